Background: an optimization exercise with open tools, aiming at small area and a short achievable clock period. Do not read the settings as production practice.
In this exercise RTL edits were held to simulation tests only and were not proved equivalent to the original.
Runs are listed by start time; runs that overlapped did not see each other's results, and the first one shown may already differ from the original design.
The series may have gaps, and a smaller design here may also do less where the tests do not look.

**flow/design.v**
```verilog
module PE (
    input              clk,
    input              CIM_en,
    input              STDW,  
    input              STDR,  
    input        [5:0] STD_A,  
    input        [3:0] weight_in,  
    input      [255:0] act_in,  
    output reg   [3:0] weight_out,  
    output reg  [13:0] PSUM  
);
reg  [255:0] weight;  
integer i;
always @(posedge clk) begin
    for (i = 0; i < 64; i = i+1) begin
        if (STDW && STD_A == i) begin  
            weight[4*i+3 -: 4] <= weight_in;
        end
    end
end
always@(*) begin
    weight_out = 4'b0;
    PSUM = 14'b0;
    if (STDW) begin  
    end
    else if (STDR) begin  
        weight_out = weight[4*STD_A+3 -: 4];
    end
    else begin  
        if (CIM_en) begin
            for (i = 0; i < 64; i = i+1) begin
                PSUM = PSUM + weight[4*i+3 -: 4] * act_in[4*i+3 -: 4];  
            end
        end
    end
end
endmodule
```
**flow/run.sh**
```bash
#!/bin/bash
# synth_recipe.tcl (not shown) runs the flow's synth.tcl, then flattens the netlist and writes it again
# the make line also repeats each setting of config.mk as NAME=value (left out here)
make -C /OpenROAD-flow-scripts/flow DESIGN_CONFIG=/design/flow/config.mk WORK_HOME=/design/flow/orfs CLKGATE_MAP_FILE= SYNTH_SCRIPT=/design/flow/synth_recipe.tcl finish
```
**flow/config.mk**
```make
export PLATFORM = sky130hd
export DESIGN_NAME = PE
export DESIGN_NICKNAME = PE
export VERILOG_FILES = /design/flow/design.v
export SDC_FILE = /design/flow/constraint.sdc
export NUM_CORES = 4
export LEC_CHECK = 0
export CAP_MARGIN = 20
export CORE_MARGIN = 2
export CORE_UTILIZATION = 40
export SLEW_MARGIN = 20
```
**flow/constraint.sdc**
```tcl
create_clock -name core_clock -period 20.0 [get_ports {clk}]
set_input_delay 4.0000 -clock core_clock [delete_from_list [all_inputs] [get_ports {clk}]]
set_output_delay 4.0000 -clock core_clock [all_outputs]
set_load 0.01 [all_outputs]
```
==> results.txt, run 1 <==
share of cells above drive strength 1=0.0250; relative slew slack=0.231; Cells after Synth=4,352; Initial DRT Pass Iterations=6; CP Data Required Time=between 15,000 and 20,000 ps; CP startpoint kind=input pin; post-synthesis cell area=roughly 47,000 µm²; Hold Path Class=in -> reg; Final setup viols=0; die span in x=~350 µm; full die area=121,000 µm²; Arr. time, crit path=roughly 14,000 ps; RSZ-0062 raised after global routing=no; CTS H-Tree Depth=2; via count=30,480; core area=~120,000 µm²; postcts setup bufs=0; Post-CTS Resized=0; CTS tree=yes; busiest grt layer=met2; WL per Instance=23.4 µm; Slowest-stage cell, CP=clkdlybuf4s50_1; drc violations=0; crit path launch=act_in[36]; CTS Hold Buffers Added=0; Syn Area/Cell=10.9 µm²; largest net degree at the start of global routing=52; final WL=~150,000 µm; setup TNS=0 ps; ANT nets after route=0; chip height=~350 µm; crit end category=output port; most used cell, CP=fa_1; vias per cell=about 4.9; clock root buffer=clkbuf_16; fmax=~54 MHz; Final Hold Vio Count=0; met1 global-route usage=0.329; GR Overflow Total=0; initial antenna violation count=34; fin. max-slew vios=0; input/output buffers=~290; met3 Use GR=0.0663; post-DP HPWL=roughly 130,000 µm; critical path class=in -> out; Reg clk slew, reported paths=approximately 50 ps; Synth Register Bits=around 260; Num Clock Sinks=256; first-pass GRT wire length=about 220,000 µm; hold path cells=1; Unique masters post-synth=38; status=finished clean; grt met2 use=0.403; largest registers=weight x256; Hold Startpoint=weight_in[3]; Starting Density=0.402; gr usage total=0.250; number of flip-flops under the largest register name=approximately 260; DRT iter0 DRCs=roughly 1,800; CP max stage delay=650 ps; commonest non-fill, non-tap cell in the layout=inv_1; register area share after synthesis=0.162; minimum clock period after layout=about 18,000 ps; Post-Syn Nets=just over 6,000; fin crit share=0.923; Largest Register=weight; YS warnings=1; Worst Path Max Fanout=4; io pins=approximately 290; CTS max path bufs=3; vias in the first global route=34,153; GP Congestion=0.947; Final #Nets=~6,400; Least-Margin Pin Slew=1150 ps; Max-cap violations=0; most frequent cells in the layout=1,196 x inv_1, 1,002 x fa_1, 742 x and2_1; TritonCTS buffer count=34; std cell rows=126; area grow syn2layout=12.2%; WHS Endpoint=weight[179]
area by class of cell:
cell class              instances  area, µm²
diodes                          5       12.5
clock buffers                  39        933
clock inverters                20        199
fillers                     11134      64700
inverters                    1196       4490
multi-input cells            2867      34900
flip-flops and latches        256       7690
well taps                    1536       1920
repair buffers                296       2920
synth_stat cells:
cell,number,share of area
a21o_1,7,0.0011
a21oi_1,19,0.0020
a22oi_1,32,0.0051
a311o_1,1,0.00021
a311oi_1,3,0.00056
and2_1,742,0.098
and3_1,2,0.00026
and3b_1,1,0.00019
and4_1,4,0.00074
buf_1,3,0.00024
buf_2,5,0.00053
buf_4,4,0.00063
buf_6,8,0.0019
clkbuf_1,13,0.0010
edfxtp_1,256,0.16
fa_1,1002,0.42
ha_1,518,0.14
inv_1,1196,0.095
mux2i_1,34,0.0072
mux4_2,48,0.023
nand2_1,317,0.025
nand2b_1,4,0.00053
nand3_1,15,0.0016
nand3b_1,3,0.00048
nor2_1,79,0.0063
nor2b_1,7,0.00093
nor3_1,2,0.00021
nor3b_1,3,0.00048
nor4_1,1,0.00013
o211ai_1,2,0.00032
o21ai_0,3,0.00032
o21ai_1,4,0.00042
o221ai_1,1,0.00019
or2_2,1,0.00013
or3_1,4,0.00053
or3b_1,2,0.00037
xnor2_1,5,0.00093
xor2_1,1,0.00019
through the flow:
step / hold slack (ps) / cells / worst slack (ps) / instance area, µm² / utilization
final: 4060 / 6215 / 1530 / 53100 / 0.451
after global routing: 4090 / 6212 / 1230 / 53100 / 0.451
after floorplan: 4100 / 4352 / 3360 / 47300 / -
after CTS: 4060 / 6210 / 1550 / 53100 / 0.451
after global placement: 4660 / 6151 / 1590 / 52000 / 0.441
after detailed placement: 4660 / 6151 / 1590 / 52000 / 0.441
logic make-up (layout without fill, tap and decap cells):
kind of cell | Yosys count | in the layout | share of synthesized area
mux | 82 | 82 | 0.0300
other cells | 0 | 5 | 0
compound gates | 72 | 72 | 0.0102
fa+ha+maj | 1520 | 1520 | 0.561
flops | 256 | 256 | 0.162
simple gates | 1187 | 1187 | 0.136
buf+inv | 1229 | 1551 | 0.0992
xor+xnor | 6 | 6 | 0.00111
metal layers:
layer / part of all wire / up-vias
met4: 0.034 / 52
met1: 0.41 / 15696
met2: 0.47 / 928
met3: 0.081 / 212
met5: 0.0022 / -
li1: - / 13592
how the worst max path moves through the flow:
stage | depth (start not counted) | end | slack, ps
final | 31 | PSUM[11] | 1530
after global routing | 31 | PSUM[11] | 1230
after CTS | 31 | PSUM[11] | 1550
after detailed placement | 30 | PSUM[11] | 1590
after global placement | 32 | PSUM[11] | 1590
after floorplan | 31 | PSUM[11] | 3360
critical path, delay by kind of cell:
family / cells / cell delay [ps]
AO/OA/AOI/OAI: 3 / 740
AND/OR/NAND/NOR: 3 / 780
buffers and inverters: 10 / 1650
adder cells (fa/ha/maj): 15 / 7290
Power of run 1 is not shown: default switching activity piles up to over one toggle a cycle in this logic, so the estimate is an artifact.
## Run 2: large edit since run 1, in outline
flow/design.v: 37 -> 2069 lines; modules unchanged: 0
  PE: edited, 37 -> 2059 lines, shown in part
  PE_fa: new, 10 lines
==> module PE, changes in run 2, first 49 of 2058 lines <==
@@ -13,25 +13,2047 @@
 integer i;
 always @(posedge clk) begin
     for (i = 0; i < 64; i = i+1) begin
-        if (STDW && STD_A == i) begin  
+        if (STDW && STD_A == i) begin
             weight[4*i+3 -: 4] <= weight_in;
         end
     end
 end
-always@(*) begin
+wire [1023:0] pp;
+genvar gi, gj, gk;
+generate for (gi = 0; gi < 64; gi = gi + 1) begin : g_pp
+  for (gj = 0; gj < 4; gj = gj + 1) begin : g_w
+    for (gk = 0; gk < 4; gk = gk + 1) begin : g_a
+      assign pp[gi*16+gj*4+gk] = ~(weight[4*gi+gj] & act_in[4*gi+gk]);
+    end
+  end
+end endgenerate
+wire s0, c0;
+PE_fa u_fa0 (.a(pp[0]), .b(pp[1008]), .c(pp[112]), .s(s0), .co(c0));
+wire s1, c1;
+PE_fa u_fa1 (.a(pp[128]), .b(pp[144]), .c(pp[160]), .s(s1), .co(c1));
+wire s2, c2;
+PE_fa u_fa2 (.a(pp[16]), .b(pp[176]), .c(pp[192]), .s(s2), .co(c2));
+wire s3, c3;
+PE_fa u_fa3 (.a(pp[208]), .b(pp[224]), .c(pp[240]), .s(s3), .co(c3));
+wire s4, c4;
+PE_fa u_fa4 (.a(pp[256]), .b(pp[272]), .c(pp[288]), .s(s4), .co(c4));
+wire s5, c5;
+PE_fa u_fa5 (.a(pp[304]), .b(pp[320]), .c(pp[32]), .s(s5), .co(c5));
+wire s6, c6;
+PE_fa u_fa6 (.a(pp[336]), .b(pp[352]), .c(pp[368]), .s(s6), .co(c6));
+wire s7, c7;
+PE_fa u_fa7 (.a(pp[384]), .b(pp[400]), .c(pp[416]), .s(s7), .co(c7));
+wire s8, c8;
+PE_fa u_fa8 (.a(pp[432]), .b(pp[448]), .c(pp[464]), .s(s8), .co(c8));
+wire s9, c9;
+PE_fa u_fa9 (.a(pp[480]), .b(pp[48]), .c(pp[496]), .s(s9), .co(c9));
+wire s10, c10;
+PE_fa u_fa10 (.a(pp[512]), .b(pp[528]), .c(pp[544]), .s(s10), .co(c10));
+wire s11, c11;
+PE_fa u_fa11 (.a(pp[560]), .b(pp[576]), .c(pp[592]), .s(s11), .co(c11));
+wire s12, c12;
+PE_fa u_fa12 (.a(pp[608]), .b(pp[624]), .c(pp[640]), .s(s12), .co(c12));
+wire s13, c13;
+PE_fa u_fa13 (.a(pp[64]), .b(pp[656]), .c(pp[672]), .s(s13), .co(c13));
+wire s14, c14;
==> module PE_fa as of run 2 <==
module PE_fa (
    input  a,
    input  b,
    input  c,
    output s,
    output co
);
assign s = a ^ b ^ c;
assign co = (a & b) | (a & c) | (b & c);
endmodule
--- a/flow/config.mk
+++ b/flow/config.mk
@@ -9,3 +9,4 @@
 export CORE_MARGIN = 2
 export CORE_UTILIZATION = 40
 export SLEW_MARGIN = 20
+export SYNTH_HIERARCHICAL = 1
==> run 2 against run 1 <==
Net effect:
- still clean on timing, DRC and antenna
- flip-flop and latch count did not move
- critical path depth fell by 8
- first-iteration DRC count rose by 97%
- wire length rose by 9.6%
- cell count fell by 34%
- via count fell by 19%
- global-route usage rose by 12 points
- non-clock buffer count rose by 3
- worst hold slack improved by 180 ps
- synthesized cell count fell by 39%
- core utilization rose by 1.7 points
- die area fell by 27%
- critical path type unchanged
- largest cell class unchanged
==> results.txt, run 2 <==
Post-Syn Nets=just under 4,000; GP Congestion=about 1.1; postcts setup bufs=0; TritonCTS buffer count=34; CTS tree=yes; Final setup viols=0; Max-cap violations=0; io pins=around 290; Hold Path Class=in -> reg; Arr. time, crit path=~14,000 ps; fmax=56.6 MHz; status=finished clean; largest net degree at the start of global routing=65; DRT iter0 DRCs=3,626; most frequent cells in the layout=1,052 x nand2_1, 1,007 x fa_1, 281 x clkdlybuf4s50_1; Reg clk slew, reported paths=60 ps; Syn Area/Cell=13.1 µm²; commonest cells in the netlist=1,052 x nand2_1, 1,007 x fa_1, 256 x edfxtp_1, 84 x nor2_1, 48 x mux4_2; commonest non-fill, non-tap cell in the layout=nand2_1; chip height=just under 300 µm; ys flop type=edfxtp_1; input/output buffers=around 290; vias per cell=~6; fin. max-slew vios=0; relative slew slack=0.199; full die area=between 80,000 and 90,000 µm²; first-pass GRT wire length=roughly 220,000 µm; Largest Register=weight; crit end category=output port; WL per Instance=38.7 µm; Unique masters post-synth=36; YS warnings=7; number of fillers in the final layout=just under 8,000; Final Hold Vio Count=0; ANT nets after route=0; setup TNS=0 ps; largest registers=weight x256; Hold Startpoint=weight_in[2]; die span in x=roughly 300 µm; Post-synth EDFFs=between 200 and 300; CTS Hold Buffers Added=0; via count=24,808; GR Overflow Total=0; gr usage total=0.367; minimum clock period after layout=roughly 18,000 ps; number of flip-flops under the largest register name=roughly 260; initial antenna violation count=8; post-DP HPWL=138,000 µm; Async S/R FF share, synth=0; CP startpoint kind=input pin; hold path cells=2; post-synth top area share=0.583; drc violations=0; WHS Endpoint=weight[118]; Final #Nets=~4,200; Synth Register Bits=256; critical path class=in -> out; Yosys top cell by area=fa_1; area grow syn2layout=15.5%; CTS max path bufs=3; RSZ-0062 raised after global routing=no; share of cells above drive strength 1=0.0425; post-synthesis cell area=about 35,000 µm²; Cells after Synth=between 2,000 and 3,000; fin crit share=0.884; Post-CTS Resized=0; main area contributors after synthesis=fa_1 58%, edfxtp_1 22%, nand2_1 11%; final WL=roughly 160,000 µm; Initial DRT Pass Iterations=6; register area share after synthesis=0.222; clock root buffer=clkbuf_16; core area=about 85,000 µm²; std cell rows=approximately 110; Least-Margin Pin Slew=roughly 1200 ps; Num Clock Sinks=approximately 260; CTS H-Tree Depth=2; vias in the first global route=around 27,000; CP Data Required Time=~16,000 ps; most instantiated library cell after synthesis=nand2_1; Starting Density=0.405; Worst Path Max Fanout=4
-- run 2: cell type report --
class	instances	area (µm²)	share of cell area
antenna	5	12.5	0.000313
clock buffer	37	883	0.0221
clock inverter	22	284	0.00711
inverter	12	45.0	0.00113
multi-input combinational	2340	26600	0.667
sequential	256	7690	0.192
tap	1144	1430	0.0358
timing repair buffer	299	2950	0.0738
-- run 2: kinds of logic after synthesis --
group | after synthesis | synth area share
compound gates | 53 | 0.0106
xor+xnor | 11 | 0.00279
fa+ha+maj | 1012 | 0.585
buf+inv | 48 | 0.00709
flops | 256 | 0.222
mux | 80 | 0.0405
simple gates | 1184 | 0.132
-- run 2: worst max-delay path, cell delays in order --
cell and delay [ps]:
clkdlybuf4s50_1 650, nand2_1 290, fa_1 620, fa_1 550
fa_1 540, fa_1 680, fa_1 460, fa_1 410
fa_1 430, fa_1 480, fa_1 550, fa_1 440
fa_1 400, fa_1 420, fa_1 410, fa_1 410
fa_1 490, nor3_1 210, nand2_1 110, o31ai_1 240
xnor2_1 180, nor2_1 130, clkdlybuf4s50_1 550
-- run 2: how the worst max path moves through the flow --
stage                          start       end  slack (ps)  depth (start not counted)
after floorplan           act_in[98]  PSUM[12]        4490                         21
after global placement     act_in[0]  PSUM[12]        2430                         23
after detailed placement   act_in[0]  PSUM[12]        2470                         23
after CTS                  act_in[0]  PSUM[12]        2470                         23
after global routing       act_in[0]  PSUM[12]        2190                         23
final                      act_in[1]  PSUM[12]        2330                         23
-- run 2: through the flow --
step / cells / hold slack (ps) / utilization / instance area [µm²] / setup WS, ps
floorplan: 2644 / 4100 / - / 34600 / 4490
global placement: 4048 / 4850 / 0.453 / 38700 / 2430
detailed placement: 4050 / 4870 / 0.454 / 38700 / 2470
CTS: 4109 / 4270 / 0.467 / 39900 / 2470
global route: 4111 / 4280 / 0.467 / 39900 / 2190
finish: 4115 / 4240 / 0.468 / 39900 / 2330
-- run 2: Yosys stat by module (local to each module, per instance) --
module / cells inside / cell area (µm²)
PE_fa: 1 / 20.0
PE: 1637 / 14400
-- run 2: per-layer routing --
metal  GRT usage  share of wire  up-vias
met1       0.497           0.38    13391
met5           0        0.00035        -
met3      0.0876           0.11      403
met4       0.183          0.066        8
met2       0.558           0.45     1898
li1            -              -     9108
Power of run 2 is left out for the same reason.
==> inputs of run 3 (changes only) <==
--- a/flow/design.v
+++ b/flow/design.v
@@ -21,11 +21,11 @@
 wire [1023:0] pp;
 genvar gi, gj, gk;
 generate for (gi = 0; gi < 64; gi = gi + 1) begin : g_pp
-  for (gj = 0; gj < 4; gj = gj + 1) begin : g_w
-    for (gk = 0; gk < 4; gk = gk + 1) begin : g_a
-      assign pp[gi*16+gj*4+gk] = ~(weight[4*gi+gj] & act_in[4*gi+gk]);
+    for (gj = 0; gj < 4; gj = gj + 1) begin : g_w
+        for (gk = 0; gk < 4; gk = gk + 1) begin : g_a
+            assign pp[gi*16+gj*4+gk] = ~(weight[4*gi+gj] & act_in[4*gi+gk]);
+        end
     end
-  end
 end endgenerate
 wire s0, c0;
 PE_fa u_fa0 (.a(pp[0]), .b(pp[1008]), .c(pp[112]), .s(s0), .co(c0));
@@ -1944,7 +1944,7 @@
 wire s957, c957;
 PE_fa u_fa957 (.a(c901), .b(s955), .c(c902), .s(s957), .co(c957));
 wire s958, c958;
-PE_fa u_fa958 (.a(s956), .b(c903), .c(s957), .s(s958), .co(c958));
+PE_ha u_ha958 (.a(s956), .b(c903), .s(s958), .co(c958));
 wire s959, c959;
 PE_fa u_fa959 (.a(c904), .b(c905), .c(c906), .s(s959), .co(c959));
 wire s960, c960;
@@ -1998,7 +1998,7 @@
 wire s984, c984;
 PE_fa u_fa984 (.a(c956), .b(s982), .c(s983), .s(s984), .co(c984));
 wire s985, c985;
-PE_fa u_fa985 (.a(c957), .b(s984), .c(c958), .s(s985), .co(c985));
+PE_ha u_ha985 (.a(c957), .b(s984), .s(s985), .co(c985));
 wire s986, c986;
 PE_fa u_fa986 (.a(c959), .b(c960), .c(c961), .s(s986), .co(c986));
 wire s987, c987;
@@ -2024,7 +2024,7 @@
 wire s997, c997;
 PE_fa u_fa997 (.a(s995), .b(c983), .c(s996), .s(s997), .co(c997));
 wire s998, c998;
-PE_fa u_fa998 (.a(c984), .b(s997), .c(c985), .s(s998), .co(c998));
+PE_ha u_ha998 (.a(c984), .b(c985), .s(s998), .co(c998));
 wire s999, c999;
 PE_fa u_fa999 (.a(c986), .b(c987), .c(c988), .s(s999), .co(c999));
 wire s1000, c1000;
@@ -2036,13 +2036,13 @@
 wire s1003, c1003;
 PE_fa u_fa1003 (.a(c995), .b(s1002), .c(c996), .s(s1003), .co(c1003));
 wire s1004, c1004;
-PE_fa u_fa1004 (.a(c997), .b(s1003), .c(c998), .s(s1004), .co(c1004));
+PE_ha u_ha1004 (.a(c997), .b(s1003), .s(s1004), .co(c1004));
 wire s1005, c1005;
 PE_fa u_fa1005 (.a(c999), .b(c1000), .c(c1001), .s(s1005), .co(c1005));
 wire s1006, c1006;
 PE_fa u_fa1006 (.a(c1002), .b(s1005), .c(c1003), .s(s1006), .co(c1006));
-wire [13:0] rx = {1'b0, ~c1005, ~s1006, ~s1004, ~s998, ~s985, ~s958, ~c792, ~s792, ~s632, ~s439, ~s244, ~s109, ~s29};
-wire [13:0] ry = {1'b0, ~c1006, ~c1004, 1'b0, 1'b0, 1'b0, 1'b0, ~s903, 1'b0, 1'b0, 1'b0, 1'b0, 1'b0, ~s30};
+wire [13:0] rx = {1'b0, ~c1005, ~c1004, ~c998, ~s997, ~c958, ~s957, ~c792, ~s792, ~s632, ~s439, ~s244, ~s109, ~s29};
+wire [13:0] ry = {1'b0, ~c1006, ~s1006, ~s1004, ~s998, ~s985, ~s958, ~s903, 1'b0, 1'b0, 1'b0, 1'b0, 1'b0, ~s30};
 wire [13:0] dot = rx + ry;
 always @(*) begin
     weight_out = 4'b0;
@@ -2067,3 +2067,12 @@
 assign s = a ^ b ^ c;
 assign co = (a & b) | (a & c) | (b & c);
 endmodule
+module PE_ha (
+    input  a,
+    input  b,
+    output s,
+    output co
+);
+assign s = ~(a ^ b);
+assign co = a | b;
+endmodule
==> flow/flow/run.sh (new file) <==
#!/bin/bash
# The standard layout, with plain buf_1 cells as the port buffers.
set -euo pipefail
bash standard.sh synth > synth.log 2>&1
bash standard.sh BUFFER_PORTS_ARGS="-buffer_cell sky130_fd_sc_hd__buf_1" finish > finish.log 2>&1
==> flow/standard.sh (new file) <==
#!/bin/bash
# synth_recipe.tcl (not shown) runs the flow's synth.tcl, then flattens the netlist and writes it again
# the make line also repeats each setting of config.mk as NAME=value (left out here)
make -C /OpenROAD-flow-scripts/flow DESIGN_CONFIG=/design/flow/config.mk WORK_HOME=/design/flow/orfs CLKGATE_MAP_FILE= SYNTH_SCRIPT=/design/flow/synth_recipe.tcl "${@:-finish}"
removed: flow/run.sh
==> run 3 against run 2 <==
Net effect:
- largest cell class unchanged
- count of clock-buffer cells in the layout did not move
- critical path depth rose by 1
- final area fell by 3.9%
- synthesized cell count rose by 1.6%
- flip-flop and latch count did not move
- non-clock buffer count fell by 3
- global-route usage fell by 1.5 points
- sequential share of layout area rose by 0.79 points
==> results.txt, run 3 <==
status=finished clean; DRT iter0 DRCs=about 3,400; fin crit share=0.802; post-DP HPWL=about 130,000 µm; Placed Area=37,200 µm²; Post-Layout Inst Area=about 38,000 µm²; fmax=62.3 MHz; clock root buffer=clkbuf_16; die span in x=about 300 µm; crit end category=output port; Initial DRT Pass Iterations=5; ANT nets after route=0; CTS Hold Buffers Added=0; CP max stage delay=approximately 600 ps; number of fillers in the final layout=between 8,000 and 9,000; RSZ-0062 raised after global routing=no; Least-Margin Pin Slew=between 1000 and 1500 ps; post-synthesis simple-gate area fraction=0.132; chip height=about 300 µm; Worst Setup EP=PSUM[13]; Post-Syn Nets=approximately 4,000; Unique masters post-synth=a little under 50; fin. max-slew vios=0; relative slew slack=0.221; Hold Startpoint=weight_in[1]; critical path class=in -> out; area grow syn2layout=10.2%; YS warnings=7; largest registers=weight x256; CTS H-Tree Depth=2; synthesized-area fraction occupied by adder cells=0.582; GR Overflow Total=0; Reg clk slew, reported paths=50 ps; mux share of post-synthesis cell area=0.0405; Num Clock Sinks=~260; Cells after Synth=between 2,000 and 3,000; CTS max path bufs=3; Post-CTS Resized=0; initial antenna violation count=11; via count=24,683; WL per Instance=between 30 and 40 µm; Hold Path Class=in -> reg; commonest non-fill, non-tap cell in the layout=nand2_1; Largest Register=weight; Async S/R FF share, synth=0; most used cell, CP=fa_1; Final #Nets=about 4,300; vias in the first global route=between 20,000 and 30,000; Arr. time, crit path=between 10,000 and 15,000 ps; ys flop type=edfxtp_1; setup TNS=0 ps; Max-cap violations=0; number of flip-flops under the largest register name=approximately 260; Slowest-stage cell, CP=fa_1; worst-path cell chain=buf_1 > nand2_1 > fa_1 > fa_1 > fa_1 > fa_1 > fa_1 > fa_1 > fa_1 > fa_1 > fa_1 > fa_1 > fa_1 > inv_1 > ha_1 > inv_1 > inv_1 > ha_1 > or2_2 > a311oi_1 > o21ai_1 > a211oi_1 > nor2_1 > buf_1; first-pass GRT wire length=roughly 210,000 µm; share of cells above drive strength 1=0.0415; Worst Path Max Fanout=5; drc violations=0; main area contributors after synthesis=fa_1 58%, edfxtp_1 22%, nand2_1 11%; post-synthesis cell area=approximately 35,000 µm²; Worst path top cell family by delay=adder cells; core area=around 86,000 µm²; CP bufs+invs=5; register area share after synthesis=0.221; Syn Area/Cell=13.0 µm²; Post-synth EDFFs=between 200 and 300; XOR/XNOR Fraction of Synth Area=0.00176; crit path launch=act_in[14]; final WL=approximately 150,000 µm; CTS tree=yes; std cell rows=108; postcts setup bufs=0; WP depth=24; TritonCTS buffer count=34; commonest cells in the netlist=1,047 x nand2_1, 1,003 x fa_1, 256 x edfxtp_1, 85 x nor2_1, 48 x mux4_2; Final Hold Vio Count=0; vias per cell=between 5 and 6; io pins=288; Synth Register Bits=around 260; minimum clock period after layout=16,040 ps; post-synthesis compound-gate area fraction=0.0139; post-synth top area share=0.577; fin util=0.444; largest net degree at the start of global routing=between 60 and 70; GP Congestion=between 1 and 1.5; most frequent cells in the layout=1,047 x nand2_1, 1,003 x fa_1, 281 x buf_1; Final setup viols=0; most instantiated library cell after synthesis=nand2_1; input/output buffers=287; full die area=89,400 µm²; Yosys top cell by area=fa_1; Starting Density=0.402; CP Data Required Time=16,000 ps; CP startpoint kind=input pin; combinational family with the most area after synthesis=adder cells; gr usage total=0.352
run 3: per-module statistics from Yosys, one instance, submodules excluded:
module / flops+latches / times used
PE: 256 / 1
PE_ha: 0 / 4
PE_fa: 0 / 1003
run 3: layer usage:
layer | vias up | GRT usage | part of all wire
met3 | 385 | 0.100 | 0.11
met4 | 12 | 0.189 | 0.064
met2 | 1730 | 0.529 | 0.45
li1 | 9242 | - | -
met1 | 13314 | 0.466 | 0.38
met5 | - | 0 | 0.00055
run 3: final cells by class:
class	count	area, µm²	area share
inverters	34	128	0.00333
well taps	1155	1450	0.0377
multi-input cells	2362	26800	0.699
clock buffers	37	862	0.0225
repair buffers	296	1160	0.0302
flip-flops and latches	256	7690	0.200
clock inverters	24	269	0.00701
diodes	8	20.0	0.000522
run 3: stage by stage:
step	worst slack, ps	instances	hold slack, ps
2_1_floorplan	5170	2685	4100
3_3_place_gp	4000	4103	4830
3_5_place_dp	3970	4103	4860
4_1_cts	3990	4164	4200
5_1_grt	3760	4167	4230
6_report	3960	4172	4190
run 3: worst min path at each step:
stage,to,depth (start not counted)
after global placement,weight[61],2
after detailed placement,weight[143],2
final,weight[65],2
after floorplan,weight[0],0
after global routing,weight[65],2
after CTS,weight[65],2
run 3: logic make-up after synthesis:
family | count (synthesis)
mux | 81
simple gates | 1185
fa+ha+maj | 1016
compound gates | 73
flops | 256
xor+xnor | 7
buf+inv | 67
Power of run 3 is left out for the same reason.
==> inputs of run 4 (changes only) <==
--- a/flow/config.mk
+++ b/flow/config.mk
@@ -7,6 +7,6 @@
 export LEC_CHECK = 0
 export CAP_MARGIN = 20
 export CORE_MARGIN = 2
-export CORE_UTILIZATION = 40
+export CORE_UTILIZATION = 60
 export SLEW_MARGIN = 20
 export SYNTH_HIERARCHICAL = 1
==> run 4 against run 3 <==
Net effect:
- worst hold slack worse by 81 ps
- largest cell class unchanged
- global-route usage increased by 16 points
- core utilization grew 21 points
- area after synthesis is the same
- non-clock buffer count is 1 higher
- count of clock-buffer cells in the layout fell by 5
- still clean on timing, DRC and antenna
- critical path depth up 1
- final area decreased by 1.5%
- via count up 4.7%
- flip-flop and latch count did not move
- first-iteration DRC count increased by 20%
==> results.txt, run 4 <==
Unique masters post-synth=49; commonest non-fill, non-tap cell in the layout=nand2_1; gr usage total=0.510; largest registers=weight x256; GR Overflow Total=0; YS warnings=7; Final setup viols=0; crit end category=output port; Synth Register Bits=between 200 and 300; Initial DRT Pass Iterations=8; via count=around 26,000; fin. max-slew vios=0; Least-Margin Pin Slew=1190 ps; Post-synth EDFFs=256; io pins=about 290; XOR/XNOR Fraction of Synth Area=0.00176; Cells after Synth=between 2,000 and 3,000; first-pass GRT wire length=just over 200,000 µm; ys flop type=edfxtp_1; number of flip-flops under the largest register name=about 260; WL per Instance=a little under 40 µm; Max-cap violations=0; Post-Syn Nets=3,971; TritonCTS buffer count=31; Reg clk slew, reported paths=approximately 60 ps; relative slew slack=0.203; crit path launch=act_in[2]; full die area=approximately 60,000 µm²; std cell rows=88; CTS Hold Buffers Added=0; critical path class=in -> out; vias in the first global route=roughly 28,000; post-synthesis simple-gate area fraction=0.132; Worst Path Max Fanout=5; input/output buffers=287; drc violations=0; initial antenna violation count=7; most instantiated library cell after synthesis=nand2_1; clock root buffer=clkbuf_16; CTS max path bufs=3; post-DP HPWL=126,000 µm; Final #Nets=around 4,300; DRT iter0 DRCs=4,068; DR top layer=met5; GP Congestion=between 1 and 1.5; CTS H-Tree Depth=1; area grow syn2layout=8.54%; fin crit share=0.817; commonest cells in the netlist=1,047 x nand2_1, 1,003 x fa_1, 256 x edfxtp_1, 85 x nor2_1, 48 x mux4_2; final WL=147,000 µm; share of cells above drive strength 1=0.0419; CP Data Required Time=16,000 ps; core area=approximately 57,000 µm²; Starting Density=0.606; CP bufs+invs=7; die span in x=245 µm; mux share of post-synthesis cell area=0.0405; Slowest-stage cell, CP=fa_1; Async S/R FF share, synth=0; minimum clock period after layout=16,340 ps; ANT nets after route=0; Hold Path Class=in -> reg; CTS tree=yes; register area share after synthesis=0.221; postcts setup bufs=0; post-synthesis compound-gate area fraction=0.0139; Num Clock Sinks=about 260; status=finished clean; met3 routed WL=approximately 23,000 µm; Largest Register=weight; Syn Area/Cell=roughly 13 µm²; M1 WL=about 46,000 µm; Arr. time, crit path=12,340 ps; CP startpoint kind=input pin; Worst path top cell family by delay=adder cells; most frequent cells in the layout=1,047 x nand2_1, 1,003 x fa_1, 281 x buf_1; largest net degree at the start of global routing=65; chip height=between 200 and 250 µm; RSZ-0062 raised after global routing=no; most used cell, CP=fa_1; main area contributors after synthesis=fa_1 58%, edfxtp_1 22%, nand2_1 11%; fin util=0.657; setup TNS=0 ps; Yosys top cell by area=fa_1; post-synthesis cell area=~35,000 µm²; Placed Area=36,700 µm²; Final Hold Vio Count=0; Hold Startpoint=weight_in[0]; CP max stage delay=600 ps; Post-CTS Resized=0; fmax=61.2 MHz; Post-Layout Inst Area=about 38,000 µm²; met2 routed WL=~64,000 µm; post-synth top area share=0.577; synthesized-area fraction occupied by adder cells=0.582; combinational family with the most area after synthesis=adder cells; vias per cell=around 7
-- run 4: changes by cell type in the layout (fill, tap and decap cells not counted), sizes merged --
cell / previous run / this run
clkinv: 13 / 12
clkbuf: 43 / 38
clkinvlp: 4 / 3
diode: 8 / 3
inv: 38 / 41
buf: 290 / 291
-- run 4: cell families (layout without fill, tap and decap cells) --
kind of cell,Yosys count,after routing
simple gates,1185,1185
mux,81,81
xor+xnor,7,7
other cells,0,3
flops,256,256
compound gates,73,73
buf+inv,67,388
fa+ha+maj,1016,1016
-- run 4: worst paths after layout --
path,end,cells past startpoint
setup / recovery,PSUM[12],25
hold / removal,weight[72],2
-- run 4: per-layer routing --
layer	global-route usage	vias to the layer above
met4	0.334	8
met3	0.197	620
met1	0.641	13284
li1	-	9238
met2	0.746	2685
met5	0	-
-- run 4: per-module statistics from Yosys, one instance, submodules excluded --
module	cells	flip-flops and latches	times used	cell area, µm²
PE_ha	5	0	4	27.5
PE	1662	256	1	14600
PE_fa	1	0	1003	20.0
-- run 4: cell type report --
type | instances | area, µm²
well taps | 765 | 957
fillers | 4501 | 19700
clock inverters | 25 | 253
inverters | 34 | 128
multi-input cells | 2362 | 26800
clock buffers | 32 | 779
flip-flops and latches | 256 | 7690
repair buffers | 297 | 1160
diodes | 3 | 7.51
-- run 4: stage by stage --
step                hold slack, ps  setup WS, ps  std cells
floorplan                     4100          5170       2685
global placement              4800          3860       3714
detailed placement            4810          3830       3714
CTS                           4150          3860       3771
global route                  4170          3530       3772
finish                        4110          3660       3774
Power of run 4 is left out for the same reason.
==> inputs of run 5 (changes only) <==
--- a/flow/config.mk
+++ b/flow/config.mk
@@ -7,6 +7,7 @@
 export LEC_CHECK = 0
 export CAP_MARGIN = 20
 export CORE_MARGIN = 2
-export CORE_UTILIZATION = 60
+export CORE_UTILIZATION = 40
+export CTS_BUF_LIST = sky130_fd_sc_hd__clkbuf_4
 export SLEW_MARGIN = 20
 export SYNTH_HIERARCHICAL = 1
==> run 5 against run 4 <==
Net effect:
- critical endpoint is now PSUM[13]
- sequential share of layout area down 0.16 points
- critical path depth down 1
- non-clock buffer count down 1
- via count down 3.1%
- largest cell class unchanged
- maximum frequency up 0.96%
- die area up 49%
- worst hold slack worse by 230 ps
- area after synthesis unchanged
- core utilization down 22 points
- flip-flop and latch count unchanged
- count of clock-buffer cells in the layout up 62
- global-route usage down 16 points
==> results.txt, run 5 <==
Unique masters post-synth=just under 50; Arr. time, crit path=between 10,000 and 15,000 ps; post-route worst setup slack=3820 ps; clock root buffer=clkbuf_4; status=finished clean; Post-CTS Resized=0; number of fillers in the final layout=approximately 8,000; CTS Hold Buffers Added=0; largest net degree at the start of global routing=65; most frequent cells in the layout=1,047 x nand2_1, 1,003 x fa_1, 281 x buf_1; final WL=154,000 µm; most instantiated library cell after synthesis=nand2_1; setup TNS=0 ps; share of cells above drive strength 1=0.0578; multi-input logic area=26,800 µm²; post-synth top area share=0.577; Least-Margin Pin Slew=1180 ps; fin util=0.440; Post-synth EDFFs=~260; Yosys top cell by area=fa_1; io pins=approximately 290; Place WS=between 3000 and 4000 ps; full die area=89,400 µm²; core area=roughly 86,000 µm²; initial antenna violation count=14; die span in x=~300 µm; post-synthesis cell area=34,800 µm²; vias per cell=~6; ys flop type=edfxtp_1; Hold Startpoint=weight_in[1]; CP max stage delay=roughly 620 ps; Synth Register Bits=between 200 and 300; GR Overflow Total=0; CTS H-Tree Depth=3; WL per Instance=~36 µm; Fin Hold WS=a little under 4000 ps; Final #Nets=4,306; TritonCTS buffer count=70; chip height=between 200 and 300 µm; Max-cap violations=0; relative slew slack=0.209; number of flip-flops under the largest register name=about 260; minimum clock period after layout=roughly 16,000 ps; Largest Register=weight; std cell rows=approximately 110; CTS tree=yes; Starting Density=0.402; largest registers=weight x256; first-pass GRT wire length=approximately 210,000 µm; worst-path cell chain=buf_1 > nand2_1 > fa_1 > fa_1 > fa_1 > fa_1 > fa_1 > fa_1 > fa_1 > fa_1 > fa_1 > fa_1 > fa_1 > inv_1 > ha_1 > inv_1 > inv_1 > ha_1 > or2_2 > a311oi_1 > o21ai_1 > a211oi_1 > nor2_1 > buf_1; commonest cells in the netlist=1,047 x nand2_1, 1,003 x fa_1, 256 x edfxtp_1, 85 x nor2_1, 48 x mux4_2; CP Data Required Time=between 15,000 and 20,000 ps; hold path cells=2; commonest non-fill, non-tap cell in the layout=nand2_1; critical path class=in -> out; Final Hold Vio Count=0; crit end category=output port; DRT iter0 DRCs=3,477; CTS max path bufs=3; Reg clk slew, reported paths=roughly 60 ps; fmax=between 60 and 70 MHz; input/output buffers=287; area grow syn2layout=9.37%; YS warnings=7; main area contributors after synthesis=fa_1 58%, edfxtp_1 22%, nand2_1 11%; Slowest-stage cell, CP=fa_1; sequential cell area=~7700 µm²; drc violations=0; Num Clock Sinks=around 260; GP Congestion=around 1.1; vias in the first global route=27,040; Final setup viols=0; Hold Path Class=in -> reg; CP startpoint kind=input pin; Worst Path Max Fanout=5; Async S/R FF share, synth=0; crit path launch=act_in[1]; Initial DRT Pass Iterations=6; Cells after Synth=2,685; RSZ-0062 raised after global routing=no; via count=about 25,000; postcts setup bufs=0; Syn Area/Cell=roughly 13 µm²; register area share after synthesis=0.221; post-DP HPWL=~130,000 µm; gr usage total=0.355; ANT nets after route=0; Post-Syn Nets=about 4,000; most used cell, CP=fa_1; fin crit share=0.809; fin. max-slew vios=0
-- run 5: area by class of cell --
cell class                      count  share of cell area
Antenna cell                       16             0.00105
Clock buffer                       94              0.0185
Clock inverter                     22             0.00266
Inverter                           34             0.00335
Multi-Input combinational cell   2362               0.704
Sequential cell                   256               0.202
Tap cell                         1155              0.0380
Timing Repair Buffer              296              0.0304
-- run 5: logic make-up (layout without fill, tap and decap cells) --
| kind of cell | Yosys count | in the layout | synth area share |
|---|---|---|---|
| simple gates | 1185 | 1185 | 0.132 |
| mux | 81 | 81 | 0.0405 |
| xor+xnor | 7 | 7 | 0.00176 |
| other cells | 0 | 16 | 0 |
| flops | 256 | 256 | 0.221 |
| buf+inv | 67 | 446 | 0.00909 |
| fa+ha+maj | 1016 | 1016 | 0.582 |
| compound gates | 73 | 73 | 0.0139 |
-- run 5: metal layers --
| layer | share of wire | vias to the layer above | GRT usage |
|---|---|---|---|
| met2 | 0.45 | 1911 | 0.538 |
| met5 | 0.00034 | - | 0 |
| met4 | 0.058 | 8 | 0.173 |
| li1 | - | 9362 | - |
| met3 | 0.12 | 328 | 0.104 |
| met1 | 0.37 | 13430 | 0.470 |
-- run 5: path summary, 6_finish.rpt --
check | endpoint | slack [ps]
hold / removal | weight[61] | 3880
setup / recovery | PSUM[13] | 3820
-- run 5: per-stage QoR --
stage / std cells / area (µm²)
after floorplan: 2685 / 34800
after global placement: 4103 / 37200
after detailed placement: 4103 / 37200
after CTS: 4219 / 38000
after global routing: 4230 / 38100
final: 4235 / 38100
-- run 5: modules after synthesis, one instance, submodules excluded --
module  area, µm²  cells  copies in the design  flip-flops and latches
PE_ha        27.5      5                     4                       0
PE          14600   1662                     1                     256
PE_fa        20.0      1                  1003                       0
-- run 5: worst max-delay path, delay by kind of cell --
| family | cells | cell delay (ps) |
|---|---|---|
| fa+ha+maj | 13 | 6150 |
| simple gates | 3 | 730 |
| compound gates | 3 | 670 |
| buf+inv | 5 | 610 |
Power of run 5 is left out for the same reason.
==> inputs of run 6 (changes only) <==
--- a/flow/config.mk
+++ b/flow/config.mk
@@ -8,6 +8,6 @@
 export CAP_MARGIN = 20
 export CORE_MARGIN = 2
 export CORE_UTILIZATION = 40
-export CTS_BUF_LIST = sky130_fd_sc_hd__clkbuf_4
+export CTS_BUF_LIST = sky130_fd_sc_hd__clkbuf_2 sky130_fd_sc_hd__clkbuf_4
 export SLEW_MARGIN = 20
 export SYNTH_HIERARCHICAL = 1
==> run 6 against run 5 <==
Net effect:
- worst setup slack stayed put
- critical endpoint unchanged
- cell count stayed put
- maximum frequency stayed put
==> results.txt, run 6 <==
status=finished clean; RSZ-0062 raised after global routing=no; std cell rows=about 110; commonest cells in the netlist=1,047 x nand2_1, 1,003 x fa_1, 256 x edfxtp_1, 85 x nor2_1, 48 x mux4_2; core area=between 80,000 and 90,000 µm²; CP startpoint kind=input pin; Worst Path Max Fanout=5; WL per Instance=36.3 µm; Hold Path Class=in -> reg; DR top layer=met5; dpl cells=between 4,000 and 5,000; CTS H-Tree Depth=3; postcts setup bufs=0; minimum clock period after layout=16,180 ps; fin crit share=0.809; initial antenna violation count=14; drc violations=0; first-pass GRT wire length=between 200,000 and 250,000 µm; ANT nets after route=0; main area contributors after synthesis=fa_1 58%, edfxtp_1 22%, nand2_1 11%; CP max stage delay=620 ps; Post-synth EDFFs=between 200 and 300; final WL=about 150,000 µm; Async S/R FF share, synth=0; CP Data Required Time=16,000 ps; Least-Margin Pin Slew=about 1200 ps; Max-cap violations=0; Num Clock Sinks=256; met2 routed WL=around 70,000 µm; GR Overflow Total=0; Finished Layout Cells=4,235; Yosys top cell by area=fa_1; Largest Register=weight; full die area=about 89,000 µm²; setup TNS=0 ps; TritonCTS buffer count=70; via count=approximately 25,000; ys flop type=edfxtp_1; CTS tree=yes; M1 WL=between 50,000 and 60,000 µm; worst-path cell chain=buf_1 > nand2_1 > fa_1 > fa_1 > fa_1 > fa_1 > fa_1 > fa_1 > fa_1 > fa_1 > fa_1 > fa_1 > fa_1 > inv_1 > ha_1 > inv_1 > inv_1 > ha_1 > or2_2 > a311oi_1 > o21ai_1 > a211oi_1 > nor2_1 > buf_1; io pins=between 200 and 300; Unique masters post-synth=49; Initial DRT Pass Iterations=6; Arr. time, crit path=~12,000 ps; Cells after Synth=between 2,000 and 3,000; register area share after synthesis=0.221; largest net degree at the start of global routing=65; chip height=roughly 300 µm; fmax=between 60 and 70 MHz; Final setup viols=0; Starting Density=0.402; die span in x=roughly 300 µm; relative slew slack=0.209; DRT iter0 DRCs=approximately 3,500; crit end category=output port; Synth Register Bits=roughly 260; post-synth top area share=0.577; CTS max path bufs=3; vias per cell=5.91; YS warnings=7; share of cells above drive strength 1=0.0578; post-synthesis cell area=about 35,000 µm²; vias in the first global route=27,040; Final #Nets=around 4,300; CP bufs+invs=5; critical path class=in -> out; Post-Syn Nets=roughly 4,000; commonest non-fill, non-tap cell in the layout=nand2_1; gr usage total=0.355; Worst path top cell family by delay=adder cells; clock root buffer=clkbuf_4; most frequent cells in the layout=1,047 x nand2_1, 1,003 x fa_1, 281 x buf_1; Slowest-stage cell, CP=fa_1; area grow syn2layout=9.37%; GP Congestion=1.11; Post-CTS Resized=0; met3 routed WL=roughly 18,000 µm; Syn Area/Cell=13.0 µm²; Final Hold Vio Count=0; most used cell, CP=fa_1; largest registers=weight x256; post-DP HPWL=~130,000 µm; number of flip-flops under the largest register name=about 260; fin. max-slew vios=0; Reg clk slew, reported paths=roughly 60 ps; CTS Hold Buffers Added=0; input/output buffers=about 290; most instantiated library cell after synthesis=nand2_1
==> run 6: cell counts after synthesis <==
Identical to the previous run, type by type.
==> run 6: modules after synthesis, one instance, submodules excluded <==
| module | area, µm² | flip-flops and latches | copies in the design | cells inside |
|---|---|---|---|---|
| PE_fa | 20.0 | 0 | 1003 | 1 |
| PE | 14600 | 256 | 1 | 1662 |
| PE_ha | 27.5 | 0 | 4 | 5 |
==> run 6: final cells by class <==
type                            count  area, µm²
Antenna cell                       16       40.0
Clock buffer                       94        706
Clock inverter                     22        101
Fill cell                        8241      48400
Inverter                           34        128
Multi-Input combinational cell   2362      26800
Sequential cell                   256       7690
Tap cell                         1155       1450
Timing Repair Buffer              296       1160
==> run 6: metrics by stage <==
step	hold slack (ps)	worst slack (ps)	cell area, µm²	utilization
floorplan	4100	5170	34800	-
global placement	4830	4000	37200	0.430
detailed placement	4860	3970	37200	0.430
CTS	3880	3990	38000	0.440
global route	3910	3740	38100	0.440
finish	3880	3820	38100	0.440
==> run 6: worst paths after layout <==
path	start	endpoint	slack, ps	cells after the start
worst max-delay path	act_in[1]	PSUM[13]	3820	24
worst min-delay path	weight_in[1]	weight[61]	3880	2
==> run 6: cell families after synthesis <==
group | share of synthesized area
AND/OR/NAND/NOR | 0.132
multiplexers | 0.0405
XOR/XNOR | 0.00176
AO/OA/AOI/OAI | 0.0139
adder cells (fa/ha/maj) | 0.582
buffers and inverters | 0.00909
flip-flops | 0.221
==> run 6: metal layers <==
layer | up-vias | track usage
met3 | 328 | 0.104
met2 | 1911 | 0.538
met5 | - | 0
met4 | 8 | 0.173
li1 | 9362 | -
met1 | 13430 | 0.470
Power of run 6 is left out for the same reason.
==> inputs of run 7 (changes only) <==
==> flow/design.v (replaced) <==
module PE (
    input              clk,
    input              CIM_en,
    input              STDW,  
    input              STDR,  
    input        [5:0] STD_A,  
    input        [3:0] weight_in,  
    input      [255:0] act_in,  
    output reg   [3:0] weight_out,  
    output reg  [13:0] PSUM  
);
reg  [255:0] weight;  
integer i;
always @(posedge clk) begin
    for (i = 0; i < 64; i = i+1) begin
        if (STDW && STD_A == i) begin
            weight[4*i+3 -: 4] <= weight_in;
        end
    end
end
wire [159:0] ws;    
wire [639:0] pp;
genvar gp, gk, gj;
generate for (gp = 0; gp < 32; gp = gp + 1) begin : g_pair
    wire c0, c1, c2;
    PE_ha u_s0 (.a(weight[8*gp]),   .b(weight[8*gp+4]), .s(ws[5*gp]),   .co(c0));
    PE_fa u_s1 (.a(weight[8*gp+1]), .b(weight[8*gp+5]), .c(c0), .s(ws[5*gp+1]), .co(c1));
    PE_fa u_s2 (.a(weight[8*gp+2]), .b(weight[8*gp+6]), .c(c1), .s(ws[5*gp+2]), .co(c2));
    PE_fa u_s3 (.a(weight[8*gp+3]), .b(weight[8*gp+7]), .c(c2), .s(ws[5*gp+3]), .co(ws[5*gp+4]));
    for (gk = 0; gk < 4; gk = gk + 1) begin : g_k
        wire d1, d2, d3;
        PE_dec u_dec (.a(act_in[8*gp+gk]), .b(act_in[8*gp+4+gk]), .d1(d1), .d2(d2), .d3(d3));
        for (gj = 0; gj < 4; gj = gj + 1) begin : g_j
            PE_sel u_sel (.d1(d1), .d2(d2), .d3(d3), .x(weight[8*gp+gj]), .y(weight[8*gp+4+gj]),
                          .z(ws[5*gp+gj]), .yn(pp[5*(4*gp+gk)+gj]));
        end
        assign pp[5*(4*gp+gk)+4] = ~(d3 & ws[5*gp+4]);
    end
end endgenerate
wire en_n = ~(CIM_en & ~STDW & ~STDR);
wire s0, c0;
PE_fa u_fa0 (.a(pp[0]), .b(pp[100]), .c(pp[120]), .s(s0), .co(c0));
wire s1, c1;
PE_fa u_fa1 (.a(pp[140]), .b(pp[160]), .c(pp[180]), .s(s1), .co(c1));
wire s2, c2;
PE_fa u_fa2 (.a(pp[200]), .b(pp[20]), .c(pp[220]), .s(s2), .co(c2));
wire s3, c3;
PE_fa u_fa3 (.a(pp[240]), .b(pp[260]), .c(pp[280]), .s(s3), .co(c3));
wire s4, c4;
PE_fa u_fa4 (.a(pp[300]), .b(pp[320]), .c(pp[340]), .s(s4), .co(c4));
wire s5, c5;
PE_fa u_fa5 (.a(pp[360]), .b(pp[380]), .c(pp[400]), .s(s5), .co(c5));
wire s6, c6;
PE_fa u_fa6 (.a(pp[40]), .b(pp[420]), .c(pp[440]), .s(s6), .co(c6));
wire s7, c7;
PE_fa u_fa7 (.a(pp[460]), .b(pp[480]), .c(pp[500]), .s(s7), .co(c7));
wire s8, c8;
PE_fa u_fa8 (.a(pp[520]), .b(pp[540]), .c(pp[560]), .s(s8), .co(c8));
wire s9, c9;
PE_fa u_fa9 (.a(pp[580]), .b(pp[600]), .c(pp[60]), .s(s9), .co(c9));
wire s10, c10;
PE_fa u_fa10 (.a(pp[620]), .b(pp[80]), .c(s0), .s(s10), .co(c10));
wire s11, c11;
PE_fa u_fa11 (.a(s1), .b(s2), .c(s3), .s(s11), .co(c11));
wire s12, c12;
PE_fa u_fa12 (.a(s4), .b(s5), .c(s6), .s(s12), .co(c12));
wire s13, c13;
PE_fa u_fa13 (.a(s7), .b(s8), .c(s9), .s(s13), .co(c13));
wire s14, c14;
PE_fa u_fa14 (.a(s10), .b(s11), .c(s12), .s(s14), .co(c14));
wire s15, c15;
PE_fa u_fa15 (.a(pp[101]), .b(pp[105]), .c(pp[121]), .s(s15), .co(c15));
wire s16, c16;
PE_fa u_fa16 (.a(pp[125]), .b(pp[141]), .c(pp[145]), .s(s16), .co(c16));
wire s17, c17;
PE_fa u_fa17 (.a(pp[161]), .b(pp[165]), .c(pp[181]), .s(s17), .co(c17));
wire s18, c18;
PE_fa u_fa18 (.a(pp[185]), .b(pp[1]), .c(pp[201]), .s(s18), .co(c18));
wire s19, c19;
PE_fa u_fa19 (.a(pp[205]), .b(pp[21]), .c(pp[221]), .s(s19), .co(c19));
wire s20, c20;
PE_fa u_fa20 (.a(pp[225]), .b(pp[241]), .c(pp[245]), .s(s20), .co(c20));
wire s21, c21;
PE_fa u_fa21 (.a(pp[25]), .b(pp[261]), .c(pp[265]), .s(s21), .co(c21));
wire s22, c22;
PE_fa u_fa22 (.a(pp[281]), .b(pp[285]), .c(pp[301]), .s(s22), .co(c22));
wire s23, c23;
PE_fa u_fa23 (.a(pp[305]), .b(pp[321]), .c(pp[325]), .s(s23), .co(c23));
wire s24, c24;
PE_fa u_fa24 (.a(pp[341]), .b(pp[345]), .c(pp[361]), .s(s24), .co(c24));
wire s25, c25;
PE_fa u_fa25 (.a(pp[365]), .b(pp[381]), .c(pp[385]), .s(s25), .co(c25));
wire s26, c26;
PE_fa u_fa26 (.a(pp[401]), .b(pp[405]), .c(pp[41]), .s(s26), .co(c26));
wire s27, c27;
PE_fa u_fa27 (.a(pp[421]), .b(pp[425]), .c(pp[441]), .s(s27), .co(c27));
wire s28, c28;
PE_fa u_fa28 (.a(pp[445]), .b(pp[45]), .c(pp[461]), .s(s28), .co(c28));
wire s29, c29;
PE_fa u_fa29 (.a(pp[465]), .b(pp[481]), .c(pp[485]), .s(s29), .co(c29));
wire s30, c30;
PE_fa u_fa30 (.a(pp[501]), .b(pp[505]), .c(pp[521]), .s(s30), .co(c30));
wire s31, c31;
PE_fa u_fa31 (.a(pp[525]), .b(pp[541]), .c(pp[545]), .s(s31), .co(c31));
wire s32, c32;
PE_fa u_fa32 (.a(pp[561]), .b(pp[565]), .c(pp[581]), .s(s32), .co(c32));
wire s33, c33;
PE_fa u_fa33 (.a(pp[585]), .b(pp[5]), .c(pp[601]), .s(s33), .co(c33));
wire s34, c34;
PE_fa u_fa34 (.a(pp[605]), .b(pp[61]), .c(pp[621]), .s(s34), .co(c34));
wire s35, c35;
PE_fa u_fa35 (.a(pp[625]), .b(pp[65]), .c(pp[81]), .s(s35), .co(c35));
wire s36, c36;
PE_fa u_fa36 (.a(pp[85]), .b(c0), .c(c1), .s(s36), .co(c36));
wire s37, c37;
PE_fa u_fa37 (.a(c2), .b(c3), .c(c4), .s(s37), .co(c37));
wire s38, c38;
PE_fa u_fa38 (.a(c5), .b(c6), .c(c7), .s(s38), .co(c38));
wire s39, c39;
PE_fa u_fa39 (.a(c8), .b(c9), .c(s15), .s(s39), .co(c39));
wire s40, c40;
PE_fa u_fa40 (.a(s16), .b(s17), .c(s18), .s(s40), .co(c40));
wire s41, c41;
PE_fa u_fa41 (.a(s19), .b(s20), .c(s21), .s(s41), .co(c41));
wire s42, c42;
PE_fa u_fa42 (.a(s22), .b(s23), .c(s24), .s(s42), .co(c42));
wire s43, c43;
PE_fa u_fa43 (.a(s25), .b(s26), .c(s27), .s(s43), .co(c43));
wire s44, c44;
PE_fa u_fa44 (.a(s28), .b(s29), .c(s30), .s(s44), .co(c44));
wire s45, c45;
PE_fa u_fa45 (.a(s31), .b(s32), .c(s33), .s(s45), .co(c45));
wire s46, c46;
PE_fa u_fa46 (.a(s34), .b(s35), .c(c10), .s(s46), .co(c46));
wire s47, c47;
PE_fa u_fa47 (.a(s36), .b(c11), .c(c12), .s(s47), .co(c47));
wire s48, c48;
PE_fa u_fa48 (.a(c13), .b(s37), .c(s38), .s(s48), .co(c48));
wire s49, c49;
PE_fa u_fa49 (.a(s39), .b(s40), .c(s41), .s(s49), .co(c49));
wire s50, c50;
PE_fa u_fa50 (.a(s42), .b(s43), .c(s44), .s(s50), .co(c50));
wire s51, c51;
PE_fa u_fa51 (.a(s45), .b(s46), .c(c14), .s(s51), .co(c51));
wire s52, c52;
PE_fa u_fa52 (.a(s47), .b(s48), .c(s49), .s(s52), .co(c52));
wire s53, c53;
PE_fa u_fa53 (.a(s50), .b(s51), .c(s52), .s(s53), .co(c53));
wire s54, c54;
PE_fa u_fa54 (.a(pp[102]), .b(pp[106]), .c(pp[10]), .s(s54), .co(c54));
wire s55, c55;
PE_fa u_fa55 (.a(pp[110]), .b(pp[122]), .c(pp[126]), .s(s55), .co(c55));
wire s56, c56;
PE_fa u_fa56 (.a(pp[130]), .b(pp[142]), .c(pp[146]), .s(s56), .co(c56));
wire s57, c57;
PE_fa u_fa57 (.a(pp[150]), .b(pp[162]), .c(pp[166]), .s(s57), .co(c57));
wire s58, c58;
PE_fa u_fa58 (.a(pp[170]), .b(pp[182]), .c(pp[186]), .s(s58), .co(c58));
wire s59, c59;
PE_fa u_fa59 (.a(pp[190]), .b(pp[202]), .c(pp[206]), .s(s59), .co(c59));
wire s60, c60;
PE_fa u_fa60 (.a(pp[210]), .b(pp[222]), .c(pp[226]), .s(s60), .co(c60));
wire s61, c61;
PE_fa u_fa61 (.a(pp[22]), .b(pp[230]), .c(pp[242]), .s(s61), .co(c61));
wire s62, c62;
PE_fa u_fa62 (.a(pp[246]), .b(pp[250]), .c(pp[262]), .s(s62), .co(c62));
wire s63, c63;
PE_fa u_fa63 (.a(pp[266]), .b(pp[26]), .c(pp[270]), .s(s63), .co(c63));
wire s64, c64;
PE_fa u_fa64 (.a(pp[282]), .b(pp[286]), .c(pp[290]), .s(s64), .co(c64));
wire s65, c65;
PE_fa u_fa65 (.a(pp[2]), .b(pp[302]), .c(pp[306]), .s(s65), .co(c65));
wire s66, c66;
PE_fa u_fa66 (.a(pp[30]), .b(pp[310]), .c(pp[322]), .s(s66), .co(c66));
wire s67, c67;
PE_fa u_fa67 (.a(pp[326]), .b(pp[330]), .c(pp[342]), .s(s67), .co(c67));
wire s68, c68;
PE_fa u_fa68 (.a(pp[346]), .b(pp[350]), .c(pp[362]), .s(s68), .co(c68));
wire s69, c69;
PE_fa u_fa69 (.a(pp[366]), .b(pp[370]), .c(pp[382]), .s(s69), .co(c69));
wire s70, c70;
PE_fa u_fa70 (.a(pp[386]), .b(pp[390]), .c(pp[402]), .s(s70), .co(c70));
wire s71, c71;
PE_fa u_fa71 (.a(pp[406]), .b(pp[410]), .c(pp[422]), .s(s71), .co(c71));
wire s72, c72;
PE_fa u_fa72 (.a(pp[426]), .b(pp[42]), .c(pp[430]), .s(s72), .co(c72));
wire s73, c73;
PE_fa u_fa73 (.a(pp[442]), .b(pp[446]), .c(pp[450]), .s(s73), .co(c73));
wire s74, c74;
PE_fa u_fa74 (.a(pp[462]), .b(pp[466]), .c(pp[46]), .s(s74), .co(c74));
wire s75, c75;
PE_fa u_fa75 (.a(pp[470]), .b(pp[482]), .c(pp[486]), .s(s75), .co(c75));
wire s76, c76;
PE_fa u_fa76 (.a(pp[490]), .b(pp[502]), .c(pp[506]), .s(s76), .co(c76));
wire s77, c77;
PE_fa u_fa77 (.a(pp[50]), .b(pp[510]), .c(pp[522]), .s(s77), .co(c77));
wire s78, c78;
PE_fa u_fa78 (.a(pp[526]), .b(pp[530]), .c(pp[542]), .s(s78), .co(c78));
wire s79, c79;
PE_fa u_fa79 (.a(pp[546]), .b(pp[550]), .c(pp[562]), .s(s79), .co(c79));
wire s80, c80;
PE_fa u_fa80 (.a(pp[566]), .b(pp[570]), .c(pp[582]), .s(s80), .co(c80));
wire s81, c81;
PE_fa u_fa81 (.a(pp[586]), .b(pp[590]), .c(pp[602]), .s(s81), .co(c81));
wire s82, c82;
PE_fa u_fa82 (.a(pp[606]), .b(pp[610]), .c(pp[622]), .s(s82), .co(c82));
wire s83, c83;
PE_fa u_fa83 (.a(pp[626]), .b(pp[62]), .c(pp[630]), .s(s83), .co(c83));
wire s84, c84;
PE_fa u_fa84 (.a(pp[66]), .b(pp[6]), .c(pp[70]), .s(s84), .co(c84));
wire s85, c85;
PE_fa u_fa85 (.a(pp[82]), .b(pp[86]), .c(pp[90]), .s(s85), .co(c85));
wire s86, c86;
PE_fa u_fa86 (.a(c15), .b(c16), .c(c17), .s(s86), .co(c86));
wire s87, c87;
PE_fa u_fa87 (.a(c18), .b(c19), .c(c20), .s(s87), .co(c87));
wire s88, c88;
PE_fa u_fa88 (.a(c21), .b(c22), .c(c23), .s(s88), .co(c88));
wire s89, c89;
PE_fa u_fa89 (.a(c24), .b(c25), .c(c26), .s(s89), .co(c89));
wire s90, c90;
PE_fa u_fa90 (.a(c27), .b(c28), .c(c29), .s(s90), .co(c90));
wire s91, c91;
PE_fa u_fa91 (.a(c30), .b(c31), .c(c32), .s(s91), .co(c91));
wire s92, c92;
PE_fa u_fa92 (.a(c33), .b(c34), .c(c35), .s(s92), .co(c92));
wire s93, c93;
PE_fa u_fa93 (.a(s54), .b(s55), .c(s56), .s(s93), .co(c93));
wire s94, c94;
PE_fa u_fa94 (.a(s57), .b(s58), .c(s59), .s(s94), .co(c94));
wire s95, c95;
PE_fa u_fa95 (.a(s60), .b(s61), .c(s62), .s(s95), .co(c95));
wire s96, c96;
PE_fa u_fa96 (.a(s63), .b(s64), .c(s65), .s(s96), .co(c96));
wire s97, c97;
PE_fa u_fa97 (.a(s66), .b(s67), .c(s68), .s(s97), .co(c97));
wire s98, c98;
PE_fa u_fa98 (.a(s69), .b(s70), .c(s71), .s(s98), .co(c98));
wire s99, c99;
PE_fa u_fa99 (.a(s72), .b(s73), .c(s74), .s(s99), .co(c99));
wire s100, c100;
PE_fa u_fa100 (.a(s75), .b(s76), .c(s77), .s(s100), .co(c100));
wire s101, c101;
PE_fa u_fa101 (.a(s78), .b(s79), .c(s80), .s(s101), .co(c101));
wire s102, c102;
PE_fa u_fa102 (.a(s81), .b(s82), .c(s83), .s(s102), .co(c102));
wire s103, c103;
PE_fa u_fa103 (.a(s84), .b(s85), .c(c36), .s(s103), .co(c103));
wire s104, c104;
PE_fa u_fa104 (.a(c37), .b(c38), .c(c39), .s(s104), .co(c104));
wire s105, c105;
PE_fa u_fa105 (.a(c40), .b(c41), .c(c42), .s(s105), .co(c105));
wire s106, c106;
PE_fa u_fa106 (.a(c43), .b(c44), .c(c45), .s(s106), .co(c106));
wire s107, c107;
PE_fa u_fa107 (.a(s86), .b(s87), .c(s88), .s(s107), .co(c107));
wire s108, c108;
PE_fa u_fa108 (.a(s89), .b(s90), .c(s91), .s(s108), .co(c108));
wire s109, c109;
PE_fa u_fa109 (.a(s92), .b(s100), .c(s101), .s(s109), .co(c109));
wire s110, c110;
PE_fa u_fa110 (.a(s102), .b(s93), .c(s94), .s(s110), .co(c110));
wire s111, c111;
PE_fa u_fa111 (.a(s95), .b(s96), .c(s97), .s(s111), .co(c111));
wire s112, c112;
PE_fa u_fa112 (.a(s98), .b(s99), .c(c46), .s(s112), .co(c112));
wire s113, c113;
PE_fa u_fa113 (.a(s103), .b(c47), .c(c48), .s(s113), .co(c113));
wire s114, c114;
PE_fa u_fa114 (.a(s104), .b(c49), .c(c50), .s(s114), .co(c114));
wire s115, c115;
PE_fa u_fa115 (.a(s105), .b(s106), .c(s107), .s(s115), .co(c115));
wire s116, c116;
PE_fa u_fa116 (.a(s108), .b(s109), .c(s110), .s(s116), .co(c116));
wire s117, c117;
PE_fa u_fa117 (.a(s111), .b(s112), .c(c51), .s(s117), .co(c117));
wire s118, c118;
PE_fa u_fa118 (.a(s113), .b(c52), .c(s114), .s(s118), .co(c118));
wire s119, c119;
PE_fa u_fa119 (.a(s115), .b(s116), .c(s117), .s(s119), .co(c119));
wire s120, c120;
PE_fa u_fa120 (.a(c53), .b(s118), .c(s119), .s(s120), .co(c120));
wire s121, c121;
PE_fa u_fa121 (.a(pp[103]), .b(pp[107]), .c(pp[111]), .s(s121), .co(c121));
wire s122, c122;
PE_fa u_fa122 (.a(pp[115]), .b(pp[11]), .c(pp[123]), .s(s122), .co(c122));
wire s123, c123;
PE_fa u_fa123 (.a(pp[127]), .b(pp[131]), .c(pp[135]), .s(s123), .co(c123));
wire s124, c124;
PE_fa u_fa124 (.a(pp[143]), .b(pp[147]), .c(pp[151]), .s(s124), .co(c124));
wire s125, c125;
PE_fa u_fa125 (.a(pp[155]), .b(pp[15]), .c(pp[163]), .s(s125), .co(c125));
wire s126, c126;
PE_fa u_fa126 (.a(pp[167]), .b(pp[171]), .c(pp[175]), .s(s126), .co(c126));
wire s127, c127;
PE_fa u_fa127 (.a(pp[183]), .b(pp[187]), .c(pp[191]), .s(s127), .co(c127));
wire s128, c128;
PE_fa u_fa128 (.a(pp[195]), .b(pp[203]), .c(pp[207]), .s(s128), .co(c128));
wire s129, c129;
PE_fa u_fa129 (.a(pp[211]), .b(pp[215]), .c(pp[223]), .s(s129), .co(c129));
wire s130, c130;
PE_fa u_fa130 (.a(pp[227]), .b(pp[231]), .c(pp[235]), .s(s130), .co(c130));
wire s131, c131;
PE_fa u_fa131 (.a(pp[23]), .b(pp[243]), .c(pp[247]), .s(s131), .co(c131));
wire s132, c132;
PE_fa u_fa132 (.a(pp[251]), .b(pp[255]), .c(pp[263]), .s(s132), .co(c132));
wire s133, c133;
PE_fa u_fa133 (.a(pp[267]), .b(pp[271]), .c(pp[275]), .s(s133), .co(c133));
wire s134, c134;
PE_fa u_fa134 (.a(pp[27]), .b(pp[283]), .c(pp[287]), .s(s134), .co(c134));
wire s135, c135;
PE_fa u_fa135 (.a(pp[291]), .b(pp[295]), .c(pp[303]), .s(s135), .co(c135));
wire s136, c136;
PE_fa u_fa136 (.a(pp[307]), .b(pp[311]), .c(pp[315]), .s(s136), .co(c136));
wire s137, c137;
PE_fa u_fa137 (.a(pp[31]), .b(pp[323]), .c(pp[327]), .s(s137), .co(c137));
wire s138, c138;
PE_fa u_fa138 (.a(pp[331]), .b(pp[335]), .c(pp[343]), .s(s138), .co(c138));
wire s139, c139;
PE_fa u_fa139 (.a(pp[347]), .b(pp[351]), .c(pp[355]), .s(s139), .co(c139));
wire s140, c140;
PE_fa u_fa140 (.a(pp[35]), .b(pp[363]), .c(pp[367]), .s(s140), .co(c140));
wire s141, c141;
PE_fa u_fa141 (.a(pp[371]), .b(pp[375]), .c(pp[383]), .s(s141), .co(c141));
wire s142, c142;
PE_fa u_fa142 (.a(pp[387]), .b(pp[391]), .c(pp[395]), .s(s142), .co(c142));
wire s143, c143;
PE_fa u_fa143 (.a(pp[3]), .b(pp[403]), .c(pp[407]), .s(s143), .co(c143));
wire s144, c144;
PE_fa u_fa144 (.a(pp[411]), .b(pp[415]), .c(pp[423]), .s(s144), .co(c144));
wire s145, c145;
PE_fa u_fa145 (.a(pp[427]), .b(pp[431]), .c(pp[435]), .s(s145), .co(c145));
wire s146, c146;
PE_fa u_fa146 (.a(pp[43]), .b(pp[443]), .c(pp[447]), .s(s146), .co(c146));
wire s147, c147;
PE_fa u_fa147 (.a(pp[451]), .b(pp[455]), .c(pp[463]), .s(s147), .co(c147));
wire s148, c148;
PE_fa u_fa148 (.a(pp[467]), .b(pp[471]), .c(pp[475]), .s(s148), .co(c148));
wire s149, c149;
PE_fa u_fa149 (.a(pp[47]), .b(pp[483]), .c(pp[487]), .s(s149), .co(c149));
wire s150, c150;
PE_fa u_fa150 (.a(pp[491]), .b(pp[495]), .c(pp[503]), .s(s150), .co(c150));
wire s151, c151;
PE_fa u_fa151 (.a(pp[507]), .b(pp[511]), .c(pp[515]), .s(s151), .co(c151));
wire s152, c152;
PE_fa u_fa152 (.a(pp[51]), .b(pp[523]), .c(pp[527]), .s(s152), .co(c152));
wire s153, c153;
PE_fa u_fa153 (.a(pp[531]), .b(pp[535]), .c(pp[543]), .s(s153), .co(c153));
wire s154, c154;
PE_fa u_fa154 (.a(pp[547]), .b(pp[551]), .c(pp[555]), .s(s154), .co(c154));
wire s155, c155;
PE_fa u_fa155 (.a(pp[55]), .b(pp[563]), .c(pp[567]), .s(s155), .co(c155));
wire s156, c156;
PE_fa u_fa156 (.a(pp[571]), .b(pp[575]), .c(pp[583]), .s(s156), .co(c156));
wire s157, c157;
PE_fa u_fa157 (.a(pp[587]), .b(pp[591]), .c(pp[595]), .s(s157), .co(c157));
wire s158, c158;
PE_fa u_fa158 (.a(pp[603]), .b(pp[607]), .c(pp[611]), .s(s158), .co(c158));
wire s159, c159;
PE_fa u_fa159 (.a(pp[615]), .b(pp[623]), .c(pp[627]), .s(s159), .co(c159));
wire s160, c160;
PE_fa u_fa160 (.a(pp[631]), .b(pp[635]), .c(pp[63]), .s(s160), .co(c160));
wire s161, c161;
PE_fa u_fa161 (.a(pp[67]), .b(pp[71]), .c(pp[75]), .s(s161), .co(c161));
wire s162, c162;
PE_fa u_fa162 (.a(pp[7]), .b(pp[83]), .c(pp[87]), .s(s162), .co(c162));
wire s163, c163;
PE_fa u_fa163 (.a(pp[91]), .b(pp[95]), .c(c54), .s(s163), .co(c163));
wire s164, c164;
PE_fa u_fa164 (.a(c55), .b(c56), .c(c57), .s(s164), .co(c164));
wire s165, c165;
PE_fa u_fa165 (.a(c58), .b(c59), .c(c60), .s(s165), .co(c165));
wire s166, c166;
PE_fa u_fa166 (.a(c61), .b(c62), .c(c63), .s(s166), .co(c166));
wire s167, c167;
PE_fa u_fa167 (.a(c64), .b(c65), .c(c66), .s(s167), .co(c167));
wire s168, c168;
PE_fa u_fa168 (.a(c67), .b(c68), .c(c69), .s(s168), .co(c168));
wire s169, c169;
PE_fa u_fa169 (.a(c70), .b(c71), .c(c72), .s(s169), .co(c169));
wire s170, c170;
PE_fa u_fa170 (.a(c73), .b(c74), .c(c75), .s(s170), .co(c170));
wire s171, c171;
PE_fa u_fa171 (.a(c76), .b(c77), .c(c78), .s(s171), .co(c171));
wire s172, c172;
PE_fa u_fa172 (.a(c79), .b(c80), .c(c81), .s(s172), .co(c172));
wire s173, c173;
PE_fa u_fa173 (.a(c82), .b(c83), .c(c84), .s(s173), .co(c173));
wire s174, c174;
PE_fa u_fa174 (.a(c85), .b(s121), .c(s122), .s(s174), .co(c174));
wire s175, c175;
PE_fa u_fa175 (.a(s123), .b(s124), .c(s125), .s(s175), .co(c175));
wire s176, c176;
PE_fa u_fa176 (.a(s126), .b(s127), .c(s128), .s(s176), .co(c176));
wire s177, c177;
PE_fa u_fa177 (.a(s129), .b(s130), .c(s131), .s(s177), .co(c177));
wire s178, c178;
PE_fa u_fa178 (.a(s132), .b(s133), .c(s134), .s(s178), .co(c178));
wire s179, c179;
PE_fa u_fa179 (.a(s135), .b(s136), .c(s137), .s(s179), .co(c179));
wire s180, c180;
PE_fa u_fa180 (.a(s138), .b(s139), .c(s140), .s(s180), .co(c180));
wire s181, c181;
PE_fa u_fa181 (.a(s141), .b(s142), .c(s143), .s(s181), .co(c181));
wire s182, c182;
PE_fa u_fa182 (.a(s144), .b(s145), .c(s146), .s(s182), .co(c182));
wire s183, c183;
PE_fa u_fa183 (.a(s147), .b(s148), .c(s149), .s(s183), .co(c183));
wire s184, c184;
PE_fa u_fa184 (.a(s150), .b(s151), .c(s152), .s(s184), .co(c184));
wire s185, c185;
PE_fa u_fa185 (.a(s153), .b(s154), .c(s155), .s(s185), .co(c185));
wire s186, c186;
PE_fa u_fa186 (.a(s156), .b(s157), .c(s158), .s(s186), .co(c186));
wire s187, c187;
PE_fa u_fa187 (.a(s159), .b(s160), .c(s161), .s(s187), .co(c187));
wire s188, c188;
PE_fa u_fa188 (.a(s162), .b(s163), .c(c86), .s(s188), .co(c188));
wire s189, c189;
PE_fa u_fa189 (.a(c87), .b(c88), .c(c89), .s(s189), .co(c189));
wire s190, c190;
PE_fa u_fa190 (.a(c90), .b(c91), .c(c92), .s(s190), .co(c190));
wire s191, c191;
PE_fa u_fa191 (.a(c100), .b(c101), .c(c102), .s(s191), .co(c191));
wire s192, c192;
PE_fa u_fa192 (.a(c93), .b(c94), .c(c95), .s(s192), .co(c192));
wire s193, c193;
PE_fa u_fa193 (.a(c96), .b(c97), .c(c98), .s(s193), .co(c193));
wire s194, c194;
PE_fa u_fa194 (.a(c99), .b(s164), .c(s165), .s(s194), .co(c194));
wire s195, c195;
PE_fa u_fa195 (.a(s166), .b(s167), .c(s168), .s(s195), .co(c195));
wire s196, c196;
PE_fa u_fa196 (.a(s169), .b(s170), .c(s171), .s(s196), .co(c196));
wire s197, c197;
PE_fa u_fa197 (.a(s172), .b(s173), .c(s174), .s(s197), .co(c197));
wire s198, c198;
PE_fa u_fa198 (.a(s175), .b(s176), .c(s177), .s(s198), .co(c198));
wire s199, c199;
PE_fa u_fa199 (.a(s178), .b(s179), .c(s180), .s(s199), .co(c199));
wire s200, c200;
PE_fa u_fa200 (.a(s181), .b(s182), .c(s183), .s(s200), .co(c200));
wire s201, c201;
PE_fa u_fa201 (.a(s184), .b(s185), .c(s186), .s(s201), .co(c201));
wire s202, c202;
PE_fa u_fa202 (.a(s187), .b(c103), .c(c104), .s(s202), .co(c202));
wire s203, c203;
PE_fa u_fa203 (.a(s188), .b(c105), .c(c106), .s(s203), .co(c203));
wire s204, c204;
PE_fa u_fa204 (.a(c107), .b(c108), .c(s189), .s(s204), .co(c204));
wire s205, c205;
PE_fa u_fa205 (.a(s190), .b(c109), .c(c110), .s(s205), .co(c205));
wire s206, c206;
PE_fa u_fa206 (.a(c111), .b(s191), .c(s192), .s(s206), .co(c206));
wire s207, c207;
PE_fa u_fa207 (.a(s193), .b(s194), .c(s195), .s(s207), .co(c207));
wire s208, c208;
PE_fa u_fa208 (.a(s196), .b(s197), .c(s198), .s(s208), .co(c208));
wire s209, c209;
PE_fa u_fa209 (.a(s199), .b(s200), .c(s201), .s(s209), .co(c209));
wire s210, c210;
PE_fa u_fa210 (.a(c112), .b(s202), .c(c113), .s(s210), .co(c210));
wire s211, c211;
PE_fa u_fa211 (.a(c114), .b(s203), .c(c115), .s(s211), .co(c211));
wire s212, c212;
PE_fa u_fa212 (.a(s204), .b(c116), .c(s205), .s(s212), .co(c212));
wire s213, c213;
PE_fa u_fa213 (.a(s206), .b(s207), .c(s208), .s(s213), .co(c213));
wire s214, c214;
PE_fa u_fa214 (.a(s209), .b(c117), .c(s210), .s(s214), .co(c214));
wire s215, c215;
PE_fa u_fa215 (.a(c118), .b(s211), .c(s212), .s(s215), .co(c215));
wire s216, c216;
PE_fa u_fa216 (.a(s213), .b(c119), .c(s214), .s(s216), .co(c216));
wire s217, c217;
PE_fa u_fa217 (.a(s215), .b(c120), .c(s216), .s(s217), .co(c217));
wire s218, c218;
PE_fa u_fa218 (.a(pp[104]), .b(pp[124]), .c(pp[144]), .s(s218), .co(c218));
wire s219, c219;
PE_fa u_fa219 (.a(pp[164]), .b(pp[184]), .c(pp[204]), .s(s219), .co(c219));
wire s220, c220;
PE_fa u_fa220 (.a(pp[224]), .b(pp[244]), .c(pp[24]), .s(s220), .co(c220));
wire s221, c221;
PE_fa u_fa221 (.a(pp[264]), .b(pp[284]), .c(pp[304]), .s(s221), .co(c221));
wire s222, c222;
PE_fa u_fa222 (.a(pp[324]), .b(pp[344]), .c(pp[364]), .s(s222), .co(c222));
wire s223, c223;
PE_fa u_fa223 (.a(pp[384]), .b(pp[404]), .c(pp[424]), .s(s223), .co(c223));
wire s224, c224;
PE_fa u_fa224 (.a(pp[444]), .b(pp[44]), .c(pp[464]), .s(s224), .co(c224));
wire s225, c225;
PE_fa u_fa225 (.a(pp[484]), .b(pp[4]), .c(pp[504]), .s(s225), .co(c225));
wire s226, c226;
PE_fa u_fa226 (.a(pp[524]), .b(pp[544]), .c(pp[564]), .s(s226), .co(c226));
wire s227, c227;
PE_fa u_fa227 (.a(pp[584]), .b(pp[604]), .c(pp[624]), .s(s227), .co(c227));
wire s228, c228;
PE_fa u_fa228 (.a(pp[64]), .b(pp[84]), .c(pp[108]), .s(s228), .co(c228));
wire s229, c229;
PE_fa u_fa229 (.a(pp[112]), .b(pp[116]), .c(pp[128]), .s(s229), .co(c229));
wire s230, c230;
PE_fa u_fa230 (.a(pp[12]), .b(pp[132]), .c(pp[136]), .s(s230), .co(c230));
wire s231, c231;
PE_fa u_fa231 (.a(pp[148]), .b(pp[152]), .c(pp[156]), .s(s231), .co(c231));
wire s232, c232;
PE_fa u_fa232 (.a(pp[168]), .b(pp[16]), .c(pp[172]), .s(s232), .co(c232));
wire s233, c233;
PE_fa u_fa233 (.a(pp[176]), .b(pp[188]), .c(pp[192]), .s(s233), .co(c233));
wire s234, c234;
PE_fa u_fa234 (.a(pp[196]), .b(pp[208]), .c(pp[212]), .s(s234), .co(c234));
wire s235, c235;
PE_fa u_fa235 (.a(pp[216]), .b(pp[228]), .c(pp[232]), .s(s235), .co(c235));
wire s236, c236;
PE_fa u_fa236 (.a(pp[236]), .b(pp[248]), .c(pp[252]), .s(s236), .co(c236));
wire s237, c237;
PE_fa u_fa237 (.a(pp[256]), .b(pp[268]), .c(pp[272]), .s(s237), .co(c237));
wire s238, c238;
PE_fa u_fa238 (.a(pp[276]), .b(pp[288]), .c(pp[28]), .s(s238), .co(c238));
wire s239, c239;
PE_fa u_fa239 (.a(pp[292]), .b(pp[296]), .c(pp[308]), .s(s239), .co(c239));
wire s240, c240;
PE_fa u_fa240 (.a(pp[312]), .b(pp[316]), .c(pp[328]), .s(s240), .co(c240));
wire s241, c241;
PE_fa u_fa241 (.a(pp[32]), .b(pp[332]), .c(pp[336]), .s(s241), .co(c241));
wire s242, c242;
PE_fa u_fa242 (.a(pp[348]), .b(pp[352]), .c(pp[356]), .s(s242), .co(c242));
wire s243, c243;
PE_fa u_fa243 (.a(pp[368]), .b(pp[36]), .c(pp[372]), .s(s243), .co(c243));
wire s244, c244;
PE_fa u_fa244 (.a(pp[376]), .b(pp[388]), .c(pp[392]), .s(s244), .co(c244));
wire s245, c245;
PE_fa u_fa245 (.a(pp[396]), .b(pp[408]), .c(pp[412]), .s(s245), .co(c245));
wire s246, c246;
PE_fa u_fa246 (.a(pp[416]), .b(pp[428]), .c(pp[432]), .s(s246), .co(c246));
wire s247, c247;
PE_fa u_fa247 (.a(pp[436]), .b(pp[448]), .c(pp[452]), .s(s247), .co(c247));
wire s248, c248;
PE_fa u_fa248 (.a(pp[456]), .b(pp[468]), .c(pp[472]), .s(s248), .co(c248));
wire s249, c249;
PE_fa u_fa249 (.a(pp[476]), .b(pp[488]), .c(pp[48]), .s(s249), .co(c249));
wire s250, c250;
PE_fa u_fa250 (.a(pp[492]), .b(pp[496]), .c(pp[508]), .s(s250), .co(c250));
wire s251, c251;
PE_fa u_fa251 (.a(pp[512]), .b(pp[516]), .c(pp[528]), .s(s251), .co(c251));
wire s252, c252;
PE_fa u_fa252 (.a(pp[52]), .b(pp[532]), .c(pp[536]), .s(s252), .co(c252));
wire s253, c253;
PE_fa u_fa253 (.a(pp[548]), .b(pp[552]), .c(pp[556]), .s(s253), .co(c253));
wire s254, c254;
PE_fa u_fa254 (.a(pp[568]), .b(pp[56]), .c(pp[572]), .s(s254), .co(c254));
wire s255, c255;
PE_fa u_fa255 (.a(pp[576]), .b(pp[588]), .c(pp[592]), .s(s255), .co(c255));
wire s256, c256;
PE_fa u_fa256 (.a(pp[596]), .b(pp[608]), .c(pp[612]), .s(s256), .co(c256));
wire s257, c257;
PE_fa u_fa257 (.a(pp[616]), .b(pp[628]), .c(pp[632]), .s(s257), .co(c257));
wire s258, c258;
PE_fa u_fa258 (.a(pp[636]), .b(pp[68]), .c(pp[72]), .s(s258), .co(c258));
wire s259, c259;
PE_fa u_fa259 (.a(pp[76]), .b(pp[88]), .c(pp[8]), .s(s259), .co(c259));
wire s260, c260;
PE_fa u_fa260 (.a(pp[92]), .b(pp[96]), .c(s218), .s(s260), .co(c260));
wire s261, c261;
PE_fa u_fa261 (.a(s219), .b(s220), .c(s221), .s(s261), .co(c261));
wire s262, c262;
PE_fa u_fa262 (.a(s222), .b(s223), .c(s224), .s(s262), .co(c262));
wire s263, c263;
PE_fa u_fa263 (.a(s225), .b(s226), .c(s227), .s(s263), .co(c263));
wire s264, c264;
PE_fa u_fa264 (.a(s228), .b(c121), .c(c122), .s(s264), .co(c264));
wire s265, c265;
PE_fa u_fa265 (.a(c123), .b(c124), .c(c125), .s(s265), .co(c265));
wire s266, c266;
PE_fa u_fa266 (.a(c126), .b(c127), .c(c128), .s(s266), .co(c266));
wire s267, c267;
PE_fa u_fa267 (.a(c129), .b(c130), .c(c131), .s(s267), .co(c267));
wire s268, c268;
PE_fa u_fa268 (.a(c132), .b(c133), .c(c134), .s(s268), .co(c268));
wire s269, c269;
PE_fa u_fa269 (.a(c135), .b(c136), .c(c137), .s(s269), .co(c269));
wire s270, c270;
PE_fa u_fa270 (.a(c138), .b(c139), .c(c140), .s(s270), .co(c270));
wire s271, c271;
PE_fa u_fa271 (.a(c141), .b(c142), .c(c143), .s(s271), .co(c271));
wire s272, c272;
PE_fa u_fa272 (.a(c144), .b(c145), .c(c146), .s(s272), .co(c272));
wire s273, c273;
PE_fa u_fa273 (.a(c147), .b(c148), .c(c149), .s(s273), .co(c273));
wire s274, c274;
PE_fa u_fa274 (.a(c150), .b(c151), .c(c152), .s(s274), .co(c274));
wire s275, c275;
PE_fa u_fa275 (.a(c153), .b(c154), .c(c155), .s(s275), .co(c275));
wire s276, c276;
PE_fa u_fa276 (.a(c156), .b(c157), .c(c158), .s(s276), .co(c276));
wire s277, c277;
PE_fa u_fa277 (.a(c159), .b(c160), .c(c161), .s(s277), .co(c277));
wire s278, c278;
PE_fa u_fa278 (.a(c162), .b(s229), .c(s230), .s(s278), .co(c278));
wire s279, c279;
PE_fa u_fa279 (.a(s231), .b(s232), .c(s233), .s(s279), .co(c279));
wire s280, c280;
PE_fa u_fa280 (.a(s234), .b(s235), .c(s236), .s(s280), .co(c280));
wire s281, c281;
PE_fa u_fa281 (.a(s237), .b(s238), .c(s239), .s(s281), .co(c281));
wire s282, c282;
PE_fa u_fa282 (.a(s240), .b(s241), .c(s242), .s(s282), .co(c282));
wire s283, c283;
PE_fa u_fa283 (.a(s243), .b(s244), .c(s245), .s(s283), .co(c283));
wire s284, c284;
PE_fa u_fa284 (.a(s246), .b(s247), .c(s248), .s(s284), .co(c284));
wire s285, c285;
PE_fa u_fa285 (.a(s249), .b(s250), .c(s251), .s(s285), .co(c285));
wire s286, c286;
PE_fa u_fa286 (.a(s252), .b(s253), .c(s254), .s(s286), .co(c286));
wire s287, c287;
PE_fa u_fa287 (.a(s255), .b(s256), .c(s257), .s(s287), .co(c287));
wire s288, c288;
PE_fa u_fa288 (.a(s258), .b(s259), .c(s260), .s(s288), .co(c288));
wire s289, c289;
PE_fa u_fa289 (.a(c163), .b(s261), .c(s262), .s(s289), .co(c289));
wire s290, c290;
PE_fa u_fa290 (.a(s263), .b(c164), .c(c165), .s(s290), .co(c290));
wire s291, c291;
PE_fa u_fa291 (.a(c166), .b(c167), .c(c168), .s(s291), .co(c291));
wire s292, c292;
PE_fa u_fa292 (.a(c169), .b(c170), .c(c171), .s(s292), .co(c292));
wire s293, c293;
PE_fa u_fa293 (.a(c172), .b(c173), .c(c174), .s(s293), .co(c293));
wire s294, c294;
PE_fa u_fa294 (.a(s264), .b(c175), .c(c176), .s(s294), .co(c294));
wire s295, c295;
PE_fa u_fa295 (.a(c177), .b(c178), .c(c179), .s(s295), .co(c295));
wire s296, c296;
PE_fa u_fa296 (.a(c180), .b(c181), .c(c182), .s(s296), .co(c296));
wire s297, c297;
PE_fa u_fa297 (.a(c183), .b(c184), .c(c185), .s(s297), .co(c297));
wire s298, c298;
PE_fa u_fa298 (.a(c186), .b(c187), .c(s265), .s(s298), .co(c298));
wire s299, c299;
PE_fa u_fa299 (.a(s266), .b(s267), .c(s268), .s(s299), .co(c299));
wire s300, c300;
PE_fa u_fa300 (.a(s269), .b(s270), .c(s271), .s(s300), .co(c300));
wire s301, c301;
PE_fa u_fa301 (.a(s272), .b(s273), .c(s274), .s(s301), .co(c301));
wire s302, c302;
PE_fa u_fa302 (.a(s275), .b(s276), .c(s277), .s(s302), .co(c302));
wire s303, c303;
PE_fa u_fa303 (.a(s278), .b(s279), .c(s280), .s(s303), .co(c303));
wire s304, c304;
PE_fa u_fa304 (.a(s281), .b(s282), .c(s283), .s(s304), .co(c304));
wire s305, c305;
PE_fa u_fa305 (.a(s284), .b(s285), .c(s286), .s(s305), .co(c305));
wire s306, c306;
PE_fa u_fa306 (.a(s287), .b(s288), .c(c188), .s(s306), .co(c306));
wire s307, c307;
PE_fa u_fa307 (.a(s289), .b(c189), .c(c190), .s(s307), .co(c307));
wire s308, c308;
PE_fa u_fa308 (.a(s290), .b(c191), .c(c192), .s(s308), .co(c308));
wire s309, c309;
PE_fa u_fa309 (.a(c193), .b(c194), .c(c195), .s(s309), .co(c309));
wire s310, c310;
PE_fa u_fa310 (.a(c196), .b(c197), .c(s291), .s(s310), .co(c310));
wire s311, c311;
PE_fa u_fa311 (.a(s292), .b(s293), .c(s294), .s(s311), .co(c311));
wire s312, c312;
PE_fa u_fa312 (.a(c198), .b(c199), .c(c200), .s(s312), .co(c312));
wire s313, c313;
PE_fa u_fa313 (.a(c201), .b(s295), .c(s296), .s(s313), .co(c313));
wire s314, c314;
PE_fa u_fa314 (.a(s297), .b(s298), .c(s299), .s(s314), .co(c314));
wire s315, c315;
PE_fa u_fa315 (.a(s300), .b(s301), .c(s302), .s(s315), .co(c315));
wire s316, c316;
PE_fa u_fa316 (.a(s303), .b(s304), .c(s305), .s(s316), .co(c316));
wire s317, c317;
PE_fa u_fa317 (.a(c202), .b(s306), .c(c203), .s(s317), .co(c317));
wire s318, c318;
PE_fa u_fa318 (.a(s307), .b(c204), .c(c205), .s(s318), .co(c318));
wire s319, c319;
PE_fa u_fa319 (.a(s308), .b(c206), .c(c207), .s(s319), .co(c319));
wire s320, c320;
PE_fa u_fa320 (.a(c208), .b(s309), .c(s310), .s(s320), .co(c320));
wire s321, c321;
PE_fa u_fa321 (.a(s311), .b(s312), .c(s313), .s(s321), .co(c321));
wire s322, c322;
PE_fa u_fa322 (.a(s314), .b(c209), .c(s315), .s(s322), .co(c322));
wire s323, c323;
PE_fa u_fa323 (.a(s316), .b(c210), .c(s317), .s(s323), .co(c323));
wire s324, c324;
PE_fa u_fa324 (.a(c211), .b(s318), .c(c212), .s(s324), .co(c324));
wire s325, c325;
PE_fa u_fa325 (.a(s319), .b(c213), .c(s320), .s(s325), .co(c325));
wire s326, c326;
PE_fa u_fa326 (.a(s321), .b(s322), .c(c214), .s(s326), .co(c326));
wire s327, c327;
PE_fa u_fa327 (.a(s323), .b(c215), .c(s324), .s(s327), .co(c327));
wire s328, c328;
PE_fa u_fa328 (.a(s325), .b(s326), .c(c216), .s(s328), .co(c328));
wire s329, c329;
PE_fa u_fa329 (.a(s327), .b(c217), .c(s328), .s(s329), .co(c329));
wire s330, c330;
PE_fa u_fa330 (.a(pp[109]), .b(pp[129]), .c(pp[149]), .s(s330), .co(c330));
wire s331, c331;
PE_fa u_fa331 (.a(pp[169]), .b(pp[189]), .c(pp[209]), .s(s331), .co(c331));
wire s332, c332;
PE_fa u_fa332 (.a(pp[229]), .b(pp[249]), .c(pp[269]), .s(s332), .co(c332));
wire s333, c333;
PE_fa u_fa333 (.a(pp[289]), .b(pp[29]), .c(pp[309]), .s(s333), .co(c333));
wire s334, c334;
PE_fa u_fa334 (.a(pp[329]), .b(pp[349]), .c(pp[369]), .s(s334), .co(c334));
wire s335, c335;
PE_fa u_fa335 (.a(pp[389]), .b(pp[409]), .c(pp[429]), .s(s335), .co(c335));
wire s336, c336;
PE_fa u_fa336 (.a(pp[449]), .b(pp[469]), .c(pp[489]), .s(s336), .co(c336));
wire s337, c337;
PE_fa u_fa337 (.a(pp[49]), .b(pp[509]), .c(pp[529]), .s(s337), .co(c337));
wire s338, c338;
PE_fa u_fa338 (.a(pp[549]), .b(pp[569]), .c(pp[589]), .s(s338), .co(c338));
wire s339, c339;
PE_fa u_fa339 (.a(pp[609]), .b(pp[629]), .c(pp[69]), .s(s339), .co(c339));
wire s340, c340;
PE_fa u_fa340 (.a(pp[89]), .b(pp[9]), .c(pp[113]), .s(s340), .co(c340));
wire s341, c341;
PE_fa u_fa341 (.a(pp[117]), .b(pp[133]), .c(pp[137]), .s(s341), .co(c341));
wire s342, c342;
PE_fa u_fa342 (.a(pp[13]), .b(pp[153]), .c(pp[157]), .s(s342), .co(c342));
wire s343, c343;
PE_fa u_fa343 (.a(pp[173]), .b(pp[177]), .c(pp[17]), .s(s343), .co(c343));
wire s344, c344;
PE_fa u_fa344 (.a(pp[193]), .b(pp[197]), .c(pp[213]), .s(s344), .co(c344));
wire s345, c345;
PE_fa u_fa345 (.a(pp[217]), .b(pp[233]), .c(pp[237]), .s(s345), .co(c345));
wire s346, c346;
PE_fa u_fa346 (.a(pp[253]), .b(pp[257]), .c(pp[273]), .s(s346), .co(c346));
wire s347, c347;
PE_fa u_fa347 (.a(pp[277]), .b(pp[293]), .c(pp[297]), .s(s347), .co(c347));
wire s348, c348;
PE_fa u_fa348 (.a(pp[313]), .b(pp[317]), .c(pp[333]), .s(s348), .co(c348));
wire s349, c349;
PE_fa u_fa349 (.a(pp[337]), .b(pp[33]), .c(pp[353]), .s(s349), .co(c349));
wire s350, c350;
PE_fa u_fa350 (.a(pp[357]), .b(pp[373]), .c(pp[377]), .s(s350), .co(c350));
wire s351, c351;
PE_fa u_fa351 (.a(pp[37]), .b(pp[393]), .c(pp[397]), .s(s351), .co(c351));
wire s352, c352;
PE_fa u_fa352 (.a(pp[413]), .b(pp[417]), .c(pp[433]), .s(s352), .co(c352));
wire s353, c353;
PE_fa u_fa353 (.a(pp[437]), .b(pp[453]), .c(pp[457]), .s(s353), .co(c353));
wire s354, c354;
PE_fa u_fa354 (.a(pp[473]), .b(pp[477]), .c(pp[493]), .s(s354), .co(c354));
wire s355, c355;
PE_fa u_fa355 (.a(pp[497]), .b(pp[513]), .c(pp[517]), .s(s355), .co(c355));
wire s356, c356;
PE_fa u_fa356 (.a(pp[533]), .b(pp[537]), .c(pp[53]), .s(s356), .co(c356));
wire s357, c357;
PE_fa u_fa357 (.a(pp[553]), .b(pp[557]), .c(pp[573]), .s(s357), .co(c357));
wire s358, c358;
PE_fa u_fa358 (.a(pp[577]), .b(pp[57]), .c(pp[593]), .s(s358), .co(c358));
wire s359, c359;
PE_fa u_fa359 (.a(pp[597]), .b(pp[613]), .c(pp[617]), .s(s359), .co(c359));
wire s360, c360;
PE_fa u_fa360 (.a(pp[633]), .b(pp[637]), .c(pp[73]), .s(s360), .co(c360));
wire s361, c361;
PE_fa u_fa361 (.a(pp[77]), .b(pp[93]), .c(pp[97]), .s(s361), .co(c361));
wire s362, c362;
PE_fa u_fa362 (.a(c218), .b(c219), .c(c220), .s(s362), .co(c362));
wire s363, c363;
PE_fa u_fa363 (.a(c221), .b(c222), .c(c223), .s(s363), .co(c363));
wire s364, c364;
PE_fa u_fa364 (.a(c224), .b(c225), .c(c226), .s(s364), .co(c364));
wire s365, c365;
PE_fa u_fa365 (.a(c227), .b(s330), .c(s331), .s(s365), .co(c365));
wire s366, c366;
PE_fa u_fa366 (.a(s332), .b(s333), .c(s334), .s(s366), .co(c366));
wire s367, c367;
PE_fa u_fa367 (.a(s335), .b(s336), .c(s337), .s(s367), .co(c367));
wire s368, c368;
PE_fa u_fa368 (.a(s338), .b(s339), .c(c228), .s(s368), .co(c368));
wire s369, c369;
PE_fa u_fa369 (.a(s340), .b(c229), .c(c230), .s(s369), .co(c369));
wire s370, c370;
PE_fa u_fa370 (.a(c231), .b(c232), .c(c233), .s(s370), .co(c370));
wire s371, c371;
PE_fa u_fa371 (.a(c234), .b(c235), .c(c236), .s(s371), .co(c371));
wire s372, c372;
PE_fa u_fa372 (.a(c237), .b(c238), .c(c239), .s(s372), .co(c372));
wire s373, c373;
PE_fa u_fa373 (.a(c240), .b(c241), .c(c242), .s(s373), .co(c373));
wire s374, c374;
PE_fa u_fa374 (.a(c243), .b(c244), .c(c245), .s(s374), .co(c374));
wire s375, c375;
PE_fa u_fa375 (.a(c246), .b(c247), .c(c248), .s(s375), .co(c375));
wire s376, c376;
PE_fa u_fa376 (.a(c249), .b(c250), .c(c251), .s(s376), .co(c376));
wire s377, c377;
PE_fa u_fa377 (.a(c252), .b(c253), .c(c254), .s(s377), .co(c377));
wire s378, c378;
PE_fa u_fa378 (.a(c255), .b(c256), .c(c257), .s(s378), .co(c378));
wire s379, c379;
PE_fa u_fa379 (.a(c258), .b(c259), .c(s341), .s(s379), .co(c379));
wire s380, c380;
PE_fa u_fa380 (.a(s342), .b(s343), .c(s344), .s(s380), .co(c380));
wire s381, c381;
PE_fa u_fa381 (.a(s345), .b(s346), .c(s347), .s(s381), .co(c381));
wire s382, c382;
PE_fa u_fa382 (.a(s348), .b(s349), .c(s350), .s(s382), .co(c382));
wire s383, c383;
PE_fa u_fa383 (.a(s351), .b(s352), .c(s353), .s(s383), .co(c383));
wire s384, c384;
PE_fa u_fa384 (.a(s354), .b(s355), .c(s356), .s(s384), .co(c384));
wire s385, c385;
PE_fa u_fa385 (.a(s357), .b(s358), .c(s359), .s(s385), .co(c385));
wire s386, c386;
PE_fa u_fa386 (.a(s360), .b(s361), .c(c260), .s(s386), .co(c386));
wire s387, c387;
PE_fa u_fa387 (.a(c261), .b(c262), .c(c263), .s(s387), .co(c387));
wire s388, c388;
PE_fa u_fa388 (.a(s362), .b(s363), .c(s364), .s(s388), .co(c388));
wire s389, c389;
PE_fa u_fa389 (.a(s365), .b(s366), .c(s367), .s(s389), .co(c389));
wire s390, c390;
PE_fa u_fa390 (.a(s368), .b(c264), .c(c265), .s(s390), .co(c390));
wire s391, c391;
PE_fa u_fa391 (.a(c266), .b(c267), .c(c268), .s(s391), .co(c391));
wire s392, c392;
PE_fa u_fa392 (.a(c269), .b(c270), .c(c271), .s(s392), .co(c392));
wire s393, c393;
PE_fa u_fa393 (.a(c272), .b(c273), .c(c274), .s(s393), .co(c393));
wire s394, c394;
PE_fa u_fa394 (.a(c275), .b(c276), .c(c277), .s(s394), .co(c394));
wire s395, c395;
PE_fa u_fa395 (.a(c278), .b(s369), .c(c279), .s(s395), .co(c395));
wire s396, c396;
PE_fa u_fa396 (.a(c280), .b(c281), .c(c282), .s(s396), .co(c396));
wire s397, c397;
PE_fa u_fa397 (.a(c283), .b(c284), .c(c285), .s(s397), .co(c397));
wire s398, c398;
PE_fa u_fa398 (.a(c286), .b(c287), .c(s370), .s(s398), .co(c398));
wire s399, c399;
PE_fa u_fa399 (.a(s371), .b(s372), .c(s373), .s(s399), .co(c399));
wire s400, c400;
PE_fa u_fa400 (.a(s374), .b(s375), .c(s376), .s(s400), .co(c400));
wire s401, c401;
PE_fa u_fa401 (.a(s377), .b(s378), .c(s379), .s(s401), .co(c401));
wire s402, c402;
PE_fa u_fa402 (.a(s380), .b(s381), .c(s382), .s(s402), .co(c402));
wire s403, c403;
PE_fa u_fa403 (.a(s383), .b(s384), .c(s385), .s(s403), .co(c403));
wire s404, c404;
PE_fa u_fa404 (.a(c288), .b(s386), .c(c289), .s(s404), .co(c404));
wire s405, c405;
PE_fa u_fa405 (.a(s387), .b(s388), .c(s389), .s(s405), .co(c405));
wire s406, c406;
PE_fa u_fa406 (.a(c290), .b(c291), .c(c292), .s(s406), .co(c406));
wire s407, c407;
PE_fa u_fa407 (.a(c293), .b(s390), .c(c294), .s(s407), .co(c407));
wire s408, c408;
PE_fa u_fa408 (.a(c295), .b(c296), .c(c297), .s(s408), .co(c408));
wire s409, c409;
PE_fa u_fa409 (.a(c298), .b(c299), .c(c300), .s(s409), .co(c409));
wire s410, c410;
PE_fa u_fa410 (.a(c301), .b(c302), .c(s391), .s(s410), .co(c410));
wire s411, c411;
PE_fa u_fa411 (.a(s392), .b(s393), .c(s394), .s(s411), .co(c411));
wire s412, c412;
PE_fa u_fa412 (.a(c303), .b(s395), .c(c304), .s(s412), .co(c412));
wire s413, c413;
PE_fa u_fa413 (.a(c305), .b(s396), .c(s397), .s(s413), .co(c413));
wire s414, c414;
PE_fa u_fa414 (.a(s398), .b(s399), .c(s400), .s(s414), .co(c414));
wire s415, c415;
PE_fa u_fa415 (.a(s401), .b(s402), .c(s403), .s(s415), .co(c415));
wire s416, c416;
PE_fa u_fa416 (.a(c306), .b(s404), .c(s405), .s(s416), .co(c416));
wire s417, c417;
PE_fa u_fa417 (.a(c307), .b(s406), .c(c308), .s(s417), .co(c417));
wire s418, c418;
PE_fa u_fa418 (.a(c309), .b(c310), .c(c311), .s(s418), .co(c418));
wire s419, c419;
PE_fa u_fa419 (.a(s407), .b(c312), .c(c313), .s(s419), .co(c419));
wire s420, c420;
PE_fa u_fa420 (.a(c314), .b(c315), .c(s408), .s(s420), .co(c420));
wire s421, c421;
PE_fa u_fa421 (.a(s409), .b(s410), .c(s411), .s(s421), .co(c421));
wire s422, c422;
PE_fa u_fa422 (.a(c316), .b(s412), .c(s413), .s(s422), .co(c422));
wire s423, c423;
PE_fa u_fa423 (.a(s414), .b(s415), .c(s416), .s(s423), .co(c423));
wire s424, c424;
PE_fa u_fa424 (.a(c317), .b(c318), .c(s417), .s(s424), .co(c424));
wire s425, c425;
PE_fa u_fa425 (.a(c319), .b(c320), .c(s418), .s(s425), .co(c425));
wire s426, c426;
PE_fa u_fa426 (.a(c321), .b(s419), .c(c322), .s(s426), .co(c426));
wire s427, c427;
PE_fa u_fa427 (.a(s420), .b(s421), .c(s422), .s(s427), .co(c427));
wire s428, c428;
PE_fa u_fa428 (.a(s423), .b(c323), .c(s424), .s(s428), .co(c428));
wire s429, c429;
PE_fa u_fa429 (.a(c324), .b(c325), .c(s425), .s(s429), .co(c429));
wire s430, c430;
PE_fa u_fa430 (.a(s426), .b(s427), .c(c326), .s(s430), .co(c430));
wire s431, c431;
PE_fa u_fa431 (.a(s428), .b(c327), .c(s429), .s(s431), .co(c431));
wire s432, c432;
PE_fa u_fa432 (.a(s430), .b(c328), .c(s431), .s(s432), .co(c432));
wire s433, c433;
PE_fa u_fa433 (.a(pp[114]), .b(pp[134]), .c(pp[14]), .s(s433), .co(c433));
wire s434, c434;
PE_fa u_fa434 (.a(pp[154]), .b(pp[174]), .c(pp[194]), .s(s434), .co(c434));
wire s435, c435;
PE_fa u_fa435 (.a(pp[214]), .b(pp[234]), .c(pp[254]), .s(s435), .co(c435));
wire s436, c436;
PE_fa u_fa436 (.a(pp[274]), .b(pp[294]), .c(pp[314]), .s(s436), .co(c436));
wire s437, c437;
PE_fa u_fa437 (.a(pp[334]), .b(pp[34]), .c(pp[354]), .s(s437), .co(c437));
wire s438, c438;
PE_fa u_fa438 (.a(pp[374]), .b(pp[394]), .c(pp[414]), .s(s438), .co(c438));
wire s439, c439;
PE_fa u_fa439 (.a(pp[434]), .b(pp[454]), .c(pp[474]), .s(s439), .co(c439));
wire s440, c440;
PE_fa u_fa440 (.a(pp[494]), .b(pp[514]), .c(pp[534]), .s(s440), .co(c440));
wire s441, c441;
PE_fa u_fa441 (.a(pp[54]), .b(pp[554]), .c(pp[574]), .s(s441), .co(c441));
wire s442, c442;
PE_fa u_fa442 (.a(pp[594]), .b(pp[614]), .c(pp[634]), .s(s442), .co(c442));
wire s443, c443;
PE_fa u_fa443 (.a(pp[74]), .b(pp[94]), .c(pp[118]), .s(s443), .co(c443));
wire s444, c444;
PE_fa u_fa444 (.a(pp[138]), .b(pp[158]), .c(pp[178]), .s(s444), .co(c444));
wire s445, c445;
PE_fa u_fa445 (.a(pp[18]), .b(pp[198]), .c(pp[218]), .s(s445), .co(c445));
wire s446, c446;
PE_fa u_fa446 (.a(pp[238]), .b(pp[258]), .c(pp[278]), .s(s446), .co(c446));
wire s447, c447;
PE_fa u_fa447 (.a(pp[298]), .b(pp[318]), .c(pp[338]), .s(s447), .co(c447));
wire s448, c448;
PE_fa u_fa448 (.a(pp[358]), .b(pp[378]), .c(pp[38]), .s(s448), .co(c448));
wire s449, c449;
PE_fa u_fa449 (.a(pp[398]), .b(pp[418]), .c(pp[438]), .s(s449), .co(c449));
wire s450, c450;
PE_fa u_fa450 (.a(pp[458]), .b(pp[478]), .c(pp[498]), .s(s450), .co(c450));
wire s451, c451;
PE_fa u_fa451 (.a(pp[518]), .b(pp[538]), .c(pp[558]), .s(s451), .co(c451));
wire s452, c452;
PE_fa u_fa452 (.a(pp[578]), .b(pp[58]), .c(pp[598]), .s(s452), .co(c452));
wire s453, c453;
PE_fa u_fa453 (.a(pp[618]), .b(pp[638]), .c(pp[78]), .s(s453), .co(c453));
wire s454, c454;
PE_fa u_fa454 (.a(pp[98]), .b(c330), .c(c331), .s(s454), .co(c454));
wire s455, c455;
PE_fa u_fa455 (.a(c332), .b(c333), .c(c334), .s(s455), .co(c455));
wire s456, c456;
PE_fa u_fa456 (.a(c335), .b(c336), .c(c337), .s(s456), .co(c456));
wire s457, c457;
PE_fa u_fa457 (.a(c338), .b(c339), .c(s433), .s(s457), .co(c457));
wire s458, c458;
PE_fa u_fa458 (.a(s434), .b(s435), .c(s436), .s(s458), .co(c458));
wire s459, c459;
PE_fa u_fa459 (.a(s437), .b(s438), .c(s439), .s(s459), .co(c459));
wire s460, c460;
PE_fa u_fa460 (.a(s440), .b(s441), .c(s442), .s(s460), .co(c460));
wire s461, c461;
PE_fa u_fa461 (.a(c340), .b(s443), .c(c341), .s(s461), .co(c461));
wire s462, c462;
PE_fa u_fa462 (.a(c342), .b(c343), .c(c344), .s(s462), .co(c462));
wire s463, c463;
PE_fa u_fa463 (.a(c345), .b(c346), .c(c347), .s(s463), .co(c463));
wire s464, c464;
PE_fa u_fa464 (.a(c348), .b(c349), .c(c350), .s(s464), .co(c464));
wire s465, c465;
PE_fa u_fa465 (.a(c351), .b(c352), .c(c353), .s(s465), .co(c465));
wire s466, c466;
PE_fa u_fa466 (.a(c354), .b(c355), .c(c356), .s(s466), .co(c466));
wire s467, c467;
PE_fa u_fa467 (.a(c357), .b(c358), .c(c359), .s(s467), .co(c467));
wire s468, c468;
PE_fa u_fa468 (.a(c360), .b(c361), .c(s444), .s(s468), .co(c468));
wire s469, c469;
PE_fa u_fa469 (.a(s445), .b(s446), .c(s447), .s(s469), .co(c469));
wire s470, c470;
PE_fa u_fa470 (.a(s448), .b(s449), .c(s450), .s(s470), .co(c470));
wire s471, c471;
PE_fa u_fa471 (.a(s451), .b(s452), .c(s453), .s(s471), .co(c471));
wire s472, c472;
PE_fa u_fa472 (.a(c362), .b(c363), .c(c364), .s(s472), .co(c472));
wire s473, c473;
PE_fa u_fa473 (.a(c365), .b(s454), .c(c366), .s(s473), .co(c473));
wire s474, c474;
PE_fa u_fa474 (.a(c367), .b(c368), .c(s455), .s(s474), .co(c474));
wire s475, c475;
PE_fa u_fa475 (.a(s456), .b(s457), .c(s458), .s(s475), .co(c475));
wire s476, c476;
PE_fa u_fa476 (.a(s459), .b(s460), .c(c369), .s(s476), .co(c476));
wire s477, c477;
PE_fa u_fa477 (.a(c370), .b(c371), .c(c372), .s(s477), .co(c477));
wire s478, c478;
PE_fa u_fa478 (.a(c373), .b(c374), .c(c375), .s(s478), .co(c478));
wire s479, c479;
PE_fa u_fa479 (.a(c376), .b(c377), .c(c378), .s(s479), .co(c479));
wire s480, c480;
PE_fa u_fa480 (.a(c379), .b(s461), .c(c380), .s(s480), .co(c480));
wire s481, c481;
PE_fa u_fa481 (.a(c381), .b(c382), .c(c383), .s(s481), .co(c481));
wire s482, c482;
PE_fa u_fa482 (.a(c384), .b(c385), .c(s462), .s(s482), .co(c482));
wire s483, c483;
PE_fa u_fa483 (.a(s463), .b(s464), .c(s465), .s(s483), .co(c483));
wire s484, c484;
PE_fa u_fa484 (.a(s466), .b(s467), .c(s468), .s(s484), .co(c484));
wire s485, c485;
PE_fa u_fa485 (.a(s469), .b(s470), .c(s471), .s(s485), .co(c485));
wire s486, c486;
PE_fa u_fa486 (.a(c386), .b(c387), .c(c388), .s(s486), .co(c486));
wire s487, c487;
PE_fa u_fa487 (.a(s472), .b(c389), .c(s473), .s(s487), .co(c487));
wire s488, c488;
PE_fa u_fa488 (.a(s474), .b(s475), .c(c390), .s(s488), .co(c488));
wire s489, c489;
PE_fa u_fa489 (.a(s476), .b(c391), .c(c392), .s(s489), .co(c489));
wire s490, c490;
PE_fa u_fa490 (.a(c393), .b(c394), .c(c395), .s(s490), .co(c490));
wire s491, c491;
PE_fa u_fa491 (.a(c396), .b(c397), .c(c398), .s(s491), .co(c491));
wire s492, c492;
PE_fa u_fa492 (.a(c399), .b(c400), .c(c401), .s(s492), .co(c492));
wire s493, c493;
PE_fa u_fa493 (.a(s477), .b(s478), .c(s479), .s(s493), .co(c493));
wire s494, c494;
PE_fa u_fa494 (.a(s480), .b(c402), .c(c403), .s(s494), .co(c494));
wire s495, c495;
PE_fa u_fa495 (.a(s481), .b(s482), .c(s483), .s(s495), .co(c495));
wire s496, c496;
PE_fa u_fa496 (.a(s484), .b(s485), .c(c404), .s(s496), .co(c496));
wire s497, c497;
PE_fa u_fa497 (.a(s486), .b(c405), .c(s487), .s(s497), .co(c497));
wire s498, c498;
PE_fa u_fa498 (.a(s488), .b(c406), .c(c407), .s(s498), .co(c498));
wire s499, c499;
PE_fa u_fa499 (.a(s489), .b(c408), .c(c409), .s(s499), .co(c499));
wire s500, c500;
PE_fa u_fa500 (.a(c410), .b(c411), .c(s490), .s(s500), .co(c500));
wire s501, c501;
PE_fa u_fa501 (.a(c412), .b(c413), .c(c414), .s(s501), .co(c501));
wire s502, c502;
PE_fa u_fa502 (.a(s491), .b(s492), .c(s493), .s(s502), .co(c502));
wire s503, c503;
PE_fa u_fa503 (.a(c415), .b(s494), .c(s495), .s(s503), .co(c503));
wire s504, c504;
PE_fa u_fa504 (.a(s496), .b(c416), .c(s497), .s(s504), .co(c504));
wire s505, c505;
PE_fa u_fa505 (.a(c417), .b(s498), .c(c418), .s(s505), .co(c505));
wire s506, c506;
PE_fa u_fa506 (.a(c419), .b(s499), .c(c420), .s(s506), .co(c506));
wire s507, c507;
PE_fa u_fa507 (.a(c421), .b(s500), .c(c422), .s(s507), .co(c507));
wire s508, c508;
PE_fa u_fa508 (.a(s501), .b(s502), .c(s503), .s(s508), .co(c508));
wire s509, c509;
PE_fa u_fa509 (.a(c423), .b(s504), .c(c424), .s(s509), .co(c509));
wire s510, c510;
PE_fa u_fa510 (.a(s505), .b(c425), .c(c426), .s(s510), .co(c510));
wire s511, c511;
PE_fa u_fa511 (.a(s506), .b(c427), .c(s507), .s(s511), .co(c511));
wire s512, c512;
PE_fa u_fa512 (.a(s508), .b(s509), .c(c428), .s(s512), .co(c512));
wire s513, c513;
PE_fa u_fa513 (.a(c429), .b(s510), .c(s511), .s(s513), .co(c513));
wire s514, c514;
PE_fa u_fa514 (.a(c430), .b(s512), .c(c431), .s(s514), .co(c514));
wire s515;
PE_xor u_hx515 (.a(s513), .b(c432), .y(s515));
wire c515;
PE_nor u_hn515 (.a(s513), .b(c432), .y(c515));
wire s516, c516;
PE_fa u_fa516 (.a(pp[119]), .b(pp[139]), .c(pp[159]), .s(s516), .co(c516));
wire s517, c517;
PE_fa u_fa517 (.a(pp[179]), .b(pp[199]), .c(pp[19]), .s(s517), .co(c517));
wire s518, c518;
PE_fa u_fa518 (.a(pp[219]), .b(pp[239]), .c(pp[259]), .s(s518), .co(c518));
wire s519, c519;
PE_fa u_fa519 (.a(pp[279]), .b(pp[299]), .c(pp[319]), .s(s519), .co(c519));
wire s520, c520;
PE_fa u_fa520 (.a(pp[339]), .b(pp[359]), .c(pp[379]), .s(s520), .co(c520));
wire s521, c521;
PE_fa u_fa521 (.a(pp[399]), .b(pp[39]), .c(pp[419]), .s(s521), .co(c521));
wire s522, c522;
PE_fa u_fa522 (.a(pp[439]), .b(pp[459]), .c(pp[479]), .s(s522), .co(c522));
wire s523, c523;
PE_fa u_fa523 (.a(pp[499]), .b(pp[519]), .c(pp[539]), .s(s523), .co(c523));
wire s524, c524;
PE_fa u_fa524 (.a(pp[559]), .b(pp[579]), .c(pp[599]), .s(s524), .co(c524));
wire s525, c525;
PE_fa u_fa525 (.a(pp[59]), .b(pp[619]), .c(pp[639]), .s(s525), .co(c525));
wire s526, c526;
PE_fa u_fa526 (.a(pp[79]), .b(pp[99]), .c(c433), .s(s526), .co(c526));
wire s527, c527;
PE_fa u_fa527 (.a(c434), .b(c435), .c(c436), .s(s527), .co(c527));
wire s528, c528;
PE_fa u_fa528 (.a(c437), .b(c438), .c(c439), .s(s528), .co(c528));
wire s529, c529;
PE_fa u_fa529 (.a(c440), .b(c441), .c(c442), .s(s529), .co(c529));
wire s530, c530;
PE_fa u_fa530 (.a(s516), .b(s517), .c(s518), .s(s530), .co(c530));
wire s531, c531;
PE_fa u_fa531 (.a(s519), .b(s520), .c(s521), .s(s531), .co(c531));
wire s532, c532;
PE_fa u_fa532 (.a(s522), .b(s523), .c(s524), .s(s532), .co(c532));
wire s533, c533;
PE_fa u_fa533 (.a(s525), .b(c443), .c(c444), .s(s533), .co(c533));
wire s534, c534;
PE_fa u_fa534 (.a(c445), .b(c446), .c(c447), .s(s534), .co(c534));
wire s535, c535;
PE_fa u_fa535 (.a(c448), .b(c449), .c(c450), .s(s535), .co(c535));
wire s536, c536;
PE_fa u_fa536 (.a(c451), .b(c452), .c(c453), .s(s536), .co(c536));
wire s537, c537;
PE_fa u_fa537 (.a(s526), .b(c454), .c(c455), .s(s537), .co(c537));
wire s538, c538;
PE_fa u_fa538 (.a(c456), .b(c457), .c(c458), .s(s538), .co(c538));
wire s539, c539;
PE_fa u_fa539 (.a(c459), .b(c460), .c(s527), .s(s539), .co(c539));
wire s540, c540;
PE_fa u_fa540 (.a(s528), .b(s529), .c(s530), .s(s540), .co(c540));
wire s541, c541;
PE_fa u_fa541 (.a(s531), .b(s532), .c(c461), .s(s541), .co(c541));
wire s542, c542;
PE_fa u_fa542 (.a(s533), .b(c462), .c(c463), .s(s542), .co(c542));
wire s543, c543;
PE_fa u_fa543 (.a(c464), .b(c465), .c(c466), .s(s543), .co(c543));
wire s544, c544;
PE_fa u_fa544 (.a(c467), .b(c468), .c(c469), .s(s544), .co(c544));
wire s545, c545;
PE_fa u_fa545 (.a(c470), .b(c471), .c(s534), .s(s545), .co(c545));
wire s546, c546;
PE_fa u_fa546 (.a(s535), .b(s536), .c(c472), .s(s546), .co(c546));
wire s547, c547;
PE_fa u_fa547 (.a(s537), .b(c473), .c(c474), .s(s547), .co(c547));
wire s548, c548;
PE_fa u_fa548 (.a(c475), .b(s538), .c(c476), .s(s548), .co(c548));
wire s549, c549;
PE_fa u_fa549 (.a(s539), .b(s540), .c(s541), .s(s549), .co(c549));
wire s550, c550;
PE_fa u_fa550 (.a(c477), .b(c478), .c(c479), .s(s550), .co(c550));
wire s551, c551;
PE_fa u_fa551 (.a(c480), .b(s542), .c(c481), .s(s551), .co(c551));
wire s552, c552;
PE_fa u_fa552 (.a(c482), .b(c483), .c(c484), .s(s552), .co(c552));
wire s553, c553;
PE_fa u_fa553 (.a(s543), .b(s544), .c(c485), .s(s553), .co(c553));
wire s554, c554;
PE_fa u_fa554 (.a(s545), .b(s546), .c(c486), .s(s554), .co(c554));
wire s555, c555;
PE_fa u_fa555 (.a(c487), .b(s547), .c(c488), .s(s555), .co(c555));
wire s556, c556;
PE_fa u_fa556 (.a(s548), .b(s549), .c(c489), .s(s556), .co(c556));
wire s557, c557;
PE_fa u_fa557 (.a(c490), .b(c491), .c(c492), .s(s557), .co(c557));
wire s558, c558;
PE_fa u_fa558 (.a(c493), .b(s550), .c(s551), .s(s558), .co(c558));
wire s559, c559;
PE_fa u_fa559 (.a(c494), .b(c495), .c(s552), .s(s559), .co(c559));
wire s560, c560;
PE_fa u_fa560 (.a(s553), .b(c496), .c(s554), .s(s560), .co(c560));
wire s561, c561;
PE_fa u_fa561 (.a(c497), .b(s555), .c(c498), .s(s561), .co(c561));
wire s562, c562;
PE_fa u_fa562 (.a(s556), .b(c499), .c(c500), .s(s562), .co(c562));
wire s563, c563;
PE_fa u_fa563 (.a(c501), .b(s557), .c(c502), .s(s563), .co(c563));
wire s564, c564;
PE_fa u_fa564 (.a(s558), .b(c503), .c(s559), .s(s564), .co(c564));
wire s565, c565;
PE_fa u_fa565 (.a(s560), .b(c504), .c(s561), .s(s565), .co(c565));
wire s566, c566;
PE_fa u_fa566 (.a(c505), .b(s562), .c(c506), .s(s566), .co(c566));
wire s567, c567;
PE_fa u_fa567 (.a(c507), .b(c508), .c(s563), .s(s567), .co(c567));
wire s568, c568;
PE_fa u_fa568 (.a(s564), .b(c509), .c(s565), .s(s568), .co(c568));
wire s569, c569;
PE_fa u_fa569 (.a(c510), .b(s566), .c(c511), .s(s569), .co(c569));
wire s570, c570;
PE_fa u_fa570 (.a(s567), .b(c512), .c(s568), .s(s570), .co(c570));
wire s571, c571;
PE_fa u_fa571 (.a(c513), .b(s569), .c(s570), .s(s571), .co(c571));
wire i572 = ~c515;
wire s573, c573;
PE_fa u_fa573 (.a(c514), .b(i572), .c(s571), .s(s573), .co(c573));
wire s574, c574;
PE_fa u_fa574 (.a(c516), .b(c517), .c(c518), .s(s574), .co(c574));
wire s575, c575;
PE_fa u_fa575 (.a(c519), .b(c520), .c(c521), .s(s575), .co(c575));
wire s576, c576;
PE_fa u_fa576 (.a(c522), .b(c523), .c(c524), .s(s576), .co(c576));
wire s577, c577;
PE_fa u_fa577 (.a(c525), .b(c526), .c(c527), .s(s577), .co(c577));
wire s578, c578;
PE_fa u_fa578 (.a(c528), .b(c529), .c(c530), .s(s578), .co(c578));
wire s579, c579;
PE_fa u_fa579 (.a(c531), .b(c532), .c(s574), .s(s579), .co(c579));
wire s580, c580;
PE_fa u_fa580 (.a(s575), .b(s576), .c(c533), .s(s580), .co(c580));
wire s581, c581;
PE_fa u_fa581 (.a(c534), .b(c535), .c(c536), .s(s581), .co(c581));
wire s582, c582;
PE_fa u_fa582 (.a(s577), .b(c537), .c(c538), .s(s582), .co(c582));
wire s583, c583;
PE_fa u_fa583 (.a(c539), .b(c540), .c(s578), .s(s583), .co(c583));
wire s584, c584;
PE_fa u_fa584 (.a(c541), .b(s579), .c(s580), .s(s584), .co(c584));
wire s585, c585;
PE_fa u_fa585 (.a(c542), .b(c543), .c(c544), .s(s585), .co(c585));
wire s586, c586;
PE_fa u_fa586 (.a(c545), .b(s581), .c(c546), .s(s586), .co(c586));
wire s587, c587;
PE_fa u_fa587 (.a(s582), .b(c547), .c(c548), .s(s587), .co(c587));
wire s588, c588;
PE_fa u_fa588 (.a(c549), .b(s583), .c(s584), .s(s588), .co(c588));
wire s589, c589;
PE_fa u_fa589 (.a(c550), .b(c551), .c(s585), .s(s589), .co(c589));
wire s590, c590;
PE_fa u_fa590 (.a(c552), .b(c553), .c(s586), .s(s590), .co(c590));
wire s591, c591;
PE_fa u_fa591 (.a(c554), .b(s587), .c(c555), .s(s591), .co(c591));
wire s592, c592;
PE_fa u_fa592 (.a(c556), .b(s588), .c(c557), .s(s592), .co(c592));
wire s593, c593;
PE_fa u_fa593 (.a(c558), .b(s589), .c(c559), .s(s593), .co(c593));
wire s594, c594;
PE_fa u_fa594 (.a(s590), .b(c560), .c(s591), .s(s594), .co(c594));
wire s595, c595;
PE_fa u_fa595 (.a(c561), .b(s592), .c(c562), .s(s595), .co(c595));
wire s596, c596;
PE_fa u_fa596 (.a(c563), .b(s593), .c(c564), .s(s596), .co(c596));
wire s597, c597;
PE_fa u_fa597 (.a(s594), .b(c565), .c(s595), .s(s597), .co(c597));
wire s598, c598;
PE_fa u_fa598 (.a(c566), .b(c567), .c(s596), .s(s598), .co(c598));
wire s599, c599;
PE_fa u_fa599 (.a(c568), .b(s597), .c(c569), .s(s599), .co(c599));
wire s600, c600;
PE_fa u_fa600 (.a(s598), .b(c570), .c(s599), .s(s600), .co(c600));
wire s601;
PE_xor u_hx601 (.a(c571), .b(s600), .y(s601));
wire c601;
PE_nor u_hn601 (.a(c571), .b(s600), .y(c601));
wire s602, c602;
PE_fa u_fa602 (.a(c574), .b(c575), .c(c576), .s(s602), .co(c602));
wire s603, c603;
PE_fa u_fa603 (.a(c577), .b(c578), .c(c579), .s(s603), .co(c603));
wire s604, c604;
PE_fa u_fa604 (.a(c580), .b(s602), .c(c581), .s(s604), .co(c604));
wire s605, c605;
PE_fa u_fa605 (.a(c582), .b(s603), .c(c583), .s(s605), .co(c605));
wire s606, c606;
PE_fa u_fa606 (.a(c584), .b(s604), .c(c585), .s(s606), .co(c606));
wire s607, c607;
PE_fa u_fa607 (.a(c586), .b(c587), .c(s605), .s(s607), .co(c607));
wire s608, c608;
PE_fa u_fa608 (.a(c588), .b(s606), .c(c589), .s(s608), .co(c608));
wire s609, c609;
PE_fa u_fa609 (.a(c590), .b(c591), .c(s607), .s(s609), .co(c609));
wire s610, c610;
PE_fa u_fa610 (.a(c592), .b(s608), .c(c593), .s(s610), .co(c610));
wire s611, c611;
PE_fa u_fa611 (.a(c594), .b(s609), .c(c595), .s(s611), .co(c611));
wire s612, c612;
PE_fa u_fa612 (.a(s610), .b(c596), .c(s611), .s(s612), .co(c612));
wire s613, c613;
PE_fa u_fa613 (.a(c597), .b(c598), .c(s612), .s(s613), .co(c613));
wire s614, c614;
PE_fa u_fa614 (.a(c599), .b(s613), .c(c600), .s(s614), .co(c614));
wire s615, c615;
PE_fa u_fa615 (.a(c602), .b(c603), .c(c604), .s(s615), .co(c615));
wire s616, c616;
PE_fa u_fa616 (.a(c605), .b(s615), .c(c606), .s(s616), .co(c616));
wire s617, c617;
PE_fa u_fa617 (.a(c607), .b(s616), .c(c608), .s(s617), .co(c617));
wire s618, c618;
PE_fa u_fa618 (.a(c609), .b(s617), .c(c610), .s(s618), .co(c618));
wire s619, c619;
PE_fa u_fa619 (.a(c611), .b(s618), .c(c612), .s(s619), .co(c619));
wire s620;
PE_xor u_hx620 (.a(c613), .b(s619), .y(s620));
wire c620;
PE_nor u_hn620 (.a(c613), .b(s619), .y(c620));
wire s621, c621;
PE_fa u_fa621 (.a(c615), .b(c616), .c(c617), .s(s621), .co(c621));
wire s622, c622;
PE_fa u_fa622 (.a(s621), .b(c618), .c(c619), .s(s622), .co(c622));
wire k0;
PE_nor2 u_k0 (.a(s13), .b(s14), .y(k0));
wire k1;
PE_nand2 u_k1 (.a(s13), .b(s14), .y(k1));
wire k2;
PE_xor2 u_k2 (.a(s13), .b(s14), .y(k2));
wire k3;
PE_nor2 u_k3 (.a(c329), .b(s432), .y(k3));
wire k4;
PE_nand2 u_k4 (.a(c329), .b(s432), .y(k4));
wire k5;
PE_xor2 u_k5 (.a(c329), .b(s432), .y(k5));
wire k6;
PE_inv u_k6 (.a(s514), .y(k6));
wire k7;
PE_nand2 u_k7 (.a(k6), .b(s515), .y(k7));
wire k8;
PE_nor2 u_k8 (.a(k6), .b(s515), .y(k8));
wire k9;
PE_xor2 u_k9 (.a(k6), .b(s515), .y(k9));
wire k10;
PE_inv u_k10 (.a(s601), .y(k10));
wire k11;
PE_nor2 u_k11 (.a(k10), .b(c573), .y(k11));
wire k12;
PE_nand2 u_k12 (.a(k10), .b(c573), .y(k12));
wire k13;
PE_xor2 u_k13 (.a(k10), .b(c573), .y(k13));
wire k14;
PE_inv u_k14 (.a(c601), .y(k14));
wire k15;
PE_nor2 u_k15 (.a(k14), .b(s614), .y(k15));
wire k16;
PE_nand2 u_k16 (.a(k14), .b(s614), .y(k16));
wire k17;
PE_xor2 u_k17 (.a(k14), .b(s614), .y(k17));
wire k18;
PE_inv u_k18 (.a(s620), .y(k18));
wire k19;
PE_nor2 u_k19 (.a(k18), .b(c614), .y(k19));
wire k20;
PE_nand2 u_k20 (.a(k18), .b(c614), .y(k20));
wire k21;
PE_xor2 u_k21 (.a(k18), .b(c614), .y(k21));
wire k22;
PE_inv u_k22 (.a(c620), .y(k22));
wire k23;
PE_nor2 u_k23 (.a(k22), .b(s622), .y(k23));
wire k24;
PE_nand2 u_k24 (.a(k22), .b(s622), .y(k24));
wire k25;
PE_xor2 u_k25 (.a(k22), .b(s622), .y(k25));
wire k26;
PE_nor2 u_k26 (.a(c621), .b(c622), .y(k26));
wire k27;
PE_nand2 u_k27 (.a(c621), .b(c622), .y(k27));
wire k28;
PE_xor2 u_k28 (.a(c621), .b(c622), .y(k28));
wire k29;
PE_inv u_k29 (.a(k2), .y(k29));
wire k30;
PE_nor2 u_k30 (.a(k29), .b(en_n), .y(k30));
wire k31;
PE_xor2 u_k31 (.a(s53), .b(k0), .y(k31));
wire k32;
PE_nor2 u_k32 (.a(k31), .b(en_n), .y(k32));
wire k33;
PE_inv u_k33 (.a(s53), .y(k33));
wire k34;
PE_nand2 u_k34 (.a(k33), .b(k0), .y(k34));
wire k35;
PE_xnor2 u_k35 (.a(s120), .b(k34), .y(k35));
wire k36;
PE_nor2 u_k36 (.a(k35), .b(en_n), .y(k36));
wire k37;
PE_nor2 u_k37 (.a(s120), .b(s53), .y(k37));
wire k38;
PE_nor2 u_k38 (.a(s120), .b(k34), .y(k38));
wire k39;
PE_xor2 u_k39 (.a(s217), .b(k38), .y(k39));
wire k40;
PE_nor2 u_k40 (.a(k39), .b(en_n), .y(k40));
wire k41;
PE_nor2 u_k41 (.a(s217), .b(s120), .y(k41));
wire k42;
PE_inv u_k42 (.a(k41), .y(k42));
wire k43;
PE_nor2 u_k43 (.a(k42), .b(s53), .y(k43));
wire k44;
PE_inv u_k44 (.a(s217), .y(k44));
wire k45;
PE_nand2 u_k45 (.a(k44), .b(k38), .y(k45));
wire k46;
PE_xnor2 u_k46 (.a(s329), .b(k45), .y(k46));
wire k47;
PE_nor2 u_k47 (.a(k46), .b(en_n), .y(k47));
wire k48;
PE_nor2 u_k48 (.a(s329), .b(s217), .y(k48));
wire k49;
PE_inv u_k49 (.a(k48), .y(k49));
wire k50;
PE_nor2 u_k50 (.a(k49), .b(s120), .y(k50));
wire k51;
PE_inv u_k51 (.a(k50), .y(k51));
wire k52;
PE_nor2 u_k52 (.a(k51), .b(s53), .y(k52));
wire k53;
PE_nor2 u_k53 (.a(s329), .b(k45), .y(k53));
wire k54;
PE_xnor2 u_k54 (.a(k5), .b(k53), .y(k54));
wire k55;
PE_nor2 u_k55 (.a(k54), .b(en_n), .y(k55));
wire k56;
PE_inv u_k56 (.a(k4), .y(k56));
wire k57;
PE_nor2 u_k57 (.a(k56), .b(s329), .y(k57));
wire k58;
PE_nand2 u_k58 (.a(k4), .b(k48), .y(k58));
wire k59;
PE_nand2 u_k59 (.a(k4), .b(k50), .y(k59));
wire k60;
PE_nand2 u_k60 (.a(k4), .b(k52), .y(k60));
wire k61;
PE_aoi21 u_k61 (.a1(k4), .a2(k53), .b1(k3), .y(k61));
wire k62;
PE_xor2 u_k62 (.a(k9), .b(k61), .y(k62));
wire k63;
PE_nor2 u_k63 (.a(k62), .b(en_n), .y(k63));
wire k64;
PE_inv u_k64 (.a(k8), .y(k64));
wire k65;
PE_inv u_k65 (.a(k7), .y(k65));
wire k66;
PE_aoi21 u_k66 (.a1(k64), .a2(k3), .b1(k65), .y(k66));
wire k67;
PE_inv u_k67 (.a(k8), .y(k67));
wire k68;
PE_nand2 u_k68 (.a(k67), .b(k4), .y(k68));
wire k69;
PE_inv u_k69 (.a(k8), .y(k69));
wire k70;
PE_inv u_k70 (.a(k7), .y(k70));
wire k71;
PE_aoi21 u_k71 (.a1(k69), .a2(k3), .b1(k70), .y(k71));
wire k72;
PE_inv u_k72 (.a(k8), .y(k72));
wire k73;
PE_nand2 u_k73 (.a(k72), .b(k57), .y(k73));
wire k74;
PE_inv u_k74 (.a(k8), .y(k74));
wire k75;
PE_inv u_k75 (.a(k7), .y(k75));
wire k76;
PE_aoi21 u_k76 (.a1(k74), .a2(k3), .b1(k75), .y(k76));
wire k77;
PE_nor2 u_k77 (.a(k8), .b(k58), .y(k77));
wire k78;
PE_inv u_k78 (.a(k8), .y(k78));
wire k79;
PE_inv u_k79 (.a(k7), .y(k79));
wire k80;
PE_aoi21 u_k80 (.a1(k78), .a2(k3), .b1(k79), .y(k80));
wire k81;
PE_nor2 u_k81 (.a(k8), .b(k59), .y(k81));
wire k82;
PE_inv u_k82 (.a(k8), .y(k82));
wire k83;
PE_inv u_k83 (.a(k7), .y(k83));
wire k84;
PE_aoi21 u_k84 (.a1(k82), .a2(k3), .b1(k83), .y(k84));
wire k85;
PE_nor2 u_k85 (.a(k8), .b(k60), .y(k85));
wire k86;
PE_oai21 u_k86 (.a1(k8), .a2(k61), .b1(k7), .y(k86));
wire k87;
PE_xor2 u_k87 (.a(s573), .b(k86), .y(k87));
wire k88;
PE_nor2 u_k88 (.a(k87), .b(en_n), .y(k88));
wire k89;
PE_nor2 u_k89 (.a(s573), .b(k7), .y(k89));
wire k90;
PE_nor2 u_k90 (.a(s573), .b(k8), .y(k90));
wire k91;
PE_nor2 u_k91 (.a(s573), .b(k66), .y(k91));
wire k92;
PE_nor2 u_k92 (.a(s573), .b(k68), .y(k92));
wire k93;
PE_nor2 u_k93 (.a(s573), .b(k71), .y(k93));
wire k94;
PE_nor2 u_k94 (.a(s573), .b(k73), .y(k94));
wire k95;
PE_nor2 u_k95 (.a(s573), .b(k76), .y(k95));
wire k96;
PE_inv u_k96 (.a(s573), .y(k96));
wire k97;
PE_nand2 u_k97 (.a(k96), .b(k77), .y(k97));
wire k98;
PE_nor2 u_k98 (.a(s573), .b(k80), .y(k98));
wire k99;
PE_inv u_k99 (.a(s573), .y(k99));
wire k100;
PE_nand2 u_k100 (.a(k99), .b(k81), .y(k100));
wire k101;
PE_nor2 u_k101 (.a(s573), .b(k84), .y(k101));
wire k102;
PE_inv u_k102 (.a(s573), .y(k102));
wire k103;
PE_nand2 u_k103 (.a(k102), .b(k85), .y(k103));
wire k104;
PE_inv u_k104 (.a(s573), .y(k104));
wire k105;
PE_nand2 u_k105 (.a(k104), .b(k86), .y(k105));
wire k106;
PE_xor2 u_k106 (.a(k13), .b(k105), .y(k106));
wire k107;
PE_nor2 u_k107 (.a(k106), .b(en_n), .y(k107));
wire k108;
PE_inv u_k108 (.a(k12), .y(k108));
wire k109;
PE_nor2 u_k109 (.a(k108), .b(s573), .y(k109));
wire k110;
PE_aoi21 u_k110 (.a1(k12), .a2(k89), .b1(k11), .y(k110));
wire k111;
PE_nand2 u_k111 (.a(k12), .b(k90), .y(k111));
wire k112;
PE_aoi21 u_k112 (.a1(k12), .a2(k91), .b1(k11), .y(k112));
wire k113;
PE_nand2 u_k113 (.a(k12), .b(k92), .y(k113));
wire k114;
PE_aoi21 u_k114 (.a1(k12), .a2(k93), .b1(k11), .y(k114));
wire k115;
PE_nand2 u_k115 (.a(k12), .b(k94), .y(k115));
wire k116;
PE_aoi21 u_k116 (.a1(k12), .a2(k95), .b1(k11), .y(k116));
wire k117;
PE_inv u_k117 (.a(k12), .y(k117));
wire k118;
PE_nor2 u_k118 (.a(k117), .b(k97), .y(k118));
wire k119;
PE_aoi21 u_k119 (.a1(k12), .a2(k98), .b1(k11), .y(k119));
wire k120;
PE_inv u_k120 (.a(k12), .y(k120));
wire k121;
PE_nor2 u_k121 (.a(k120), .b(k100), .y(k121));
wire k122;
PE_aoi21 u_k122 (.a1(k12), .a2(k101), .b1(k11), .y(k122));
wire k123;
PE_inv u_k123 (.a(k12), .y(k123));
wire k124;
PE_nor2 u_k124 (.a(k123), .b(k103), .y(k124));
wire k125;
PE_inv u_k125 (.a(k12), .y(k125));
wire k126;
PE_inv u_k126 (.a(k11), .y(k126));
wire k127;
PE_oai21 u_k127 (.a1(k125), .a2(k105), .b1(k126), .y(k127));
wire k128;
PE_xnor2 u_k128 (.a(k17), .b(k127), .y(k128));
wire k129;
PE_nor2 u_k129 (.a(k128), .b(en_n), .y(k129));
wire k130;
PE_aoi21 u_k130 (.a1(k16), .a2(k11), .b1(k15), .y(k130));
wire k131;
PE_nand2 u_k131 (.a(k16), .b(k12), .y(k131));
wire k132;
PE_aoi21 u_k132 (.a1(k16), .a2(k11), .b1(k15), .y(k132));
wire k133;
PE_nand2 u_k133 (.a(k16), .b(k109), .y(k133));
wire k134;
PE_inv u_k134 (.a(k16), .y(k134));
wire k135;
PE_inv u_k135 (.a(k15), .y(k135));
wire k136;
PE_oai21 u_k136 (.a1(k134), .a2(k110), .b1(k135), .y(k136));
wire k137;
PE_inv u_k137 (.a(k16), .y(k137));
wire k138;
PE_nor2 u_k138 (.a(k137), .b(k111), .y(k138));
wire k139;
PE_inv u_k139 (.a(k16), .y(k139));
wire k140;
PE_inv u_k140 (.a(k15), .y(k140));
wire k141;
PE_oai21 u_k141 (.a1(k139), .a2(k112), .b1(k140), .y(k141));
wire k142;
PE_inv u_k142 (.a(k16), .y(k142));
wire k143;
PE_nor2 u_k143 (.a(k142), .b(k113), .y(k143));
wire k144;
PE_inv u_k144 (.a(k16), .y(k144));
wire k145;
PE_inv u_k145 (.a(k15), .y(k145));
wire k146;
PE_oai21 u_k146 (.a1(k144), .a2(k114), .b1(k145), .y(k146));
wire k147;
PE_inv u_k147 (.a(k16), .y(k147));
wire k148;
PE_nor2 u_k148 (.a(k147), .b(k115), .y(k148));
wire k149;
PE_inv u_k149 (.a(k16), .y(k149));
wire k150;
PE_inv u_k150 (.a(k15), .y(k150));
wire k151;
PE_oai21 u_k151 (.a1(k149), .a2(k116), .b1(k150), .y(k151));
wire k152;
PE_nand2 u_k152 (.a(k16), .b(k118), .y(k152));
wire k153;
PE_inv u_k153 (.a(k16), .y(k153));
wire k154;
PE_inv u_k154 (.a(k15), .y(k154));
wire k155;
PE_oai21 u_k155 (.a1(k153), .a2(k119), .b1(k154), .y(k155));
wire k156;
PE_nand2 u_k156 (.a(k16), .b(k121), .y(k156));
wire k157;
PE_inv u_k157 (.a(k16), .y(k157));
wire k158;
PE_inv u_k158 (.a(k15), .y(k158));
wire k159;
PE_oai21 u_k159 (.a1(k157), .a2(k122), .b1(k158), .y(k159));
wire k160;
PE_nand2 u_k160 (.a(k16), .b(k124), .y(k160));
wire k161;
PE_inv u_k161 (.a(k133), .y(k161));
wire k162;
PE_inv u_k162 (.a(k132), .y(k162));
wire k163;
PE_aoi21 u_k163 (.a1(k161), .a2(k86), .b1(k162), .y(k163));
wire k164;
PE_xor2 u_k164 (.a(k21), .b(k163), .y(k164));
wire k165;
PE_nor2 u_k165 (.a(k164), .b(en_n), .y(k165));
wire k166;
PE_aoi21 u_k166 (.a1(k20), .a2(k15), .b1(k19), .y(k166));
wire k167;
PE_nand2 u_k167 (.a(k20), .b(k16), .y(k167));
wire k168;
PE_inv u_k168 (.a(k167), .y(k168));
wire k169;
PE_inv u_k169 (.a(k166), .y(k169));
wire k170;
PE_aoi21 u_k170 (.a1(k168), .a2(k11), .b1(k169), .y(k170));
wire k171;
PE_inv u_k171 (.a(k167), .y(k171));
wire k172;
PE_nand2 u_k172 (.a(k171), .b(k12), .y(k172));
wire k173;
PE_inv u_k173 (.a(k167), .y(k173));
wire k174;
PE_inv u_k174 (.a(k166), .y(k174));
wire k175;
PE_aoi21 u_k175 (.a1(k173), .a2(k11), .b1(k174), .y(k175));
wire k176;
PE_inv u_k176 (.a(k167), .y(k176));
wire k177;
PE_nand2 u_k177 (.a(k176), .b(k109), .y(k177));
wire k178;
PE_oai21 u_k178 (.a1(k167), .a2(k110), .b1(k166), .y(k178));
wire k179;
PE_nor2 u_k179 (.a(k167), .b(k111), .y(k179));
wire k180;
PE_oai21 u_k180 (.a1(k167), .a2(k112), .b1(k166), .y(k180));
wire k181;
PE_nor2 u_k181 (.a(k167), .b(k113), .y(k181));
wire k182;
PE_oai21 u_k182 (.a1(k167), .a2(k114), .b1(k166), .y(k182));
wire k183;
PE_nor2 u_k183 (.a(k167), .b(k115), .y(k183));
wire k184;
PE_oai21 u_k184 (.a1(k167), .a2(k116), .b1(k166), .y(k184));
wire k185;
PE_inv u_k185 (.a(k167), .y(k185));
wire k186;
PE_nand2 u_k186 (.a(k185), .b(k118), .y(k186));
wire k187;
PE_oai21 u_k187 (.a1(k167), .a2(k119), .b1(k166), .y(k187));
wire k188;
PE_inv u_k188 (.a(k167), .y(k188));
wire k189;
PE_nand2 u_k189 (.a(k188), .b(k121), .y(k189));
wire k190;
PE_oai21 u_k190 (.a1(k167), .a2(k122), .b1(k166), .y(k190));
wire k191;
PE_inv u_k191 (.a(k167), .y(k191));
wire k192;
PE_nand2 u_k192 (.a(k191), .b(k124), .y(k192));
wire k193;
PE_inv u_k193 (.a(k167), .y(k193));
wire k194;
PE_inv u_k194 (.a(k166), .y(k194));
wire k195;
PE_aoi21 u_k195 (.a1(k193), .a2(k127), .b1(k194), .y(k195));
wire k196;
PE_xor2 u_k196 (.a(k25), .b(k195), .y(k196));
wire k197;
PE_nor2 u_k197 (.a(k196), .b(en_n), .y(k197));
wire k198;
PE_aoi21 u_k198 (.a1(k24), .a2(k19), .b1(k23), .y(k198));
wire k199;
PE_nand2 u_k199 (.a(k24), .b(k20), .y(k199));
wire k200;
PE_inv u_k200 (.a(k199), .y(k200));
wire k201;
PE_inv u_k201 (.a(k198), .y(k201));
wire k202;
PE_aoi21 u_k202 (.a1(k200), .a2(k15), .b1(k201), .y(k202));
wire k203;
PE_inv u_k203 (.a(k199), .y(k203));
wire k204;
PE_nand2 u_k204 (.a(k203), .b(k16), .y(k204));
wire k205;
PE_oai21 u_k205 (.a1(k199), .a2(k130), .b1(k198), .y(k205));
wire k206;
PE_nor2 u_k206 (.a(k199), .b(k131), .y(k206));
wire k207;
PE_oai21 u_k207 (.a1(k199), .a2(k132), .b1(k198), .y(k207));
wire k208;
PE_nor2 u_k208 (.a(k199), .b(k133), .y(k208));
wire k209;
PE_inv u_k209 (.a(k199), .y(k209));
wire k210;
PE_inv u_k210 (.a(k198), .y(k210));
wire k211;
PE_aoi21 u_k211 (.a1(k209), .a2(k136), .b1(k210), .y(k211));
wire k212;
PE_inv u_k212 (.a(k199), .y(k212));
wire k213;
PE_nand2 u_k213 (.a(k212), .b(k138), .y(k213));
wire k214;
PE_inv u_k214 (.a(k199), .y(k214));
wire k215;
PE_inv u_k215 (.a(k198), .y(k215));
wire k216;
PE_aoi21 u_k216 (.a1(k214), .a2(k141), .b1(k215), .y(k216));
wire k217;
PE_inv u_k217 (.a(k199), .y(k217));
wire k218;
PE_nand2 u_k218 (.a(k217), .b(k143), .y(k218));
wire k219;
PE_inv u_k219 (.a(k199), .y(k219));
wire k220;
PE_inv u_k220 (.a(k198), .y(k220));
wire k221;
PE_aoi21 u_k221 (.a1(k219), .a2(k146), .b1(k220), .y(k221));
wire k222;
PE_inv u_k222 (.a(k199), .y(k222));
wire k223;
PE_nand2 u_k223 (.a(k222), .b(k148), .y(k223));
wire k224;
PE_inv u_k224 (.a(k199), .y(k224));
wire k225;
PE_inv u_k225 (.a(k198), .y(k225));
wire k226;
PE_aoi21 u_k226 (.a1(k224), .a2(k151), .b1(k225), .y(k226));
wire k227;
PE_nor2 u_k227 (.a(k199), .b(k152), .y(k227));
wire k228;
PE_inv u_k228 (.a(k199), .y(k228));
wire k229;
PE_inv u_k229 (.a(k198), .y(k229));
wire k230;
PE_aoi21 u_k230 (.a1(k228), .a2(k155), .b1(k229), .y(k230));
wire k231;
PE_nor2 u_k231 (.a(k199), .b(k156), .y(k231));
wire k232;
PE_inv u_k232 (.a(k199), .y(k232));
wire k233;
PE_inv u_k233 (.a(k198), .y(k233));
wire k234;
PE_aoi21 u_k234 (.a1(k232), .a2(k159), .b1(k233), .y(k234));
wire k235;
PE_nor2 u_k235 (.a(k199), .b(k160), .y(k235));
wire k236;
PE_aoi21 u_k236 (.a1(k208), .a2(k86), .b1(k207), .y(k236));
wire k237;
PE_xor2 u_k237 (.a(k28), .b(k236), .y(k237));
wire k238;
PE_nor2 u_k238 (.a(k237), .b(en_n), .y(k238));
wire k239;
PE_aoi21 u_k239 (.a1(k27), .a2(k23), .b1(k26), .y(k239));
wire k240;
PE_nand2 u_k240 (.a(k27), .b(k24), .y(k240));
wire k241;
PE_inv u_k241 (.a(k240), .y(k241));
wire k242;
PE_inv u_k242 (.a(k239), .y(k242));
wire k243;
PE_aoi21 u_k243 (.a1(k241), .a2(k19), .b1(k242), .y(k243));
wire k244;
PE_inv u_k244 (.a(k240), .y(k244));
wire k245;
PE_nand2 u_k245 (.a(k244), .b(k20), .y(k245));
wire k246;
PE_oai21 u_k246 (.a1(k240), .a2(k166), .b1(k239), .y(k246));
wire k247;
PE_nor2 u_k247 (.a(k240), .b(k167), .y(k247));
wire k248;
PE_oai21 u_k248 (.a1(k245), .a2(k130), .b1(k243), .y(k248));
wire k249;
PE_nor2 u_k249 (.a(k245), .b(k131), .y(k249));
wire k250;
PE_oai21 u_k250 (.a1(k245), .a2(k132), .b1(k243), .y(k250));
wire k251;
PE_nor2 u_k251 (.a(k245), .b(k133), .y(k251));
wire k252;
PE_inv u_k252 (.a(k245), .y(k252));
wire k253;
PE_inv u_k253 (.a(k243), .y(k253));
wire k254;
PE_aoi21 u_k254 (.a1(k252), .a2(k136), .b1(k253), .y(k254));
wire k255;
PE_inv u_k255 (.a(k245), .y(k255));
wire k256;
PE_nand2 u_k256 (.a(k255), .b(k138), .y(k256));
wire k257;
PE_inv u_k257 (.a(k245), .y(k257));
wire k258;
PE_inv u_k258 (.a(k243), .y(k258));
wire k259;
PE_aoi21 u_k259 (.a1(k257), .a2(k141), .b1(k258), .y(k259));
wire k260;
PE_inv u_k260 (.a(k245), .y(k260));
wire k261;
PE_nand2 u_k261 (.a(k260), .b(k143), .y(k261));
wire k262;
PE_inv u_k262 (.a(k245), .y(k262));
wire k263;
PE_inv u_k263 (.a(k243), .y(k263));
wire k264;
PE_aoi21 u_k264 (.a1(k262), .a2(k146), .b1(k263), .y(k264));
wire k265;
PE_inv u_k265 (.a(k245), .y(k265));
wire k266;
PE_nand2 u_k266 (.a(k265), .b(k148), .y(k266));
wire k267;
PE_inv u_k267 (.a(k245), .y(k267));
wire k268;
PE_inv u_k268 (.a(k243), .y(k268));
wire k269;
PE_aoi21 u_k269 (.a1(k267), .a2(k151), .b1(k268), .y(k269));
wire k270;
PE_nor2 u_k270 (.a(k245), .b(k152), .y(k270));
wire k271;
PE_inv u_k271 (.a(k245), .y(k271));
wire k272;
PE_inv u_k272 (.a(k243), .y(k272));
wire k273;
PE_aoi21 u_k273 (.a1(k271), .a2(k155), .b1(k272), .y(k273));
wire k274;
PE_nor2 u_k274 (.a(k245), .b(k156), .y(k274));
wire k275;
PE_inv u_k275 (.a(k245), .y(k275));
wire k276;
PE_inv u_k276 (.a(k243), .y(k276));
wire k277;
PE_aoi21 u_k277 (.a1(k275), .a2(k159), .b1(k276), .y(k277));
wire k278;
PE_nor2 u_k278 (.a(k245), .b(k160), .y(k278));
wire k279;
PE_aoi21 u_k279 (.a1(k247), .a2(k127), .b1(k246), .y(k279));
wire k280;
PE_nor2 u_k280 (.a(k279), .b(en_n), .y(k280));
wire [13:0] psum_g = {k280, k238, k197, k165, k129, k107, k88, k63, k55, k47, k40, k36, k32, k30};
always @(*) begin
    weight_out = 4'b0;
    if (STDW) begin
    end
    else if (STDR) begin
        weight_out = weight[4*STD_A+3 -: 4];
    end
end
always @(*) begin
    PSUM = psum_g;
end
endmodule
module PE_fa (
    input  a,
    input  b,
    input  c,
    output s,
    output co
);
assign s = a ^ b ^ c;
assign co = (a & b) | (a & c) | (b & c);
endmodule
module PE_aoi21 (
    input  a1,
    input  a2,
    input  b1,
    output y
);
assign y = ~((a1 & a2) | b1);
endmodule
module PE_inv (
    input  a,
    output y
);
assign y = ~a;
endmodule
module PE_nand2 (
    input  a,
    input  b,
    output y
);
assign y = ~(a & b);
endmodule
module PE_nor2 (
    input  a,
    input  b,
    output y
);
assign y = ~(a | b);
endmodule
module PE_oai21 (
    input  a1,
    input  a2,
    input  b1,
    output y
);
assign y = ~((a1 | a2) & b1);
endmodule
module PE_xnor2 (
    input  a,
    input  b,
    output y
);
assign y = ~(a ^ b);
endmodule
module PE_xor2 (
    input  a,
    input  b,
    output y
);
assign y = a ^ b;
endmodule
module PE_ha (
    input  a,
    input  b,
    output s,
    output co
);
assign s = a ^ b;
assign co = a & b;
endmodule
module PE_dec (
    input  a,
    input  b,
    output d1,
    output d2,
    output d3
);
assign d1 = a & ~b;
assign d2 = ~a & b;
assign d3 = a & b;
endmodule
module PE_sel (
    input  d1,
    input  d2,
    input  d3,
    input  x,
    input  y,
    input  z,
    output yn
);
assign yn = ~((d1 & x) | (d2 & y) | (d3 & z));
endmodule
module PE_xor (
    input  a,
    input  b,
    output y
);
assign y = a ^ b;
endmodule
module PE_nor (
    input  a,
    input  b,
    output y
);
assign y = ~(a | b);
endmodule
--- a/flow/config.mk
+++ b/flow/config.mk
@@ -8,6 +8,6 @@
 export CAP_MARGIN = 20
 export CORE_MARGIN = 2
 export CORE_UTILIZATION = 40
-export CTS_BUF_LIST = sky130_fd_sc_hd__clkbuf_2 sky130_fd_sc_hd__clkbuf_4
+export CTS_BUF_LIST = sky130_fd_sc_hd__clkbuf_4
 export SLEW_MARGIN = 20
 export SYNTH_HIERARCHICAL = 1
==> run 7 against run 6 <==
Net effect:
- worst setup slack better by 480 ps
- flip-flop and latch count unchanged
- via count increased by 13%
- first-iteration DRC count grew 81%
- core utilization increased by 0.42 points
- critical path depth down 3
==> results.txt, run 7 <==
GP Congestion=~1.1; input/output buffers=287; DRT iter0 DRCs=roughly 6,300; fin crit share=0.785; largest registers=weight x256; io pins=288; full die area=87,500 µm²; post-synthesis compound-gate area fraction=0.163; Cells after Synth=around 2,400; number of fillers in the final layout=7,679; TritonCTS buffer count=between 70 and 80; Largest Register=weight; Post-synth EDFFs=between 200 and 300; CTS Hold Buffers Added=0; Worst path top cell family by delay=adder cells; largest net degree at the start of global routing=65; CTS tree=yes; Hold Startpoint=weight_in[1]; post-synth top area share=0.420; synthesized-area fraction occupied by adder cells=0.432; post-synthesis simple-gate area fraction=0.121; Slowest-stage cell, CP=a222oi_1; fmax=63.7 MHz; die span in x=296 µm; commonest cells in the netlist=715 x fa_1, 512 x a222oi_1, 256 x edfxtp_1, 168 x nand2_1, 134 x nor2b_1; gr usage total=0.347; RSZ-0062 raised after global routing=no; postcts setup bufs=0; fin. max-slew vios=0; WP depth=21; crit end category=output port; Arr. time, crit path=between 10,000 and 15,000 ps; ys flop type=edfxtp_1; WHS Endpoint=weight[165]; Reg clk slew, reported paths=around 60 ps; Yosys top cell by area=fa_1; XOR/XNOR Fraction of Synth Area=0.00592; dpl cells=around 3,800; most used cell, CP=fa_1; register area share after synthesis=0.226; Final setup viols=0; worst-path cell chain=buf_1 > and2b_2 > a222oi_1 > fa_1 > fa_1 > fa_1 > fa_1 > fa_1 > fa_1 > fa_1 > fa_1 > fa_1 > fa_1 > fa_1 > nor2_1 > a21oi_2 > o21ai_1 > a21oi_2 > xor2_1 > nor2_1 > buf_1; most frequent cells in the layout=715 x fa_1, 512 x a222oi_1, 281 x buf_1; commonest non-fill, non-tap cell in the layout=fa_1; Max-cap violations=0; core area=~84,000 µm²; CP startpoint kind=input pin; YS warnings=7; clock root buffer=clkbuf_4; Unique masters post-synth=37; final WL=151,000 µm; hold path cells=2; Post-Syn Nets=3,449; GR Overflow Total=0; main area contributors after synthesis=fa_1 42%, edfxtp_1 23%, a222oi_1 15%; CP Data Required Time=16,000 ps; CTS H-Tree Depth=3; WL per Instance=between 30 and 40 µm; Finished Layout Cells=slightly below 4,000; relative slew slack=0.208; ANT nets after route=0; Syn Area/Cell=14.0 µm²; post-DP HPWL=127,000 µm; Hold Path Class=in -> reg; Synth Register Bits=~260; most instantiated library cell after synthesis=fa_1; Initial DRT Pass Iterations=17; minimum clock period after layout=roughly 16,000 ps; std cell rows=106; Final #Nets=around 3,800; combinational family with the most area after synthesis=adder cells; area grow syn2layout=9.61%; Least-Margin Pin Slew=between 1000 and 1500 ps; share of cells above drive strength 1=0.160; CTS max path bufs=3; vias in the first global route=around 28,000; Final Hold Vio Count=0; Worst Path Max Fanout=4; status=finished clean; setup TNS=0 ps; via count=28,281; mux share of post-synthesis cell area=0.0412; Starting Density=0.405; CP max stage delay=690 ps; initial antenna violation count=12; Num Clock Sinks=between 200 and 300; CP bufs+invs=2; post-synthesis cell area=~34,000 µm²; Post-CTS Resized=0; chip height=slightly below 300 µm; drc violations=0; Fin Hold WS=just under 4000 ps; Async S/R FF share, synth=0; first-pass GRT wire length=210,000 µm; number of flip-flops under the largest register name=~260; vias per cell=between 7 and 8; critical path class=in -> out
[run 7: changes by cell type in the layout (fill, tap and decap cells not counted), moves of 11 or more]
cell      change
a21oi_1      -11
a222oi_1    +512
and2_2      +128
and2b_2     +128
diode_2      -14
fa_1        -288
ha_1         +19
inv_1        -17
nand2_1     -879
nor2_1       +13
nor2b_1     +128
xor2_1       +16
[run 7: per-stage QoR]
stage,util,instance area (µm²),worst slack (ps)
2_1_floorplan,-,34000,5540
3_3_place_gp,0.433,36300,4500
3_5_place_dp,0.433,36300,4390
4_1_cts,0.444,37300,4360
5_1_grt,0.444,37300,4210
6_report,0.444,37300,4300
[run 7: cell families after synthesis]
kind of cell	after synthesis
XOR/XNOR	23
AND/OR/NAND/NOR	689
flip-flops	256
AO/OA/AOI/OAI	573
adder cells (fa/ha/maj)	747
buffers and inverters	64
multiplexers	80
[run 7: final cells by class]
class,instances,area (µm²),share of cell area
multi-input combinational,2112,26000,0.697
sequential,256,7690,0.206
tap,1134,1420,0.0380
timing repair buffer,298,1170,0.0314
clock buffer,103,773,0.0207
clock inverter,27,194,0.00520
inverter,17,63.8,0.00171
antenna,2,5.00,0.000134
[run 7: worst max-delay path by stage]
stage	endpoint	slack [ps]	start
after global routing	PSUM[12]	4210	act_in[11]
final	PSUM[12]	4300	act_in[11]
after global placement	PSUM[12]	4500	act_in[11]
after floorplan	PSUM[11]	5540	act_in[45]
after CTS	PSUM[12]	4360	act_in[11]
after detailed placement	PSUM[12]	4390	act_in[11]
[run 7: layer usage]
layer | vias up | GRT usage | wire length (µm)
met2 | 2528 | 0.560 | 70900
met3 | 467 | 0.0713 | 16800
met4 | 16 | 0.161 | 8520
met1 | 14605 | 0.450 | 55100
li1 | 10665 | - | -
met5 | - | 0 | 104
[run 7: modules after synthesis (local to each module, per instance), a selection]
| module | cells inside | area (µm²) | flops+latches |
|---|---|---|---|
| PE_ha | 1 | 12.5 | 0 |
| PE_nor | 1 | 3.75 | 0 |
| PE_dec | 3 | 22.5 | 0 |
| PE_oai21 | 1 | 5.00 | 0 |
| PE_xnor2 | 1 | 8.76 | 0 |
| PE_xor2 | 1 | 8.76 | 0 |
Power of run 7 is left out for the same reason.
==> run 8: too many edits to list; what changed since run 7 <==
flow/design.v: 1971 -> 2146 lines; modules unchanged: 13
  PE: edited, 1866 -> 2016 lines, shown in part
  PE_nand3: new, 8 lines
  PE_nand4: new, 9 lines
  PE_nor3: new, 8 lines
==> module PE, changes in run 8, first 41 of 2918 lines <==
@@ -11,17 +11,52 @@
 );
 reg  [255:0] weight;  
 integer i;
+wire [5:0] an = ~STD_A;
+wire rd = STDR & ~STDW;
+wire [3:0] n0, n1, nw, nr;
+genvar ga, gb;
+generate for (ga = 0; ga < 4; ga = ga + 1) begin : g_pre
+    PE_nand2 u_n0 (.a(ga[0] ? STD_A[0] : an[0]), .b(ga[1] ? STD_A[1] : an[1]), .y(n0[ga]));
+    PE_nand2 u_n1 (.a(ga[0] ? STD_A[2] : an[2]), .b(ga[1] ? STD_A[3] : an[3]), .y(n1[ga]));
+    PE_nand3 u_nw (.a(ga[0] ? STD_A[4] : an[4]), .b(ga[1] ? STD_A[5] : an[5]), .c(STDW), .y(nw[ga]));
+    PE_nand3 u_nr (.a(ga[0] ? STD_A[4] : an[4]), .b(ga[1] ? STD_A[5] : an[5]), .c(rd), .y(nr[ga]));
+end endgenerate
+wire [63:0] we, rs;
+generate for (ga = 0; ga < 64; ga = ga + 1) begin : g_dec
+    PE_nor3 u_we (.a(n0[ga % 4]), .b(n1[(ga / 4) % 4]), .c(nw[ga / 16]), .y(we[ga]));
+    PE_nor3 u_rs (.a(n0[ga % 4]), .b(n1[(ga / 4) % 4]), .c(nr[ga / 16]), .y(rs[ga]));
+end endgenerate
 always @(posedge clk) begin
     for (i = 0; i < 64; i = i+1) begin
-        if (STDW && STD_A == i) begin
+        if (we[i]) begin
             weight[4*i+3 -: 4] <= weight_in;
         end
     end
 end
-wire [159:0] ws;    
-wire [639:0] pp;
+wire [3:0] rdo;
+generate for (gb = 0; gb < 4; gb = gb + 1) begin : g_rd
+    wire [21:0] t;    
+    for (ga = 0; ga < 21; ga = ga + 1) begin : g_t
+        PE_sel u_t (.d1(rs[3*ga]), .d2(rs[3*ga+1]), .d3(rs[3*ga+2]), .x(weight[4*(3*ga)+gb]),
+                    .y(weight[4*(3*ga+1)+gb]), .z(weight[4*(3*ga+2)+gb]), .yn(t[ga]));
+    end
+    PE_nand2 u_t21 (.a(rs[63]), .b(weight[4*63+gb]), .y(t[21]));
+    wire [5:0] o;
+    PE_nand4 u_o0 (.a(t[0]), .b(t[1]), .c(t[2]), .d(t[3]), .y(o[0]));
+    PE_nand4 u_o1 (.a(t[4]), .b(t[5]), .c(t[6]), .d(t[7]), .y(o[1]));
+    PE_nand4 u_o2 (.a(t[8]), .b(t[9]), .c(t[10]), .d(t[11]), .y(o[2]));
==> module PE_nand3 as of run 8 <==
module PE_nand3 (
    input  a,
    input  b,
    input  c,
    output y
);
assign y = ~(a & b & c);
endmodule
==> module PE_nand4 as of run 8 <==
module PE_nand4 (
    input  a,
    input  b,
    input  c,
    input  d,
    output y
);
assign y = ~(a & b & c & d);
endmodule
==> module PE_nor3 as of run 8 <==
module PE_nor3 (
    input  a,
    input  b,
    input  c,
    output y
);
assign y = ~(a | b | c);
endmodule
==> flow/flow/run.sh (replaced) <==
#!/bin/bash
# The standard layout, with two changes: after the standard synthesis every
# combinational cell is set to the smallest drive strength of its family
# (flow/downsize.py; the repair steps size up where needed), and the port
# buffers are plain buf_1 cells.
set -euo pipefail
R=orfs/results/$FLOW_PLATFORM/PE/base
bash standard.sh synth > synth.log 2>&1
python3 flow/downsize.py $R/1_2_yosys.v $FLOW_HOME/platforms/$FLOW_PLATFORM/lef/sky130_fd_sc_hd_merged.lef > downsize.log 2>&1
touch $R/1_2_yosys.v
bash standard.sh synth > synth_odb.log 2>&1
bash standard.sh BUFFER_PORTS_ARGS="-buffer_cell sky130_fd_sc_hd__buf_1" finish > finish.log 2>&1
==> flow/flow/downsize.py (new file) <==
#!/usr/bin/env python3
"""Set every combinational cell of a synthesized netlist to the smallest drive
strength of its own cell family (same function, same pins), in place.
Flip-flops, latches and clock cells are left as they are. The layout's repair
steps size up again wherever slew, capacitance or timing need it.
usage: downsize.py NETLIST.v CELLS.lef"""
import re, sys, collections

net_path, lef_path = sys.argv[1], sys.argv[2]
lef = open(lef_path).read()
area = {m.group(1): float(m.group(2)) * float(m.group(3))
        for m in re.finditer(r'MACRO (\w+).*?SIZE\s+([\d.]+)\s+BY\s+([\d.]+)', lef, re.S)}
fam = collections.defaultdict(list)
for c in area:
    m = re.match(r'(sky130_fd_sc_hd__\w+?)_(\d+)$', c)
    if m:
        fam[m.group(1)].append((area[c], -int(m.group(2)), c))
SKIP = ('df', 'dl', 'clk', 'lpflow', 'probe', 'tap', 'fill', 'decap', 'conb', 'diode', 'sdf', 'edf')
swaps = collections.Counter()
def repl(m):
    cell = m.group(2)
    f = re.match(r'(sky130_fd_sc_hd__\w+?)_(\d+)$', cell)
    if not f or any(s in cell for s in SKIP):
        return m.group(0)
    best = min(fam[f.group(1)])[2]
    if area[best] < area[cell]:
        swaps[(cell, best)] += 1
        return m.group(1) + best + m.group(3)
    return m.group(0)
src = open(net_path).read()
out = re.sub(r'^(\s*)(sky130_fd_sc_hd__\w+)(\s)', repl, src, flags=re.M)
# and2b (X = ~A_N & B) is the same function as nor2b (Y = ~A & B_N), which is smaller
def and2b(m):
    body = m.group(2).replace(".A_N(", ".@A(").replace(".B(", ".B_N(").replace(".X(", ".Y(").replace(".@A(", ".A(")
    swaps[(m.group(1), "sky130_fd_sc_hd__nor2b_1")] += 1
    return "sky130_fd_sc_hd__nor2b_1" + body
out = re.sub(r'(sky130_fd_sc_hd__and2b_\d+)(\s[^;]*?\);)', and2b, out, flags=re.S)
open(net_path, 'w').write(out)
saved = 0.0
for (a, b), n in sorted(swaps.items()):
    saved += (area[a] - area[b]) * n
    print(f"{n:5d} {a} -> {b}")
print(f"area saved: {saved:.1f} um2")
--- a/flow/config.mk
+++ b/flow/config.mk
@@ -6,8 +6,11 @@
 export NUM_CORES = 4
 export LEC_CHECK = 0
 export CAP_MARGIN = 20
+export CELL_PAD_IN_SITES_DETAIL_PLACEMENT = 1
+export CELL_PAD_IN_SITES_GLOBAL_PLACEMENT = 1
 export CORE_MARGIN = 2
 export CORE_UTILIZATION = 40
 export CTS_BUF_LIST = sky130_fd_sc_hd__clkbuf_4
+export PLACE_DENSITY = 0.5
 export SLEW_MARGIN = 20
 export SYNTH_HIERARCHICAL = 1
==> run 8 against run 7 <==
Net effect:
- worst hold slack got worse by 80 ps
- sequential share of layout area rose by 0.58 points
- die area fell by 3.4%
- flip-flop and latch count did not move
- global-route usage rose by 3.2 points
- maximum frequency fell by 1.9%
- via count fell by 0.76%
- core utilization barely moved
- critical path depth did not move
- still clean on timing, DRC and antenna
==> results.txt, run 8 <==
number of fillers in the final layout=about 8,500; Least-Margin Pin Slew=~1300 ps; full die area=~84,000 µm²; vias per cell=7.14; input/output buffers=~290; vias in the first global route=29,492; Max-cap violations=0; Cells after Synth=around 2,400; postcts setup bufs=0; chip height=around 290 µm; commonest non-fill, non-tap cell in the layout=fa_1; CTS tree=yes; die span in x=291 µm; CTS max path bufs=3; crit end category=output port; clock root buffer=clkbuf_4; CP Data Required Time=approximately 16,000 ps; Initial DRT Pass Iterations=12; Arr. time, crit path=roughly 12,000 ps; first-pass GRT wire length=225,000 µm; largest net degree at the start of global routing=65; YS warnings=7; crit path launch=act_in[76]; Final setup viols=0; CTS Hold Buffers Added=0; relative slew slack=0.116; Place WS=4210 ps; fmax=~62 MHz; fin crit share=0.800; minimum clock period after layout=about 16,000 ps; io pins=around 290; Num Clock Sinks=between 200 and 300; setup TNS=0 ps; drc violations=0; share of cells above drive strength 1=0.0480; Syn Area/Cell=around 13 µm²; post-synthesis cell area=about 33,000 µm²; number of flip-flops under the largest register name=256; Post-Syn Nets=3,490; ANT nets after route=0; largest registers=weight x256; std cell rows=105; area grow syn2layout=10.4%; TritonCTS buffer count=75; status=finished clean; Finished Layout Cells=3,933; gr usage total=0.378; critical path class=in -> out; CTS H-Tree Depth=3; post-DP HPWL=around 130,000 µm; dpl cells=about 3,800; Hold Startpoint=weight_in[2]; core area=81,700 µm²; Starting Density=0.402; CP startpoint kind=input pin; most frequent cells in the layout=749 x fa_1, 532 x a222oi_1, 283 x buf_1; Post-CTS Resized=0; Final #Nets=between 3,000 and 4,000; Largest Register=weight; post-route worst setup slack=approximately 4000 ps; Reg clk slew, reported paths=60 ps; GP Congestion=between 1 and 1.5; fin. max-slew vios=0; Final Hold Vio Count=0; via count=28,065; WL per Instance=around 40 µm; RSZ-0062 raised after global routing=no; Hold Path Class=in -> reg; final WL=159,000 µm; DRT iter0 DRCs=roughly 5,500; initial antenna violation count=6; Worst Path Max Fanout=5; GR Overflow Total=0
run 8: worst max-delay path, stage by stage:
cell and delay [ps]:
buf_1 90, and2_1 210, a222oi_1 1110, fa_1 690
fa_1 470, fa_1 450, fa_1 400, fa_1 460
fa_1 470, fa_1 570, fa_1 430, fa_1 550
nand2_1 60, a21oi_1 240, o21ai_1 160, a21oi_1 450
o21ai_1 250, a21oi_1 460, xor2_1 160, nor2_1 130
buf_1 160
run 8: final cells by class:
cell class / count / area [µm²] / share of cell area
well taps: 1070 / 1340 / 0.0369
inverters: 23 / 86.3 / 0.00238
diodes: 6 / 15.0 / 0.000414
flip-flops and latches: 256 / 7690 / 0.212
clock buffers: 101 / 758 / 0.0209
clock inverters: 19 / 113 / 0.00310
multi-input cells: 2150 / 25000 / 0.690
repair buffers: 308 / 1250 / 0.0345
run 8: worst paths after layout:
check	end	slack, ps	cells past startpoint
setup / recovery	PSUM[11]	4000	21
hold / removal	weight[230]	3870	2
run 8: metal layers:
| layer | global-route usage | share of wire | up-vias |
|---|---|---|---|
| met5 | 0 | 0.00018 | - |
| met2 | 0.610 | 0.47 | 2060 |
| met3 | 0.0644 | 0.094 | 307 |
| met1 | 0.513 | 0.39 | 14947 |
| li1 | - | - | 10747 |
| met4 | 0.146 | 0.047 | 4 |
run 8: per-stage QoR:
step	hold slack [ps]	utilization	area, µm²
global route	3830	0.444	36300
floorplan	4100	-	32900
global placement	4870	0.433	35400
CTS	3870	0.444	36300
finish	3870	0.444	36300
detailed placement	4890	0.433	35400
Power of run 8 is left out for the same reason.
==> inputs of run 9 (changes only) <==
==> flow/flow/run.sh (replaced) <==
#!/bin/bash
# The standard layout, with two changes: after the standard synthesis the
# nor3 cells (the address decoders) are set to their smallest drive strength
# (flow/downsize.py; the repair steps size up where needed), and the port
# buffers are plain buf_1 cells.
set -euo pipefail
R=orfs/results/$FLOW_PLATFORM/PE/base
bash standard.sh synth > synth.log 2>&1
python3 flow/downsize.py $R/1_2_yosys.v $FLOW_HOME/platforms/$FLOW_PLATFORM/lef/sky130_fd_sc_hd_merged.lef nor3 > downsize.log 2>&1
touch $R/1_2_yosys.v
bash standard.sh synth > synth_odb.log 2>&1
bash standard.sh BUFFER_PORTS_ARGS="-buffer_cell sky130_fd_sc_hd__buf_1" finish > finish.log 2>&1
==> flow/flow/downsize.py (replaced) <==
#!/usr/bin/env python3
"""Set the cells of the families named on the command line to the smallest
drive strength of their family (same function, same pins), in place. Used
for the address decoders, which are far from the critical path; the layout's
repair steps size up again wherever slew or capacitance need it.
usage: downsize.py NETLIST.v CELLS.lef FAMILY..."""
import re, sys, collections

net_path, lef_path = sys.argv[1], sys.argv[2]
ONLY = ["sky130_fd_sc_hd__" + f for f in sys.argv[3:]]
lef = open(lef_path).read()
area = {m.group(1): float(m.group(2)) * float(m.group(3))
        for m in re.finditer(r'MACRO (\w+).*?SIZE\s+([\d.]+)\s+BY\s+([\d.]+)', lef, re.S)}
fam = collections.defaultdict(list)
for c in area:
    m = re.match(r'(sky130_fd_sc_hd__\w+?)_(\d+)$', c)
    if m:
        fam[m.group(1)].append((area[c], -int(m.group(2)), c))
SKIP = ('df', 'dl', 'clk', 'lpflow', 'probe', 'tap', 'fill', 'decap', 'conb', 'diode', 'sdf', 'edf')
swaps = collections.Counter()
def repl(m):
    cell = m.group(2)
    f = re.match(r'(sky130_fd_sc_hd__\w+?)_(\d+)$', cell)
    if not f or any(s in cell for s in SKIP) or f.group(1) not in ONLY:
        return m.group(0)
    best = min(fam[f.group(1)])[2]
    if area[best] < area[cell]:
        swaps[(cell, best)] += 1
        return m.group(1) + best + m.group(3)
    return m.group(0)
src = open(net_path).read()
out = re.sub(r'^(\s*)(sky130_fd_sc_hd__\w+)(\s)', repl, src, flags=re.M)
open(net_path, 'w').write(out)
saved = 0.0
for (a, b), n in sorted(swaps.items()):
    saved += (area[a] - area[b]) * n
    print(f"{n:5d} {a} -> {b}")
print(f"area saved: {saved:.1f} um2")
==> flow/config.mk (replaced) <==
export PLATFORM = sky130hd
export DESIGN_NAME = PE
export DESIGN_NICKNAME = PE
export VERILOG_FILES = /design/flow/design.v
export SDC_FILE = /design/flow/constraint.sdc
export NUM_CORES = 4
export LEC_CHECK = 0
export CAP_MARGIN = 20
export CORE_MARGIN = 2
export CORE_UTILIZATION = 40
export CTS_BUF_LIST = sky130_fd_sc_hd__clkbuf_4
export SLEW_MARGIN = 20
export SYNTH_HIERARCHICAL = 1
==> run 9 against run 8 <==
Net effect:
- still clean on timing, DRC and antenna
- area after synthesis up 1.5%
- global-route usage down 3.1 points
- critical path depth up 1
- count of clock-buffer cells in the layout down 4
- die area up 1.5%
- critical path type unchanged
==> results.txt, run 9 <==
Finished Layout Cells=3,943; Worst path top cell family by delay=adder cells; core area=82,400 µm²; GP Congestion=~1.1; TritonCTS buffer count=79; Largest Register=weight; Post-Syn Nets=between 3,000 and 4,000; CP bufs+invs=3; Max-cap violations=0; first-pass GRT wire length=209,000 µm; initial antenna violation count=2; setup TNS=0 ps; fmax=around 65 MHz; ANT nets after route=0; gr usage total=0.347; CTS max path bufs=3; Arr. time, crit path=11,410 ps; postcts setup bufs=0; Hold Startpoint=weight_in[2]; number of flip-flops under the largest register name=between 200 and 300; Hold Path Class=in -> reg; Least-Margin Pin Slew=around 1300 ps; Final #Nets=3,863; WL per Instance=37.7 µm; Initial DRT Pass Iterations=15; GR Overflow Total=0; minimum clock period after layout=15,410 ps; most used cell, CP=fa_1; share of cells above drive strength 1=0.128; vias per cell=7.19; final WL=149,000 µm; Final setup viols=0; Slowest-stage cell, CP=fa_1; via count=28,354; Final Hold Vio Count=0; vias in the first global route=slightly below 30,000; CP max stage delay=between 600 and 700 ps; relative slew slack=0.162; Starting Density=0.405; CP startpoint kind=input pin; input/output buffers=roughly 290; full die area=85,700 µm²; CTS H-Tree Depth=3; critical path class=in -> out; worst-path cell chain=buf_1 > nand2_1 > fa_1 > fa_1 > fa_1 > fa_1 > fa_1 > fa_1 > fa_1 > fa_1 > fa_1 > fa_1 > fa_1 > xor2_1 > nand2_1 > o21ai_1 > a21oi_2 > inv_1 > a21oi_2 > xor2_1 > nor2_1 > buf_1; fin crit share=0.771; chip height=between 200 and 300 µm; Worst Path Max Fanout=4; post-synthesis cell area=33,400 µm²; fin. max-slew vios=0; Cells after Synth=between 2,000 and 2,500; dpl cells=around 3,800; Reg clk slew, reported paths=approximately 60 ps; CP Data Required Time=16,000 ps; area grow syn2layout=10.6%; status=finished clean; clock root buffer=clkbuf_4; CTS Hold Buffers Added=0; die span in x=293 µm; crit end category=output port; drc violations=0; DRT iter0 DRCs=about 7,200; Syn Area/Cell=roughly 14 µm²; largest registers=weight x256; Post-CTS Resized=0; number of fillers in the final layout=around 7,500; std cell rows=about 110; Num Clock Sinks=between 200 and 300; CTS tree=yes; YS warnings=7; RSZ-0062 raised after global routing=no; commonest non-fill, non-tap cell in the layout=fa_1; io pins=around 290; most frequent cells in the layout=749 x fa_1, 532 x a222oi_1, 283 x buf_1; crit path launch=act_in[234]; post-DP HPWL=approximately 120,000 µm; largest net degree at the start of global routing=between 60 and 70
run 9: final cells by class:
cell class / count / area, µm² / area share
multi-input cells: 2150 / 25500 / 0.691
inverters: 23 / 86.3 / 0.00234
repair buffers: 306 / 1240 / 0.0335
clock buffers: 97 / 728 / 0.0197
well taps: 1070 / 1340 / 0.0363
diodes: 3 / 7.51 / 0.000203
flip-flops and latches: 256 / 7690 / 0.208
clock inverters: 38 / 317 / 0.00858
run 9: layer usage:
layer | GRT usage | share of wire | vias up
met2 | 0.563 | 0.47 | 2551
met5 | 0 | 0 | -
li1 | - | - | 10776
met4 | 0.167 | 0.059 | 0
met3 | 0.0637 | 0.11 | 404
met1 | 0.450 | 0.36 | 14623
run 9: per-stage QoR:
step                hold slack (ps)  setup WS (ps)  instance area [µm²]  utilization
finish                         3990           4590                36900        0.448
global route                   3960           4410                36900        0.448
CTS                            3920           4660                36900        0.448
detailed placement             4860           4670                35800        0.435
global placement               4850           4680                35800        0.435
floorplan                      4100           5740                33400            -
run 9: worst paths after layout:
path / to / slack [ps] / depth (start not counted)
max: PSUM[12] / 4590 / 22
min: weight[222] / 3990 / 2
Power of run 9 is left out for the same reason.
==> inputs of run 10 (changes only) <==
--- a/flow/config.mk
+++ b/flow/config.mk
@@ -8,6 +8,8 @@
 export CAP_MARGIN = 20
 export CORE_MARGIN = 2
 export CORE_UTILIZATION = 40
-export CTS_BUF_LIST = sky130_fd_sc_hd__clkbuf_4
+export CTS_BUF_LIST = sky130_fd_sc_hd__clkbuf_8
+export CTS_CLUSTER_DIAMETER = 80
+export CTS_CLUSTER_SIZE = 16
 export SLEW_MARGIN = 20
 export SYNTH_HIERARCHICAL = 1
==> run 10 against run 9 <==
Net effect:
- count of clock-buffer cells in the layout down 69
- still clean
- maximum frequency about the same
- wire length down 0.61%
- synthesized cell count unchanged
- critical path type unchanged
- die area unchanged
==> results.txt, run 10 <==
fmax=around 65 MHz; Syn Area/Cell=about 14 µm²; std cell rows=between 100 and 150; commonest non-fill, non-tap cell in the layout=fa_1; Reg clk slew, reported paths=100 ps; minimum clock period after layout=~15,000 ps; Final Hold Vio Count=0; GP Congestion=approximately 1.1; hold path cells=2; Worst Path Max Fanout=4; area grow syn2layout=9.31%; WHS Endpoint=weight[234]; Cells after Synth=between 2,000 and 2,500; TritonCTS buffer count=28; critical path class=in -> out; die span in x=between 200 and 300 µm; DRT iter0 DRCs=roughly 7,300; CTS H-Tree Depth=1; share of cells above drive strength 1=0.108; number of flip-flops under the largest register name=~260; ANT nets after route=0; first-pass GRT wire length=around 210,000 µm; Slowest-stage cell, CP=fa_1; worst-path cell chain=buf_1 > nand2_1 > fa_1 > fa_1 > fa_1 > fa_1 > fa_1 > fa_1 > fa_1 > fa_1 > fa_1 > fa_1 > fa_1 > xor2_1 > nand2_1 > o21ai_1 > a21oi_2 > inv_1 > a21oi_2 > xor2_1 > nor2_1 > buf_1; most frequent cells in the layout=749 x fa_1, 532 x a222oi_1, 283 x buf_1; Hold Startpoint=weight_in[2]; setup TNS=0 ps; CTS tree=yes; GR Overflow Total=0; initial antenna violation count=3; WL per Instance=38.3 µm; CP startpoint kind=input pin; gr usage total=0.343; final WL=148,000 µm; input/output buffers=287; RSZ-0062 raised after global routing=no; Post-CTS Resized=0; io pins=around 290; largest registers=weight x256; core area=around 80,000 µm²; relative slew slack=0.218; chip height=293 µm; post-synthesis cell area=approximately 33,000 µm²; drc violations=0; CP max stage delay=roughly 630 ps; status=finished clean; largest net degree at the start of global routing=65; CTS max path bufs=3; most used cell, CP=fa_1; CP bufs+invs=3; Max-cap violations=0; Least-Margin Pin Slew=1170 ps; CP Data Required Time=around 16,000 ps; full die area=85,700 µm²; Largest Register=weight; Post-Syn Nets=between 3,000 and 4,000; Num Clock Sinks=between 200 and 300; Final setup viols=0; crit end category=output port; postcts setup bufs=0; Arr. time, crit path=around 11,000 ps; fin. max-slew vios=0; Final #Nets=between 3,000 and 4,000; YS warnings=7; Starting Density=0.405; clock root buffer=clkbuf_8; vias in the first global route=roughly 28,000; Hold Path Class=in -> reg; vias per cell=just over 7; CTS Hold Buffers Added=0; fin crit share=0.770; Initial DRT Pass Iterations=15; via count=27,973; post-DP HPWL=between 100,000 and 150,000 µm; Worst path top cell family by delay=adder cells
-- run 10: metal layers --
metal | global-route usage | share of wire
met4 | 0.145 | 0.054
met1 | 0.446 | 0.37
met5 | 0 | 0.00015
met2 | 0.565 | 0.47
met3 | 0.0624 | 0.11
-- run 10: how the worst max path moves through the flow --
| stage | startpoint | slack, ps | to | depth (start not counted) |
|---|---|---|---|---|
| floorplan | act_in[251] | 5740 | PSUM[12] | 21 |
| global placement | act_in[234] | 4680 | PSUM[12] | 22 |
| detailed placement | act_in[234] | 4670 | PSUM[12] | 22 |
| CTS | act_in[234] | 4660 | PSUM[12] | 22 |
| global route | act_in[234] | 4410 | PSUM[12] | 22 |
| finish | act_in[234] | 4600 | PSUM[12] | 22 |
-- run 10: through the flow --
stage                     instance area, µm²  hold slack, ps   util  cells  setup WS, ps
after floorplan                        33400            4100      -   2443          5740
after global placement                 35800            4850  0.435   3805          4680
after detailed placement               35800            4860  0.435   3805          4670
after CTS                              36500            4070  0.443   3856          4660
after global routing                   36500            4070  0.443   3857          4410
final                                  36500            4070  0.443   3858          4600
-- run 10: final cells by class --
class                      count  area [µm²]
antenna                        2        5.00
clock buffer                  28         385
clock inverter                23         240
fill                        7469       45900
inverter                      23        86.3
multi-input combinational   2150       25500
sequential                   256        7690
tap                         1070        1340
timing repair buffer         306        1240
Power of run 10 is left out for the same reason.
==> inputs of run 11 (changes only) <==
--- a/flow/config.mk
+++ b/flow/config.mk
@@ -9,7 +9,7 @@
 export CORE_MARGIN = 2
 export CORE_UTILIZATION = 40
 export CTS_BUF_LIST = sky130_fd_sc_hd__clkbuf_8
-export CTS_CLUSTER_DIAMETER = 80
-export CTS_CLUSTER_SIZE = 16
+export CTS_CLUSTER_DIAMETER = 60
+export CTS_CLUSTER_SIZE = 10
 export SLEW_MARGIN = 20
 export SYNTH_HIERARCHICAL = 1
==> run 11 against run 10 <==
Net effect:
- still clean
- worst hold slack better by 91 ps
- area after synthesis unchanged
- final area rose by 0.51%
- critical path type unchanged
- flip-flop and latch count did not move
- wire length grew 0.14%
- cell count increased by 0.44%
- synthesized cell count unchanged
- global-route usage rose by 0.16 points
- first-iteration DRC count down 1.2%
- count of clock-buffer cells in the layout is 14 higher
==> results.txt, run 11 <==
Place WS=about 4700 ps; post-route worst setup slack=roughly 4600 ps; Least-Margin Pin Slew=between 1000 and 1500 ps; Cells after Synth=2,443; CP max stage delay=approximately 620 ps; Max-cap violations=0; setup TNS=0 ps; Syn Area/Cell=roughly 14 µm²; vias per cell=about 7.2; io pins=roughly 290; area grow syn2layout=9.87%; minimum clock period after layout=between 15,000 and 20,000 ps; chip height=293 µm; CTS Hold Buffers Added=0; die span in x=~300 µm; CP startpoint kind=input pin; final WL=~150,000 µm; fin. max-slew vios=0; postcts setup bufs=0; Placed Area=35,800 µm²; CP Data Required Time=between 15,000 and 20,000 ps; share of cells above drive strength 1=0.113; Worst Setup EP=PSUM[12]; number of flip-flops under the largest register name=~260; Slowest-stage cell, CP=fa_1; post-synthesis cell area=33,400 µm²; Post-Syn Nets=about 3,500; CTS H-Tree Depth=2; gr usage total=0.344; Num Clock Sinks=between 200 and 300; crit path launch=act_in[234]; commonest non-fill, non-tap cell in the layout=fa_1; Reg clk slew, reported paths=70 ps; Arr. time, crit path=around 11,000 ps; GP Congestion=between 1 and 1.5; most used cell, CP=fa_1; Largest Register=weight; Starting Density=0.405; CTS max path bufs=3; vias in the first global route=28,632; fmax=64.9 MHz; input/output buffers=about 290; via count=between 20,000 and 30,000; first-pass GRT wire length=around 210,000 µm; full die area=between 80,000 and 90,000 µm²; ANT nets after route=0; Initial DRT Pass Iterations=17; GR Overflow Total=0; largest net degree at the start of global routing=65; DRT iter0 DRCs=about 7,200; crit end category=output port; most frequent cells in the layout=749 x fa_1, 532 x a222oi_1, 283 x buf_1; CTS tree=yes; status=finished clean; RSZ-0062 raised after global routing=no; Worst Path Max Fanout=4; number of fillers in the final layout=between 7,000 and 8,000; fin crit share=0.770; Post-Layout Inst Area=roughly 37,000 µm²; core area=slightly above 80,000 µm²; YS warnings=7; drc violations=0; TritonCTS buffer count=between 40 and 50; Post-CTS Resized=0; std cell rows=105; relative slew slack=0.179; Final #Nets=approximately 3,800; post-DP HPWL=123,000 µm; Final Hold Vio Count=0; Final setup viols=0; largest registers=weight x256; critical path class=in -> out; worst-path cell chain=buf_1 > nand2_1 > fa_1 > fa_1 > fa_1 > fa_1 > fa_1 > fa_1 > fa_1 > fa_1 > fa_1 > fa_1 > fa_1 > xor2_1 > nand2_1 > o21ai_1 > a21oi_2 > inv_1 > a21oi_2 > xor2_1 > nor2_1 > buf_1; initial antenna violation count=3; clock root buffer=clkbuf_8; Hold Path Class=in -> reg; WL per Instance=38.2 µm
==> run 11: how the worst min path moves through the flow <==
stage,from,endpoint,slack (ps),depth (start not counted)
after global placement,weight_in[1],weight[237],4850,2
after CTS,weight_in[3],weight[239],4150,2
after global routing,weight_in[1],weight[237],4170,2
final,weight_in[3],weight[239],4170,2
after detailed placement,weight_in[3],weight[235],4860,2
after floorplan,weight_in[0],weight[0],4100,0
==> run 11: worst max-delay path: cells and delay by family <==
kind            cells  cell delay [ps]
fa+ha+maj          11             5660
xor+xnor            2              570
compound gates      3              380
simple gates        3              320
buf+inv             3              450
==> run 11: metal layers <==
metal | global-route usage | share of wire
met5 | 0 | 0.000074
met4 | 0.154 | 0.057
met3 | 0.0640 | 0.11
met2 | 0.565 | 0.47
met1 | 0.446 | 0.37
==> run 11: through the flow <==
step           cells  utilization  hold WS [ps]
2_1_floorplan   2443            -          4100
3_3_place_gp    3805        0.435          4850
3_5_place_dp    3805        0.435          4860
4_1_cts         3874        0.445          4150
5_1_grt         3875        0.445          4170
6_report        3875        0.445          4170
==> run 11: area by class of cell <==
class,instances,area [µm²],share of cell area
repair buffers,306,1240,0.0338
clock buffers,42,578,0.0158
diodes,1,2.50,0.0000683
flip-flops and latches,256,7690,0.210
multi-input cells,2150,25500,0.695
clock inverters,27,238,0.00648
well taps,1070,1340,0.0365
inverters,23,86.3,0.00235
Power of run 11 is left out for the same reason.

what the ideal ports hide:
The results above use ideal ports. As a check the final layouts listed here were re-extracted and re-timed, cells and wires unchanged.
Step 1 (the two cells are an assumption about what drives the block):
set clk [get_ports {clk}]
set_driving_cell -lib_cell sky130_fd_sc_hd__clkbuf_16 $clk
set_driving_cell -lib_cell sky130_fd_sc_hd__buf_2 [delete_from_list [all_inputs] $clk]
Step 2 times the ports against the registers' clock, not the clock port: input delays grow and output delays shrink by t, the midpoint of the rising clock arrivals with the driver on.
Three values: no drivers, after step 1, after step 2; two values: the first two.
run | shift t [ns] | setup slack, ns | hold slack, ns
run 1 | 0.631 | 1.530 / 1.477 / 1.477 | 4.062 / 4.013 / 4.644
run 2 | 0.639 | 2.330 / 2.298 / 2.298 | 4.241 / 4.189 / 4.827
run 3 | 0.656 | 3.958 / 3.887 / 3.887 | 4.193 / 4.143 / 4.799
run 4 | 0.700 | 3.661 / 3.632 / 3.632 | 4.111 / 4.064 / 4.765
run 5 | 0.942 | 3.817 / 3.736 / 3.736 | 3.880 / 3.833 / 4.775
run 6 | 0.942 | 3.817 / 3.736 / 3.736 | 3.880 / 3.833 / 4.775
run 7 | 0.904 | 4.298 / 4.268 / 4.268 | 3.950 / 3.905 / 4.810
run 8 | 1.012 | 4.000 / 3.971 / 3.971 | 3.870 / 3.823 / 4.835
run 9 | 0.889 | 4.587 / 4.559 / 4.559 | 3.994 / 3.952 / 4.842
run 10 | 0.766 | 4.599 / 4.571 / 4.571 | 4.074 / 4.031 / 4.797
run 11 | 0.693 | 4.591 / 4.563 / 4.563 | 4.166 / 4.123 / 4.816
After both steps every run listed still meets setup and hold.
